This is an optimization exercise on Yosys and OpenROAD, whose aim is small area and a short achievable clock period, not a production implementation.
Where RTL was checked, it was by simulation tests only, not by an equivalence proof against the original.
Order is by start time. A run may have started before the one above it ended, and the first run may already hold edits.
Not every run is shown, and edits may drop behaviour that the tests do not exercise.
No functional check of the RTL was part of runs 2, 5 and 22.

File: flow/run.sh
#!/bin/bash
# synth_recipe.tcl (not shown) runs the flow's synth.tcl, then flattens the netlist and writes it again
# the make line also repeats each setting of config.mk as NAME=value (left out here)
make -C /OpenROAD-flow-scripts/flow DESIGN_CONFIG=/design/flow/config.mk WORK_HOME=/design/flow/orfs CLKGATE_MAP_FILE= SYNTH_SCRIPT=/design/flow/synth_recipe.tcl finish
File: flow/constraint.sdc
create_clock -name core_clock -period 5.5 [get_ports {clk}]
set_input_delay 1.1000 -clock core_clock [delete_from_list [all_inputs] [get_ports {clk}]]
set_output_delay 1.1000 -clock core_clock [all_outputs]
set_load 0.01 [all_outputs]
File: flow/design.v
`timescale 1ns / 1ps
module top_pip(input [15:0] X,Y,
input [3:0] sn_1,
input clk,
input reset,
input [15:0] theta_in,
output reg [3:0] sn_op,
output reg [15:0] theta_op,
output reg [15:0] Xo,Yo);
wire [15:0] Xin_r1,Yin_r1,theta_in_r1;
reg [15:0] Xin_r2,Yin_r2,theta_in_r2;
reg [15:0] Xin_r3,Yin_r3,theta_in_r3;
reg [15:0] Xin_r4,Yin_r4,theta_in_r4;
reg [15:0] Xin_r5,Yin_r5,theta_in_r5;
reg [15:0] Xin_r6,Yin_r6,theta_in_r6;
reg [15:0] Xin_r7,Yin_r7,theta_in_r7;
reg [15:0] Xin_r8,Yin_r8,theta_in_r8;
reg [15:0] Xin_r9,Yin_r9,theta_in_r9;
reg [15:0] Xin_r10,Yin_r10,theta_in_r10;
reg [15:0] Xin_r11,Yin_r11,theta_in_r11;
wire [3:0] sn_l_r1;
reg [3:0] sn_l_r2;
reg [3:0] sn_l_r3;
reg [3:0] sn_l_r4;
reg [3:0] sn_l_r5;
reg [3:0] sn_l_r6;
reg [3:0] sn_l_r7;
reg [3:0] sn_l_r8;
reg [3:0] sn_l_r9;
reg [3:0] sn_l_r10;
reg [3:0] sn_l_r11;
wire [15:0] Xo_w1,Yo_w1,theta_op_w1;
wire [15:0] Xo_w2,Yo_w2,theta_op_w2;
wire [15:0] Xo_w3,Yo_w3,theta_op_w3;
wire [15:0] Xo_w4,Yo_w4,theta_op_w4;
wire [15:0] Xo_w5,Yo_w5,theta_op_w5;
wire [15:0] Xo_w6,Yo_w6,theta_op_w6;
wire [15:0] Xo_w7,Yo_w7,theta_op_w7;
wire [15:0] Xo_w8,Yo_w8,theta_op_w8;
wire [15:0] Xo_w9,Yo_w9,theta_op_w9;
wire [15:0] Xo_w10,Yo_w10,theta_op_w10;
wire [15:0] Xo_w11,Yo_w11,theta_op_w11;
wire [3:0] sn_op_w1;
wire [3:0] sn_op_w2;
wire [3:0] sn_op_w3;
wire [3:0] sn_op_w4;
wire [3:0] sn_op_w5;
wire [3:0] sn_op_w6;
wire [3:0] sn_op_w7;
wire [3:0] sn_op_w8;
wire [3:0] sn_op_w9;
wire [3:0] sn_op_w10;
wire [3:0] sn_op_w11;
assign Xin_r1 = X;
assign Yin_r1 = Y;
assign theta_in_r1 = theta_in;
assign sn_l_r1 = sn_1;
s_cordic itr_1(.X(Xin_r1),.Y(Yin_r1),.theta_in(theta_in_r1),.sn_1( sn_l_r1),.sn_op(sn_op_w1),.theta_op(theta_op_w1),.Xo(Xo_w1),.Yo(Yo_w1));
s_cordic itr_2(.X(Xin_r2),.Y(Yin_r2),.theta_in(theta_in_r2),.sn_1( sn_l_r2),.sn_op(sn_op_w2),.theta_op(theta_op_w2),.Xo(Xo_w2),.Yo(Yo_w2));
s_cordic itr_3(.X(Xin_r3),.Y(Yin_r3),.theta_in(theta_in_r3),.sn_1( sn_l_r3),.sn_op(sn_op_w3),.theta_op(theta_op_w3),.Xo(Xo_w3),.Yo(Yo_w3));
s_cordic itr_4(.X(Xin_r4),.Y(Yin_r4),.theta_in(theta_in_r4),.sn_1( sn_l_r4),.sn_op(sn_op_w4),.theta_op(theta_op_w4),.Xo(Xo_w4),.Yo(Yo_w4));
s_cordic itr_5(.X(Xin_r5),.Y(Yin_r5),.theta_in(theta_in_r5),.sn_1( sn_l_r5),.sn_op(sn_op_w5),.theta_op(theta_op_w5),.Xo(Xo_w5),.Yo(Yo_w5));
s_cordic itr_6(.X(Xin_r6),.Y(Yin_r6),.theta_in(theta_in_r6),.sn_1( sn_l_r6),.sn_op(sn_op_w6),.theta_op(theta_op_w6),.Xo(Xo_w6),.Yo(Yo_w6));
s_cordic itr_7(.X(Xin_r7),.Y(Yin_r7),.theta_in(theta_in_r7),.sn_1( sn_l_r7),.sn_op(sn_op_w7),.theta_op(theta_op_w7),.Xo(Xo_w7),.Yo(Yo_w7));
s_cordic itr_8(.X(Xin_r8),.Y(Yin_r8),.theta_in(theta_in_r8),.sn_1( sn_l_r8),.sn_op(sn_op_w8),.theta_op(theta_op_w8),.Xo(Xo_w8),.Yo(Yo_w8));
s_cordic itr_9(.X(Xin_r9),.Y(Yin_r9),.theta_in(theta_in_r9),.sn_1( sn_l_r9),.sn_op(sn_op_w9),.theta_op(theta_op_w9),.Xo(Xo_w9),.Yo(Yo_w9));
s_cordic itr_10(.X(Xin_r10),.Y(Yin_r10),.theta_in(theta_in_r10),.sn_1( sn_l_r10),.sn_op(sn_op_w10),.theta_op(theta_op_w10),.Xo(Xo_w10),.Yo(Yo_w10));
always@(posedge clk)
	begin
	if (reset)
	begin
	       Xo    <= 0;  
           Yo    <= 0;  
           sn_op <= 0;
           theta_op <= 0;
	end
	   else
	   begin
	   Xin_r2      <= Xo_w1;
	   Yin_r2      <= Yo_w1;
	   theta_in_r2 <= theta_op_w1;
	   sn_l_r2     <= sn_op_w1;
	   Xin_r3      <= Xo_w2;
	   Yin_r3      <= Yo_w2;
	   theta_in_r3 <= theta_op_w2;
	   sn_l_r3     <= sn_op_w2;
	   Xin_r4      <= Xo_w3;
	   Yin_r4      <= Yo_w3;
	   theta_in_r4 <= theta_op_w3;
	   sn_l_r4     <= sn_op_w3;
	   Xin_r5      <= Xo_w4;
	   Yin_r5      <= Yo_w4;
	   theta_in_r5 <= theta_op_w4;
	   sn_l_r5     <= sn_op_w4;
	   Xin_r6      <= Xo_w5;
	   Yin_r6      <= Yo_w5;
	   theta_in_r6 <= theta_op_w5;
	   sn_l_r6     <= sn_op_w5;
	   Xin_r7      <= Xo_w6;
	   Yin_r7      <= Yo_w6;
	   theta_in_r7 <= theta_op_w6;
	   sn_l_r7     <= sn_op_w6;
	   Xin_r8      <= Xo_w7;
	   Yin_r8      <= Yo_w7;
	   theta_in_r8 <= theta_op_w7;
	   sn_l_r8     <= sn_op_w7;
	   Xin_r9      <= Xo_w8;
	   Yin_r9      <= Yo_w8;
	   theta_in_r9 <= theta_op_w8;
	   sn_l_r9     <= sn_op_w8;
	   Xin_r10      <= Xo_w9;
	   Yin_r10      <= Yo_w9;
	   theta_in_r10 <= theta_op_w9;
	   sn_l_r10     <= sn_op_w9;
       Xo    <= Xo_w10;  
       Yo    <= Yo_w10;  
       sn_op <= sn_op_w10;
       theta_op <= theta_op_w10;
       end
    end
endmodule
module s_cordic( input [15:0] X,Y,
input [3:0] sn_1,
input [15:0] theta_in,
output [3:0] sn_op,
output [15:0] theta_op,
output [15:0] Xo,Yo
    );
wire [3:0] so;
wire [15:0] theta_o;
(*DONT_TOUCH = "YES"*) micro_sequence_gen inst_micro (.theta(theta_in),.so(so),.theta_o(theta_o));
assign theta_op =  theta_o;  
assign sn_op = so;  
wire [3:0] op1; 
wire [3:0] op2; 
(*DONT_TOUCH = "YES"*) shift inst_sh (.s_n_1(sn_1),.op1(op1),.op2(op2));
wire [15:0] Xout,Yout;
(*DONT_TOUCH = "YES"*) coordinate_calc inst_cord (.xn(X),.yn(Y),.i(sn_1),
                            .op1(op1),.op2(op2),
                             .xo(Xout),.yo(Yout));
assign Xo = Xout;  
assign Yo = Yout;  
endmodule
module micro_sequence_gen(input [15:0]theta,
                          output [3:0] so,  
                          output [15:0] theta_o);
wire [3:0] x1;
wire [3:0]ML;
localparam integer N = 15;  
wire [15:0] Nc;  
assign Nc = N[15:0];
(*DONT_TOUCH = "YES"*) MSODetector instMSO (.data(theta),.MSO(ML));
assign x1 = 15 - ML;  
assign so = (ML == N-1) ? 2 : x1;
wire [15:0] theta_n;
reg [15:0] temp;
always@ *
begin
    temp = 16'h7FFF; 
    temp[ML-1] = 0;  
end
assign theta_n = theta & temp;
assign theta_o = (ML == (Nc-4'b0001)) ? (theta - 16'b0010000000000000) :theta_n;
endmodule
module coordinate_calc(input [15:0]xn,yn,
                       input [3:0] op1,op2,i,
                       output [15:0]xo,yo);
wire [15:0] x1,x2;
wire [15:0] y1,y2;
assign x1 = xn + (xn >> op1);
assign y1 = (xn >> op2) + (xn >> i) ;
assign x2 = (yn >> op2) + (yn >> i) ;
assign y2 = yn + (yn >> op1);
assign xo = x1 + x2;
assign yo = y1 + y2;
endmodule 
module shift(input [3:0] s_n_1,
output reg [3:0] op1,op2);
wire [3:0] w1,w2;
assign w1 =  (s_n_1 << 1);
assign w2 =  s_n_1 + 2;
always@(*)begin
 op1 = w1 + 4'b0001;   
 op2 = w1 + w2;  
end
endmodule
module MSODetector (
    input [15:0] data,   
    output reg [3:0] MSO        
);
    parameter integer N = 16;   
    always @(data) begin
        casex (data)
		16'b01xxxxxxxxxxxxxx : MSO = 14;
		16'b001xxxxxxxxxxxxx : MSO = 13;
		16'b0001xxxxxxxxxxxx : MSO = 12;
		16'b00001xxxxxxxxxxx : MSO = 11;
		16'b000001xxxxxxxxxx : MSO = 10;
		16'b0000001xxxxxxxxx : MSO = 9;
		16'b00000001xxxxxxxx : MSO = 8;
		16'b000000001xxxxxxx : MSO = 7;
		16'b0000000001xxxxxx : MSO = 6;
		16'b00000000001xxxxx : MSO = 5;
		16'b000000000001xxxx : MSO = 4;
		16'b0000000000001xxx : MSO = 3;
		16'b00000000000001xx : MSO = 2;
		16'b000000000000001x : MSO = 1;
		16'b0000000000000001 : MSO = 0;
		default : MSO = 0;
		endcase    
    end
endmodule
File: flow/config.mk
export PLATFORM = sky130hd
export DESIGN_NAME = top_pip
export DESIGN_NICKNAME = top_pip
export VERILOG_FILES = /design/flow/design.v
export SDC_FILE = /design/flow/constraint.sdc
export NUM_CORES = 4
export LEC_CHECK = 0
export CAP_MARGIN = 20
export CORE_MARGIN = 2
export CORE_UTILIZATION = 40
export SLEW_MARGIN = 20
==> summary.txt, run 1 <==
Setup path
  – CP arrival: around 5.8 ns
  – RR Endpoint: Yin_r9[14]
  – Worst Setup SP: sn_l_r8[0]
  – Slowest cell on crit path: fa_1
  – Crit path top cell by count: a21oi_1
  – CP cell instances: clkinv_1 > ha_4 > buf_2 > buf_4 > o21ai_0 > nor2_1 > a21oi_1 > mux2_2 > fa_1 > fa_1 > inv_1 > ha_1 > a21o_1 > a21oi_1 > o21ai_0 > a31o_2 > o41ai_1 > buf_4 > o21bai_1 > a21oi_1 > xnor2_1
  – WS Path Type: reg2reg
  – Critical R2R Launch: sn_l_r8[0]
  – R2R setup slack: ~0.21 ns
  – WP data required: about 6.0 ns
  – Worst-path fanout max: 6
  – CP endpoint kind: register
  – Reg2reg path depth: 21
  – Nature of the critical path startpoint: register
  – CP max stage delay: around 0.55 ns

CTS
  – Clk slew on worst S/H paths: 0.06 ns
  – H-tree depth: 3
  – CTS tree: built
  – CTS root buffer: clkbuf_16
  – Hold_buf cts: 0
  – CTS Buf Count: 70
  – Sink Count: between 500 and 600
  – CTS Buffer Depth: 3
  – Worst skew pair latency: roughly 0.70 ns

STA
  – Slew Viols, Final: 0
  – Hold Fails Final Rpt: 0
  – Final min period: 5.29 ns
  – Fmax: 0.189 GHz
  – Least-Margin Pin Slew: between 0.9 and 1 ns
  – Skew final: between 0.04 and 0.05 ns
  – # setup viols final: 0
  – RSZ-0062 raised after global routing: yes
  – Worst hold slack: 0.558 ns
  – Slew HR: ~36%
  – Final worst path period share: 96.3%

Logic synthesis
  – Synth cell types: 99
  – Mapped Avg Cell Area: 8.36 sq um
  – Most common cell in the synthesized netlist: nor2_1
  – Post-synth EDFFs: 468
  – Mapped Area: ~80000 sq um
  – Ys flop type: edfxtp_1
  – Leading area contributor after synthesis: edfxtp_1
  – Gate Count Post-Synth: around 9400
  – FF+latch count, synth: 520
  – Synth cell count leaders: 1171 x nor2_1, 826 x nand2_1, 743 x o21ai_0
  – Synth top area cells: edfxtp_1 18%, fa_1 15%, ha_1 7.5%
  – Post-synth top area share: roughly 18%
  – Asr flop ratio synth: 0%
  – Yosys warnings: 4
  – Post-synthesis sequential area ratio: between 10% and 20%

Layout
  – # diodes: 0
  – Share of cells above drive strength 1: between 10% and 20%
  – Nets@finish: between 10000 and 15000
  – Synth-to-layout area growth: 16.7%
  – Fill cells: roughly 19000

Routing
  – Wirelength per Cell: a little over 20 um
  – DRT antenna net count: 0
  – DR iter-0 viols: ~6900
  – Drt pass-1 iters: 9
  – Drt total wl: between 200000 and 300000 um
  – DR DRC count: 0
  – Via Count: 73200
  – Vias per inst: roughly 5.8

Global route
  – Grt ovf: 0
  – First-pass GRT wire length: around 410000 um
  – Initial antenna violation count: 2
  – Total global-route track usage: approximately a quarter
  – Vias in the first global route: about 70000
  – Largest net degree at the start of global routing: approximately 130

Placed design
  – PortBufs: 105
  – Gpl congestion: 0.966
  – Hpwl dp: between 200000 and 250000 um

Floorplan
  – Die area: 201000 sq um
  – Starting density of the core: 40.1%
  – Cell Rows: around 160
  – Core area: 197000 sq um
  – I/O Pins: about 110
  – Height of the chip: approximately 450 um
  – Width of the die: roughly 450 um

Min path
  – Hold Path Depth: 1
  – Hold Crit Start: theta_in_r7[1]
  – Worst hold endpoint: theta_in_r8[1]
  – Hold Crit Class: reg2reg

Status
  – Outcome: timing/DRC/antenna clean

Run
  – Max Cap Violations: 0
[per-stage QoR]
step | worst slack, ns | instance area, sq um | util, % | std cells | TNS [ns]
floorplan | -0.123 | 79300 | - | 9448 | -0.123
global placement | -0.665 | 88500 | 45.0 | 12500 | -4.22
detailed placement | -0.652 | 88500 | 45.0 | 12500 | -6.45
CTS | 0.00310 | 91100 | 46.3 | 12700 | 0
global route | -0.0565 | 92200 | 46.8 | 12700 | -0.140
finish | 0.205 | 92200 | 46.8 | 12700 | 0
[what timing repair did]
item / 4_1_cts / 5_1_grt
pin swaps: 1 / 25
cloned: 0 / 8
gates resized for setup: 22 / 193
endpoints found under the setup margin: 15 / 133
buffers inserted: 5 / 15
[layer usage]
layer | vias up | wire length (um) | share of wire, % | global-route usage, %
met5 | - | 13 | 0.0050 | 0
met4 | 2 | 7220 | 2.8 | 6.88
met3 | 447 | 17100 | 6.5 | 2.93
met2 | 2750 | 122000 | 46 | 41.6
met1 | 35500 | 116000 | 44 | 35.5
li1 | 34600 | - | - | -
[area by class of cell]
| class | count | area [sq um] | share of cell area, % |
|---|---|---|---|
| well taps | 2640 | 3300 | 3.58 |
| inverters | 722 | 2730 | 2.96 |
| clock inverters | 54 | 723 | 0.785 |
| clock buffers | 74 | 1810 | 1.96 |
| multi-input cells | 7683 | 60000 | 65.1 |
| flip-flops and latches | 520 | 15100 | 16.4 |
| repair buffers | 1009 | 8500 | 9.23 |
[critical path, delay by kind of cell (launching register included)]
family | cells | cell delay, ns
adders and majority gates | 4 | 1.57
DFF | 1 | 0.45
muxes | 1 | 0.25
and+or+nand+nor | 1 | 0.07
xor gates and xnor gates | 1 | 0.08
AOI/OAI and AO/OA | 9 | 1.86
buffers and inverters | 5 | 0.77
[placed cells by master (no fill, tap or decap), types with 52 or more instances in the layout]
cell / instances
mux2i_1: 342
buf_4: 835
a21oi_1: 694
o21ai_0: 697
a31oi_1: 106
clkdlybuf4s50_1: 101
nand2_1: 826
or3_1: 54
and2_1: 76
edfxtp_1: 468
dfxtp_1: 52
nand3_1: 177
mux4_2: 147
ha_1: 457
clkbuf_16: 80
nand2b_1: 94
xor2_1: 60
a21o_1: 91
and3_1: 59
a211oi_1: 178
nor3_1: 253
nor2b_1: 180
nor2_1: 1167
xnor2_1: 313
o22ai_1: 82
mux2_2: 158
fa_1: 599
o21a_1: 113
inv_1: 703
[cell families (layout without fill, tap and decap cells)]
kind of cell               count (synthesis)  after routing  synth area share [%]
DFF                                      520            520                  19.1
and+or+nand+nor                         3109           3109                  18.0
AOI/OAI and AO/OA                       2452           2452                  19.0
adders and majority gates               1072           1072                  22.7
muxes                                    652            652                  10.8
xor gates and xnor gates                 398            398                  4.47
buffers and inverters                   1245           1859                  5.94
[worst max path at each step]
stage                 end  slack (ns)
2_1_floorplan  Yin_r2[15]       -0.12
3_3_place_gp   Yin_r2[15]       -0.66
3_5_place_dp   Yin_r2[15]       -0.65
4_1_cts        Yin_r4[15]       0.003
5_1_grt        Xin_r5[15]       -0.06
6_report       Yin_r9[14]        0.21
Power of run 1 is left out: the tool's default activity adds up to more than one toggle a clock period on the data nets, which glitch-free logic cannot reach.
==> run 2: changes to the inputs <==
==> flow/design.v (replaced) <==
module top_pip(input [15:0] X,Y,
input [3:0] sn_1,
input clk,
input reset,
input [15:0] theta_in,
output reg [3:0] sn_op,
output reg [15:0] theta_op,
output reg [15:0] Xo,Yo);
wire [14:0] t = theta_in[14:0];
reg  [3:0]  s_c;
reg  [14:0] th_fin;
integer j;
always @* begin
    s_c = 4'd15;
    for (j = 1; j <= 13; j = j + 1)
        if (t[j]) s_c = 15 - j;
    if (t[14]) s_c = 4'd2;
end
always @* begin
    for (j = 0; j <= 12; j = j + 1)
        th_fin[j] = t[j] & ~(t[j+1] & ~|(t >> (j+2)));
    th_fin[13] = t[13];
    th_fin[14] = 1'b0;
    if (t[14]) th_fin = {3'b010, t[11:0]};
end
wire [15:0] xo_w [1:10];
wire [15:0] yo_w [1:10];
wire [14:0] th_w [1:10];
wire [3:0]  s_w  [1:10];
reg         b15;
rot r1 (.xn(X), .yn(Y), .i(sn_1), .xo(xo_w[1]), .yo(yo_w[1]));
assign th_w[1] = th_fin;
assign s_w[1]  = s_c;
always @(posedge clk) b15 <= theta_in[15];
genvar k;
generate
    for (k = 2; k <= 10; k = k + 1) begin : st
        reg [15:0] xr, yr;
        reg [14:0] thr;
        reg [3:0]  sr;
        always @(posedge clk) begin
            xr  <= xo_w[k-1];
            yr  <= yo_w[k-1];
            thr <= th_w[k-1];
            sr  <= s_w[k-1];
        end
        if (k == 2) begin : first
            rot rk (.xn(xr), .yn(yr), .i(b15 ? 4'd15 : sr), .xo(xo_w[k]), .yo(yo_w[k]));
        end else begin : other
            rot rk (.xn(xr), .yn(yr), .i(sr), .xo(xo_w[k]), .yo(yo_w[k]));
        end
        assign th_w[k] = thr;
        assign s_w[k]  = sr;
    end
endgenerate
always @(posedge clk) begin
    if (reset) begin
        Xo <= 0;
        Yo <= 0;
        sn_op <= 0;
        theta_op <= 0;
    end else begin
        Xo <= xo_w[10];
        Yo <= yo_w[10];
        sn_op <= s_w[10];
        theta_op <= {1'b0, th_w[10]};
    end
end
endmodule
module rot(input [15:0] xn, yn,
           input [3:0] i,
           output [15:0] xo, yo);
wire [3:0] op1 = {i[2:0], 1'b1};       
wire [3:0] op2 = {i[2:0], 1'b0} + i + 4'd2;  
assign xo = xn + (xn >> op1) + (yn >> op2) + (yn >> i);
assign yo = yn + (yn >> op1) + (xn >> op2) + (xn >> i);
endmodule
==> run 2 against run 1 <==
Net effect:
- die area shrank 15%
- still clean
- final cell count shrank 12%
- worst setup slack gained 0.073 ns
- critical path type unchanged
==> summary.txt, run 2 <==
Setup path
  – Slowest cell on crit path: fa_1 (unchanged)
  – CP max stage delay: 0.47 ns (was 0.55 ns)
  – CP endpoint kind: register (unchanged)
  – Nature of the critical path startpoint: register (unchanged)
  – WP data required: 6.12 ns (was 5.96 ns)
  – Crit path max-delay family: compound AO/OA/AOI/OAI gates (unchanged)
  – WS Path Type: reg2reg (unchanged)
  – CP arrival: 5.85 ns (was 5.75 ns)
  – Buf/Inv on CP: 4 (was 5)
  – CP cell instances: buf_4 > nor2b_1 > xnor2_1 > nand2_2 > xnor2_4 > mux2i_1 > mux2i_1 > o21ai_0 > fa_1 > inv_1 > fa_1 > inv_1 > ha_1 > o21a_1 > a2111oi_1 > buf_4 > o21bai_1 > nor3_1 > o21bai_1 > a21oi_1 > xnor2_1 (was clkinv_1 > ha_4 > buf_2 > buf_4 > o21ai_0 > nor2_1 > a21oi_1 > mux2_2 > fa_1 > fa_1 > inv_1 > ha_1 > a21o_1 > a21oi_1 > o21ai_0 > a31o_2 > o41ai_1 > buf_4 > o21bai_1 > a21oi_1 > xnor2_1)
  – Worst-path fanout max: 4 (was 6)

Routing
  – DRT antenna net count: 0 (unchanged)
  – DR DRC count: 0 (unchanged)
  – DR iter-0 viols: 6157 (was 6930)
  – Drt total wl: 247000 um (was 262000 um)
  – Via Count: 63400 (was 73200)
  – Vias per inst: 5.67 (was 5.76)
  – Drt pass-1 iters: 8 (was 9)
  – Wirelength per Cell: 22.1 um (was 20.6 um)

CTS
  – CTS Buffer Depth: 3 (unchanged)
  – CTS tree: built (unchanged)
  – H-tree depth: 3 (unchanged)
  – CTS root buffer: clkbuf_16 (unchanged)
  – Worst skew pair latency: 0.70 ns (about the same)
  – Sink Count: 501 (was 520)
  – Clk slew on worst S/H paths: 0.06 ns (about the same)
  – CTS Buf Count: 66 (was 70)

Layout
  – Nets@finish: 9901 (was 11100)
  – Share of cells above drive strength 1: 12.8% (was 15.5%)
  – Seq. cell area: 10100 sq um (was 15100 sq um)
  – Most common cell after layout, fill and taps aside: nand2_1 (was nor2_1)
  – Most frequent cells in the layout: 1100 x nand2_1, 902 x inv_1, 838 x o21ai_0 (was 1167 x nor2_1, 835 x buf_4, 826 x nand2_1)
  – Multi-input combinational cell area: 52200 sq um (was 60000 sq um)
  – Largest regs: st.xr (144), st.yr (144), st.thr (126)
  – Synth-to-layout area growth: 14.6% (was 16.7%)
  – Fill cells: 16700 (was 19200)
  – # diodes: 0 (unchanged)
  – Layout Cells excl Fill: 11200 (was 12700)

Global route
  – Initial antenna violation count: 0 (was 2)
  – Total global-route track usage: 28.0% (was 25.4%)
  – First-pass GRT wire length: 376000 um (was 406000 um)
  – Largest net degree at the start of global routing: 92 (was 127)
  – Grt ovf: 0 (unchanged)
  – Vias in the first global route: 62100 (was 71000)

Logic synthesis
  – Synth cell types: 82 (was 99)
  – Most common cell in the synthesized netlist: nand2_1 (was nor2_1)
  – FF+latch count, synth: 501 (was 520)
  – Yosys warnings: 1 (was 4)
  – Synth top area cells: fa_1 18%, dfxtp_1 15%, mux4_2 6.5% (was edfxtp_1 18%, fa_1 15%, ha_1 7.5%)
  – Gate Count Post-Synth: 8591 (was 9448)
  – Synth cell count leaders: 1101 x nand2_1, 903 x inv_1, 852 x o21ai_0 (was 1171 x nor2_1, 826 x nand2_1, 743 x o21ai_0)
  – Post-synthesis sequential area ratio: 14.9% (was 19.1%)
  – Leading area contributor after synthesis: fa_1 (was edfxtp_1)
  – Post-synth top area share: 17.8% (about the same)
  – Mapped Area: 67400 sq um (was 79000 sq um)
  – Post-synth EDFFs: 0 (was 468)
  – Mapped Avg Cell Area: 7.84 sq um (was 8.36 sq um)
  – Ys flop type: dfxtp_1 (was edfxtp_1)
  – Asr flop ratio synth: 0% (unchanged)

Placed design
  – DP Worst Slack: -0.489 ns (was -0.652 ns)
  – Hpwl dp: 201000 um (was 207000 um)
  – Gpl congestion: 0.985 (was 0.966)
  – PortBufs: 103 (was 105)
  – Placed insts: 11100 (was 12500)

STA
  – Final worst path period share: 94.9% (was 96.3%)
  – Worst hold slack: 0.315 ns (was 0.558 ns)
  – # setup viols final: 0 (unchanged)
  – Slew Viols, Final: 0 (unchanged)
  – Hold Fails Final Rpt: 0 (unchanged)
  – Final min period: 5.22 ns (was 5.29 ns)
  – Skew final: 0.0346 ns (was 0.0432 ns)
  – Fmax: 0.192 GHz (was 0.189 GHz)
  – Slew HR: 41.3% (was 35.7%)
  – Least-Margin Pin Slew: 0.880 ns (was 0.965 ns)
  – Worst setup slack after layout: 0.278 ns (was 0.205 ns)

Floorplan
  – Core area: 167000 sq um (was 197000 sq um)
  – Starting density of the core: 40.3% (was 40.1%)
  – Cell Rows: 150 (was 163)
  – Height of the chip: 414 um (was 448 um)
  – I/O Pins: 106 (unchanged)
  – Die area: 172000 sq um (was 201000 sq um)
  – Width of the die: 414 um (was 448 um)

Run
  – Max Cap Violations: 0 (unchanged)

Status
  – Outcome: timing/DRC/antenna clean (unchanged)

Min path
  – Hold Crit Class: reg2reg (unchanged)
==> run 2: layout make-up <==
class	instances	share of cell area, %
Inverter	919	4.49
Clock inverter	44	0.842
Clock buffer	75	2.22
Timing Repair Buffer	769	8.27
Multi-Input combinational cell	6661	67.6
Tap cell	2204	3.57
Sequential cell	501	13.0
==> run 2: worst paths after layout <==
kind              cells past startpoint            end  slack, ns          start
setup reg to reg                     21   st[3].xr[14]       0.28    st[2].sr[2]
hold / removal                        0  st[4].thr[13]       0.32  st[3].thr[13]
hold reg to reg                       0  st[4].thr[13]       0.32  st[3].thr[13]
setup / recovery                     21   st[3].xr[14]       0.28    st[2].sr[2]
==> run 2: repair_timing <==
item | 4_1_cts | 5_1_grt
buffers inserted | 0 | 0
cloned | 0 | 2
hold buffers | 0 | 0
gates resized for setup | 1 | 60
setup endpoints to repair | 1 | 36
pin swaps | 0 | 1
==> run 2: worst register-to-register path: cells and delay by family (launching register included) <==
kind	cells	cell delay, ns
AO/OA/AOI/OAI	6	1.33
adder cells (fa/ha/maj)	3	1.20
AND/OR/NAND/NOR	3	0.73
XOR/XNOR	3	0.61
buffers and inverters	4	0.55
flip-flops	1	0.41
multiplexers	2	0.34
==> run 2: metal layers <==
metal  share of wire (%)  track usage (%)  routed length (um)
met4                 3.6             9.44                8780
met2                  46             45.6              114000
met1                  44             38.7              108000
met5                   0                0                   0
met3                 6.2             2.81               15200
==> run 2: kinds of logic (layout without fill, tap and decap cells) <==
logic type | Yosys count | count (layout) | synth area share [%]
AND/OR/NAND/NOR | 2588 | 2588 | 16.7
AO/OA/AOI/OAI | 2253 | 2253 | 19.8
buffers and inverters | 1430 | 1807 | 8.22
adder cells (fa/ha/maj) | 929 | 929 | 23.9
multiplexers | 557 | 557 | 12.0
flip-flops | 501 | 501 | 14.9
XOR/XNOR | 332 | 332 | 4.45
other | 1 | 2 | 0.00556
==> run 2: through the flow <==
step / instance area (sq um) / TNS, ns / util [%]
after floorplan: 67500 / -0.0370 / -
final: 77300 / 0 / 46.2
after CTS: 76900 / 0 / 46.0
after global placement: 74600 / -3.01 / 44.6
after global routing: 77300 / -0.000595 / 46.2
after detailed placement: 74600 / -3.25 / 44.6
Power of run 2 is left out for the same reason.
==> run 3: changes to the inputs <==
==> flow/design.v (replaced) <==
module top_pip(input [15:0] X,Y,
input [3:0] sn_1,
input clk,
input reset,
input [15:0] theta_in,
output reg [3:0] sn_op,
output reg [15:0] theta_op,
output reg [15:0] Xo,Yo);
wire [14:0] t = theta_in[14:0];
reg  [3:0]  s_c;
reg  [14:0] th_fin;
integer j;
always @* begin
    s_c = 4'd15;
    for (j = 1; j <= 13; j = j + 1)
        if (t[j]) s_c = 15 - j;
    if (t[14]) s_c = 4'd2;
end
always @* begin
    for (j = 0; j <= 12; j = j + 1)
        th_fin[j] = t[j] & ~(t[j+1] & ~|(t >> (j+2)));
    th_fin[13] = t[13];
    th_fin[14] = 1'b0;
    if (t[14]) th_fin = {3'b010, t[11:0]};
end
wire [3:0] p_c = {s_c[2:0], 1'b0} + s_c + 4'd2;    
wire [3:0] s_1 = theta_in[15] ? 4'd15 : s_c;
wire [3:0] p_1 = theta_in[15] ? 4'd15 : p_c;        
wire [15:0] xo_w [1:10];
wire [15:0] yo_w [1:10];
rot1 r1 (.xn(X), .yn(Y), .i(sn_1), .xo(xo_w[1]), .yo(yo_w[1]));
reg [15:0] x2r, y2r;
reg [14:0] th2r;
reg [3:0]  i2r, p2r, c2r, q2r;    
always @(posedge clk) begin
    x2r <= xo_w[1]; y2r <= yo_w[1];
    th2r <= th_fin;
    i2r <= s_1; p2r <= p_1;
    c2r <= s_c; q2r <= p_c;
end
rot r2 (.xn(x2r), .yn(y2r), .i(i2r), .op2(p2r), .xo(xo_w[2]), .yo(yo_w[2]));
wire [14:0] th_w [2:10];
wire [3:0]  i_w  [2:10];
wire [3:0]  p_w  [2:10];
assign th_w[2] = th2r;
assign i_w[2]  = c2r;
assign p_w[2]  = q2r;
genvar k;
generate
    for (k = 3; k <= 10; k = k + 1) begin : st
        reg [15:0] xr, yr;
        reg [14:0] thr;
        reg [3:0]  ir, pr;
        always @(posedge clk) begin
            xr  <= xo_w[k-1];
            yr  <= yo_w[k-1];
            thr <= th_w[k-1];
            ir  <= i_w[k-1];
            pr  <= p_w[k-1];
        end
        rot rk (.xn(xr), .yn(yr), .i(ir), .op2(pr), .xo(xo_w[k]), .yo(yo_w[k]));
        assign th_w[k] = thr;
        assign i_w[k]  = ir;
        assign p_w[k]  = pr;
    end
endgenerate
always @(posedge clk) begin
    if (reset) begin
        Xo <= 0;
        Yo <= 0;
        sn_op <= 0;
        theta_op <= 0;
    end else begin
        Xo <= xo_w[10];
        Yo <= yo_w[10];
        sn_op <= i_w[10];
        theta_op <= {1'b0, th_w[10]};
    end
end
endmodule
module shr16(input [15:0] a, input [3:0] s, output [15:0] y);
wire [15:0] l1 = s[0] ? {1'b0, a[15:1]}  : a;
wire [15:0] l2 = s[1] ? {2'b0, l1[15:2]} : l1;
wire [15:0] l4 = s[2] ? {4'b0, l2[15:4]} : l2;
assign y       = s[3] ? {8'b0, l4[15:8]} : l4;
endmodule
module add4(input [15:0] a, b, c, d, output [15:0] y);
wire [15:0] s1 = a ^ b ^ c;
wire [15:0] c1 = {(a[14:0] & b[14:0]) | (a[14:0] & c[14:0]) | (b[14:0] & c[14:0]), 1'b0};
wire [15:0] s2 = s1 ^ c1 ^ d;
wire [15:0] c2 = {(s1[14:0] & c1[14:0]) | (s1[14:0] & d[14:0]) | (c1[14:0] & d[14:0]), 1'b0};
assign y = s2 + c2;
endmodule
module rot1(input [15:0] xn, yn,
            input [3:0] i,
            output [15:0] xo, yo);
wire [3:0] op2 = {i[2:0], 1'b0} + i + 4'd2;    
wire [15:0] x1, y1, x2, y2, xi, yi;
assign x1 = {1'b0, xn[15:1]} >> {i[2:0], 1'b0};
assign y1 = {1'b0, yn[15:1]} >> {i[2:0], 1'b0};
shr16 sx2 (.a(xn), .s(op2), .y(x2));
shr16 sy2 (.a(yn), .s(op2), .y(y2));
shr16 sxi (.a(xn), .s(i),   .y(xi));
shr16 syi (.a(yn), .s(i),   .y(yi));
add4 ax (.a(xn), .b(x1), .c(y2), .d(yi), .y(xo));
add4 ay (.a(yn), .b(y1), .c(x2), .d(xi), .y(yo));
endmodule
module rot(input [15:0] xn, yn,
           input [3:0] i, op2,
           output [15:0] xo, yo);
wire [3:0] u = i - 4'd2;                        
wire [15:0] x1 = {1'b0, xn[15:1]} >> {i[2:0], 1'b0};
wire [15:0] y1 = {1'b0, yn[15:1]} >> {i[2:0], 1'b0};
wire [15:0] x2, y2, xi, yi;
shr16 sx2 (.a(xn), .s(op2), .y(x2));
shr16 sy2 (.a(yn), .s(op2), .y(y2));
shr16 sxi (.a({2'b0, xn[15:2]}), .s(u), .y(xi));
shr16 syi (.a({2'b0, yn[15:2]}), .s(u), .y(yi));
add4 ax (.a(xn), .b(x1), .c(y2), .d(yi), .y(xo));
add4 ay (.a(yn), .b(y1), .c(x2), .d(xi), .y(yo));
endmodule
--- a/flow/config.mk
+++ b/flow/config.mk
@@ -9,3 +9,3 @@
 export CORE_MARGIN = 2
-export CORE_UTILIZATION = 40
+export CORE_UTILIZATION = 65
 export SLEW_MARGIN = 20
==> run 3 against run 2 <==
Net effect:
- still clean on timing, DRC and antenna
- worst setup slack got worse by 0.030 ns
- synthesized cell count decreased by 2.9%
- critical path depth down 2
- sequential share of layout area rose by 1.7 points
- non-clock buffer count shrank 302
- final cell count is 12% lower
- largest cell class unchanged
- highest routed layer is now met5
==> summary.txt, run 3 <==
Status
  – Outcome: timing/DRC/antenna clean (unchanged)

Logic synthesis
  – Yosys warnings: 1 (unchanged)
  – Gate Count Post-Synth: 8344 (was 8591)
  – Asr flop ratio synth: 0% (unchanged)
  – Mapped Area: 67200 sq um (was 67400 sq um)
  – Synth cell count leaders: 1008 x nor2_1, 827 x nand2_1, 764 x inv_1 (was 1101 x nand2_1, 903 x inv_1, 852 x o21ai_0)
  – FF+latch count, synth: 534 (was 501)
  – Post-synth top area share: 17.3% (was 17.8%)
  – Synth top area cells: fa_1 17%, dfxtp_1 16%, ha_1 6.2% (was fa_1 18%, dfxtp_1 15%, mux4_2 6.5%)
  – Leading area contributor after synthesis: fa_1 (unchanged)
  – Post-synthesis sequential area ratio: 15.9% (was 14.9%)
  – Synth cell types: 84 (was 82)
  – Mapped Avg Cell Area: 8.05 sq um (was 7.84 sq um)
  – Most common cell in the synthesized netlist: nor2_1 (was nand2_1)
  – Post-synth EDFFs: 0 (unchanged)
  – Ys flop type: dfxtp_1 (unchanged)

Floorplan
  – Core area: 102000 sq um (was 167000 sq um)
  – Die area: 106000 sq um (was 172000 sq um)
  – Cell Rows: 117 (was 150)
  – Width of the die: 326 um (was 414 um)
  – Height of the chip: 326 um (was 414 um)
  – I/O Pins: 106 (unchanged)
  – Starting density of the core: 65.8% (was 40.3%)

STA
  – Fmax: 0.190 GHz (was 0.192 GHz)
  – # setup viols final: 0 (unchanged)
  – Skew final: 0.0307 ns (was 0.0346 ns)
  – Slew Viols, Final: 0 (unchanged)
  – Final worst path period share: 95.5% (was 94.9%)
  – Final min period: 5.25 ns (was 5.22 ns)
  – RSZ-0062 raised after global routing: no
  – Worst setup slack after layout: 0.248 ns (was 0.278 ns)
  – Hold Fails Final Rpt: 0 (unchanged)
  – Least-Margin Pin Slew: 1.18 ns (was 0.880 ns)
  – Slew HR: 20.4% (was 41.3%)

Global route
  – Grt ovf: 0 (unchanged)
  – Vias in the first global route: 62100 (about the same)
  – Initial antenna violation count: 12 (was 0)
  – Largest net degree at the start of global routing: 82 (was 92)
  – First-pass GRT wire length: 355000 um (was 376000 um)
  – Total global-route track usage: 42.3% (was 28.0%)

Layout
  – Share of cells above drive strength 1: 10.0% (was 12.8%)
  – Most common cell after layout, fill and taps aside: nor2_1 (was nand2_1)
  – Largest regs: st.xr (128), st.yr (128), st.thr (112) (was st.xr (144), st.yr (144), st.thr (126))
  – Most frequent cells in the layout: 1008 x nor2_1, 827 x nand2_1, 763 x inv_1 (was 1100 x nand2_1, 902 x inv_1, 838 x o21ai_0)
  – Synth-to-layout area growth: 8.61% (was 14.6%)
  – Util after Layout: 71.4% (was 46.2%)
  – Nets@finish: 9346 (was 9901)

Min path
  – Hold Crit Start: st[3].thr[1] (was st[3].thr[13])
  – Hold Crit Class: reg2reg (unchanged)
  – Hold Path Depth: 0 (unchanged)

CTS
  – Clk slew on worst S/H paths: 0.06 ns (about the same)
  – Worst skew pair latency: 0.70 ns (about the same)
  – CTS Buf Count: 60 (was 66)
  – CTS Buffer Depth: 3 (unchanged)
  – Sink Count: 534 (was 501)
  – CTS tree: built (unchanged)
  – Hold_buf cts: 0 (unchanged)
  – H-tree depth: 2 (was 3)
  – CTS root buffer: clkbuf_16 (unchanged)
  – Post-CTS setup buffers: 0 (unchanged)

Setup path
  – Nature of the critical path startpoint: register (unchanged)
  – Crit path top cell by count: fa_1
  – Crit path max-delay family: adder cells (was compound AO/OA/AOI/OAI gates)
  – CP endpoint kind: register (unchanged)
  – CP max stage delay: 0.66 ns (was 0.47 ns)
  – Setup crit end: st[8].yr[15] (was st[3].xr[14])
  – Critical path depth: 19 (was 21)
  – Worst Setup SP: st[7].pr[0] (was st[2].sr[2])
  – Critical R2R Launch: st[7].pr[0] (was st[2].sr[2])
  – Slowest cell on crit path: dfxtp_2 (was fa_1)
  – CP cell instances: buf_4 > nor2_1 > a211oi_1 > nor3_1 > a21oi_1 > nor2_1 > a21o_1 > fa_1 > inv_1 > fa_1 > ha_1 > inv_1 > fa_1 > nor2b_1 > o31a_1 > o22ai_1 > o211ai_1 > o41ai_1 > xnor2_1 (was buf_4 > nor2b_1 > xnor2_1 > nand2_2 > xnor2_4 > mux2i_1 > mux2i_1 > o21ai_0 > fa_1 > inv_1 > fa_1 > inv_1 > ha_1 > o21a_1 > a2111oi_1 > buf_4 > o21bai_1 > nor3_1 > o21bai_1 > a21oi_1 > xnor2_1)
  – Buf/Inv on CP: 3 (was 4)
  – WS Path Type: reg2reg (unchanged)
  – Reg2reg path depth: 19 (was 21)
  – Worst-path fanout max: 23 (was 4)
  – R2R setup slack: 0.25 ns (was 0.28 ns)
  – WP data required: 6.03 ns (was 6.12 ns)
  – RR Endpoint: st[8].yr[15] (was st[3].xr[14])
  – CP arrival: 5.78 ns (was 5.85 ns)

Routing
  – Drt total wl: 228000 um (was 247000 um)
  – DR DRC count: 0 (unchanged)
  – Wirelength per Cell: 23.3 um (was 22.1 um)
  – Vias per inst: 6.56 (was 5.67)
  – DR iter-0 viols: 8761 (was 6157)
  – Drt pass-1 iters: 7 (was 8)
  – DRT antenna net count: 0 (unchanged)
  – Via Count: 64300 (was 63400)

Placed design
  – DP Worst Slack: -0.255 ns (was -0.489 ns)
  – Gpl congestion: 1.08 (was 0.985)
  – PortBufs: 103 (unchanged)
  – Hpwl dp: 180000 um (was 201000 um)

Run
  – Max Cap Violations: 0 (unchanged)
[run 3: cells by family after synthesis]
| logic type | after synthesis | share of synthesized area [%] |
|---|---|---|
| AND/OR/NAND/NOR | 2525 | 16.5 |
| buffers and inverters | 1274 | 7.31 |
| adder cells (fa/ha/maj) | 915 | 23.5 |
| XOR/XNOR | 295 | 3.85 |
| other | 1 | 0.00558 |
| multiplexers | 651 | 13.1 |
| AO/OA/AOI/OAI | 2149 | 19.7 |
| flip-flops | 534 | 15.9 |
[run 3: repair_timing]
action / 4_1_cts / 5_1_grt
setup endpoints to repair: 0 / 2
gates resized for setup: 0 / 3
endpoints found under the hold margin: 0 / 0
[run 3: final cells by class]
class	instances	area, sq um
diodes	2	5.00
fillers	8219	29200
inverters	777	2920
multi-input cells	6537	51700
clock inverters	42	428
flip-flops and latches	534	10700
well taps	1368	1710
clock buffers	71	1610
repair buffers	467	3860
[run 3: worst min path at each step]
stage / to / slack [ns]
4_1_cts: st[4].thr[1] / 0.32
5_1_grt: st[9].thr[9] / 0.33
3_3_place_gp: st[7].thr[6] / 0.31
6_report: st[4].thr[1] / 0.32
2_1_floorplan: st[10].thr[0] / 0.31
3_5_place_dp: st[3].pr[2] / 0.31
[run 3: routing by layer]
layer	global-route usage (%)	part of all wire [%]	up-vias
met5	0	0.018	-
met4	20.9	5.9	6
met3	10.5	12	808
met2	63.9	43	4310
met1	56.9	39	30300
li1	-	-	28800
[run 3: metrics by stage]
stage	setup TNS [ns]	cells	hold slack [ns]	instance area [sq um]
after global routing	0	9796	0.328	73000
after CTS	0	9795	0.323	73000
after global placement	-0.710	9682	0.309	70900
after detailed placement	-1.24	9682	0.312	70900
after floorplan	0	8345	0.310	67400
final	0	9798	0.323	73000
Power of run 3 is left out for the same reason.
==> run 4: changes to the inputs <==
--- a/flow/config.mk
+++ b/flow/config.mk
@@ -9,3 +9,4 @@
 export CORE_MARGIN = 2
-export CORE_UTILIZATION = 65
+export CORE_UTILIZATION = 40
+export SETUP_SLACK_MARGIN = 1.0
 export SLEW_MARGIN = 20
==> run 4 against run 3 <==
Net effect:
- register-to-register slack gained 0.69 ns
- routed wire length grew 7.5%
- critical path type is now in2reg
- first-iteration DRC count shrank 18%
- largest cell class unchanged
==> summary.txt, run 4 <==
Logic synthesis
  – Synth top area cells: fa_1 17%, dfxtp_1 16%, ha_1 6.2% (unchanged)
  – Mapped Avg Cell Area: 8.05 sq um (unchanged)
  – Post-synth top area share: 17.3% (unchanged)
  – Post-synth EDFFs: 0 (unchanged)
  – FF+latch count, synth: 534 (unchanged)
  – Synth cell count leaders: 1008 x nor2_1, 827 x nand2_1, 764 x inv_1 (unchanged)
  – Synth cell types: 84 (unchanged)
  – Post-synthesis sequential area ratio: 15.9% (unchanged)
  – Asr flop ratio synth: 0% (unchanged)
  – Leading area contributor after synthesis: fa_1 (unchanged)
  – Ys flop type: dfxtp_1 (unchanged)
  – Yosys warnings: 1 (unchanged)
  – Mapped Area: 67200 sq um (unchanged)
  – Most common cell in the synthesized netlist: nor2_1 (unchanged)
  – Gate Count Post-Synth: 8344 (unchanged)

Routing
  – Vias per inst: 5.87 (was 6.56)
  – DR iter-0 viols: 7222 (was 8761)
  – DRT antenna net count: 0 (unchanged)
  – Wirelength per Cell: 22.3 um (was 23.3 um)
  – Drt pass-1 iters: 6 (was 7)
  – DR DRC count: 0 (unchanged)
  – Drt total wl: 245000 um (was 228000 um)
  – Via Count: 64600 (was 64300)

Global route
  – Vias in the first global route: 61300 (was 62100)
  – Largest net degree at the start of global routing: 72 (was 82)
  – Met2 GRT Util: 41.8% (was 63.9%)
  – Total global-route track usage: 27.4% (was 42.3%)
  – First-pass GRT wire length: 367000 um (was 355000 um)
  – Met1 usage: 39.1% (was 56.9%)
  – GRT busiest layer: met2 (unchanged)
  – Grt ovf: 0 (unchanged)
  – Initial antenna violation count: 3 (was 12)
  – Met3 Track Usage GR: 5.09% (was 10.5%)

Layout
  – Multi-input combinational cell area: 55100 sq um (was 51700 sq um)
  – Most frequent cells in the layout: 987 x nor2_1, 807 x nand2_1, 720 x inv_1 (was 1008 x nor2_1, 827 x nand2_1, 763 x inv_1)
  – Util after Layout: 48.9% (was 71.4%)
  – Synth-to-layout area growth: 21.6% (was 8.61%)
  – Largest regs: st.xr (128), st.yr (128), st.thr (112) (unchanged)
  – Nets@finish: 9706 (was 9346)
  – Fill cells: 16100 (was 8219)
  – Share of cells above drive strength 1: 21.2% (was 10.0%)
  – Seq. cell area: 10900 sq um (was 10700 sq um)
  – Most common cell after layout, fill and taps aside: nor2_1 (unchanged)

Setup path
  – Slowest cell on crit path: clkdlybuf4s50_1 (was dfxtp_2)
  – WS Path Type: in2reg (was reg2reg)
  – CP cell instances: clkdlybuf4s50_1 > buf_4 > mux2i_1 > nor2_1 > a31oi_1 > a21oi_1 > fa_1 > inv_2 > fa_1 > inv_2 > ha_4 > inv_2 > fa_2 > nor2b_2 > o2111ai_2 > a211oi_2 > nor4_1 > o21bai_1 > xnor2_1 (was buf_4 > nor2_1 > a211oi_1 > nor3_1 > a21oi_1 > nor2_1 > a21o_1 > fa_1 > inv_1 > fa_1 > ha_1 > inv_1 > fa_1 > nor2b_1 > o31a_1 > o22ai_1 > o211ai_1 > o41ai_1 > xnor2_1)
  – CP max stage delay: 0.58 ns (was 0.66 ns)
  – Nature of the critical path startpoint: input pin (was register)
  – CP endpoint kind: register (unchanged)
  – Crit path max-delay family: adder cells (unchanged)
  – CP arrival: 5.31 ns (was 5.78 ns)
  – Buf/Inv on CP: 5 (was 3)
  – Reg2reg path depth: 14 (was 19)
  – WP data required: 6.11 ns (was 6.03 ns)
  – Worst-path fanout max: 4 (was 23)
  – Crit path top cell by count: inv_2 (was fa_1)
  – Critical path depth: 19 (unchanged)

CTS
  – H-tree depth: 3 (was 2)
  – Clk slew on worst S/H paths: 0.06 ns (about the same)
  – Hold_buf cts: 0 (unchanged)
  – CTS Buffer Depth: 3 (unchanged)
  – Worst skew pair latency: 0.71 ns (was 0.70 ns)
  – Sink Count: 534 (unchanged)
  – CTS Buf Count: 68 (was 60)
  – CTS tree: built (unchanged)
  – CTS root buffer: clkbuf_16 (unchanged)

STA
  – # setup viols final: 0 (unchanged)
  – Slew HR: 25.3% (was 20.4%)
  – Worst setup slack after layout: 0.799 ns (was 0.248 ns)
  – Skew final: 0.0622 ns (was 0.0307 ns)
  – Slew Viols, Final: 0 (unchanged)
  – Fmax: 0.213 GHz (was 0.190 GHz)
  – Final min period: 4.70 ns (was 5.25 ns)
  – Final worst path period share: 85.5% (was 95.5%)
  – Hold Fails Final Rpt: 0 (unchanged)
  – RSZ-0062 raised after global routing: yes (was no)
  – Least-Margin Pin Slew: 1.12 ns (was 1.18 ns)

Status
  – Outcome: timing/DRC/antenna clean (unchanged)

Floorplan
  – Cell Rows: 150 (was 117)
  – Die area: 171000 sq um (was 106000 sq um)
  – Starting density of the core: 40.2% (was 65.8%)
  – Height of the chip: 414 um (was 326 um)
  – Width of the die: 414 um (was 326 um)
  – I/O Pins: 106 (unchanged)
  – Core area: 167000 sq um (was 102000 sq um)

Min path
  – Hold Crit Class: reg2reg (unchanged)
  – Hold Path Depth: 0 (unchanged)

Placed design
  – PortBufs: 103 (unchanged)
  – Hpwl dp: 186000 um (was 180000 um)
  – DP Worst Slack: -0.0675 ns (was -0.255 ns)
  – Gpl congestion: 0.994 (was 1.08)

Run
  – Max Cap Violations: 0 (unchanged)
==> run 4: changes by cell type in the layout (fill, tap and decap cells not counted), sizes merged <==
cell,delta
inv,-15
clkbuf,+23
dlygate4sd2,+3
clkinvlp,+17
clkinv,-7
bufbuf,+6
clkdlybuf4s50,-6
dlymetal6s2s,+3
bufinv,+2
buf,+339
diode,-1
==> run 4: worst paths after layout <==
path                               startpoint  slack, ns              to
worst min-delay path            st[9].thr[13]       0.32  st[10].thr[13]
worst max-delay path                    X[10]       0.80         x2r[15]
worst min register to register  st[9].thr[13]       0.32  st[10].thr[13]
worst max register to register    st[5].ir[2]       0.94    st[6].xr[14]
==> run 4: kinds of logic (layout without fill, tap and decap cells) <==
kind of cell    after synthesis  after routing  share of synthesized area, %
flops                       534            534                          15.9
compound gates             2149           2149                          19.7
xor+xnor                    295            295                          3.85
other cells                   1              3                       0.00558
fa+ha+maj                   915            915                          23.5
buf+inv                    1274           1722                          7.31
mux                         651            651                          13.1
simple gates               2525           2525                          16.5
==> run 4: final cells by class <==
| type | count | area share (%) |
|---|---|---|
| Sequential cell | 534 | 13.3 |
| Multi-Input combinational cell | 6537 | 67.5 |
| Timing Repair Buffer | 818 | 9.29 |
| Timing Repair inverter | 1 | 0.00919 |
| Antenna cell | 1 | 0.00306 |
| Clock buffer | 88 | 2.34 |
| Tap cell | 2204 | 3.38 |
| Inverter | 777 | 3.63 |
| Clock inverter | 38 | 0.584 |
==> run 4: what timing repair did <==
| item | 4_1_cts | 5_1_grt |
|---|---|---|
| resized for setup | 332 | 718 |
| endpoints found under the setup margin | 137 | 113 |
| pin swaps | 89 | 263 |
| buffers inserted | 98 | 209 |
| cloned | 9 | 7 |
==> run 4: layer usage <==
metal | routed length, um | share of wire [%] | vias up
li1 | - | - | 29500
met1 | 105000 | 43 | 31200
met2 | 108000 | 44 | 3298
met3 | 23000 | 9.4 | 576
met4 | 9160 | 3.7 | 2
met5 | 13 | 0.0053 | -
==> run 4: worst reg2reg max path: cells and delay by family, from the launching register on <==
kind / cells / cell delay [ns]
AO/OA/AOI/OAI: 5 / 1.57
adder cells (fa/ha/maj): 3 / 1.12
AND/OR/NAND/NOR: 3 / 0.86
buffers and inverters: 2 / 0.49
flip-flops: 1 / 0.33
XOR/XNOR: 1 / 0.11
==> run 4: through the flow <==
| step | cells | hold slack (ns) | TNS [ns] | area [sq um] |
|---|---|---|---|---|
| 5_1_grt | 11000 | 0.327 | 0 | 81700 |
| 6_report | 11000 | 0.319 | 0 | 81700 |
| 3_3_place_gp | 10500 | 0.310 | -0.314 | 72400 |
| 2_1_floorplan | 8345 | 0.310 | 0 | 67600 |
| 4_1_cts | 10800 | 0.323 | 0 | 77100 |
| 3_5_place_dp | 10500 | 0.312 | -0.325 | 72400 |
Power of run 4 is left out for the same reason.
==> run 5: changes to the inputs <==
--- a/flow/design.v
+++ b/flow/design.v
@@ -7,3 +7,3 @@
 output reg [15:0] theta_op,
-output reg [15:0] Xo,Yo);
+output [15:0] Xo,Yo);
 wire [14:0] t = theta_in[14:0];
@@ -28,6 +28,10 @@
 wire [3:0] p_1 = theta_in[15] ? 4'd15 : p_c;        
-wire [15:0] xo_w [1:10];
-wire [15:0] yo_w [1:10];
-rot1 r1 (.xn(X), .yn(Y), .i(sn_1), .xo(xo_w[1]), .yo(yo_w[1]));
-reg [15:0] x2r, y2r;
+wire [15:0] xs_w [1:10];
+wire [15:0] xc_w [1:10];
+wire [15:0] ys_w [1:10];
+wire [15:0] yc_w [1:10];
+rot1 r1 (.xn(X), .yn(Y), .i(sn_1),
+         .xs(xs_w[1]), .xc(xc_w[1]), .ys(ys_w[1]), .yc(yc_w[1]));
+reg [15:0] xs2r, ys2r;
+reg [15:1] xc2r, yc2r;
 reg [14:0] th2r;
@@ -35,3 +39,4 @@
 always @(posedge clk) begin
-    x2r <= xo_w[1]; y2r <= yo_w[1];
+    xs2r <= xs_w[1]; xc2r <= xc_w[1][15:1];
+    ys2r <= ys_w[1]; yc2r <= yc_w[1][15:1];
     th2r <= th_fin;
@@ -40,3 +45,4 @@
 end
-rot r2 (.xn(x2r), .yn(y2r), .i(i2r), .op2(p2r), .xo(xo_w[2]), .yo(yo_w[2]));
+rot r2 (.xn(xs2r + {xc2r, 1'b0}), .yn(ys2r + {yc2r, 1'b0}), .i(i2r), .op2(p2r),
+        .xs(xs_w[2]), .xc(xc_w[2]), .ys(ys_w[2]), .yc(yc_w[2]));
 wire [14:0] th_w [2:10];
@@ -50,3 +56,4 @@
     for (k = 3; k <= 10; k = k + 1) begin : st
-        reg [15:0] xr, yr;
+        reg [15:0] xs, ys;
+        reg [15:1] xc, yc;
         reg [14:0] thr;
@@ -54,4 +61,6 @@
         always @(posedge clk) begin
-            xr  <= xo_w[k-1];
-            yr  <= yo_w[k-1];
+            xs  <= xs_w[k-1];
+            xc  <= xc_w[k-1][15:1];
+            ys  <= ys_w[k-1];
+            yc  <= yc_w[k-1][15:1];
             thr <= th_w[k-1];
@@ -60,3 +69,4 @@
         end
-        rot rk (.xn(xr), .yn(yr), .i(ir), .op2(pr), .xo(xo_w[k]), .yo(yo_w[k]));
+        rot rk (.xn(xs + {xc, 1'b0}), .yn(ys + {yc, 1'b0}), .i(ir), .op2(pr),
+                .xs(xs_w[k]), .xc(xc_w[k]), .ys(ys_w[k]), .yc(yc_w[k]));
         assign th_w[k] = thr;
@@ -66,6 +76,8 @@
 endgenerate
+reg [15:0] xso, yso;
+reg [15:1] xco, yco;
 always @(posedge clk) begin
     if (reset) begin
-        Xo <= 0;
-        Yo <= 0;
+        xso <= 0; xco <= 0;
+        yso <= 0; yco <= 0;
         sn_op <= 0;
@@ -73,4 +85,4 @@
     end else begin
-        Xo <= xo_w[10];
-        Yo <= yo_w[10];
+        xso <= xs_w[10]; xco <= xc_w[10][15:1];
+        yso <= ys_w[10]; yco <= yc_w[10][15:1];
         sn_op <= i_w[10];
@@ -79,2 +91,4 @@
 end
+assign Xo = xso + {xco, 1'b0};
+assign Yo = yso + {yco, 1'b0};
 endmodule
@@ -86,8 +100,18 @@
 endmodule
-module add4(input [15:0] a, b, c, d, output [15:0] y);
-wire [15:0] s1 = a ^ b ^ c;
-wire [15:0] c1 = {(a[14:0] & b[14:0]) | (a[14:0] & c[14:0]) | (b[14:0] & c[14:0]), 1'b0};
-wire [15:0] s2 = s1 ^ c1 ^ d;
-wire [15:0] c2 = {(s1[14:0] & c1[14:0]) | (s1[14:0] & d[14:0]) | (c1[14:0] & d[14:0]), 1'b0};
-assign y = s2 + c2;
+module csa4(input [15:0] a, b, c, d, output [15:0] s, cy);
+wire [15:0] s1, c1, c2;
+genvar k;
+generate
+    for (k = 0; k < 16; k = k + 1) begin : l1
+        assign {c1[k], s1[k]} = a[k] + b[k] + c[k];
+    end
+    for (k = 0; k < 16; k = k + 1) begin : l2
+        if (k == 0) begin : b0
+            assign {c2[k], s[k]} = s1[k] + d[k];
+        end else begin : bk
+            assign {c2[k], s[k]} = s1[k] + c1[k-1] + d[k];
+        end
+    end
+endgenerate
+assign cy = {c2[14:0], 1'b0};
 endmodule
@@ -95,3 +119,3 @@
             input [3:0] i,
-            output [15:0] xo, yo);
+            output [15:0] xs, xc, ys, yc);
 wire [3:0] op2 = {i[2:0], 1'b0} + i + 4'd2;    
@@ -104,4 +128,4 @@
 shr16 syi (.a(yn), .s(i),   .y(yi));
-add4 ax (.a(xn), .b(x1), .c(y2), .d(yi), .y(xo));
-add4 ay (.a(yn), .b(y1), .c(x2), .d(xi), .y(yo));
+csa4 ax (.a(xn), .b(x1), .c(y2), .d(yi), .s(xs), .cy(xc));
+csa4 ay (.a(yn), .b(y1), .c(x2), .d(xi), .s(ys), .cy(yc));
 endmodule
@@ -109,3 +133,3 @@
            input [3:0] i, op2,
-           output [15:0] xo, yo);
+           output [15:0] xs, xc, ys, yc);
 wire [3:0] u = i - 4'd2;                        
@@ -118,4 +142,4 @@
 shr16 syi (.a({2'b0, yn[15:2]}), .s(u), .y(yi));
-add4 ax (.a(xn), .b(x1), .c(y2), .d(yi), .y(xo));
-add4 ay (.a(yn), .b(y1), .c(x2), .d(xi), .y(yo));
+csa4 ax (.a(xn), .b(x1), .c(y2), .d(yi), .s(xs), .cy(xc));
+csa4 ay (.a(yn), .b(y1), .c(x2), .d(xi), .s(ys), .cy(yc));
 endmodule
--- a/flow/config.mk
+++ b/flow/config.mk
@@ -10,3 +10,2 @@
 export CORE_UTILIZATION = 40
-export SETUP_SLACK_MARGIN = 1.0
 export SLEW_MARGIN = 20
==> run 5 against run 4 <==
Net effect:
- still clean on timing, DRC and antenna
- synthesized area grew 10%
- fmax decreased by 8.4%
- global-route usage up 1.7 points
- routed wire length is 15% higher
- worst hold slack worse by 0.0022 ns
- first-iteration DRC count up 8.6%
- final area grew 0.13%
- register-to-register slack worse by 0.41 ns
- critical path type is now reg2out
- highest routed layer unchanged
==> summary.txt, run 5 <==
Layout
  – Most common cell after layout, fill and taps aside: nor2_1 (unchanged)
  – Nets@finish: 9816 (was 9706)
  – Synth-to-layout area growth: 10.2% (was 21.6%)
  – Most frequent cells in the layout: 932 x nor2_1, 815 x dfxtp_1, 745 x nand2_1, 745 x inv_1, 667 x a21oi_1 (was 987 x nor2_1, 807 x nand2_1, 720 x inv_1)
  – Largest regs: st.xs (128), st.ys (128) (was st.xr (128), st.yr (128), st.thr (112))
  – Share of cells above drive strength 1: 8.89% (was 21.2%)

Setup path
  – Nature of the critical path startpoint: register (was input pin)
  – WP data required: 4.40 ns (was 6.11 ns)
  – CP arrival: 4.03 ns (was 5.31 ns)
  – Worst-path fanout max: 3 (was 4)
  – Reg2reg path depth: 13 (was 14)
  – CP endpoint kind: output port (was register)
  – WS Path Type: reg2out (was in2reg)

Logic synthesis
  – Yosys warnings: 1 (unchanged)
  – Ys flop type: dfxtp_1 (unchanged)
  – Synth cell types: 108 (was 84)
  – Synth cell count leaders: 932 x nor2_1, 834 x dfxtp_1, 745 x inv_1, 745 x nand2_1, 668 x a21oi_1 (was 1008 x nor2_1, 827 x nand2_1, 764 x inv_1)
  – Most common cell in the synthesized netlist: nor2_1 (unchanged)
  – Post-synth EDFFs: 0 (unchanged)
  – Post-synthesis sequential area ratio: 22.5% (was 15.9%)
  – Gate Count Post-Synth: 8876 (was 8344)
  – Mapped Area: 74200 sq um (was 67200 sq um)
  – Synth top area cells: dfxtp_1 22%, fa_1 16%, ha_1 5.6% (was fa_1 17%, dfxtp_1 16%, ha_1 6.2%)
  – Post-synth top area share: 22.5% (was 17.3%)
  – Leading area contributor after synthesis: dfxtp_1 (was fa_1)
  – Asr flop ratio synth: 0% (unchanged)
  – Mapped Avg Cell Area: 8.36 sq um (was 8.05 sq um)
  – FF+latch count, synth: 834 (was 534)

Min path
  – Hold Path Depth: 0 (unchanged)
  – Hold Crit Class: reg2reg (unchanged)

Floorplan
  – Core area: 185000 sq um (was 167000 sq um)
  – Die area: 189000 sq um (was 171000 sq um)
  – Starting density of the core: 40.1% (was 40.2%)
  – Cell Rows: 158 (was 150)
  – Height of the chip: 435 um (was 414 um)
  – I/O Pins: 106 (unchanged)
  – Width of the die: 435 um (was 414 um)

Routing
  – Vias per inst: 6.01 (was 5.87)
  – Drt pass-1 iters: 6 (unchanged)
  – Via Count: 68500 (was 64600)
  – DRT antenna net count: 0 (unchanged)
  – DR DRC count: 0 (unchanged)
  – DR iter-0 viols: 7844 (was 7222)
  – Drt total wl: 283000 um (was 245000 um)
  – Wirelength per Cell: 24.8 um (was 22.3 um)

CTS
  – CTS Buffer Depth: 3 (unchanged)
  – CTS Buf Count: 92 (was 68)
  – Sink Count: 834 (was 534)
  – Hold_buf cts: 0 (unchanged)
  – H-tree depth: 3 (unchanged)
  – Worst skew pair latency: 0.77 ns (was 0.71 ns)
  – Clk slew on worst S/H paths: 0.07 ns (was 0.06 ns)
  – CTS tree: built (unchanged)
  – CTS root buffer: clkbuf_16 (unchanged)

Placed design
  – Gpl congestion: 1.02 (was 0.994)
  – Hpwl dp: 223000 um (was 186000 um)
  – PortBufs: 103 (unchanged)

STA
  – Slew HR: 22.0% (was 25.3%)
  – Fmax: 0.195 GHz (was 0.213 GHz)
  – RSZ-0062 raised after global routing: no (was yes)
  – Slew Viols, Final: 0 (unchanged)
  – Hold Fails Final Rpt: 0 (unchanged)
  – # setup viols final: 0 (unchanged)
  – Final min period: 5.13 ns (was 4.70 ns)
  – Setup TNS: 0 ns (unchanged)
  – Final worst path period share: 93.3% (was 85.5%)
  – Least-Margin Pin Slew: 1.17 ns (was 1.12 ns)
  – Skew final: 0.0673 ns (was 0.0622 ns)

Status
  – Outcome: timing/DRC/antenna clean (unchanged)

Global route
  – Largest net degree at the start of global routing: 77 (was 72)
  – Total global-route track usage: 29.1% (was 27.4%)
  – First-pass GRT wire length: 426000 um (was 367000 um)
  – Vias in the first global route: 67500 (was 61300)
  – Grt ovf: 0 (unchanged)
  – Initial antenna violation count: 2 (was 3)

Run
  – Max Cap Violations: 0 (unchanged)
## run 5: changes by cell type in the layout (fill, tap and decap cells not counted), moves of 54 or more
cell	previous run	this run
nor2_1	987	932
dfxtp_1	439	815
mux4_2	175	91
ha_1	276	333
nand3_1	70	135
a211oi_1	116	209
dfxtp_2	73	19
nand2_1	807	745
a21oi_1	550	667
a21oi_2	95	5
buf_4	599	269
nor3_1	105	180
a21o_1	76	137
## run 5: what timing repair did
item                       in CTS  in global routing
buffers inserted                0                  0
gates resized for setup         0                  3
setup endpoints to repair       0                  2
## run 5: area by class of cell
type / count / area (sq um)
clock inverters: 37 / 584
well taps: 2480 / 3100
fillers: 18300 / 103000
flip-flops and latches: 834 / 16700
clock buffers: 129 / 2630
inverters: 775 / 2910
diodes: 9 / 22.5
multi-input cells: 6771 / 52800
repair buffers: 373 / 3050
## run 5: cell families (layout without fill, tap and decap cells)
logic type	after synthesis	in the layout	share of synthesized area, %
xor gates and xnor gates	274	274	3.27
other	1	11	0.00505
buffers and inverters	1272	1314	6.47
AOI/OAI and AO/OA	2508	2508	22.3
adders and majority gates	915	915	21.3
muxes	494	494	8.38
DFF	834	834	22.5
and+or+nand+nor	2578	2578	15.7
## run 5: routing by layer
metal	GRT usage, %	vias up	share of wire (%)
li1	-	31100	-
met1	36.7	33300	40
met2	48.1	3379	47
met3	3.58	718	7.3
met4	16.7	2	6.3
met5	0	-	0.0035
## run 5: path summary, 6_finish.rpt
kind | slack, ns | endpoint | startpoint
min reg2reg | 0.32 | st[7].thr[0] | st[6].thr[0]
max | 0.37 | Xo[15] | xso[1]
min | 0.32 | st[7].thr[0] | st[6].thr[0]
max reg2reg | 0.53 | st[6].ys[12] | st[5].xs[1]
## run 5: stage by stage
step | std cells | worst slack, ns | utilization [%] | hold slack, ns | instance area, sq um
global placement | 11200 | 0.127 | 42.5 | 0.310 | 78500
finish | 11400 | 0.370 | 44.2 | 0.316 | 81800
CTS | 11400 | 0.0461 | 44.2 | 0.318 | 81700
global route | 11400 | 0.0514 | 44.2 | 0.322 | 81800
floorplan | 8877 | 0.822 | - | 0.310 | 74200
detailed placement | 11200 | 0.560 | 42.5 | 0.312 | 78500
## run 5: critical path, stage by stage, from the launching register on
cell and delay (ns):
dfxtp_1 0.32, ha_1 0.16, inv_1 0.06, fa_1 0.40, nor2b_1 0.12, o21ai_0 0.11, a21boi_0 0.30, o21ai_1 0.17
a211oi_2 0.29, nor3_1 0.14, o41ai_2 0.35, a21oi_1 0.15, xnor2_1 0.15, clkdlybuf4s50_1 0.58
Power of run 5 is left out for the same reason.
==> run 6: changes to the inputs <==
==> flow/design.v: back to that of run 3 <==
==> run 6 against run 5 <==
Net effect:
- worst setup slack worse by 0.15 ns
- fmax shrank 2.8%
- die area is 9.4% lower
- largest cell class unchanged
==> summary.txt, run 6 <==
Status
  – Outcome: timing/DRC/antenna clean (unchanged)

CTS
  – Hold_buf cts: 0 (unchanged)
  – Clk slew on worst S/H paths: 0.06 ns (was 0.07 ns)
  – Worst skew pair latency: 0.73 ns (was 0.77 ns)
  – Sink Count: 534 (was 834)
  – CTS root buffer: clkbuf_16 (unchanged)
  – CTS Buf Count: 61 (was 92)
  – H-tree depth: 2 (was 3)
  – CTS tree: built (unchanged)
  – CTS Buffer Depth: 3 (unchanged)

Floorplan
  – Starting density of the core: 40.2% (was 40.1%)
  – Core area: 167000 sq um (was 185000 sq um)
  – Height of the chip: 414 um (was 435 um)
  – Width of the die: 414 um (was 435 um)
  – Die area: 171000 sq um (was 189000 sq um)
  – Cell Rows: 150 (was 158)
  – I/O Pins: 106 (unchanged)

Global route
  – Largest net degree at the start of global routing: 88 (was 77)
  – Total global-route track usage: 26.5% (was 29.1%)
  – Initial antenna violation count: 1 (was 2)
  – Vias in the first global route: 59500 (was 67500)
  – Grt ovf: 0 (unchanged)
  – First-pass GRT wire length: 357000 um (was 426000 um)

Logic synthesis
  – Synth Area in Adders: 23.5% (was 21.3%)
  – Synth cell types: 84 (was 108)
  – Synth Area in XOR/XNOR: 3.85% (was 3.27%)
  – Post-synthesis sequential area ratio: 15.9% (was 22.5%)
  – Mapped Area: 67200 sq um (was 74200 sq um)
  – Leading area contributor after synthesis: fa_1 (was dfxtp_1)
  – Mux cell area share after synthesis: 13.1% (was 8.38%)
  – Largest family of logic cells by synthesized area: adder cells (was compound AO/OA/AOI/OAI gates)
  – Most common cell in the synthesized netlist: nor2_1 (unchanged)
  – Gate Count Post-Synth: 8344 (was 8876)
  – Post-Synth Simple-Gate Area: 16.5% (was 15.7%)
  – Yosys warnings: 1 (unchanged)
  – Post-synth top area share: 17.3% (was 22.5%)
  – Mapped Avg Cell Area: 8.05 sq um (was 8.36 sq um)
  – FF+latch count, synth: 534 (was 834)
  – Post-synth EDFFs: 0 (unchanged)
  – Synth cell count leaders: 1008 x nor2_1, 827 x nand2_1, 764 x inv_1 (was 932 x nor2_1, 834 x dfxtp_1, 745 x inv_1, 745 x nand2_1, 668 x a21oi_1)
  – Ys flop type: dfxtp_1 (unchanged)
  – Synth top area cells: fa_1 17%, dfxtp_1 16%, ha_1 6.2% (was dfxtp_1 22%, fa_1 16%, ha_1 5.6%)
  – Asr flop ratio synth: 0% (unchanged)
  – Synth Area in Compound Gates: 19.7% (was 22.3%)

STA
  – Final min period: 5.28 ns (was 5.13 ns)
  – # setup viols final: 0 (unchanged)
  – Fmax: 0.189 GHz (was 0.195 GHz)
  – Final worst path period share: 96.0% (was 93.3%)
  – Skew final: 0.0441 ns (was 0.0673 ns)
  – Slew HR: 25.5% (was 22.0%)
  – Slew Viols, Final: 0 (unchanged)
  – RSZ-0062 raised after global routing: no (unchanged)
  – Least-Margin Pin Slew: 1.12 ns (was 1.17 ns)
  – Hold Fails Final Rpt: 0 (unchanged)

Placed design
  – Placed insts: 10600 (was 11200)
  – Gpl congestion: 0.987 (was 1.02)
  – Hpwl dp: 185000 um (was 223000 um)
  – PortBufs: 103 (unchanged)
  – Post-placement cell area: 72300 sq um (was 78500 sq um)

Layout
  – Util after Layout: 44.7% (was 44.2%)
  – Layout Cells excl Fill: 10700 (was 11400)
  – Share of cells above drive strength 1: 10.4% (was 8.89%)
  – Largest regs: st.xr (128), st.yr (128), st.thr (112) (was st.xs (128), st.ys (128))
  – Synth-to-layout area growth: 11.1% (was 10.2%)
  – Most frequent cells in the layout: 1008 x nor2_1, 827 x nand2_1, 763 x inv_1 (was 932 x nor2_1, 815 x dfxtp_1, 745 x nand2_1, 745 x inv_1, 667 x a21oi_1)
  – Design area: 74600 sq um (was 81800 sq um)
  – Most common cell after layout, fill and taps aside: nor2_1 (unchanged)
  – Nets@finish: 9382 (was 9816)

Routing
  – Vias per inst: 5.79 (was 6.01)
  – DRT antenna net count: 0 (unchanged)
  – DR DRC count: 0 (unchanged)
  – Drt total wl: 231000 um (was 283000 um)
  – Drt pass-1 iters: 8 (was 6)
  – Wirelength per Cell: 21.6 um (was 24.8 um)
  – DR iter-0 viols: 6141 (was 7844)
  – Via Count: 61800 (was 68500)

Run
  – Max Cap Violations: 0 (unchanged)

Setup path
  – Buf/Inv on CP: 2 (unchanged)
  – Worst-path fanout max: 35 (was 3)
  – Crit path max-delay family: adder cells (was compound AO/OA/AOI/OAI gates)
  – CP cell instances: buf_4 > mux2i_1 > mux4_2 > o21ai_0 > fa_1 > fa_1 > ha_1 > inv_1 > fa_1 > nor2b_1 > o211ai_1 > a31oi_1 > a221o_1 > mux2i_1 > nand4_1 (was ha_1 > inv_1 > fa_1 > nor2b_1 > o21ai_0 > a21boi_0 > o21ai_1 > a211oi_2 > nor3_1 > o41ai_2 > a21oi_1 > xnor2_1 > clkdlybuf4s50_1)
  – Nature of the critical path startpoint: register (unchanged)
  – WP data required: 6.06 ns (was 4.40 ns)
  – Slowest cell on crit path: dfxtp_2 (was clkdlybuf4s50_1)
  – CP max stage delay: 0.60 ns (was 0.58 ns)
  – Crit path top cell by count: fa_1
  – WS Path Type: reg2reg (was reg2out)
  – CP endpoint kind: register (was output port)
  – CP arrival: 5.84 ns (was 4.03 ns)

Min path
  – Hold Crit Class: reg2reg (unchanged)
-- run 6: changes by cell type after synthesis, moves of 53 or more --
cell | previous run | this run
nor2_1 | 932 | 1008
dfxtp_1 | 834 | 534
or2_2 | 63 | 10
clkbuf_1 | 442 | 315
nand2_1 | 745 | 827
buf_2 | 4 | 98
mux2i_1 | 292 | 380
nor3_1 | 180 | 113
mux4_2 | 91 | 175
o21ai_0 | 491 | 616
a21o_1 | 137 | 76
nand3_1 | 135 | 72
-- run 6: stage by stage --
step / TNS, ns / worst slack, ns / hold WS, ns
floorplan: 0 / 0.000270 / 0.310
global placement: -0.654 / -0.126 / 0.310
detailed placement: -0.966 / -0.189 / 0.312
CTS: 0 / 0.262 / 0.327
global route: 0 / 0.0166 / 0.329
finish: 0 / 0.221 / 0.320
-- run 6: final cells by class --
| class | instances | area (sq um) |
|---|---|---|
| clock inverter | 43 | 574 |
| inverter | 777 | 2920 |
| fill | 16800 | 92400 |
| tap | 2204 | 2760 |
| multi-input combinational | 6537 | 51700 |
| clock buffer | 73 | 1680 |
| sequential | 534 | 10700 |
| antenna | 1 | 2.50 |
| timing repair buffer | 502 | 4230 |
-- run 6: repair_timing --
item,CTS,global route
resized for setup,0,3
setup endpoints to repair,0,4
setup buffers,0,1
-- run 6: logic make-up (layout without fill, tap and decap cells) --
logic type	after synthesis	count (layout)
compound gates	2149	2149
flops	534	534
buf+inv	1274	1395
simple gates	2525	2525
fa+ha+maj	915	915
other cells	1	3
xor+xnor	295	295
mux	651	651
-- run 6: final timing paths --
kind | startpoint | to | slack, ns | cells past startpoint
worst max-delay path | st[6].pr[1] | st[7].xr[15] | 0.22 | 15
worst min-delay path | st[6].thr[3] | st[7].thr[3] | 0.32 | 0
worst max register to register | st[6].pr[1] | st[7].xr[15] | 0.22 | 15
worst min register to register | st[6].thr[3] | st[7].thr[3] | 0.32 | 0
-- run 6: routing by layer --
layer  vias up  track usage [%]  wire, um
li1      28900                -         -
met1     29900             37.9    103000
met2      2681             41.7    103000
met3       387             3.63     17500
met4         0             7.28      7080
met5         -                0         0
Power of run 6 is left out for the same reason.
==> run 7: changes to the inputs <==
==> flow/flow/run.sh (new file) <==
#!/bin/bash
# The standard layout, with Yosys's generic synthesis run without its quick
# ABC pass (SYNTH_ARGS=-noabc): the full adders are then extracted from the
# unmapped logic and need no polarity-fixing inverters.  Everything else,
# including the final ABC mapping, is the standard flow.
set -euo pipefail
bash standard.sh SYNTH_ARGS=-noabc finish > orfs_make.log 2>&1
==> flow/standard.sh (new file) <==
#!/bin/bash
# synth_recipe.tcl (not shown) runs the flow's synth.tcl, then flattens the netlist and writes it again
# the make line also repeats each setting of config.mk as NAME=value (left out here)
make -C /OpenROAD-flow-scripts/flow DESIGN_CONFIG=/design/flow/config.mk WORK_HOME=/design/flow/orfs CLKGATE_MAP_FILE= SYNTH_SCRIPT=/design/flow/synth_recipe.tcl "${@:-finish}"
removed: flow/run.sh
==> run 7 against run 6 <==
Net effect:
- sequential cell count unchanged
- count of clock-buffer cells in the layout is 12 higher
- first-iteration DRC count grew 4.3%
- final cell count is 9.9% lower
- largest cell class unchanged
- clock skew up 0.0084 ns
- critical endpoint is now st[6].xr[15]
- critical path depth shrank 1
- sequential share of layout area up 0.73 points
- via count shrank 6.6%
- core utilization is 0.62 points higher
- still clean
- routed wire length down 2.0%
==> summary.txt, run 7 <==
Layout
  – Largest regs: st.xr (128), st.yr (128), st.thr (112) (unchanged)
  – Seq. cell area: 10700 sq um (about the same)
  – Nets@finish: 8471 (was 9382)
  – Design area: 70900 sq um (was 74600 sq um)
  – Multi-input combinational cell area: 50300 sq um (was 51700 sq um)
  – Most frequent cells in the layout: 1079 x nor2_1, 689 x a21oi_1, 580 x fa_1 (was 1008 x nor2_1, 827 x nand2_1, 763 x inv_1)
  – Most common cell after layout, fill and taps aside: nor2_1 (unchanged)
  – Fill cells: 15500 (was 16800)
  – Synth-to-layout area growth: 12.2% (was 11.1%)
  – Share of cells above drive strength 1: 12.1% (was 10.4%)

Floorplan
  – Die area: 161000 sq um (was 171000 sq um)
  – I/O Pins: 106 (unchanged)
  – Cell Rows: 145 (was 150)
  – Width of the die: 402 um (was 414 um)
  – Core area: 157000 sq um (was 167000 sq um)
  – Starting density of the core: 40.4% (was 40.2%)
  – Height of the chip: 402 um (was 414 um)

Global route
  – Met2 GRT Util: 40.7% (was 41.7%)
  – Largest net degree at the start of global routing: 91 (was 88)
  – Vias in the first global route: 56000 (was 59500)
  – Met1 usage: 40.2% (was 37.9%)
  – GRT busiest layer: met2 (unchanged)
  – Met3 Track Usage GR: 5.56% (was 3.63%)
  – First-pass GRT wire length: 346000 um (was 357000 um)
  – Total global-route track usage: 27.5% (was 26.5%)
  – Grt ovf: 0 (unchanged)
  – Initial antenna violation count: 8 (was 1)

Routing
  – Via Count: 57700 (was 61800)
  – DRT antenna net count: 0 (unchanged)
  – Wirelength per Cell: 23.5 um (was 21.6 um)
  – DR iter-0 viols: 6402 (was 6141)
  – DR DRC count: 0 (unchanged)
  – Drt pass-1 iters: 8 (unchanged)
  – Vias per inst: 6.00 (was 5.79)
  – Drt total wl: 226000 um (was 231000 um)

Placed design
  – Post-placement cell area: 68600 sq um (was 72300 sq um)
  – Gpl congestion: 0.998 (was 0.987)
  – PortBufs: 103 (unchanged)
  – Hpwl dp: 182000 um (was 185000 um)

Setup path
  – CP cell instances: mux4_2 > and2_1 > a211oi_1 > a21oi_1 > fa_1 > fa_1 > ha_1 > fa_1 > a211oi_2 > o21bai_2 > o41ai_2 > a21oi_2 > or4_1 > and3_1 (was buf_4 > mux2i_1 > mux4_2 > o21ai_0 > fa_1 > fa_1 > ha_1 > inv_1 > fa_1 > nor2b_1 > o211ai_1 > a31oi_1 > a221o_1 > mux2i_1 > nand4_1)
  – WP data required: 6.07 ns (was 6.06 ns)
  – CP arrival: 5.78 ns (was 5.84 ns)
  – Buf/Inv on CP: 0 (was 2)
  – WS Path Type: reg2reg (unchanged)
  – Crit path max-delay family: adder cells (unchanged)
  – Nature of the critical path startpoint: register (unchanged)
  – CP endpoint kind: register (unchanged)
  – CP max stage delay: 0.65 ns (was 0.60 ns)
  – Worst-path fanout max: 21 (was 35)
  – Crit path top cell by count: fa_1 (unchanged)
  – Slowest cell on crit path: dfxtp_2 (unchanged)

Logic synthesis
  – Leading area contributor after synthesis: fa_1 (unchanged)
  – Mapped Area: 63200 sq um (was 67200 sq um)
  – Ys flop type: dfxtp_1 (unchanged)
  – Post-synthesis sequential area ratio: 16.9% (was 15.9%)
  – Mapped Avg Cell Area: 8.62 sq um (was 8.05 sq um)
  – Gate Count Post-Synth: 7331 (was 8344)
  – Post-synth EDFFs: 0 (unchanged)
  – Synth cell count leaders: 1079 x nor2_1, 691 x a21oi_1, 582 x fa_1 (was 1008 x nor2_1, 827 x nand2_1, 764 x inv_1)
  – FF+latch count, synth: 534 (unchanged)
  – Yosys warnings: 1 (unchanged)
  – Synth cell types: 74 (was 84)
  – Post-synth top area share: 18.4% (was 17.3%)
  – Asr flop ratio synth: 0% (unchanged)
  – Synth top area cells: fa_1 18%, dfxtp_1 17%, mux2i_1 8.3% (was fa_1 17%, dfxtp_1 16%, ha_1 6.2%)
  – Most common cell in the synthesized netlist: nor2_1 (unchanged)

CTS
  – Hold_buf cts: 0 (unchanged)
  – Post-cts resize count: 0 (unchanged)
  – Worst skew pair latency: 0.71 ns (was 0.73 ns)
  – Sink Count: 534 (unchanged)
  – CTS Buffer Depth: 3 (unchanged)
  – CTS Buf Count: 69 (was 61)
  – CTS tree: built (unchanged)
  – H-tree depth: 3 (was 2)
  – CTS root buffer: clkbuf_16 (unchanged)
  – Post-CTS setup buffers: 0 (unchanged)
  – Clk slew on worst S/H paths: 0.06 ns (about the same)

STA
  – Skew final: 0.0525 ns (was 0.0441 ns)
  – Final worst path period share: 94.8% (was 96.0%)
  – Hold Fails Final Rpt: 0 (unchanged)
  – Least-Margin Pin Slew: 1.02 ns (was 1.12 ns)
  – RSZ-0062 raised after global routing: no (unchanged)
  – Slew Viols, Final: 0 (unchanged)
  – Fmax: 0.192 GHz (was 0.189 GHz)
  – Setup TNS: 0 ns (unchanged)
  – Slew HR: 31.5% (was 25.5%)
  – Final min period: 5.21 ns (was 5.28 ns)
  – # setup viols final: 0 (unchanged)

Min path
  – Hold Crit Class: reg2reg (unchanged)

Status
  – Outcome: timing/DRC/antenna clean (unchanged)

Run
  – Max Cap Violations: 0 (unchanged)
==> run 7: changes by cell type after synthesis, sizes merged, moves of 51 or more <==
cell	before	now
o22ai	30	116
inv	772	83
nor2	1008	1079
nand2	827	523
clkbuf	316	247
o21ai	617	459
a211oi	159	210
mux4	175	115
mux2	96	152
o21a	102	51
mux2i	380	526
==> run 7: worst paths after layout <==
kind | startpoint | slack (ns) | cells past startpoint | to
hold reg to reg | st[7].thr[0] | 0.31 | 0 | st[8].thr[0]
hold / removal | st[7].thr[0] | 0.31 | 0 | st[8].thr[0]
setup reg to reg | st[5].pr[1] | 0.29 | 14 | st[6].xr[15]
setup / recovery | st[5].pr[1] | 0.29 | 14 | st[6].xr[15]
==> run 7: metrics by stage <==
step / hold WS, ns / std cells / setup slack, ns / utilization, %
finish: 0.310 / 9615 / 0.287 / 45.3
global route: 0.320 / 9613 / 0.00157 / 45.3
CTS: 0.314 / 9613 / 0.249 / 45.3
detailed placement: 0.312 / 9489 / -0.297 / 43.8
global placement: 0.311 / 9489 / -0.267 / 43.8
floorplan: 0.310 / 7332 / 0.0275 / -
==> run 7: kinds of logic after synthesis <==
kind of cell,share of synthesized area (%)
flip-flops,16.9
multiplexers,15.1
buffers and inverters,3.55
AND/OR/NAND/NOR,14.7
XOR/XNOR,4.64
adder cells (fa/ha/maj),25.0
AO/OA/AOI/OAI,20.0
other,0.00593
==> run 7: routing by layer <==
| layer | routed length (um) | part of all wire, % |
|---|---|---|
| met1 | 102000 | 45 |
| met2 | 96500 | 43 |
| met3 | 20900 | 9.2 |
| met4 | 6420 | 2.8 |
| met5 | 28 | 0.012 |
==> run 7: layout make-up <==
type	count	area share, %
Multi-Input combinational cell	6247	71.0
Sequential cell	534	15.1
Timing Repair Buffer	543	6.37
Tap cell	2058	3.63
Clock buffer	85	2.68
Clock inverter	39	0.626
Inverter	107	0.580
Antenna cell	2	0.00706
==> run 7: worst register-to-register path, stage by stage, from the launching register on <==
cell and delay [ns]:
dfxtp_2 0.65, mux4_2 0.57, and2_1 0.18, a211oi_1 0.28, a21oi_1 0.12, fa_1 0.58, fa_1 0.44, ha_1 0.26
fa_1 0.49, a211oi_2 0.22, o21bai_2 0.13, o41ai_2 0.38, a21oi_2 0.14, or4_1 0.48, and3_1 0.19
Power of run 7 is left out for the same reason.
==> run 8: changes to the inputs <==
==> flow/flow/run.sh (replaced) <==
#!/bin/bash
# The standard layout, with two synthesis options changed:
#  - Yosys's generic synthesis runs without its quick ABC pass
#    (SYNTH_ARGS=-noabc), so the full adders are extracted from the unmapped
#    logic and need no polarity-fixing inverters;
#  - the carry-propagate adders use Yosys's own Brent-Kung carry-lookahead
#    instead of the Kogge-Stone extra map (SYNTH_OPERATIONS_ARGS holds only
#    -nofsm, which the standard flow's synthesis passes anyway).
# Everything else, including the final ABC mapping, is the standard flow.
set -euo pipefail
bash standard.sh SYNTH_ARGS=-noabc SYNTH_OPERATIONS_ARGS=-nofsm finish > orfs_make.log 2>&1
==> run 8 against run 7 <==
Net effect:
- still clean on timing, DRC and antenna
- critical path depth increased by 1
- fmax shrank 2.7%
- first-iteration DRC count grew 0.36%
- synthesized area is 1.7% lower
- largest cell class unchanged
==> summary.txt, run 8 <==
Routing
  – DRT antenna net count: 0 (unchanged)
  – Wirelength per Cell: 24.2 um (was 23.5 um)
  – DR iter-0 viols: 6425 (was 6402)
  – Vias per inst: 5.95 (was 6.00)
  – Via Count: 54100 (was 57700)
  – Drt total wl: 220000 um (was 226000 um)
  – DR DRC count: 0 (unchanged)
  – Drt pass-1 iters: 9 (was 8)

Setup path
  – CP arrival: 5.88 ns (was 5.78 ns)
  – RR Endpoint: st[5].xr[12] (was st[6].xr[15])
  – WP data required: 6.02 ns (was 6.07 ns)
  – Reg2reg path depth: 15 (was 14)
  – WS Path Type: reg2reg (unchanged)
  – R2R setup slack: 0.14 ns (was 0.29 ns)
  – Worst-path fanout max: 17 (was 21)
  – Nature of the critical path startpoint: register (unchanged)
  – Critical R2R Launch: st[4].pr[1] (was st[5].pr[1])
  – CP endpoint kind: register (unchanged)

Floorplan
  – Die area: 159000 sq um (was 161000 sq um)
  – Starting density of the core: 40.3% (was 40.4%)
  – I/O Pins: 106 (unchanged)
  – Width of the die: 398 um (was 402 um)
  – Cell Rows: 144 (was 145)
  – Height of the chip: 398 um (was 402 um)
  – Core area: 154000 sq um (was 157000 sq um)

Layout
  – Largest regs: st.xr (128), st.yr (128), st.thr (112) (unchanged)
  – Most common cell after layout, fill and taps aside: nor2_1 (unchanged)
  – Nets@finish: 8070 (was 8471)
  – Share of cells above drive strength 1: 13.5% (was 12.1%)
  – Most frequent cells in the layout: 904 x nor2_1, 696 x fa_1, 580 x a21oi_1 (was 1079 x nor2_1, 689 x a21oi_1, 580 x fa_1)
  – Synth-to-layout area growth: 11.6% (was 12.2%)

CTS
  – Clk slew on worst S/H paths: 0.06 ns (about the same)
  – Sink Count: 534 (unchanged)
  – H-tree depth: 3 (unchanged)
  – Worst skew pair latency: 0.68 ns (was 0.71 ns)
  – CTS Buf Count: 67 (was 69)
  – CTS Buffer Depth: 3 (unchanged)
  – CTS root buffer: clkbuf_16 (unchanged)
  – CTS tree: built (unchanged)

STA
  – Worst setup slack after layout: 0.142 ns (was 0.287 ns)
  – Slew HR: 34.6% (was 31.5%)
  – Least-Margin Pin Slew: 0.982 ns (was 1.02 ns)
  – # setup viols final: 0 (unchanged)
  – Setup TNS: 0 ns (unchanged)
  – Fmax: 0.187 GHz (was 0.192 GHz)
  – Final min period: 5.36 ns (was 5.21 ns)
  – Worst hold slack: 0.319 ns (was 0.310 ns)
  – Slew Viols, Final: 0 (unchanged)
  – Hold Fails Final Rpt: 0 (unchanged)
  – Skew final: 0.0389 ns (was 0.0525 ns)
  – RSZ-0062 raised after global routing: no (unchanged)
  – Final worst path period share: 97.4% (was 94.8%)

Global route
  – GRT busiest layer: met1 (was met2)
  – Met2 GRT Util: 40.1% (was 40.7%)
  – Total global-route track usage: 27.3% (was 27.5%)
  – Met3 Track Usage GR: 4.65% (was 5.56%)
  – First-pass GRT wire length: 333000 um (was 346000 um)
  – Met1 usage: 40.4% (was 40.2%)
  – Largest net degree at the start of global routing: 70 (was 91)
  – Grt ovf: 0 (unchanged)
  – Vias in the first global route: 52800 (was 56000)
  – Initial antenna violation count: 4 (was 8)

Logic synthesis
  – Ys flop type: dfxtp_1 (unchanged)
  – Mapped Avg Cell Area: 9.10 sq um (was 8.62 sq um)
  – Post-synth EDFFs: 0 (unchanged)
  – FF+latch count, synth: 534 (unchanged)
  – Synth cell types: 85 (was 74)
  – Most common cell in the synthesized netlist: nor2_1 (unchanged)
  – Leading area contributor after synthesis: fa_1 (unchanged)
  – Synth cell count leaders: 904 x nor2_1, 702 x fa_1, 587 x a21oi_1 (was 1079 x nor2_1, 691 x a21oi_1, 582 x fa_1)
  – Synth top area cells: fa_1 23%, dfxtp_1 17%, mux2i_1 7.3% (was fa_1 18%, dfxtp_1 17%, mux2i_1 8.3%)
  – Yosys warnings: 1 (unchanged)
  – Mapped Area: 62100 sq um (was 63200 sq um)
  – Post-synthesis sequential area ratio: 17.2% (was 16.9%)
  – Gate Count Post-Synth: 6831 (was 7331)
  – Post-synth top area share: 22.6% (was 18.4%)
  – Asr flop ratio synth: 0% (unchanged)

Placed design
  – Hpwl dp: 177000 um (was 182000 um)
  – PortBufs: 103 (unchanged)
  – Gpl congestion: 0.982 (was 0.998)
  – DP Worst Slack: -0.413 ns (was -0.297 ns)

Min path
  – Hold Path Depth: 0 (unchanged)
  – Hold Crit Start: st[6].thr[6] (was st[7].thr[0])
  – Hold Crit Class: reg2reg (unchanged)
  – Worst hold endpoint: st[7].thr[6] (was st[8].thr[0])

Run
  – Max Cap Violations: 0 (unchanged)

Status
  – Outcome: timing/DRC/antenna clean (unchanged)
==> run 8: cells by family after synthesis <==
family	share of synthesized area, %
buf+inv	4.60
simple gates	14.2
fa+ha+maj	28.9
xor+xnor	3.14
compound gates	17.2
flops	17.2
mux	14.7
other cells	0.00603
==> run 8: worst max-delay path: stages, from the launching register on <==
cell,delay [ns]
dfxtp_2,0.62
mux4_2,0.55
and2_1,0.16
a211oi_1,0.44
a21oi_1,0.20
fa_1,0.58
fa_1,0.42
ha_1,0.23
fa_1,0.47
a21oi_1,0.22
nand4b_1,0.17
a21bo_2,0.17
o21a_1,0.13
o21ai_0,0.11
fa_1,0.45
xor2_1,0.27
==> run 8: stage by stage <==
step,util (%),instance area [sq um],cells
2_1_floorplan,-,62300,6832
3_3_place_gp,43.5,67100,8976
3_5_place_dp,43.5,67100,8976
4_1_cts,45.0,69300,9095
5_1_grt,45.0,69300,9095
6_report,45.0,69400,9097
==> run 8: how the worst max path moves through the flow <==
stage / start / end / cells past startpoint / slack [ns]
floorplan: sn_1[0] / x2r[12] / 21 / -0.25
CTS: st[6].pr[1] / st[7].yr[12] / 18 / 0.13
detailed placement: sn_1[1] / y2r[12] / 21 / -0.41
global placement: sn_1[0] / y2r[12] / 22 / -0.40
global route: st[4].pr[1] / st[5].xr[12] / 15 / 0.005
finish: st[4].pr[1] / st[5].xr[12] / 15 / 0.14
==> run 8: timing repair <==
| action | CTS | global route |
|---|---|---|
| endpoints found under the setup margin | 0 | 9 |
| buffers inserted | 0 | 0 |
| hold buffers | 0 | 0 |
| endpoints found under the hold margin | 0 | 0 |
| gates resized for setup | 0 | 6 |
==> run 8: area by class of cell <==
type,instances,area (sq um)
diodes,2,5.00
clock buffers,80,1810
clock inverters,39,440
flip-flops and latches,534,10700
repair buffers,552,4630
multi-input cells,5725,48700
inverters,121,464
fillers,15100,84900
well taps,2044,2560
==> run 8: layer usage <==
| layer | vias to the layer above | wire length (um) |
|---|---|---|
| met1 | 26500 | 99900 |
| li1 | 24600 | - |
| met2 | 2562 | 93200 |
| met4 | 2 | 8080 |
| met5 | - | 13 |
| met3 | 388 | 18600 |
Power of run 8 is left out for the same reason.
==> run 9: changes to the inputs <==
--- a/flow/design.v
+++ b/flow/design.v
@@ -32,3 +32,3 @@
 reg [15:0] x2r, y2r;
-reg [14:0] th2r;
+reg [11:0] th2r;
 reg [3:0]  i2r, p2r, c2r, q2r;    
@@ -36,3 +36,3 @@
     x2r <= xo_w[1]; y2r <= yo_w[1];
-    th2r <= th_fin;
+    th2r <= th_fin[11:0];
     i2r <= s_1; p2r <= p_1;
@@ -41,3 +41,3 @@
 rot r2 (.xn(x2r), .yn(y2r), .i(i2r), .op2(p2r), .xo(xo_w[2]), .yo(yo_w[2]));
-wire [14:0] th_w [2:10];
+wire [11:0] th_w [2:10];
 wire [3:0]  i_w  [2:10];
@@ -51,3 +51,3 @@
         reg [15:0] xr, yr;
-        reg [14:0] thr;
+        reg [11:0] thr;
         reg [3:0]  ir, pr;
@@ -76,3 +76,3 @@
         sn_op <= i_w[10];
-        theta_op <= {1'b0, th_w[10]};
+        theta_op <= {2'b00, i_w[10] == 4'd2, i_w[10] == 4'd3, th_w[10]};
     end
==> flow/flow/run.sh (replaced) <==
#!/bin/bash
# The standard layout, with Yosys's generic synthesis run without its quick
# ABC pass (SYNTH_ARGS=-noabc): the full adders are then extracted from the
# unmapped logic and need no polarity-fixing inverters.  Everything else,
# including the final ABC mapping, is the standard flow.
set -euo pipefail
bash standard.sh SYNTH_ARGS=-noabc finish > orfs_make.log 2>&1
==> run 9 against run 8 <==
Net effect:
- still clean
- sequential share of layout area is 0.78 points lower
- via count is 6.7% higher
- fmax is 1.2% higher
- final cell count is 5.5% higher
- worst hold slack worse by 0.011 ns
- clock skew is 0.035 ns higher
- core utilization hardly changed
- synthesized cell count is 7.9% higher
- synthesized area is 1.9% higher
- global-route usage is 0.84 points lower
- routed wire length hardly changed
- die area is 1.8% higher
- largest cell class unchanged
==> summary.txt, run 9 <==
Layout
  – Largest regs: st.xr (128), st.yr (128), st.thr (96) (was st.xr (128), st.yr (128), st.thr (112))
  – Synth-to-layout area growth: 11.4% (was 11.6%)
  – Share of cells above drive strength 1: 11.6% (was 13.5%)
  – Design area: 70500 sq um (was 69400 sq um)
  – Most frequent cells in the layout: 1007 x nor2_1, 719 x a21oi_1, 580 x fa_1 (was 904 x nor2_1, 696 x fa_1, 580 x a21oi_1)
  – Nets@finish: 8461 (was 8070)
  – # diodes: 0 (was 2)
  – Util after Layout: 45.0% (about the same)
  – Most common cell after layout, fill and taps aside: nor2_1 (unchanged)
  – Fill cells: 15600 (was 15100)

Routing
  – Drt pass-1 iters: 6 (was 9)
  – DRT antenna net count: 0 (unchanged)
  – DR iter-0 viols: 5832 (was 6425)
  – Via Count: 57700 (was 54100)
  – Drt total wl: 220000 um (about the same)
  – DR DRC count: 0 (unchanged)
  – Wirelength per Cell: 22.9 um (was 24.2 um)
  – Vias per inst: 6.01 (was 5.95)

Placed design
  – DP Worst Slack: -0.200 ns (was -0.413 ns)
  – Hpwl dp: 176000 um (was 177000 um)
  – PortBufs: 103 (unchanged)
  – Gpl congestion: 0.975 (was 0.982)
  – Post-placement cell area: 68400 sq um (was 67100 sq um)

STA
  – Final min period: 5.29 ns (was 5.36 ns)
  – Slew Viols, Final: 0 (unchanged)
  – Least-Margin Pin Slew: 0.933 ns (was 0.982 ns)
  – Fmax: 0.189 GHz (was 0.187 GHz)
  – # setup viols final: 0 (unchanged)
  – Final worst path period share: 96.2% (was 97.4%)
  – Hold Fails Final Rpt: 0 (unchanged)
  – RSZ-0062 raised after global routing: no (unchanged)
  – Skew final: 0.0743 ns (was 0.0389 ns)
  – Slew HR: 37.1% (was 34.6%)
  – Worst setup slack after layout: 0.207 ns (was 0.142 ns)

Min path
  – Worst hold endpoint: st[3].pr[2] (was st[7].thr[6])
  – Hold Crit Start: q2r[2] (was st[6].thr[6])
  – Hold Crit Class: reg2reg (unchanged)
  – Hold Path Depth: 0 (unchanged)

Global route
  – Met1 usage: 37.1% (was 40.4%)
  – Grt ovf: 0 (unchanged)
  – Total global-route track usage: 26.5% (was 27.3%)
  – Vias in the first global route: 56600 (was 52800)
  – GRT busiest layer: met2 (was met1)
  – Met3 Track Usage GR: 3.38% (was 4.65%)
  – Met2 GRT Util: 42.5% (was 40.1%)
  – Initial antenna violation count: 5 (was 4)
  – Largest net degree at the start of global routing: 71 (was 70)
  – First-pass GRT wire length: 340000 um (was 333000 um)

Logic synthesis
  – Gate Count Post-Synth: 7374 (was 6831)
  – Ys flop type: dfxtp_1 (unchanged)
  – Post-Synth Simple-Gate Area: 14.9% (was 14.2%)
  – Synth cell types: 79 (was 85)
  – Post-synthesis sequential area ratio: 16.3% (was 17.2%)
  – Mapped Avg Cell Area: 8.58 sq um (was 9.10 sq um)
  – Synth Area in Adders: 25.0% (was 28.9%)
  – Mapped Area: 63300 sq um (was 62100 sq um)
  – Post-synth top area share: 18.4% (was 22.6%)
  – Most common cell in the synthesized netlist: nor2_1 (unchanged)
  – Largest family of logic cells by synthesized area: adder cells (unchanged)
  – Synth Area in XOR/XNOR: 4.52% (was 3.14%)
  – Yosys warnings: 1 (unchanged)
  – Post-synth EDFFs: 0 (unchanged)
  – Synth cell count leaders: 1007 x nor2_1, 719 x a21oi_1, 582 x fa_1 (was 904 x nor2_1, 702 x fa_1, 587 x a21oi_1)
  – Mux cell area share after synthesis: 14.9% (was 14.7%)
  – FF+latch count, synth: 516 (was 534)
  – Asr flop ratio synth: 0% (unchanged)
  – Synth Area in Compound Gates: 20.7% (was 17.2%)
  – Synth top area cells: fa_1 18%, dfxtp_1 16%, mux2i_1 8.0% (was fa_1 23%, dfxtp_1 17%, mux2i_1 7.3%)
  – Leading area contributor after synthesis: fa_1 (unchanged)

Run
  – Max Cap Violations: 0 (unchanged)

Setup path
  – CP endpoint kind: register (unchanged)
  – Crit path top cell by count: fa_1 (unchanged)
  – Worst-path fanout max: 15 (was 17)
  – WS Path Type: reg2reg (unchanged)
  – WP data required: 6.10 ns (was 6.02 ns)
  – Buf/Inv on CP: 0 (unchanged)
  – Nature of the critical path startpoint: register (unchanged)
  – R2R setup slack: 0.21 ns (was 0.14 ns)
  – Slowest cell on crit path: a311oi_1 (was dfxtp_2)
  – RR Endpoint: st[4].yr[11] (was st[5].xr[12])
  – CP arrival: 5.89 ns (was 5.88 ns)
  – CP max stage delay: 0.60 ns (was 0.62 ns)
  – Crit path max-delay family: compound AO/OA/AOI/OAI gates (was adder cells)
  – Reg2reg path depth: 14 (was 15)
  – CP cell instances: mux2_2 > o21ai_0 > nor2_1 > a311oi_1 > a21oi_1 > fa_1 > fa_1 > fa_1 > a211oi_1 > o21bai_1 > a2111oi_1 > o21bai_1 > a21oi_1 > xnor2_1 (was mux4_2 > and2_1 > a211oi_1 > a21oi_1 > fa_1 > fa_1 > ha_1 > fa_1 > a21oi_1 > nand4b_1 > a21bo_2 > o21a_1 > o21ai_0 > fa_1 > xor2_1)
  – Critical R2R Launch: st[3].pr[1] (was st[4].pr[1])

CTS
  – CTS Buf Count: 59 (was 67)
  – CTS tree: built (unchanged)
  – Post-CTS setup buffers: 0 (unchanged)
  – CTS root buffer: clkbuf_16 (unchanged)
  – Worst skew pair latency: 0.71 ns (was 0.68 ns)
  – H-tree depth: 2 (was 3)
  – Hold_buf cts: 0 (unchanged)
  – CTS Buffer Depth: 3 (unchanged)
  – Clk slew on worst S/H paths: 0.07 ns (was 0.06 ns)
  – Sink Count: 516 (was 534)

Floorplan
  – Width of the die: 402 um (was 398 um)
  – Die area: 161000 sq um (was 159000 sq um)
  – Height of the chip: 402 um (was 398 um)
  – Core area: 157000 sq um (was 154000 sq um)
  – Starting density of the core: 40.4% (was 40.3%)
  – Cell Rows: 145 (was 144)
  – I/O Pins: 106 (unchanged)

Status
  – Outcome: timing/DRC/antenna clean (unchanged)
run 9: per-layer routing:
metal	part of all wire, %	up-vias
met4	3.2	2
met2	45	2449
met5	0.0091	-
met3	7.3	402
li1	-	26700
met1	44	28100
run 9: final cells by class:
class / count / area [sq um] / share of cell area, %
flip-flops and latches: 516 / 10400 / 14.7
clock buffers: 69 / 1540 / 2.19
multi-input cells: 6292 / 50700 / 72.0
inverters: 111 / 429 / 0.609
repair buffers: 512 / 4350 / 6.16
well taps: 2058 / 2570 / 3.65
clock inverters: 41 / 508 / 0.720
run 9: cell families (layout without fill, tap and decap cells):
kind of cell,Yosys count,after routing
buffers and inverters,567,733
adder cells (fa/ha/maj),915,915
flip-flops,516,516
multiplexers,784,784
AND/OR/NAND/NOR,2145,2145
XOR/XNOR,327,327
AO/OA/AOI/OAI,2119,2119
other,1,2
run 9: worst max-delay path by stage:
stage               slack (ns)           end  depth (start not counted)        start
global placement         -0.15       x2r[15]                         20      sn_1[1]
finish                    0.21  st[4].yr[11]                         14  st[3].pr[1]
CTS                       0.25  st[4].yr[11]                         14  st[3].pr[1]
global route             0.007  st[6].xr[15]                         15  st[5].pr[1]
floorplan                -0.03       y2r[15]                         23      sn_1[0]
detailed placement       -0.20       y2r[15]                         19      sn_1[1]
run 9: through the flow:
step                instances  setup TNS, ns  hold WS, ns
floorplan                7375        -0.0842        0.310
global placement         9489         -0.553        0.310
detailed placement       9489          -1.03        0.312
CTS                      9599              0        0.317
global route             9599              0        0.330
finish                   9599              0        0.308
run 9: worst reg2reg max path, delay by kind of cell (launching register included):
kind | cells | cell delay (ns)
AO/OA/AOI/OAI | 8 | 2.50
flip-flops | 1 | 0.57
AND/OR/NAND/NOR | 1 | 0.08
adder cells (fa/ha/maj) | 3 | 1.49
XOR/XNOR | 1 | 0.16
multiplexers | 1 | 0.40
run 9: repair_timing:
action / 4_1_cts / 5_1_grt
gates resized for setup: 0 / 4
endpoints found under the hold margin: 0 / 0
endpoints found under the setup margin: 0 / 3
Power of run 9 is left out for the same reason.
==> run 10: changes to the inputs <==
--- a/flow/config.mk
+++ b/flow/config.mk
@@ -10,2 +10,4 @@
 export CORE_UTILIZATION = 40
+export CTS_BUF_LIST = sky130_fd_sc_hd__clkbuf_8 sky130_fd_sc_hd__clkbuf_4
+export CTS_CLUSTER_SIZE = 24
 export SLEW_MARGIN = 20
==> run 10 against run 9 <==
Net effect:
- non-clock buffer count is the same
- worst hold slack got worse by 0.0067 ns
- clock skew shrank 0.014 ns
- via count is 0.18% higher
- global-route usage rose by 0.14 points
- synthesized cell count unchanged
- sequential cell count did not move
- synthesized area unchanged
- routed wire length up 0.15%
- sequential share of layout area about the same
- count of clock-buffer cells in the layout grew 56
- highest routed layer is now met4
==> summary.txt, run 10 <==
Logic synthesis
  – Synth top area cells: fa_1 18%, dfxtp_1 16%, mux2i_1 8.0% (unchanged)
  – Asr flop ratio synth: 0% (unchanged)
  – FF+latch count, synth: 516 (unchanged)
  – Post-synth top area share: 18.4% (unchanged)
  – Mapped Avg Cell Area: 8.58 sq um (unchanged)
  – Post-synthesis sequential area ratio: 16.3% (unchanged)
  – Ys flop type: dfxtp_1 (unchanged)
  – Post-synth EDFFs: 0 (unchanged)
  – Gate Count Post-Synth: 7374 (unchanged)
  – Synth cell types: 79 (unchanged)
  – Mapped Area: 63300 sq um (unchanged)
  – Leading area contributor after synthesis: fa_1 (unchanged)
  – Most common cell in the synthesized netlist: nor2_1 (unchanged)
  – Yosys warnings: 1 (unchanged)
  – Synth cell count leaders: 1007 x nor2_1, 719 x a21oi_1, 582 x fa_1 (unchanged)

CTS
  – CTS tree: built (unchanged)
  – Worst skew pair latency: 0.84 ns (was 0.71 ns)
  – CTS Buf Count: 88 (was 59)
  – CTS root buffer: clkbuf_8 (was clkbuf_16)
  – Post-CTS setup buffers: 0 (unchanged)
  – Clk slew on worst S/H paths: 0.06 ns (was 0.07 ns)
  – H-tree depth: 3 (was 2)
  – CTS Buffer Depth: 3 (unchanged)
  – Sink Count: 516 (unchanged)

STA
  – Least-Margin Pin Slew: 0.948 ns (was 0.933 ns)
  – Hold Fails Final Rpt: 0 (unchanged)
  – Slew HR: 36.1% (was 37.1%)
  – Final worst path period share: 96.1% (was 96.2%)
  – Final min period: 5.28 ns (was 5.29 ns)
  – Fmax: 0.189 GHz (about the same)
  – Skew final: 0.0601 ns (was 0.0743 ns)
  – Slew Viols, Final: 0 (unchanged)
  – Setup TNS: 0 ns (unchanged)
  – RSZ-0062 raised after global routing: no (unchanged)
  – # setup viols final: 0 (unchanged)

Floorplan
  – I/O Pins: 106 (unchanged)
  – Cell Rows: 145 (unchanged)
  – Width of the die: 402 um (unchanged)
  – Die area: 161000 sq um (unchanged)
  – Starting density of the core: 40.4% (unchanged)
  – Height of the chip: 402 um (unchanged)
  – Core area: 157000 sq um (unchanged)

Setup path
  – WP data required: 6.22 ns (was 6.10 ns)
  – Setup crit end: st[4].yr[11] (unchanged)
  – R2R setup slack: 0.22 ns (was 0.21 ns)
  – Worst Setup SP: st[3].pr[1] (unchanged)
  – CP endpoint kind: register (unchanged)
  – RR Endpoint: st[4].yr[11] (unchanged)
  – Reg2reg path depth: 14 (unchanged)
  – Critical R2R Launch: st[3].pr[1] (unchanged)
  – CP arrival: 6.00 ns (was 5.89 ns)
  – Nature of the critical path startpoint: register (unchanged)
  – WS Path Type: reg2reg (unchanged)
  – Worst-path fanout max: 15 (unchanged)

Layout
  – Design area: 70400 sq um (was 70500 sq um)
  – Most frequent cells in the layout: 1007 x nor2_1, 719 x a21oi_1, 580 x fa_1 (unchanged)
  – Multi-input combinational cell area: 50700 sq um (unchanged)
  – Largest regs: st.xr (128), st.yr (128), st.thr (96) (unchanged)
  – Synth-to-layout area growth: 11.2% (was 11.4%)
  – Seq. cell area: 10400 sq um (about the same)
  – Util after Layout: 44.9% (was 45.0%)
  – Most common cell after layout, fill and taps aside: nor2_1 (unchanged)
  – Nets@finish: 8490 (was 8461)
  – Fill cells: 15600 (about the same)
  – Share of cells above drive strength 1: 12.2% (was 11.6%)

Routing
  – DR iter-0 viols: 5807 (was 5832)
  – Wirelength per Cell: 22.8 um (was 22.9 um)
  – Via Count: 57800 (was 57700)
  – DR DRC count: 0 (unchanged)
  – Vias per inst: 5.99 (was 6.01)
  – Drt total wl: 220000 um (about the same)
  – Drt pass-1 iters: 8 (was 6)
  – DRT antenna net count: 0 (unchanged)

Placed design
  – Gpl congestion: 0.975 (unchanged)
  – PortBufs: 103 (unchanged)
  – Hpwl dp: 176000 um (unchanged)
  – Post-placement cell area: 68400 sq um (unchanged)

Min path
  – Hold Crit Class: reg2reg (unchanged)

Global route
  – Initial antenna violation count: 5 (unchanged)
  – First-pass GRT wire length: 340000 um (about the same)
  – Largest net degree at the start of global routing: 71 (unchanged)
  – Vias in the first global route: 56900 (was 56600)
  – Grt ovf: 0 (unchanged)
  – Total global-route track usage: 26.6% (was 26.5%)

Status
  – Outcome: timing/DRC/antenna clean (unchanged)

Run
  – Max Cap Violations: 0 (unchanged)
-- run 10: cell count changes in the layout (fill, tap and decap cells not counted), moves of 4 or more --
| cell | change |
|---|---|
| clkbuf_16 | -59 |
| clkbuf_1 | -7 |
| clkbuf_8 | +97 |
| inv_8 | -4 |
| clkbuf_4 | +25 |
-- run 10: metrics by stage --
step	hold slack, ns	instances	setup WS [ns]
2_1_floorplan	0.310	7375	-0.0259
3_3_place_gp	0.310	9489	-0.150
3_5_place_dp	0.312	9489	-0.200
4_1_cts	0.300	9646	0.245
5_1_grt	0.312	9647	0.0401
6_report	0.301	9647	0.216
-- run 10: how the worst min path moves through the flow --
| stage | startpoint | end | slack [ns] | cells after the start |
|---|---|---|---|---|
| 2_1_floorplan | st[9].thr[0] | st[10].thr[0] | 0.31 | 0 |
| 3_3_place_gp | st[8].thr[0] | st[9].thr[0] | 0.31 | 0 |
| 3_5_place_dp | st[9].thr[3] | st[10].thr[3] | 0.31 | 0 |
| 4_1_cts | st[3].thr[6] | st[4].thr[6] | 0.30 | 0 |
| 5_1_grt | st[8].thr[0] | st[9].thr[0] | 0.31 | 0 |
| 6_report | st[7].thr[2] | st[8].thr[2] | 0.30 | 0 |
-- run 10: area by class of cell --
cell class	instances	share of cell area [%]
repair buffers	512	6.18
diodes	1	0.00356
clock buffers	125	2.22
flip-flops and latches	516	14.7
inverters	111	0.610
clock inverters	32	0.484
multi-input cells	6292	72.1
well taps	2058	3.66
-- run 10: critical path: stages, from the launching register on --
cell       delay (ns)
dfxtp_2          0.57
mux2_2           0.39
o21ai_0          0.40
nor2_1           0.08
a311oi_1         0.58
a21oi_1          0.12
fa_1             0.56
fa_1             0.47
fa_1             0.46
a211oi_1         0.38
o21bai_1         0.16
a2111oi_1        0.50
o21bai_1         0.14
a21oi_1          0.19
xnor2_1          0.16
-- run 10: metal layers --
| layer | share of wire [%] | track usage, % | vias to the layer above |
|---|---|---|---|
| met1 | 44 | 37.0 | 28200 |
| li1 | - | - | 26800 |
| met2 | 45 | 42.4 | 2447 |
| met5 | 0 | 0 | - |
| met4 | 3.4 | 9.23 | 0 |
| met3 | 7.1 | 3.56 | 415 |
-- run 10: repair_timing --
item | in CTS | in global routing
endpoints found under the hold margin | 0 | 0
hold buffers | 0 | 0
resized for setup | 0 | 5
endpoints found under the setup margin | 0 | 4
-- run 10: logic make-up (layout without fill, tap and decap cells) --
group           Yosys count  after routing  synth area share [%]
xor+xnor                327            327                  4.52
flops                   516            516                  16.3
buf+inv                 567            780                  3.62
simple gates           2145           2145                  14.9
other cells               1              3               0.00592
mux                     784            784                  14.9
fa+ha+maj               915            915                  25.0
compound gates         2119           2119                  20.7
Power of run 10 is left out for the same reason.
==> run 11: changes to the inputs <==
--- a/flow/config.mk
+++ b/flow/config.mk
@@ -7,2 +7,3 @@
 export LEC_CHECK = 0
+export ABC_AREA = 1
 export CAP_MARGIN = 20
@@ -10,4 +11,2 @@
 export CORE_UTILIZATION = 40
-export CTS_BUF_LIST = sky130_fd_sc_hd__clkbuf_8 sky130_fd_sc_hd__clkbuf_4
-export CTS_CLUSTER_SIZE = 24
 export SLEW_MARGIN = 20
==> run 11 against run 10 <==
Net effect:
- still clean
- sequential share of layout area is 0.76 points higher
- critical path depth up 3
- sequential cell count stayed put
- die area down 3.4%
- fmax grew 6.8%
==> summary.txt, run 11 <==
Logic synthesis
  – Mapped Area: 61100 sq um (was 63300 sq um)
  – Ys flop type: dfxtp_1 (unchanged)
  – Gate Count Post-Synth: 9043 (was 7374)
  – Post-synth top area share: 19.1% (was 18.4%)
  – Post-synth EDFFs: 0 (unchanged)
  – FF+latch count, synth: 516 (unchanged)
  – Synth top area cells: fa_1 19%, dfxtp_1 17%, nand2_1 17% (was fa_1 18%, dfxtp_1 16%, mux2i_1 8.0%)
  – Leading area contributor after synthesis: fa_1 (unchanged)
  – Asr flop ratio synth: 0% (unchanged)
  – Post-synthesis sequential area ratio: 16.9% (was 16.3%)
  – Synth cell count leaders: 2746 x nand2_1, 1094 x o21ai_0, 818 x nor2_1 (was 1007 x nor2_1, 719 x a21oi_1, 582 x fa_1)
  – Synth cell types: 55 (was 79)
  – Mapped Avg Cell Area: 6.76 sq um (was 8.58 sq um)
  – Most common cell in the synthesized netlist: nand2_1 (was nor2_1)
  – Yosys warnings: 1 (unchanged)

Global route
  – Vias in the first global route: 58200 (was 56900)
  – Initial antenna violation count: 10 (was 5)
  – First-pass GRT wire length: 344000 um (was 340000 um)
  – Grt ovf: 0 (unchanged)
  – Total global-route track usage: 27.9% (was 26.6%)
  – Largest net degree at the start of global routing: 71 (unchanged)

CTS
  – CTS root buffer: clkbuf_16 (was clkbuf_8)
  – Post-cts resize count: 0 (unchanged)
  – CTS Buffer Depth: 3 (unchanged)
  – CTS tree: built (unchanged)
  – H-tree depth: 3 (unchanged)
  – Worst skew pair latency: 0.68 ns (was 0.84 ns)
  – Hold_buf cts: 0 (unchanged)
  – Sink Count: 516 (unchanged)
  – Clk slew on worst S/H paths: 0.07 ns (was 0.06 ns)
  – Post-CTS setup buffers: 0 (unchanged)
  – CTS Buf Count: 68 (was 88)

Setup path
  – Nature of the critical path startpoint: register (unchanged)
  – Worst-path fanout max: 38 (was 15)
  – WS Path Type: reg2reg (unchanged)
  – WP data required: 6.04 ns (was 6.22 ns)
  – CP endpoint kind: register (unchanged)
  – CP arrival: 5.48 ns (was 6.00 ns)

Floorplan
  – Starting density of the core: 40.2% (was 40.4%)
  – Die area: 156000 sq um (was 161000 sq um)
  – Core area: 152000 sq um (was 157000 sq um)
  – I/O Pins: 106 (unchanged)
  – Height of the chip: 395 um (was 402 um)
  – Width of the die: 395 um (was 402 um)
  – Cell Rows: 143 (was 145)

STA
  – Worst setup slack after layout: 0.554 ns (was 0.216 ns)
  – Slew HR: 36.7% (was 36.1%)
  – Final worst path period share: 89.9% (was 96.1%)
  – Fmax: 0.202 GHz (was 0.189 GHz)
  – RSZ-0062 raised after global routing: no (unchanged)
  – # setup viols final: 0 (unchanged)
  – Final min period: 4.95 ns (was 5.28 ns)
  – Skew final: 0.0279 ns (was 0.0601 ns)
  – Hold Fails Final Rpt: 0 (unchanged)
  – Worst hold slack: 0.314 ns (was 0.301 ns)
  – Slew Viols, Final: 0 (unchanged)
  – Least-Margin Pin Slew: 0.946 ns (was 0.948 ns)

Placed design
  – Gpl congestion: 0.963 (was 0.975)
  – DP Worst Slack: -0.0218 ns (was -0.200 ns)
  – Hpwl dp: 183000 um (was 176000 um)
  – PortBufs: 103 (unchanged)

Routing
  – Wirelength per Cell: 20.1 um (was 22.8 um)
  – Via Count: 61200 (was 57800)
  – DRT antenna net count: 0 (unchanged)
  – Vias per inst: 5.53 (was 5.99)
  – Drt total wl: 223000 um (was 220000 um)
  – DR DRC count: 0 (unchanged)
  – DR iter-0 viols: 6015 (was 5807)
  – Drt pass-1 iters: 8 (unchanged)

Layout
  – Fill cells: 16100 (was 15600)
  – Share of cells above drive strength 1: 4.48% (was 12.2%)
  – Most frequent cells in the layout: 2746 x nand2_1, 1094 x o21ai_0, 818 x nor2_1 (was 1007 x nor2_1, 719 x a21oi_1, 580 x fa_1)
  – Nets@finish: 9948 (was 8490)
  – Largest regs: st.xr (128), st.yr (128), st.thr (96) (unchanged)
  – Synth-to-layout area growth: 9.07% (was 11.2%)
  – Most common cell after layout, fill and taps aside: nand2_1 (was nor2_1)

Min path
  – Hold Crit Class: reg2reg (unchanged)

Status
  – Outcome: timing/DRC/antenna clean (unchanged)

Run
  – Max Cap Violations: 0 (unchanged)
## run 11: changes by cell type in the layout (fill, tap and decap cells not counted), moves of 170 or more
cell      before   now
nand2_1      549  2746
o21ai_0      467  1094
mux2i_1      506     9
nand3_1       56   509
inv_1         82   475
a21oi_1      719   441
a211oi_1     215     7
nor2_1      1007   818
buf_4        389   219
## run 11: cells by family after synthesis
logic type | synth area share (%)
fa+ha+maj | 25.9
simple gates | 28.3
flops | 16.9
buf+inv | 6.63
mux | 0.147
xor+xnor | 3.44
other cells | 0.00614
compound gates | 18.7
## run 11: final cells by class
cell class | instances | area [sq um] | area share, %
tap | 2030 | 2540 | 3.81
timing repair buffer | 326 | 2750 | 4.13
antenna | 4 | 10.0 | 0.0150
inverter | 517 | 1950 | 2.92
multi-input combinational | 7550 | 46700 | 70.1
sequential | 516 | 10300 | 15.5
clock buffer | 82 | 1820 | 2.74
clock inverter | 43 | 518 | 0.777
## run 11: path summary, 6_finish.rpt
kind,from,cells past startpoint,to,slack [ns]
setup reg to reg,st[3].pr[0],17,st[4].yr[8],0.55
hold / removal,st[5].thr[1],0,st[6].thr[1],0.31
setup / recovery,st[3].pr[0],17,st[4].yr[8],0.55
hold reg to reg,st[5].thr[1],0,st[6].thr[1],0.31
## run 11: metrics by stage
step / TNS (ns) / std cells / area [sq um] / util [%]
2_1_floorplan: 0 / 9044 / 61100 / -
3_3_place_gp: -0.108 / 10900 / 64300 / 42.3
3_5_place_dp: -0.0503 / 10900 / 64300 / 42.3
4_1_cts: 0 / 11100 / 66700 / 43.9
5_1_grt: 0 / 11100 / 66700 / 43.9
6_report: 0 / 11100 / 66700 / 43.9
## run 11: metal layers
metal | track usage, % | wire length (um) | share of wire [%] | vias up
met5 | 0 | 91 | 0.041 | -
met4 | 7.71 | 6020 | 2.7 | 12
met3 | 4.85 | 16500 | 7.4 | 332
met2 | 43.0 | 97400 | 44 | 2281
met1 | 40.0 | 103000 | 46 | 28900
li1 | - | - | - | 29700
## run 11: critical path: stages, from the launching register on
cell and delay (ns):
dfxtp_1 0.36, inv_2 0.53, nand2_1 0.15, nand2_1 0.17, inv_1 0.11, nand2_1 0.06
o21ai_0 0.13, nand2_1 0.09, nand2_1 0.07, o21ai_0 0.44, fa_1 0.55, fa_1 0.48
ha_1 0.39, a21oi_1 0.19, nand2_1 0.12, a21boi_0 0.43, o21ai_0 0.17, xor2_1 0.34
Power of run 11 is left out for the same reason.
==> run 12: changes to the inputs <==
==> flow/flow/run.sh (replaced) <==
#!/bin/bash
# The standard layout, with two synthesis options changed:
#  - Yosys's generic synthesis runs without its quick ABC pass
#    (SYNTH_ARGS=-noabc), so the full adders are extracted from the unmapped
#    logic and need no polarity-fixing inverters;
#  - the carry-propagate adders use Yosys's own Brent-Kung carry-lookahead
#    instead of the Kogge-Stone extra map (SYNTH_OPERATIONS_ARGS holds only
#    -nofsm, which the standard flow's synthesis passes anyway).
# Everything else, including the final ABC mapping, is the standard flow.
set -euo pipefail
bash standard.sh SYNTH_ARGS=-noabc SYNTH_OPERATIONS_ARGS=-nofsm finish > orfs_make.log 2>&1
==> run 12 against run 11 <==
Net effect:
- critical path type is now in2reg
- global-route usage decreased by 0.99 points
- final cell count decreased by 9.6%
- synthesized area decreased by 4.3%
- first-iteration DRC count decreased by 3.3%
- sequential cell count unchanged
- critical path depth increased by 3
- via count decreased by 9.5%
- non-clock buffer count increased by 101
- routed wire length decreased by 8.3%
- highest routed layer unchanged
==> summary.txt, run 12 <==
Status
  – Outcome: timing/DRC/antenna clean (unchanged)

Logic synthesis
  – Yosys warnings: 1 (unchanged)
  – Synth cell count leaders: 2359 x nand2_1, 801 x o21ai_0, 702 x fa_1 (was 2746 x nand2_1, 1094 x o21ai_0, 818 x nor2_1)
  – Most common cell in the synthesized netlist: nand2_1 (unchanged)
  – Asr flop ratio synth: 0% (unchanged)
  – Mapped Avg Cell Area: 7.30 sq um (was 6.76 sq um)
  – Post-synth EDFFs: 0 (unchanged)
  – Post-synth top area share: 24.0% (was 19.1%)
  – Post-synthesis sequential area ratio: 17.7% (was 16.9%)
  – Ys flop type: dfxtp_1 (unchanged)
  – Mapped Area: 58500 sq um (was 61100 sq um)
  – FF+latch count, synth: 516 (unchanged)
  – Synth top area cells: fa_1 24%, dfxtp_1 18%, nand2_1 15% (was fa_1 19%, dfxtp_1 17%, nand2_1 17%)
  – Leading area contributor after synthesis: fa_1 (unchanged)
  – Synth cell types: 59 (was 55)
  – Gate Count Post-Synth: 8013 (was 9043)

Global route
  – Vias in the first global route: 52500 (was 58200)
  – Total global-route track usage: 26.9% (was 27.9%)
  – Grt ovf: 0 (unchanged)
  – Largest net degree at the start of global routing: 69 (was 71)
  – Initial antenna violation count: 7 (was 10)
  – First-pass GRT wire length: 315000 um (was 344000 um)

STA
  – Slew HR: 34.0% (was 36.7%)
  – Least-Margin Pin Slew: 0.989 ns (was 0.946 ns)
  – RSZ-0062 raised after global routing: no (unchanged)
  – Skew final: 0.0238 ns (was 0.0279 ns)
  – Setup TNS: 0 ns (unchanged)
  – Final min period: 5.09 ns (was 4.95 ns)
  – Slew Viols, Final: 0 (unchanged)
  – Final worst path period share: 92.6% (was 89.9%)
  – # setup viols final: 0 (unchanged)
  – Hold Fails Final Rpt: 0 (unchanged)
  – Fmax: 0.196 GHz (was 0.202 GHz)

Setup path
  – WS Path Type: in2reg (was reg2reg)
  – Nature of the critical path startpoint: input pin (was register)
  – CP endpoint kind: register (unchanged)
  – R2R setup slack: 0.57 ns (was 0.55 ns)
  – WP data required: 6.05 ns (was 6.04 ns)
  – CP arrival: 5.64 ns (was 5.48 ns)
  – Worst-path fanout max: 10 (was 38)

Layout
  – Multi-input combinational cell area: 44200 sq um (was 46700 sq um)
  – Most common cell after layout, fill and taps aside: nand2_1 (unchanged)
  – Seq. cell area: 10300 sq um (unchanged)
  – # diodes: 0 (was 4)
  – Nets@finish: 9107 (was 9948)
  – Largest regs: st.xr (128), st.yr (128), st.thr (96) (unchanged)
  – Fill cells: 15100 (was 16100)
  – Share of cells above drive strength 1: 7.00% (was 4.48%)
  – Most frequent cells in the layout: 2357 x nand2_1, 801 x o21ai_0, 700 x fa_1 (was 2746 x nand2_1, 1094 x o21ai_0, 818 x nor2_1)
  – Synth-to-layout area growth: 10.2% (was 9.07%)

Min path
  – Hold Crit Class: reg2reg (unchanged)

Routing
  – DR iter-0 viols: 5815 (was 6015)
  – DR DRC count: 0 (unchanged)
  – DRT antenna net count: 0 (unchanged)
  – Drt total wl: 204000 um (was 223000 um)
  – Drt pass-1 iters: 7 (was 8)
  – Vias per inst: 5.54 (was 5.53)
  – Wirelength per Cell: 20.4 um (was 20.1 um)
  – Via Count: 55400 (was 61200)

CTS
  – CTS root buffer: clkbuf_16 (unchanged)
  – CTS Buffer Depth: 3 (unchanged)
  – Hold_buf cts: 0 (unchanged)
  – CTS tree: built (unchanged)
  – Sink Count: 516 (unchanged)
  – Clk slew on worst S/H paths: 0.06 ns (was 0.07 ns)
  – H-tree depth: 3 (unchanged)
  – Worst skew pair latency: 0.67 ns (was 0.68 ns)
  – Post-cts resize count: 0 (unchanged)
  – CTS Buf Count: 67 (was 68)
  – Post-CTS setup buffers: 0 (unchanged)

Placed design
  – Gpl congestion: 0.953 (was 0.963)
  – Hpwl dp: 169000 um (was 183000 um)
  – PortBufs: 103 (unchanged)

Floorplan
  – Height of the chip: 386 um (was 395 um)
  – I/O Pins: 106 (unchanged)
  – Core area: 145000 sq um (was 152000 sq um)
  – Die area: 149000 sq um (was 156000 sq um)
  – Starting density of the core: 40.2% (about the same)
  – Width of the die: 386 um (was 395 um)
  – Cell Rows: 140 (was 143)

Run
  – Max Cap Violations: 0 (unchanged)
==> run 12: logic make-up (layout without fill, tap and decap cells) <==
logic type      count (synthesis)  in the layout  synth area share [%]
fa+ha+maj                    1015           1015                  30.7
other cells                     1              2               0.00641
flops                         516            516                  17.7
simple gates                 3505           3505                  24.1
compound gates               1846           1846                  17.8
xor+xnor                      182            182                  2.75
buf+inv                       943           1014                  6.83
mux                             5              5                0.0856
==> run 12: final timing paths <==
check,start,cells after the start,endpoint
max,sn_1[1],20,y2r[12]
min,st[3].thr[7],0,st[4].thr[7]
max reg2reg,p2r[0],19,st[3].xr[12]
min reg2reg,st[3].thr[7],0,st[4].thr[7]
==> run 12: area by class of cell <==
cell class	count	area share [%]
inverter	471	2.76
clock inverter	31	0.555
multi-input combinational	6555	68.5
tap	1917	3.72
clock buffer	85	2.93
sequential	516	16.0
timing repair buffer	427	5.48
==> run 12: worst max-delay path, stage by stage <==
cell,delay [ns]
clkdlybuf4s50_1,0.46
ha_1,0.31
ha_1,0.26
xor2_1,0.19
nand2_2,0.11
nand2_4,0.09
inv_4,0.16
buf_4,0.17
nand3_1,0.10
o21ai_1,0.14
fa_1,0.47
fa_1,0.48
ha_1,0.34
a21oi_1,0.19
nand2_2,0.09
nand3_1,0.09
nand2_2,0.09
a31o_2,0.23
fa_1,0.43
xor2_1,0.15
==> run 12: stage by stage <==
stage	area (sq um)	worst slack, ns	cells	utilization, %	hold slack [ns]
2_1_floorplan	58600	0.0108	8014	-	0.310
3_3_place_gp	62200	-0.236	9886	42.8	0.310
3_5_place_dp	62200	-0.275	9886	42.8	0.312
4_1_cts	64500	0.426	10000	44.4	0.312
5_1_grt	64500	0.165	10000	44.4	0.321
6_report	64500	0.407	10000	44.4	0.314
==> run 12: layer usage <==
metal	vias up	routed length, um	part of all wire (%)	global-route usage [%]
met1	26400	95800	47	40.8
li1	26300	-	-	-
met4	2	3760	1.8	5.55
met5	-	13	0.0064	0
met3	232	17200	8.4	3.77
met2	2346	87400	43	40.3
Power of run 12 is not shown: the default activity estimate is doubtful for this run.
==> run 13: changes to the inputs <==
--- a/flow/design.v
+++ b/flow/design.v
@@ -25,5 +25,3 @@
 end
-wire [3:0] p_c = {s_c[2:0], 1'b0} + s_c + 4'd2;    
 wire [3:0] s_1 = theta_in[15] ? 4'd15 : s_c;
-wire [3:0] p_1 = theta_in[15] ? 4'd15 : p_c;        
 wire [15:0] xo_w [1:10];
@@ -33,3 +31,3 @@
 reg [11:0] th2r;
-reg [3:0]  i2r, p2r, c2r, q2r;    
+reg [3:0]  i2r, c2r;    
 always @(posedge clk) begin
@@ -37,12 +35,10 @@
     th2r <= th_fin[11:0];
-    i2r <= s_1; p2r <= p_1;
-    c2r <= s_c; q2r <= p_c;
+    i2r <= s_1;
+    c2r <= s_c;
 end
-rot r2 (.xn(x2r), .yn(y2r), .i(i2r), .op2(p2r), .xo(xo_w[2]), .yo(yo_w[2]));
+rot r2 (.xn(x2r), .yn(y2r), .i(i2r), .xo(xo_w[2]), .yo(yo_w[2]));
 wire [11:0] th_w [2:10];
 wire [3:0]  i_w  [2:10];
-wire [3:0]  p_w  [2:10];
 assign th_w[2] = th2r;
 assign i_w[2]  = c2r;
-assign p_w[2]  = q2r;
 genvar k;
@@ -52,3 +48,3 @@
         reg [11:0] thr;
-        reg [3:0]  ir, pr;
+        reg [3:0]  ir;
         always @(posedge clk) begin
@@ -58,8 +54,6 @@
             ir  <= i_w[k-1];
-            pr  <= p_w[k-1];
         end
-        rot rk (.xn(xr), .yn(yr), .i(ir), .op2(pr), .xo(xo_w[k]), .yo(yo_w[k]));
+        rot rk (.xn(xr), .yn(yr), .i(ir), .xo(xo_w[k]), .yo(yo_w[k]));
         assign th_w[k] = thr;
         assign i_w[k]  = ir;
-        assign p_w[k]  = pr;
     end
@@ -96,3 +90,11 @@
             output [15:0] xo, yo);
-wire [3:0] op2 = {i[2:0], 1'b0} + i + 4'd2;    
+function [3:0] op2f(input [3:0] i);
+    case (i)
+        4'd0: op2f = 4'd2;   4'd1: op2f = 4'd5;   4'd2: op2f = 4'd8;   4'd3: op2f = 4'd11;
+        4'd4: op2f = 4'd14;  4'd5: op2f = 4'd1;   4'd6: op2f = 4'd4;   4'd7: op2f = 4'd7;
+        4'd8: op2f = 4'd10;  4'd9: op2f = 4'd13;  4'd10: op2f = 4'd0;  4'd11: op2f = 4'd3;
+        4'd12: op2f = 4'd6;  4'd13: op2f = 4'd9;  4'd14: op2f = 4'd12; default: op2f = 4'd15;
+    endcase
+endfunction
+wire [3:0] op2 = op2f(i);
 wire [15:0] x1, y1, x2, y2, xi, yi;
@@ -108,4 +110,13 @@
 module rot(input [15:0] xn, yn,
-           input [3:0] i, op2,
+           input [3:0] i,
            output [15:0] xo, yo);
+function [3:0] op2f(input [3:0] i);
+    case (i)
+        4'd0: op2f = 4'd2;   4'd1: op2f = 4'd5;   4'd2: op2f = 4'd8;   4'd3: op2f = 4'd11;
+        4'd4: op2f = 4'd14;  4'd5: op2f = 4'd1;   4'd6: op2f = 4'd4;   4'd7: op2f = 4'd7;
+        4'd8: op2f = 4'd10;  4'd9: op2f = 4'd13;  4'd10: op2f = 4'd0;  4'd11: op2f = 4'd3;
+        4'd12: op2f = 4'd6;  4'd13: op2f = 4'd9;  4'd14: op2f = 4'd12; default: op2f = 4'd15;
+    endcase
+endfunction
+wire [3:0] op2 = op2f(i);
 wire [3:0] u = i - 4'd2;                        
==> flow/flow/run.sh (replaced) <==
#!/bin/bash
# The standard layout, with Yosys's generic synthesis run without its quick
# ABC pass (SYNTH_ARGS=-noabc): the full adders are then extracted from the
# unmapped logic and need no polarity-fixing inverters.  Everything else,
# including the final ABC mapping, is the standard flow.
set -euo pipefail
bash standard.sh SYNTH_ARGS=-noabc finish > orfs_make.log 2>&1
==> run 13 against run 12 <==
Net effect:
- critical path depth decreased by 6
- critical endpoint is now st[4].xr[14]
- highest routed layer unchanged
- largest cell class unchanged
- worst hold slack improved by 0.0091 ns
- register-to-register slack improved by 0.04 ns
- final area increased by 1.4%
- clock skew increased by 0.018 ns
- non-clock buffer count decreased by 60
==> summary.txt, run 13 <==
Status
  – Outcome: timing/DRC/antenna clean (unchanged)

Floorplan
  – Cell Rows: 141 (was 140)
  – Die area: 152000 sq um (was 149000 sq um)
  – Width of the die: 390 um (was 386 um)
  – I/O Pins: 106 (unchanged)
  – Starting density of the core: 40.3% (was 40.2%)
  – Core area: 148000 sq um (was 145000 sq um)
  – Height of the chip: 390 um (was 386 um)

Layout
  – Util after Layout: 44.2% (was 44.4%)
  – Most common cell after layout, fill and taps aside: nand2_1 (unchanged)
  – Nets@finish: 9508 (was 9107)
  – Design area: 65400 sq um (was 64500 sq um)
  – Most frequent cells in the layout: 2331 x nand2_1, 1065 x o21ai_0, 735 x nor2_1 (was 2357 x nand2_1, 801 x o21ai_0, 700 x fa_1)
  – Synth-to-layout area growth: 9.77% (was 10.2%)
  – Fill cells: 15400 (was 15100)
  – Share of cells above drive strength 1: 5.47% (was 7.00%)
  – Largest regs: st.xr (128), st.yr (128), st.thr (96) (unchanged)

CTS
  – H-tree depth: 3 (unchanged)
  – Post-CTS setup buffers: 0 (unchanged)
  – CTS Buf Count: 68 (was 67)
  – Hold_buf cts: 0 (unchanged)
  – CTS Buffer Depth: 3 (unchanged)
  – Clk slew on worst S/H paths: 0.07 ns (was 0.06 ns)
  – CTS tree: built (unchanged)
  – CTS root buffer: clkbuf_16 (unchanged)
  – Sink Count: 514 (was 516)
  – Post-cts resize count: 0 (unchanged)
  – Worst skew pair latency: 0.69 ns (was 0.67 ns)

Placed design
  – Gpl congestion: 0.964 (was 0.953)
  – PortBufs: 103 (unchanged)
  – Post-placement cell area: 63200 sq um (was 62200 sq um)
  – Hpwl dp: 185000 um (was 169000 um)

Logic synthesis
  – Synth top area cells: fa_1 20%, dfxtp_1 17%, nand2_1 15% (was fa_1 24%, dfxtp_1 18%, nand2_1 15%)
  – Post-synthesis sequential area ratio: 17.3% (was 17.7%)
  – Yosys warnings: 3 (was 1)
  – Most common cell in the synthesized netlist: nand2_1 (unchanged)
  – Synth cell types: 63 (was 59)
  – Asr flop ratio synth: 0% (unchanged)
  – Mapped Avg Cell Area: 6.97 sq um (was 7.30 sq um)
  – Gate Count Post-Synth: 8554 (was 8013)
  – Post-synth top area share: 19.6% (was 24.0%)
  – Ys flop type: dfxtp_1 (unchanged)
  – Mapped Area: 59600 sq um (was 58500 sq um)
  – Synth cell count leaders: 2331 x nand2_1, 1065 x o21ai_0, 735 x nor2_1 (was 2359 x nand2_1, 801 x o21ai_0, 702 x fa_1)
  – Post-synth EDFFs: 0 (unchanged)
  – FF+latch count, synth: 514 (was 516)
  – Leading area contributor after synthesis: fa_1 (unchanged)

STA
  – # setup viols final: 0 (unchanged)
  – Setup TNS: 0 ns (unchanged)
  – Hold Fails Final Rpt: 0 (unchanged)
  – RSZ-0062 raised after global routing: no (unchanged)
  – Final worst path period share: 89.0% (was 92.6%)
  – Skew final: 0.0419 ns (was 0.0238 ns)
  – Fmax: 0.204 GHz (was 0.196 GHz)
  – Final min period: 4.89 ns (was 5.09 ns)
  – Slew HR: 30.2% (was 34.0%)
  – Least-Margin Pin Slew: 1.04 ns (was 0.989 ns)
  – Slew Viols, Final: 0 (unchanged)

Routing
  – Wirelength per Cell: 21.4 um (was 20.4 um)
  – DR DRC count: 0 (unchanged)
  – Drt total wl: 225000 um (was 204000 um)
  – DRT antenna net count: 0 (unchanged)
  – Vias per inst: 5.60 (was 5.54)
  – Drt pass-1 iters: 8 (was 7)
  – Via Count: 59000 (was 55400)
  – DR iter-0 viols: 6317 (was 5815)

Global route
  – First-pass GRT wire length: 343000 um (was 315000 um)
  – Total global-route track usage: 29.2% (was 26.9%)
  – Largest net degree at the start of global routing: 54 (was 69)
  – Initial antenna violation count: 9 (was 7)
  – Grt ovf: 0 (unchanged)
  – Vias in the first global route: 56000 (was 52500)

Setup path
  – CP endpoint kind: register (unchanged)
  – Slowest cell on crit path: nor2_1 (was fa_1)
  – CP arrival: 5.50 ns (was 5.64 ns)
  – CP cell instances: inv_1 > nor2_1 > inv_1 > o21ai_0 > fa_1 > fa_1 > ha_1 > nand2_1 > o21ai_0 > a21oi_1 > o21ai_0 > nand2_1 > o21bai_1 > xor2_1 (was clkdlybuf4s50_1 > ha_1 > ha_1 > xor2_1 > nand2_2 > nand2_4 > inv_4 > buf_4 > nand3_1 > o21ai_1 > fa_1 > fa_1 > ha_1 > a21oi_1 > nand2_2 > nand3_1 > nand2_2 > a31o_2 > fa_1 > xor2_1)
  – WS Path Type: reg2reg (was in2reg)
  – Worst-path fanout max: 10 (unchanged)
  – Buf/Inv on CP: 2 (was 3)
  – WP data required: 6.10 ns (was 6.05 ns)
  – Nature of the critical path startpoint: register (was input pin)
  – Crit path top cell by count: o21ai_0
  – Crit path max-delay family: adder cells (unchanged)
  – CP max stage delay: 0.78 ns (was 0.48 ns)

Min path
  – Hold Crit Class: reg2reg (unchanged)

Run
  – Max Cap Violations: 0 (unchanged)
-- run 13: cell count changes in the layout (fill, tap and decap cells not counted), moves of 98 or more --
| cell | change |
|---|---|
| nor2_1 | +126 |
| o21ai_1 | -208 |
| inv_1 | +164 |
| fa_1 | -118 |
| a21oi_1 | +311 |
| and2_1 | -98 |
| o21ai_0 | +264 |
-- run 13: layout make-up --
| type | count | area, sq um | area share [%] |
|---|---|---|---|
| sequential | 514 | 10300 | 15.7 |
| multi-input combinational | 6972 | 45000 | 68.9 |
| inverter | 622 | 2340 | 3.57 |
| clock buffer | 86 | 1890 | 2.89 |
| tap | 1930 | 2410 | 3.69 |
| clock inverter | 37 | 350 | 0.536 |
| antenna | 1 | 2.50 | 0.00383 |
| timing repair buffer | 367 | 3080 | 4.71 |
-- run 13: metrics by stage --
step / std cells / hold slack, ns / setup WS [ns]
2_1_floorplan: 8555 / 0.310 / 0.826
3_3_place_gp: 10400 / 0.310 / 0.156
3_5_place_dp: 10400 / 0.312 / 0.168
4_1_cts: 10500 / 0.324 / 0.680
5_1_grt: 10500 / 0.325 / 0.256
6_report: 10500 / 0.324 / 0.606
-- run 13: path summary, 6_finish.rpt --
| path | startpoint | endpoint | slack [ns] | cells after the start |
|---|---|---|---|---|
| max | st[3].ir[1] | st[4].xr[14] | 0.61 | 14 |
| min | st[9].thr[8] | st[10].thr[8] | 0.32 | 0 |
| max reg2reg | st[3].ir[1] | st[4].xr[14] | 0.61 | 14 |
| min reg2reg | st[9].thr[8] | st[10].thr[8] | 0.32 | 0 |
-- run 13: layer usage --
| metal | part of all wire, % | global-route usage [%] | vias to the layer above |
|---|---|---|---|
| li1 | - | - | 28300 |
| met1 | 47 | 43.0 | 28000 |
| met2 | 43 | 43.7 | 2390 |
| met3 | 8.2 | 4.98 | 314 |
| met4 | 2.6 | 7.60 | 8 |
| met5 | 0.025 | 0 | - |
-- run 13: worst register-to-register path, cell delays in order (launching register included) --
cell      delay (ns)
dfxtp_1         0.55
inv_1           0.10
nor2_1          0.78
inv_1           0.49
o21ai_0         0.36
fa_1            0.51
fa_1            0.49
ha_1            0.39
nand2_1         0.09
o21ai_0         0.16
a21oi_1         0.09
o21ai_0         0.38
nand2_1         0.09
o21bai_1        0.17
xor2_1          0.21
-- run 13: cell families after synthesis --
| group | share of synthesized area (%) |
|---|---|
| AOI/OAI and AO/OA | 20.6 |
| xor gates and xnor gates | 4.80 |
| adders and majority gates | 26.4 |
| buffers and inverters | 7.14 |
| DFF | 17.3 |
| muxes | 0.269 |
| other | 0.00629 |
| and+or+nand+nor | 23.4 |
Power of run 13 is left out: the tool's default activity adds up to more than one toggle a clock period on the data nets, which glitch-free logic cannot reach.
==> run 14: changes to the inputs <==
==> flow/flow/run.sh (replaced) <==
#!/bin/bash
# The standard layout, with two synthesis options changed:
#  - Yosys's generic synthesis runs without its quick ABC pass
#    (SYNTH_ARGS=-noabc), so the full adders are extracted from the unmapped
#    logic and need no polarity-fixing inverters;
#  - the carry-propagate adders use Yosys's own Brent-Kung carry-lookahead
#    instead of the Kogge-Stone extra map (SYNTH_OPERATIONS_ARGS holds only
#    -nofsm, which the standard flow's synthesis passes anyway).
# Everything else, including the final ABC mapping, is the standard flow.
set -euo pipefail
bash standard.sh SYNTH_ARGS=-noabc SYNTH_OPERATIONS_ARGS=-nofsm finish > orfs_make.log 2>&1
==> run 14 against run 13 <==
Net effect:
- still clean on timing, DRC and antenna
- routed wire length down 7.2%
- sequential cell count is the same
- worst setup slack worse by 0.32 ns
- first-iteration DRC count unchanged
- fmax shrank 6.1%
- critical path depth up 5
- die area shrank 3.1%
- critical path type unchanged
- highest routed layer unchanged
==> summary.txt, run 14 <==
CTS
  – CTS Buf Count: 66 (was 68)
  – Worst skew pair latency: 0.68 ns (was 0.69 ns)
  – Hold_buf cts: 0 (unchanged)
  – CTS root buffer: clkbuf_16 (unchanged)
  – H-tree depth: 3 (unchanged)
  – CTS Buffer Depth: 3 (unchanged)
  – Sink Count: 514 (unchanged)
  – CTS tree: built (unchanged)
  – Post-cts resize count: 0 (unchanged)
  – Post-CTS setup buffers: 0 (unchanged)
  – Clk slew on worst S/H paths: 0.07 ns (about the same)

Setup path
  – R2R setup slack: 0.29 ns (was 0.61 ns)
  – CP cell instances: clkinv_1 > a21boi_0 > nand2_1 > o21ai_0 > mux2i_1 > inv_1 > o21ai_0 > fa_1 > fa_1 > ha_1 > fa_1 > nand3_1 > nand2_1 > nand4_1 > nand3_1 > nand4_1 > nand2_1 > fa_1 > xor2_1 (was inv_1 > nor2_1 > inv_1 > o21ai_0 > fa_1 > fa_1 > ha_1 > nand2_1 > o21ai_0 > a21oi_1 > o21ai_0 > nand2_1 > o21bai_1 > xor2_1)
  – Buf/Inv on CP: 2 (unchanged)
  – CP arrival: 5.75 ns (was 5.50 ns)
  – Crit path max-delay family: adder cells (unchanged)
  – Worst-path fanout max: 16 (was 10)
  – Crit path top cell by count: fa_1 (was o21ai_0)
  – WP data required: 6.04 ns (was 6.10 ns)
  – CP endpoint kind: register (unchanged)
  – Slowest cell on crit path: a21boi_0 (was nor2_1)
  – WS Path Type: reg2reg (unchanged)
  – CP max stage delay: 0.73 ns (was 0.78 ns)
  – Critical R2R Launch: st[6].rk.sx2.s[0] (was st[3].ir[1])
  – Reg2reg path depth: 19 (was 14)
  – RR Endpoint: st[7].xr[14] (was st[4].xr[14])
  – Nature of the critical path startpoint: register (unchanged)

Logic synthesis
  – Leading area contributor after synthesis: fa_1 (unchanged)
  – Ys flop type: dfxtp_1 (unchanged)
  – Mapped Area: 57700 sq um (was 59600 sq um)
  – Yosys warnings: 3 (unchanged)
  – Asr flop ratio synth: 0% (unchanged)
  – Gate Count Post-Synth: 7915 (was 8554)
  – Post-synth EDFFs: 0 (unchanged)
  – Post-synth top area share: 24.4% (was 19.6%)
  – Post-synthesis sequential area ratio: 17.8% (was 17.3%)
  – Most common cell in the synthesized netlist: nand2_1 (unchanged)
  – FF+latch count, synth: 514 (unchanged)
  – Mapped Avg Cell Area: 7.29 sq um (was 6.97 sq um)
  – Synth cell count leaders: 2107 x nand2_1, 1062 x o21ai_0, 702 x fa_1 (was 2331 x nand2_1, 1065 x o21ai_0, 735 x nor2_1)
  – Synth cell types: 52 (was 63)
  – Synth top area cells: fa_1 24%, dfxtp_1 18%, nand2_1 14% (was fa_1 20%, dfxtp_1 17%, nand2_1 15%)

Routing
  – Vias per inst: 5.54 (was 5.60)
  – Drt total wl: 209000 um (was 225000 um)
  – DR iter-0 viols: 6317 (unchanged)
  – Wirelength per Cell: 20.9 um (was 21.4 um)
  – DRT antenna net count: 0 (unchanged)
  – DR DRC count: 0 (unchanged)
  – Via Count: 55600 (was 59000)
  – Drt pass-1 iters: 6 (was 8)

STA
  – Slew Viols, Final: 0 (unchanged)
  – Fmax: 0.192 GHz (was 0.204 GHz)
  – Skew final: 0.0256 ns (was 0.0419 ns)
  – # setup viols final: 0 (unchanged)
  – Hold Fails Final Rpt: 0 (unchanged)
  – Setup TNS: 0 ns (unchanged)
  – Final worst path period share: 94.8% (was 89.0%)
  – Least-Margin Pin Slew: 1.27 ns (was 1.04 ns)
  – Slew HR: 14.9% (was 30.2%)
  – Final min period: 5.21 ns (was 4.89 ns)
  – RSZ-0062 raised after global routing: no (unchanged)

Min path
  – Hold Crit Start: st[7].thr[8] (was st[9].thr[8])
  – Hold Path Depth: 0 (unchanged)
  – Worst hold endpoint: st[8].thr[8] (was st[10].thr[8])
  – Hold Crit Class: reg2reg (unchanged)

Layout
  – Most common cell after layout, fill and taps aside: nand2_1 (unchanged)
  – Share of cells above drive strength 1: 7.77% (was 5.47%)
  – Nets@finish: 9137 (was 9508)
  – Fill cells: 14600 (was 15400)
  – Largest regs: st.xr (128), st.yr (128), st.thr (96) (unchanged)
  – Synth-to-layout area growth: 12.5% (was 9.77%)
  – Most frequent cells in the layout: 2107 x nand2_1, 1062 x o21ai_0, 702 x fa_1 (was 2331 x nand2_1, 1065 x o21ai_0, 735 x nor2_1)
  – Util after Layout: 45.2% (was 44.2%)

Floorplan
  – Die area: 147000 sq um (was 152000 sq um)
  – I/O Pins: 106 (unchanged)
  – Starting density of the core: 40.2% (was 40.3%)
  – Cell Rows: 139 (was 141)
  – Core area: 143000 sq um (was 148000 sq um)
  – Height of the chip: 384 um (was 390 um)
  – Width of the die: 384 um (was 390 um)

Global route
  – First-pass GRT wire length: 321000 um (was 343000 um)
  – Vias in the first global route: 52800 (was 56000)
  – Total global-route track usage: 28.1% (was 29.2%)
  – Initial antenna violation count: 8 (was 9)
  – Largest net degree at the start of global routing: 56 (was 54)
  – Grt ovf: 0 (unchanged)

Placed design
  – Hpwl dp: 174000 um (was 185000 um)
  – PortBufs: 103 (unchanged)
  – Gpl congestion: 0.989 (was 0.964)

Run
  – Max Cap Violations: 0 (unchanged)

Status
  – Outcome: timing/DRC/antenna clean (unchanged)
run 14: cell types whose count changed in the layout (fill, tap and decap cells not counted), sizes merged, moves of 67 or more:
cell | previous run | this run
a21oi | 594 | 399
xnor2 | 112 | 44
nand2 | 2339 | 2107
inv | 604 | 537
fa | 582 | 702
buf | 266 | 435
run 14: worst max-delay path by stage:
stage	startpoint	endpoint	slack (ns)	cells past startpoint
global route	st[6].rk.sx2.s[0]	st[7].xr[14]	0.01	19
floorplan	sn_1[0]	x2r[14]	0.40	19
global placement	sn_1[0]	y2r[12]	-0.28	22
detailed placement	sn_1[0]	x2r[14]	-0.30	22
finish	st[6].rk.sx2.s[0]	st[7].xr[14]	0.29	19
CTS	sn_1[0]	y2r[14]	0.41	22
run 14: worst reg2reg max path: cells and delay by family, from the launching register on:
family	cells	cell delay [ns]
compound gates	3	1.10
xor+xnor	1	0.17
fa+ha+maj	5	2.03
buf+inv	2	0.63
flops	1	0.33
mux	1	0.11
simple gates	7	0.72
run 14: area by class of cell:
class | instances | area, sq um | share of cell area (%)
Antenna cell | 2 | 5.00 | 0.00771
Clock buffer | 83 | 1820 | 2.80
Clock inverter | 35 | 422 | 0.650
Inverter | 561 | 2110 | 3.24
Multi-Input combinational cell | 6394 | 43500 | 67.0
Sequential cell | 514 | 10300 | 15.9
Tap cell | 1903 | 2380 | 3.67
Timing Repair Buffer | 537 | 4400 | 6.77
run 14: logic make-up (layout without fill, tap and decap cells):
kind of cell	count (synthesis)	count (layout)	synth area share, %
AOI/OAI and AO/OA	1904	1904	18.5
xor gates and xnor gates	214	214	3.28
adders and majority gates	1009	1009	31.0
buffers and inverters	1008	1216	6.80
DFF	514	514	17.8
muxes	15	15	0.260
other	1	4	0.00650
and+or+nand+nor	3250	3250	22.3
run 14: stage by stage:
| stage | cell area, sq um | worst slack (ns) | std cells | hold slack [ns] |
|---|---|---|---|---|
| 2_1_floorplan | 57700 | 0.401 | 7916 | 0.310 |
| 3_3_place_gp | 62700 | -0.278 | 9908 | 0.310 |
| 3_5_place_dp | 62700 | -0.296 | 9908 | 0.312 |
| 5_1_grt | 64900 | 0.0130 | 10000 | 0.325 |
| 4_1_cts | 64900 | 0.408 | 10000 | 0.318 |
| 6_report | 64900 | 0.288 | 10000 | 0.318 |
run 14: layer usage:
layer  global-route usage, %  wire, um  share of wire, %
met5                       0       186             0.089
met4                    7.35      5680               2.7
met3                    5.45     18900               9.0
met2                    42.1     89500                43
met1                    41.3     95000                45
Power of run 14 is not shown: the default activity estimate is doubtful for this run.
==> run 15: changes to the inputs <==
==> flow/flow/run.sh (replaced) <==
#!/bin/bash
# The standard layout, with Yosys's generic synthesis run without its quick
# ABC pass (SYNTH_ARGS=-noabc): the full adders are then extracted from the
# unmapped logic and need no polarity-fixing inverters.  Everything else,
# including the final ABC mapping, is the standard flow.
set -euo pipefail
bash standard.sh SYNTH_ARGS=-noabc finish > orfs_make.log 2>&1
--- a/flow/config.mk
+++ b/flow/config.mk
@@ -11,2 +11,3 @@
 export CORE_UTILIZATION = 40
+export SETUP_SLACK_MARGIN = 0.3
 export SLEW_MARGIN = 20
==> run 15 against run 14 <==
Net effect:
- sequential cell count unchanged
- worst setup slack improved by 0.33 ns
- core utilization shrank 0.99 points
- sequential share of layout area down 0.12 points
- count of clock-buffer cells in the layout up 3
- global-route usage up 1.0 points
- critical path type unchanged
- register-to-register slack better by 0.33 ns
- first-iteration DRC count unchanged
- die area up 3.2%
==> summary.txt, run 15 <==
Logic synthesis
  – Mux cell area share after synthesis: 0.269% (was 0.260%)
  – Synth Area in XOR/XNOR: 4.80% (was 3.28%)
  – Mapped Area: 59600 sq um (was 57700 sq um)
  – Post-synth top area share: 19.6% (was 24.4%)
  – Most common cell in the synthesized netlist: nand2_1 (unchanged)
  – Largest family of logic cells by synthesized area: adder cells (unchanged)
  – Asr flop ratio synth: 0% (unchanged)
  – Synth cell types: 63 (was 52)
  – Post-synthesis sequential area ratio: 17.3% (was 17.8%)
  – Ys flop type: dfxtp_1 (unchanged)
  – Gate Count Post-Synth: 8554 (was 7915)
  – Mapped Avg Cell Area: 6.97 sq um (was 7.29 sq um)
  – Synth cell count leaders: 2331 x nand2_1, 1065 x o21ai_0, 735 x nor2_1 (was 2107 x nand2_1, 1062 x o21ai_0, 702 x fa_1)
  – Leading area contributor after synthesis: fa_1 (unchanged)
  – Synth Area in Compound Gates: 20.6% (was 18.5%)
  – Synth top area cells: fa_1 20%, dfxtp_1 17%, nand2_1 15% (was fa_1 24%, dfxtp_1 18%, nand2_1 14%)
  – Synth Area in Adders: 26.4% (was 31.0%)
  – Yosys warnings: 3 (unchanged)
  – FF+latch count, synth: 514 (unchanged)
  – Post-synth EDFFs: 0 (unchanged)
  – Post-Synth Simple-Gate Area: 23.4% (was 22.3%)

Placed design
  – Placed insts: 10400 (was 9908)
  – Gpl congestion: 0.964 (was 0.989)
  – Post-placement cell area: 63200 sq um (was 62700 sq um)
  – Hpwl dp: 185000 um (was 174000 um)
  – PortBufs: 103 (unchanged)

STA
  – Hold Fails Final Rpt: 0 (unchanged)
  – Final min period: 4.88 ns (was 5.21 ns)
  – Slew HR: 30.2% (was 14.9%)
  – Setup TNS: 0 ns (unchanged)
  – # setup viols final: 0 (unchanged)
  – Fmax: 0.205 GHz (was 0.192 GHz)
  – Final worst path period share: 88.7% (was 94.8%)
  – RSZ-0062 raised after global routing: no (unchanged)
  – Skew final: 0.0422 ns (was 0.0256 ns)
  – Least-Margin Pin Slew: 1.04 ns (was 1.27 ns)
  – Slew Viols, Final: 0 (unchanged)
  – Worst hold slack: 0.324 ns (was 0.318 ns)

CTS
  – Clk slew on worst S/H paths: 0.07 ns (about the same)
  – CTS Buffer Depth: 3 (unchanged)
  – H-tree depth: 3 (unchanged)
  – CTS root buffer: clkbuf_16 (unchanged)
  – CTS Buf Count: 68 (was 66)
  – Hold_buf cts: 0 (unchanged)
  – Worst skew pair latency: 0.69 ns (was 0.68 ns)
  – Sink Count: 514 (unchanged)
  – Post-CTS setup buffers: 0 (unchanged)
  – CTS tree: built (unchanged)

Setup path
  – CP arrival: 5.48 ns (was 5.75 ns)
  – Critical R2R Launch: st[3].ir[1] (was st[6].rk.sx2.s[0])
  – CP endpoint kind: register (unchanged)
  – R2R setup slack: 0.62 ns (was 0.29 ns)
  – WP data required: 6.10 ns (was 6.04 ns)
  – WS Path Type: reg2reg (unchanged)
  – Reg2reg path depth: 14 (was 19)
  – Worst-path fanout max: 10 (was 16)
  – Setup crit end: st[4].xr[14] (was st[7].xr[14])
  – Worst Setup SP: st[3].ir[1] (was st[6].rk.sx2.s[0])
  – Nature of the critical path startpoint: register (unchanged)
  – CP max stage delay: 0.76 ns (was 0.73 ns)
  – Slowest cell on crit path: nor2_1 (was a21boi_0)
  – CP cell instances: inv_1 > nor2_1 > inv_1 > o21ai_0 > fa_1 > fa_1 > ha_1 > nand2_1 > o21ai_0 > a21oi_1 > o21ai_0 > nand2_1 > o21bai_1 > xor2_1 (was clkinv_1 > a21boi_0 > nand2_1 > o21ai_0 > mux2i_1 > inv_1 > o21ai_0 > fa_1 > fa_1 > ha_1 > fa_1 > nand3_1 > nand2_1 > nand4_1 > nand3_1 > nand4_1 > nand2_1 > fa_1 > xor2_1)
  – RR Endpoint: st[4].xr[14] (was st[7].xr[14])
  – Crit path top cell by count: o21ai_0 (was fa_1)

Global route
  – First-pass GRT wire length: 343000 um (was 321000 um)
  – Vias in the first global route: 56000 (was 52800)
  – Largest net degree at the start of global routing: 54 (was 56)
  – Grt ovf: 0 (unchanged)
  – Total global-route track usage: 29.2% (was 28.1%)
  – Initial antenna violation count: 9 (was 8)

Floorplan
  – Width of the die: 390 um (was 384 um)
  – Core area: 148000 sq um (was 143000 sq um)
  – Starting density of the core: 40.3% (was 40.2%)
  – I/O Pins: 106 (unchanged)
  – Height of the chip: 390 um (was 384 um)
  – Cell Rows: 141 (was 139)
  – Die area: 152000 sq um (was 147000 sq um)

Layout
  – Most common cell after layout, fill and taps aside: nand2_1 (unchanged)
  – Synth-to-layout area growth: 9.78% (was 12.5%)
  – Most frequent cells in the layout: 2331 x nand2_1, 1065 x o21ai_0, 735 x nor2_1 (was 2107 x nand2_1, 1062 x o21ai_0, 702 x fa_1)
  – Share of cells above drive strength 1: 5.47% (was 7.77%)
  – Layout Cells excl Fill: 10500 (was 10000)
  – Largest regs: st.xr (128), st.yr (128), st.thr (96) (unchanged)
  – Design area: 65400 sq um (was 64900 sq um)
  – Nets@finish: 9508 (was 9137)

Routing
  – Vias per inst: 5.61 (was 5.54)
  – Drt total wl: 225000 um (was 209000 um)
  – Via Count: 59000 (was 55600)
  – DRT antenna net count: 0 (unchanged)
  – DR DRC count: 0 (unchanged)
  – DR iter-0 viols: 6317 (unchanged)
  – Wirelength per Cell: 21.4 um (was 20.9 um)
  – Drt pass-1 iters: 8 (was 6)

Run
  – Max Cap Violations: 0 (unchanged)

Min path
  – Hold Crit Class: reg2reg (unchanged)

Status
  – Outcome: timing/DRC/antenna clean (unchanged)
==> run 15: cell count changes after synthesis, sizes merged, moves of 41 or more <==
cell    before   now
nand2     2107  2339
a21oi      399   594
fa         702   582
xnor2       44   112
inv        530   594
buf        129   179
clkbuf     318   268
a31oi       14    55
==> run 15: final cells by class <==
cell class / count / area (sq um)
timing repair buffer: 367 / 3080
fill: 15400 / 82400
sequential: 514 / 10300
clock inverter: 37 / 350
inverter: 622 / 2340
tap: 1930 / 2410
clock buffer: 86 / 1890
antenna: 1 / 2.50
multi-input combinational: 6972 / 45000
==> run 15: logic make-up (layout without fill, tap and decap cells) <==
| group | after synthesis | after routing |
|---|---|---|
| compound gates | 2195 | 2195 |
| simple gates | 3528 | 3528 |
| xor+xnor | 322 | 322 |
| flops | 514 | 514 |
| other cells | 1 | 3 |
| fa+ha+maj | 909 | 909 |
| buf+inv | 1069 | 1112 |
| mux | 16 | 16 |
==> run 15: worst min path at each step <==
| stage | start | slack [ns] | end | depth (start not counted) |
|---|---|---|---|---|
| 6_report | st[9].thr[8] | 0.32 | st[10].thr[8] | 0 |
| 5_1_grt | th2r[4] | 0.33 | st[3].thr[4] | 0 |
| 3_5_place_dp | st[9].thr[10] | 0.31 | st[10].thr[10] | 0 |
| 3_3_place_gp | st[3].thr[8] | 0.31 | st[4].thr[8] | 0 |
| 4_1_cts | th2r[4] | 0.32 | st[3].thr[4] | 0 |
| 2_1_floorplan | st[9].thr[0] | 0.31 | st[10].thr[0] | 0 |
==> run 15: what timing repair did <==
action / 4_1_cts / 5_1_grt
setup endpoints to repair: 0 / 2
resized for setup: 0 / 2
hold endpoints to repair: 0 / 0
==> run 15: worst max-delay path, delay by kind of cell, from the launching register on <==
kind	cells	cell delay, ns
buf+inv	2	0.58
fa+ha+maj	3	1.39
xor+xnor	1	0.21
compound gates	5	1.16
simple gates	3	0.94
flops	1	0.55
==> run 15: stage by stage <==
step           setup WS (ns)  utilization, %
5_1_grt                0.340            44.2
3_5_place_dp           0.168            42.7
3_3_place_gp           0.156            42.7
2_1_floorplan          0.826               -
6_report               0.622            44.2
4_1_cts                0.680            44.2
==> run 15: layer usage <==
layer,wire (um),GRT usage [%],up-vias
met3,18600,4.98,323
met4,5820,7.60,8
met5,57,0,-
met2,95900,43.7,2385
met1,105000,43.0,28000
li1,-,-,28300
Power of run 15 is left out: the tool's default activity adds up to more than one toggle a clock period on the data nets, which glitch-free logic cannot reach.
==> run 16: changes to the inputs <==
--- a/flow/config.mk
+++ b/flow/config.mk
@@ -10,4 +10,3 @@
 export CORE_MARGIN = 2
-export CORE_UTILIZATION = 40
-export SETUP_SLACK_MARGIN = 0.3
+export CORE_UTILIZATION = 55
 export SLEW_MARGIN = 20
==> run 16 against run 15 <==
Net effect:
- sequential share of layout area is 0.37 points higher
- die area is 27% lower
- still clean on timing, DRC and antenna
- synthesized cell count stayed put
- critical path type unchanged
- critical path depth is 4 higher
- global-route usage is 6.5 points higher
- highest routed layer is now met4
==> summary.txt, run 16 <==
Status
  – Outcome: timing/DRC/antenna clean (unchanged)

Setup path
  – CP cell instances: inv_2 > buf_4 > a21oi_1 > nand2_1 > o21ai_0 > o21ai_0 > nand2_1 > o21ai_0 > fa_1 > fa_1 > ha_1 > fa_1 > nand3_1 > nand3_1 > a31oi_1 > o21ai_0 > a21oi_1 > xnor2_1 (was inv_1 > nor2_1 > inv_1 > o21ai_0 > fa_1 > fa_1 > ha_1 > nand2_1 > o21ai_0 > a21oi_1 > o21ai_0 > nand2_1 > o21bai_1 > xor2_1)
  – CP max stage delay: 0.70 ns (was 0.76 ns)
  – WP data required: 6.05 ns (was 6.10 ns)
  – Crit path top cell by count: o21ai_0 (unchanged)
  – Nature of the critical path startpoint: register (unchanged)
  – WS Path Type: reg2reg (unchanged)
  – CP endpoint kind: register (unchanged)
  – CP arrival: 5.62 ns (was 5.48 ns)
  – Slowest cell on crit path: dfxtp_1 (was nor2_1)
  – Worst-path fanout max: 21 (was 10)

STA
  – Worst hold slack: 0.272 ns (was 0.324 ns)
  – Fmax: 0.197 GHz (was 0.205 GHz)
  – Final min period: 5.07 ns (was 4.88 ns)
  – Hold Fails Final Rpt: 0 (unchanged)
  – Least-Margin Pin Slew: 1.12 ns (was 1.04 ns)
  – Final worst path period share: 92.1% (was 88.7%)
  – Slew Viols, Final: 0 (unchanged)
  – # setup viols final: 0 (unchanged)
  – Setup TNS: 0 ns (unchanged)
  – Skew final: 0.0536 ns (was 0.0422 ns)
  – RSZ-0062 raised after global routing: no (unchanged)
  – Slew HR: 25.3% (was 30.2%)

Run
  – Max Cap Violations: 0 (unchanged)

Global route
  – Vias in the first global route: 55000 (was 56000)
  – Largest net degree at the start of global routing: 54 (unchanged)
  – First-pass GRT wire length: 315000 um (was 343000 um)
  – Initial antenna violation count: 0 (was 9)
  – Total global-route track usage: 35.6% (was 29.2%)
  – Grt ovf: 0 (unchanged)

CTS
  – CTS tree: built (unchanged)
  – H-tree depth: 2 (was 3)
  – Worst skew pair latency: 0.69 ns (about the same)
  – Clk slew on worst S/H paths: 0.06 ns (was 0.07 ns)
  – Sink Count: 514 (unchanged)
  – CTS Buf Count: 58 (was 68)
  – CTS root buffer: clkbuf_16 (unchanged)
  – CTS Buffer Depth: 3 (unchanged)

Logic synthesis
  – Most common cell in the synthesized netlist: nand2_1 (unchanged)
  – Ys flop type: dfxtp_1 (unchanged)
  – Yosys warnings: 3 (unchanged)
  – Synth top area cells: fa_1 20%, dfxtp_1 17%, nand2_1 15% (unchanged)
  – Leading area contributor after synthesis: fa_1 (unchanged)
  – FF+latch count, synth: 514 (unchanged)
  – Mapped Area: 59600 sq um (unchanged)
  – Synth cell count leaders: 2331 x nand2_1, 1065 x o21ai_0, 735 x nor2_1 (unchanged)
  – Mapped Avg Cell Area: 6.97 sq um (unchanged)
  – Post-synthesis sequential area ratio: 17.3% (unchanged)
  – Post-synth top area share: 19.6% (unchanged)
  – Asr flop ratio synth: 0% (unchanged)
  – Gate Count Post-Synth: 8554 (unchanged)
  – Post-synth EDFFs: 0 (unchanged)
  – Synth cell types: 63 (unchanged)

Layout
  – # diodes: 0 (was 1)
  – Share of cells above drive strength 1: 4.42% (was 5.47%)
  – Design area: 63900 sq um (was 65400 sq um)
  – Synth-to-layout area growth: 7.24% (was 9.78%)
  – Largest regs: st.xr (128), st.yr (128), st.thr (96) (unchanged)
  – Nets@finish: 9417 (was 9508)
  – Most common cell after layout, fill and taps aside: nand2_1 (unchanged)
  – Most frequent cells in the layout: 2331 x nand2_1, 1065 x o21ai_0, 735 x nor2_1 (unchanged)

Routing
  – Drt total wl: 202000 um (was 225000 um)
  – Drt pass-1 iters: 7 (was 8)
  – Vias per inst: 6.01 (was 5.61)
  – Wirelength per Cell: 20.4 um (was 21.4 um)
  – DRT antenna net count: 0 (unchanged)
  – DR DRC count: 0 (unchanged)
  – DR iter-0 viols: 7243 (was 6317)
  – Via Count: 59600 (was 59000)

Floorplan
  – Height of the chip: 333 um (was 390 um)
  – Starting density of the core: 55.6% (was 40.3%)
  – Core area: 107000 sq um (was 148000 sq um)
  – I/O Pins: 106 (unchanged)
  – Width of the die: 333 um (was 390 um)
  – Die area: 111000 sq um (was 152000 sq um)
  – Cell Rows: 120 (was 141)

Placed design
  – Gpl congestion: 1.03 (was 0.964)
  – PortBufs: 103 (unchanged)
  – Hpwl dp: 164000 um (was 185000 um)
  – Post-placement cell area: 61900 sq um (was 63200 sq um)

Min path
  – Hold Crit Class: reg2reg (unchanged)
[run 16: final cells by class]
class,instances,area [sq um]
fill,10200,43300
timing repair buffer,286,2420
sequential,514,10300
clock inverter,33,433
multi-input combinational,6972,45000
tap,1403,1760
inverter,622,2340
clock buffer,77,1610
[run 16: critical path: cells and delay by family, from the launching register on]
kind,cells,cell delay (ns)
adder cells (fa/ha/maj),4,1.74
AO/OA/AOI/OAI,7,1.62
flip-flops,1,0.70
AND/OR/NAND/NOR,4,0.39
buffers and inverters,2,0.32
XOR/XNOR,1,0.18
[run 16: path summary, 6_finish.rpt]
path	from	endpoint	slack, ns	depth (start not counted)
worst max register to register	st[3].rk.sx2.s[0]	st[4].xr[11]	0.43	18
worst min register to register	st[3].thr[11]	st[4].thr[11]	0.27	0
worst min-delay path	st[3].thr[11]	st[4].thr[11]	0.27	0
worst max-delay path	st[3].rk.sx2.s[0]	st[4].xr[11]	0.43	18
[run 16: repair_timing]
action                                  in CTS  in global routing
hold buffers                                 0                  0
hold endpoints to repair                     0                  0
buffers inserted                             0                  0
resized for setup                            0                  2
endpoints found under the setup margin       0                  5
[run 16: cells by family (layout without fill, tap and decap cells)]
logic type               count (synthesis)  after routing  synth area share [%]
AND/OR/NAND/NOR                       3528           3528                  23.4
AO/OA/AOI/OAI                         2195           2195                  20.6
buffers and inverters                 1069           1018                  7.14
adder cells (fa/ha/maj)                909            909                  26.4
flip-flops                             514            514                  17.3
XOR/XNOR                               322            322                  4.80
multiplexers                            16             16                 0.269
other                                    1              2               0.00629
[run 16: routing by layer]
layer / vias to the layer above / global-route usage (%) / part of all wire, %
li1: 28100 / - / -
met1: 27800 / 51.4 / 43
met2: 3214 / 54.2 / 43
met3: 484 / 5.67 / 9.5
met4: 0 / 11.9 / 3.6
met5: - / 0 / 0
[run 16: through the flow]
step	utilization [%]	worst slack (ns)	std cells
finish	59.6	0.432	9907
detailed placement	57.7	0.0566	9797
global route	59.6	0.0829	9907
CTS	59.6	0.338	9907
global placement	57.7	0.0667	9797
floorplan	-	0.826	8555
Power of run 16 is left out for the same reason.
==> run 17: changes to the inputs <==
--- a/flow/config.mk
+++ b/flow/config.mk
@@ -10,3 +10,4 @@
 export CORE_MARGIN = 2
-export CORE_UTILIZATION = 55
+export CORE_UTILIZATION = 40
+export SETUP_SLACK_MARGIN = 0.8
 export SLEW_MARGIN = 20
==> run 17 against run 16 <==
Net effect:
- count of clock-buffer cells in the layout rose by 9
- routed wire length rose by 12%
- first-iteration DRC count fell by 12%
- worst hold slack improved by 0.050 ns
- register-to-register slack improved by 0.50 ns
- synthesized cell count did not move
- final cell count rose by 6.5%
- clock skew fell by 0.0079 ns
- via count fell by 0.73%
- critical path depth fell by 3
- worst setup slack improved by 0.50 ns
==> summary.txt, run 17 <==
CTS
  – CTS Buf Count: 68 (was 58)
  – CTS Buffer Depth: 3 (unchanged)
  – CTS tree: built (unchanged)
  – Hold_buf cts: 0 (unchanged)
  – Sink Count: 514 (unchanged)
  – Worst skew pair latency: 0.69 ns (about the same)
  – H-tree depth: 3 (was 2)
  – Clk slew on worst S/H paths: 0.06 ns (about the same)
  – CTS root buffer: clkbuf_16 (unchanged)

Global route
  – Met1 usage: 43.0% (was 51.4%)
  – GRT busiest layer: met2 (unchanged)
  – Grt ovf: 0 (unchanged)
  – Initial antenna violation count: 8 (was 0)
  – First-pass GRT wire length: 343000 um (was 315000 um)
  – Met2 GRT Util: 43.8% (was 54.2%)
  – Met3 Track Usage GR: 4.98% (was 5.67%)
  – Largest net degree at the start of global routing: 54 (unchanged)
  – Total global-route track usage: 29.2% (was 35.6%)
  – Vias in the first global route: 56000 (was 55000)

Setup path
  – CP arrival: 5.17 ns (was 5.62 ns)
  – CP endpoint kind: register (unchanged)
  – Buf/Inv on CP: 3 (was 2)
  – Slowest cell on crit path: fa_1 (was dfxtp_1)
  – Worst-path fanout max: 9 (was 21)
  – Crit path max-delay family: adder cells (unchanged)
  – CP max stage delay: 0.54 ns (was 0.70 ns)
  – Crit path top cell by count: fa_1 (was o21ai_0)
  – Nature of the critical path startpoint: register (unchanged)
  – WP data required: 6.10 ns (was 6.05 ns)
  – CP cell instances: buf_4 > nor2_2 > buf_4 > clkinv_1 > o221ai_1 > fa_1 > fa_1 > ha_1 > fa_1 > nand3_1 > nand2_1 > a21oi_1 > o21ai_0 > a31oi_1 > xnor2_1 (was inv_2 > buf_4 > a21oi_1 > nand2_1 > o21ai_0 > o21ai_0 > nand2_1 > o21ai_0 > fa_1 > fa_1 > ha_1 > fa_1 > nand3_1 > nand3_1 > a31oi_1 > o21ai_0 > a21oi_1 > xnor2_1)
  – WS Path Type: reg2reg (unchanged)

Logic synthesis
  – Mapped Avg Cell Area: 6.97 sq um (unchanged)
  – Synth cell count leaders: 2331 x nand2_1, 1065 x o21ai_0, 735 x nor2_1 (unchanged)
  – Gate Count Post-Synth: 8554 (unchanged)
  – Ys flop type: dfxtp_1 (unchanged)
  – Asr flop ratio synth: 0% (unchanged)
  – Post-synth EDFFs: 0 (unchanged)
  – Mapped Area: 59600 sq um (unchanged)
  – FF+latch count, synth: 514 (unchanged)
  – Leading area contributor after synthesis: fa_1 (unchanged)
  – Post-synthesis sequential area ratio: 17.3% (unchanged)
  – Most common cell in the synthesized netlist: nand2_1 (unchanged)
  – Synth top area cells: fa_1 20%, dfxtp_1 17%, nand2_1 15% (unchanged)
  – Post-synth top area share: 19.6% (unchanged)
  – Yosys warnings: 3 (unchanged)
  – Synth cell types: 63 (unchanged)

Routing
  – Vias per inst: 5.60 (was 6.01)
  – DR DRC count: 0 (unchanged)
  – Via Count: 59100 (was 59600)
  – Drt pass-1 iters: 9 (was 7)
  – Drt total wl: 226000 um (was 202000 um)
  – Wirelength per Cell: 21.5 um (was 20.4 um)
  – DR iter-0 viols: 6390 (was 7243)
  – DRT antenna net count: 0 (unchanged)

Floorplan
  – Width of the die: 390 um (was 333 um)
  – Cell Rows: 141 (was 120)
  – Starting density of the core: 40.3% (was 55.6%)
  – Die area: 152000 sq um (was 111000 sq um)
  – Core area: 148000 sq um (was 107000 sq um)
  – Height of the chip: 390 um (was 333 um)
  – I/O Pins: 106 (unchanged)

STA
  – # setup viols final: 0 (unchanged)
  – Final min period: 4.57 ns (was 5.07 ns)
  – Hold Fails Final Rpt: 0 (unchanged)
  – Final worst path period share: 83.1% (was 92.1%)
  – Slew HR: 38.6% (was 25.3%)
  – Slew Viols, Final: 0 (unchanged)
  – Least-Margin Pin Slew: 0.917 ns (was 1.12 ns)
  – Skew final: 0.0457 ns (was 0.0536 ns)
  – Setup TNS: 0 ns (unchanged)
  – Fmax: 0.219 GHz (was 0.197 GHz)
  – RSZ-0062 raised after global routing: yes (was no)

Layout
  – Multi-input combinational cell area: 45400 sq um (was 45000 sq um)
  – Largest regs: st.xr (128), st.yr (128), st.thr (96) (unchanged)
  – Synth-to-layout area growth: 11.0% (was 7.24%)
  – Seq. cell area: 10300 sq um (about the same)
  – Most common cell after layout, fill and taps aside: nand2_1 (unchanged)
  – Nets@finish: 9526 (was 9417)
  – Fill cells: 15300 (was 10200)
  – Share of cells above drive strength 1: 6.95% (was 4.42%)
  – Most frequent cells in the layout: 2325 x nand2_1, 1014 x o21ai_0, 722 x nor2_1 (was 2331 x nand2_1, 1065 x o21ai_0, 735 x nor2_1)

Status
  – Outcome: timing/DRC/antenna clean (unchanged)

Placed design
  – Hpwl dp: 185000 um (was 164000 um)
  – PortBufs: 103 (unchanged)
  – Gpl congestion: 0.964 (was 1.03)

Run
  – Max Cap Violations: 0 (unchanged)

Min path
  – Hold Crit Class: reg2reg (unchanged)
## run 17: cell count changes in the layout (fill, tap and decap cells not counted), moves of 14 or more
cell / previous run / this run
clkinvlp_4: 10 / 24
clkbuf_16: 58 / 73
a21oi_2: 3 / 27
o21ai_1: 51 / 82
o21ai_0: 1065 / 1014
buf_4: 181 / 256
a21oi_1: 591 / 567
o21ai_2: 4 / 24
## run 17: timing repair
item                       4_1_cts  5_1_grt
setup endpoints to repair       13      106
cloned                           0        6
pin swaps                        0       17
setup buffers                    0       12
gates resized for setup         10      214
## run 17: path summary, 6_finish.rpt
kind | cells after the start | slack (ns) | startpoint | to
max | 15 | 0.93 | st[9].ir[2] | st[10].xr[11]
min | 0 | 0.32 | th2r[4] | st[3].thr[4]
max reg2reg | 15 | 0.93 | st[9].ir[2] | st[10].xr[11]
min reg2reg | 0 | 0.32 | th2r[4] | st[3].thr[4]
## run 17: layout make-up
class	instances	area share, %
inverters	622	3.66
multi-input cells	6972	68.6
diodes	9	0.0340
flip-flops and latches	514	15.6
clock inverters	37	0.529
well taps	1930	3.65
repair buffers	381	5.03
clock buffers	86	2.86
repair inverters	4	0.0340
## run 17: through the flow
step	instances	hold WS [ns]	util (%)	cell area, sq um	setup slack [ns]
2_1_floorplan	8555	0.310	-	59600	0.826
3_3_place_gp	10400	0.310	42.7	63200	0.156
3_5_place_dp	10400	0.312	42.7	63200	0.168
4_1_cts	10500	0.324	44.3	65400	0.736
5_1_grt	10500	0.325	44.7	66100	0.736
6_report	10600	0.322	44.8	66200	0.929
## run 17: kinds of logic (layout without fill, tap and decap cells)
group	after synthesis	after routing	share of synthesized area, %
multiplexers	16	16	0.269
other	1	11	0.00629
buffers and inverters	1069	1130	7.14
adder cells (fa/ha/maj)	909	909	26.4
XOR/XNOR	322	322	4.80
AO/OA/AOI/OAI	2195	2195	20.6
flip-flops	514	514	17.3
AND/OR/NAND/NOR	3528	3528	23.4
## run 17: layer usage
layer	vias up	routed length (um)
li1	28400	-
met5	-	59
met4	8	5850
met1	28000	105000
met3	330	18500
met2	2431	96800
## run 17: worst reg2reg max path, stage by stage (launching register included)
cell and delay, ns:
dfxtp_1 0.49, buf_4 0.29, nor2_2 0.10, buf_4 0.20, clkinv_1 0.41, o221ai_1 0.43
fa_1 0.54, fa_1 0.49, ha_1 0.24, fa_1 0.40, nand3_1 0.10, nand2_1 0.11
a21oi_1 0.22, o21ai_0 0.17, a31oi_1 0.20, xnor2_1 0.14
Power of run 17 is left out for the same reason.
==> run 18: changes to the inputs <==
--- a/flow/config.mk
+++ b/flow/config.mk
@@ -11,3 +11,3 @@
 export CORE_UTILIZATION = 40
-export SETUP_SLACK_MARGIN = 0.8
+export SETUP_SLACK_MARGIN = 2.0
 export SLEW_MARGIN = 20
==> run 18 against run 17 <==
Net effect:
- still clean
- core utilization up 14 points
- final cell count up 7.3%
- register-to-register slack better by 0.51 ns
- final area up 31%
- routed wire length up 12%
- count of clock-buffer cells in the layout down 4
- synthesized cell count unchanged
- worst setup slack better by 0.51 ns
- critical path type unchanged
- critical endpoint is now st[5].xr[3]
==> summary.txt, run 18 <==
Status
  – Outcome: timing/DRC/antenna clean (unchanged)

Global route
  – Met3 Track Usage GR: 6.12% (was 4.98%)
  – Met2 GRT Util: 49.3% (was 43.8%)
  – Total global-route track usage: 31.6% (was 29.2%)
  – First-pass GRT wire length: 376000 um (was 343000 um)
  – GRT busiest layer: met2 (unchanged)
  – Largest net degree at the start of global routing: 70 (was 54)
  – Met1 usage: 43.2% (was 43.0%)
  – Initial antenna violation count: 6 (was 8)
  – Vias in the first global route: 63300 (was 56000)
  – Grt ovf: 0 (unchanged)

STA
  – Hold Fails Final Rpt: 0 (unchanged)
  – Fmax: 0.246 GHz (was 0.219 GHz)
  – Final worst path period share: 73.8% (was 83.1%)
  – Final min period: 4.06 ns (was 4.57 ns)
  – Least-Margin Pin Slew: 1.14 ns (was 0.917 ns)
  – # setup viols final: 0 (unchanged)
  – Skew final: 0.0299 ns (was 0.0457 ns)
  – Setup TNS: 0 ns (unchanged)
  – Slew HR: 24.1% (was 38.6%)
  – RSZ-0062 raised after global routing: yes (unchanged)
  – Slew Viols, Final: 0 (unchanged)

Layout
  – Most frequent cells in the layout: 1940 x nand2_1, 639 x buf_4, 580 x nor2_1 (was 2325 x nand2_1, 1014 x o21ai_0, 722 x nor2_1)
  – Seq. cell area: 10400 sq um (was 10300 sq um)
  – Largest regs: st.xr (128), st.yr (128), st.thr (96) (unchanged)
  – Design area: 86400 sq um (was 66200 sq um)
  – Util after Layout: 58.5% (was 44.8%)
  – Share of cells above drive strength 1: 34.8% (was 6.95%)
  – Synth-to-layout area growth: 45.0% (was 11.0%)
  – Layout Cells excl Fill: 11300 (was 10600)
  – Nets@finish: 10300 (was 9526)
  – Multi-input combinational cell area: 56300 sq um (was 45400 sq um)
  – Most common cell after layout, fill and taps aside: nand2_1 (unchanged)
  – Fill cells: 13100 (was 15300)

Setup path
  – Nature of the critical path startpoint: register (unchanged)
  – CP arrival: 4.60 ns (was 5.17 ns)
  – CP endpoint kind: register (unchanged)
  – WS Path Type: reg2reg (unchanged)
  – R2R setup slack: 1.44 ns (was 0.93 ns)
  – WP data required: 6.04 ns (was 6.10 ns)
  – Worst-path fanout max: 4 (was 9)
  – Reg2reg path depth: 22 (was 15)
  – RR Endpoint: st[5].xr[3] (was st[10].xr[11])
  – Critical R2R Launch: st[4].rk.sx2.s[0] (was st[9].ir[2])

Routing
  – DR DRC count: 0 (unchanged)
  – DR iter-0 viols: 6742 (was 6390)
  – DRT antenna net count: 0 (unchanged)
  – Drt total wl: 254000 um (was 226000 um)
  – Wirelength per Cell: 22.4 um (was 21.5 um)
  – Drt pass-1 iters: 6 (was 9)
  – Via Count: 65500 (was 59100)
  – Vias per inst: 5.79 (was 5.60)

Logic synthesis
  – Ys flop type: dfxtp_1 (unchanged)
  – Synth cell types: 63 (unchanged)
  – Synth cell count leaders: 2331 x nand2_1, 1065 x o21ai_0, 735 x nor2_1 (unchanged)
  – Gate Count Post-Synth: 8554 (unchanged)
  – Post-synthesis sequential area ratio: 17.3% (unchanged)
  – Post-synth EDFFs: 0 (unchanged)
  – Asr flop ratio synth: 0% (unchanged)
  – FF+latch count, synth: 514 (unchanged)
  – Most common cell in the synthesized netlist: nand2_1 (unchanged)
  – Synth top area cells: fa_1 20%, dfxtp_1 17%, nand2_1 15% (unchanged)
  – Yosys warnings: 3 (unchanged)
  – Post-synth top area share: 19.6% (unchanged)
  – Mapped Avg Cell Area: 6.97 sq um (unchanged)
  – Leading area contributor after synthesis: fa_1 (unchanged)
  – Mapped Area: 59600 sq um (unchanged)

CTS
  – Clk slew on worst S/H paths: 0.06 ns (about the same)
  – CTS Buffer Depth: 3 (unchanged)
  – Worst skew pair latency: 0.67 ns (was 0.69 ns)
  – CTS Buf Count: 67 (was 68)
  – Sink Count: 514 (unchanged)
  – CTS tree: built (unchanged)
  – Hold_buf cts: 0 (unchanged)
  – CTS root buffer: clkbuf_16 (unchanged)
  – H-tree depth: 3 (unchanged)

Floorplan
  – Die area: 152000 sq um (unchanged)
  – Core area: 148000 sq um (unchanged)
  – Height of the chip: 390 um (unchanged)
  – Width of the die: 390 um (unchanged)
  – Starting density of the core: 40.3% (unchanged)
  – I/O Pins: 106 (unchanged)
  – Cell Rows: 141 (unchanged)

Placed design
  – PortBufs: 103 (unchanged)
  – Placed insts: 10300 (was 10400)
  – Post-placement cell area: 63600 sq um (was 63200 sq um)
  – Gpl congestion: 1.01 (was 0.964)
  – Hpwl dp: 179000 um (was 185000 um)

Min path
  – Hold Crit Class: reg2reg (unchanged)
  – Worst hold endpoint: st[4].thr[5] (was st[3].thr[4])
  – Hold Crit Start: st[3].thr[5] (was th2r[4])
  – Hold Path Depth: 0 (unchanged)

Run
  – Max Cap Violations: 0 (unchanged)
==> run 18: routing by layer <==
layer | vias up | part of all wire (%)
met3 | 749 | 8.9
met1 | 31500 | 42
met5 | - | 0.0051
met4 | 2 | 4.9
met2 | 3297 | 44
li1 | 30000 | -
==> run 18: logic make-up (layout without fill, tap and decap cells) <==
group	Yosys count	count (layout)	share of synthesized area, %
other	1	3	0.00629
flip-flops	514	514	17.3
XOR/XNOR	322	322	4.80
AO/OA/AOI/OAI	2195	2195	20.6
multiplexers	16	16	0.269
adder cells (fa/ha/maj)	909	909	26.4
AND/OR/NAND/NOR	3528	3528	23.4
buffers and inverters	1069	1910	7.14
==> run 18: area by class of cell <==
| class | instances | area share [%] |
|---|---|---|
| Multi-Input combinational cell | 6972 | 65.2 |
| Clock inverter | 38 | 0.570 |
| Tap cell | 1930 | 2.79 |
| Clock buffer | 82 | 2.14 |
| Inverter | 622 | 3.16 |
| Timing Repair inverter | 25 | 0.229 |
| Sequential cell | 514 | 12.0 |
| Antenna cell | 1 | 0.00290 |
| Timing Repair Buffer | 1143 | 13.9 |
==> run 18: through the flow <==
stage	worst slack, ns	hold WS, ns
floorplan	1.21	0.310
detailed placement	0.189	0.312
global route	1.28	0.329
finish	1.44	0.320
global placement	0.210	0.310
CTS	1.45	0.320
==> run 18: repair_timing <==
action / in CTS / in global routing
gates resized for setup: 2380 / 937
pin swaps: 756 / 666
setup endpoints to repair: 284 / 249
buffers inserted: 553 / 265
cloned: 73 / 8
==> run 18: worst max-delay path by stage <==
| stage | startpoint | to | slack [ns] |
|---|---|---|---|
| 2_1_floorplan | sn_1[2] | y2r[11] | 1.21 |
| 4_1_cts | st[3].rk.sx2.s[0] | st[4].xr[15] | 1.45 |
| 3_5_place_dp | sn_1[1] | x2r[10] | 0.19 |
| 6_report | st[4].rk.sx2.s[0] | st[5].xr[3] | 1.44 |
| 3_3_place_gp | sn_1[1] | x2r[10] | 0.21 |
| 5_1_grt | st[4].rk.sx2.s[0] | st[5].xr[3] | 1.28 |
==> run 18: critical path, stage by stage (launching register included) <==
cell and delay [ns]:
dfxtp_4 0.39, buf_6 0.15, buf_16 0.13, buf_8 0.12, nand2_4 0.06, inv_4 0.04, a21oi_4 0.13, nor2_1 0.07
o311ai_1 0.27, o21ai_1 0.15, fa_2 0.42, fa_1 0.47, ha_2 0.20, fa_2 0.35, buf_4 0.14, buf_6 0.10
buf_6 0.10, buf_6 0.11, buf_6 0.10, buf_6 0.10, buf_6 0.10, buf_6 0.10, xor2_1 0.13
Power of run 18 is left out for the same reason.
==> run 19: changes to the inputs <==
--- a/flow/config.mk
+++ b/flow/config.mk
@@ -11,3 +11,3 @@
 export CORE_UTILIZATION = 40
-export SETUP_SLACK_MARGIN = 2.0
+export SETUP_SLACK_MARGIN = 1.6
 export SLEW_MARGIN = 20
==> run 19 against run 18 <==
Net effect:
- still clean on timing, DRC and antenna
- sequential share of layout area up 1.2 points
- worst setup slack worse by 0.0042 ns
- register-to-register slack barely moved
- count of clock-buffer cells in the layout grew 2
- final area fell by 8.8%
- core utilization is 5.2 points lower
- global-route usage fell by 1.7 points
- worst hold slack improved by 0.0051 ns
- first-iteration DRC count is 4.1% lower
- sequential cell count did not move
- synthesized area unchanged
- synthesized cell count unchanged
==> summary.txt, run 19 <==
CTS
  – Worst skew pair latency: 0.70 ns (was 0.67 ns)
  – Sink Count: 514 (unchanged)
  – CTS root buffer: clkbuf_16 (unchanged)
  – H-tree depth: 3 (unchanged)
  – CTS tree: built (unchanged)
  – CTS Buf Count: 67 (unchanged)
  – CTS Buffer Depth: 3 (unchanged)
  – Hold_buf cts: 0 (unchanged)
  – Clk slew on worst S/H paths: 0.06 ns (about the same)

Setup path
  – Slowest cell on crit path: fa_1 (unchanged)
  – Crit path max-delay family: adder cells (unchanged)
  – Worst-path fanout max: 8 (was 4)
  – Crit path top cell by count: nand2_1 (was buf_6)
  – CP max stage delay: 0.55 ns (was 0.47 ns)
  – WS Path Type: reg2reg (unchanged)
  – CP arrival: 4.68 ns (was 4.60 ns)
  – CP cell instances: buf_12 > clkinv_16 > buf_12 > a21oi_4 > nand2_2 > o21ai_2 > nand2_1 > o311ai_2 > o21ai_2 > fa_1 > fa_1 > ha_2 > fa_2 > nand3_2 > nand2_4 > nand4_1 > nand3_2 > nand2_1 > nand2_1 > a21oi_2 > xor2_1 (was buf_6 > buf_16 > buf_8 > nand2_4 > inv_4 > a21oi_4 > nor2_1 > o311ai_1 > o21ai_1 > fa_2 > fa_1 > ha_2 > fa_2 > buf_4 > buf_6 > buf_6 > buf_6 > buf_6 > buf_6 > buf_6 > buf_6 > xor2_1)
  – WP data required: 6.12 ns (was 6.04 ns)
  – CP endpoint kind: register (unchanged)
  – Buf/Inv on CP: 3 (was 12)
  – Nature of the critical path startpoint: register (unchanged)

Layout
  – Fill cells: 14100 (was 13100)
  – Nets@finish: 9973 (was 10300)
  – Most common cell after layout, fill and taps aside: nand2_1 (unchanged)
  – Most frequent cells in the layout: 2077 x nand2_1, 633 x nor2_1, 595 x o21ai_0 (was 1940 x nand2_1, 639 x buf_4, 580 x nor2_1)
  – Design area: 78800 sq um (was 86400 sq um)
  – Largest regs: st.xr (128), st.yr (128), st.thr (96) (unchanged)
  – Share of cells above drive strength 1: 26.5% (was 34.8%)
  – Synth-to-layout area growth: 32.2% (was 45.0%)
  – Util after Layout: 53.3% (was 58.5%)
  – Layout Cells excl Fill: 11000 (was 11300)

STA
  – Skew final: 0.0482 ns (was 0.0299 ns)
  – Final worst path period share: 73.9% (was 73.8%)
  – Least-Margin Pin Slew: 0.943 ns (was 1.14 ns)
  – # setup viols final: 0 (unchanged)
  – Hold Fails Final Rpt: 0 (unchanged)
  – RSZ-0062 raised after global routing: yes (unchanged)
  – Fmax: 0.246 GHz (about the same)
  – Final min period: 4.06 ns (about the same)
  – Slew HR: 36.6% (was 24.1%)
  – Slew Viols, Final: 0 (unchanged)
  – Setup TNS: 0 ns (unchanged)

Floorplan
  – I/O Pins: 106 (unchanged)
  – Starting density of the core: 40.3% (unchanged)
  – Width of the die: 390 um (unchanged)
  – Core area: 148000 sq um (unchanged)
  – Die area: 152000 sq um (unchanged)
  – Cell Rows: 141 (unchanged)
  – Height of the chip: 390 um (unchanged)

Routing
  – Drt pass-1 iters: 9 (was 6)
  – Wirelength per Cell: 22.2 um (was 22.4 um)
  – M1 WL: 106000 um (about the same)
  – DR WL met3: 20600 um (was 22500 um)
  – Routed met2 length: 108000 um (was 113000 um)
  – DR iter-0 viols: 6467 (was 6742)
  – DR DRC count: 0 (unchanged)
  – Top Layer Used: met5 (unchanged)
  – Vias per inst: 5.74 (was 5.79)
  – Via Count: 63100 (was 65500)
  – Drt total wl: 244000 um (was 254000 um)
  – DRT antenna net count: 0 (unchanged)

Logic synthesis
  – Mapped Area: 59600 sq um (unchanged)
  – Asr flop ratio synth: 0% (unchanged)
  – Post-synth top area share: 19.6% (unchanged)
  – Synth top area cells: fa_1 20%, dfxtp_1 17%, nand2_1 15% (unchanged)
  – Mapped Avg Cell Area: 6.97 sq um (unchanged)
  – Post-synth EDFFs: 0 (unchanged)
  – Most common cell in the synthesized netlist: nand2_1 (unchanged)
  – Yosys warnings: 3 (unchanged)
  – Synth cell count leaders: 2331 x nand2_1, 1065 x o21ai_0, 735 x nor2_1 (unchanged)
  – Synth cell types: 63 (unchanged)
  – Leading area contributor after synthesis: fa_1 (unchanged)
  – Post-synthesis sequential area ratio: 17.3% (unchanged)
  – Ys flop type: dfxtp_1 (unchanged)
  – FF+latch count, synth: 514 (unchanged)
  – Gate Count Post-Synth: 8554 (unchanged)

Min path
  – Hold Crit Class: reg2reg (unchanged)

Placed design
  – PortBufs: 103 (unchanged)
  – Hpwl dp: 183000 um (was 179000 um)
  – Placed insts: 10400 (was 10300)
  – Post-placement cell area: 63000 sq um (was 63600 sq um)
  – Gpl congestion: 0.972 (was 1.01)

Global route
  – Vias in the first global route: 58600 (was 63300)
  – Total global-route track usage: 30.0% (was 31.6%)
  – Initial antenna violation count: 3 (was 6)
  – Grt ovf: 0 (unchanged)
  – First-pass GRT wire length: 354000 um (was 376000 um)
  – Largest net degree at the start of global routing: 72 (was 70)

Status
  – Outcome: timing/DRC/antenna clean (unchanged)

Run
  – Max Cap Violations: 0 (unchanged)
[run 19: metal layers]
layer / vias to the layer above / global-route usage, %
met1: 30200 / 42.5
met5: - / 0
li1: 29300 / -
met2: 3020 / 46.0
met3: 552 / 4.75
met4: 2 / 10.5
[run 19: cell families after synthesis]
| kind of cell | share of synthesized area [%] |
|---|---|
| mux | 0.269 |
| simple gates | 23.4 |
| other cells | 0.00629 |
| xor+xnor | 4.80 |
| compound gates | 20.6 |
| buf+inv | 7.14 |
| flops | 17.3 |
| fa+ha+maj | 26.4 |
[run 19: layout make-up]
cell class | count | area, sq um | area share [%]
timing repair buffer | 813 | 8200 | 10.4
clock inverter | 38 | 484 | 0.615
antenna | 1 | 2.50 | 0.00318
timing repair inverter | 20 | 191 | 0.243
inverter | 622 | 2640 | 3.35
multi-input combinational | 6972 | 52600 | 66.8
tap | 1930 | 2410 | 3.07
clock buffer | 84 | 1850 | 2.35
sequential | 514 | 10400 | 13.2
[run 19: through the flow]
stage | hold WS [ns] | worst slack [ns]
after floorplan | 0.310 | 1.21
after global placement | 0.311 | 0.0527
after detailed placement | 0.312 | 0.0888
after CTS | 0.325 | 1.48
after global routing | 0.328 | 1.27
final | 0.325 | 1.44
[run 19: what timing repair did]
| item | 4_1_cts | 5_1_grt |
|---|---|---|
| cloned | 31 | 33 |
| pin swaps | 243 | 536 |
| endpoints found under the setup margin | 245 | 182 |
| buffers inserted | 172 | 279 |
| gates resized for setup | 1220 | 1383 |
[run 19: path summary, 6_finish.rpt]
| path | start | to | slack, ns | cells after the start |
|---|---|---|---|---|
| min reg2reg | st[5].thr[9] | st[6].thr[9] | 0.33 | 0 |
| max | st[3].rk.sx2.s[0] | st[4].yr[15] | 1.44 | 21 |
| max reg2reg | st[3].rk.sx2.s[0] | st[4].yr[15] | 1.44 | 21 |
| min | st[5].thr[9] | st[6].thr[9] | 0.33 | 0 |
Power of run 19 is left out for the same reason.
==> run 20: changes to the inputs <==
--- a/flow/config.mk
+++ b/flow/config.mk
@@ -11,3 +11,3 @@
 export CORE_UTILIZATION = 40
-export SETUP_SLACK_MARGIN = 1.6
+export SETUP_SLACK_MARGIN = 1.2
 export SLEW_MARGIN = 20
==> run 20 against run 19 <==
Net effect:
- highest routed layer is now met4
- routed wire length fell by 6.6%
- worst hold slack lost 0.026 ns
- critical endpoint is now st[4].xr[13]
- count of clock-buffer cells in the layout shrank 10
==> summary.txt, run 20 <==
Setup path
  – CP endpoint kind: register (unchanged)
  – Nature of the critical path startpoint: register (unchanged)
  – Buf/Inv on CP: 2 (was 3)
  – Worst-path fanout max: 24 (was 8)
  – Crit path top cell by count: fa_1 (was nand2_1)
  – WS Path Type: reg2reg (unchanged)
  – CP cell instances: buf_4 > a21oi_1 > a221o_1 > o21ai_0 > nand2_1 > o21ai_2 > fa_1 > fa_1 > ha_2 > fa_1 > nand3_1 > nand3_2 > nand3_1 > nand4_1 > buf_4 > xor2_1 (was buf_12 > clkinv_16 > buf_12 > a21oi_4 > nand2_2 > o21ai_2 > nand2_1 > o311ai_2 > o21ai_2 > fa_1 > fa_1 > ha_2 > fa_2 > nand3_2 > nand2_4 > nand4_1 > nand3_2 > nand2_1 > nand2_1 > a21oi_2 > xor2_1)
  – WP data required: 6.04 ns (was 6.12 ns)
  – CP arrival: 4.71 ns (was 4.68 ns)
  – Crit path max-delay family: adder cells (unchanged)
  – Slowest cell on crit path: fa_1 (unchanged)
  – CP max stage delay: 0.47 ns (was 0.55 ns)

Floorplan
  – Cell Rows: 141 (unchanged)
  – I/O Pins: 106 (unchanged)
  – Width of the die: 390 um (unchanged)
  – Die area: 152000 sq um (unchanged)
  – Height of the chip: 390 um (unchanged)
  – Starting density of the core: 40.3% (unchanged)
  – Core area: 148000 sq um (unchanged)

Layout
  – Most common cell after layout, fill and taps aside: nand2_1 (unchanged)
  – Most frequent cells in the layout: 2267 x nand2_1, 823 x o21ai_0, 710 x nor2_1 (was 2077 x nand2_1, 633 x nor2_1, 595 x o21ai_0)
  – Share of cells above drive strength 1: 11.3% (was 26.5%)
  – Nets@finish: 9588 (was 9973)
  – Largest regs: st.xr (128), st.yr (128), st.thr (96) (unchanged)
  – Layout Cells excl Fill: 10600 (was 11000)
  – Synth-to-layout area growth: 15.3% (was 32.2%)

Logic synthesis
  – Post-synth top area share: 19.6% (unchanged)
  – Gate Count Post-Synth: 8554 (unchanged)
  – Most common cell in the synthesized netlist: nand2_1 (unchanged)
  – Yosys warnings: 3 (unchanged)
  – Leading area contributor after synthesis: fa_1 (unchanged)
  – Asr flop ratio synth: 0% (unchanged)
  – Mapped Avg Cell Area: 6.97 sq um (unchanged)
  – Synth cell types: 63 (unchanged)
  – Post-synth EDFFs: 0 (unchanged)
  – Post-synthesis sequential area ratio: 17.3% (unchanged)
  – Synth cell count leaders: 2331 x nand2_1, 1065 x o21ai_0, 735 x nor2_1 (unchanged)
  – Synth top area cells: fa_1 20%, dfxtp_1 17%, nand2_1 15% (unchanged)
  – Mapped Area: 59600 sq um (unchanged)
  – FF+latch count, synth: 514 (unchanged)
  – Ys flop type: dfxtp_1 (unchanged)

Placed design
  – PortBufs: 103 (unchanged)
  – Hpwl dp: 182000 um (was 183000 um)
  – Placed insts: 10400 (about the same)
  – Gpl congestion: 0.959 (was 0.972)

STA
  – Slew HR: 35.4% (was 36.6%)
  – Final min period: 4.17 ns (was 4.06 ns)
  – Slew Viols, Final: 0 (unchanged)
  – Fmax: 0.240 GHz (was 0.246 GHz)
  – Final worst path period share: 75.8% (was 73.9%)
  – Setup TNS: 0 ns (unchanged)
  – RSZ-0062 raised after global routing: yes (unchanged)
  – Hold Fails Final Rpt: 0 (unchanged)
  – Least-Margin Pin Slew: 0.968 ns (was 0.943 ns)
  – Skew final: 0.0450 ns (was 0.0482 ns)
  – # setup viols final: 0 (unchanged)

Min path
  – Hold Crit Class: reg2reg (unchanged)

CTS
  – CTS Buffer Depth: 3 (unchanged)
  – H-tree depth: 2 (was 3)
  – Hold_buf cts: 0 (unchanged)
  – CTS root buffer: clkbuf_16 (unchanged)
  – Worst skew pair latency: 0.70 ns (about the same)
  – CTS tree: built (unchanged)
  – Clk slew on worst S/H paths: 0.06 ns (about the same)
  – Sink Count: 514 (unchanged)
  – CTS Buf Count: 61 (was 67)

Routing
  – DRT antenna net count: 0 (unchanged)
  – DR DRC count: 0 (unchanged)
  – Vias per inst: 5.63 (was 5.74)
  – Drt pass-1 iters: 6 (was 9)
  – Via Count: 59800 (was 63100)
  – Drt total wl: 228000 um (was 244000 um)
  – Wirelength per Cell: 21.5 um (was 22.2 um)
  – DR iter-0 viols: 6152 (was 6467)

Global route
  – First-pass GRT wire length: 341000 um (was 354000 um)
  – Grt ovf: 0 (unchanged)
  – Vias in the first global route: 56100 (was 58600)
  – Initial antenna violation count: 5 (was 3)
  – Total global-route track usage: 28.8% (was 30.0%)
  – Largest net degree at the start of global routing: 45 (was 72)

Run
  – Max Cap Violations: 0 (unchanged)

Status
  – Outcome: timing/DRC/antenna clean (unchanged)
run 20: cell types whose count changed in the layout (fill, tap and decap cells not counted), moves of 73 or more:
cell / before / now
nand2_1: 2077 / 2267
nor2_1: 633 / 710
o21ai_0: 595 / 823
buf_4: 523 / 280
o21ai_2: 260 / 77
a21oi_2: 127 / 54
ha_1: 150 / 283
nand2_2: 193 / 66
ha_4: 126 / 27
a21oi_1: 400 / 518
run 20: cell type report:
| class | instances | area, sq um |
|---|---|---|
| fillers | 15200 | 79100 |
| well taps | 1930 | 2410 |
| clock buffers | 74 | 1680 |
| multi-input cells | 6972 | 46900 |
| inverters | 622 | 2530 |
| repair inverters | 13 | 92.6 |
| clock inverters | 39 | 512 |
| flip-flops and latches | 514 | 10300 |
| repair buffers | 441 | 4210 |
| diodes | 4 | 10.0 |
run 20: cell families (layout without fill, tap and decap cells):
logic type | count (synthesis) | after routing | share of synthesized area, %
and+or+nand+nor | 3528 | 3528 | 23.4
xor gates and xnor gates | 322 | 322 | 4.80
muxes | 16 | 16 | 0.269
buffers and inverters | 1069 | 1189 | 7.14
adders and majority gates | 909 | 909 | 26.4
AOI/OAI and AO/OA | 2195 | 2195 | 20.6
DFF | 514 | 514 | 17.3
other | 1 | 6 | 0.00629
run 20: repair_timing:
item | in CTS | in global routing
endpoints found under the hold margin | 0 | 0
gates resized for setup | 215 | 671
gates cloned | 6 | 19
pin swaps | 7 | 81
setup buffers | 11 | 77
endpoints found under the setup margin | 122 | 135
run 20: path summary, 6_finish.rpt:
kind	start	end	slack (ns)	depth (start not counted)
hold reg to reg	st[7].thr[8]	st[8].thr[8]	0.30	0
setup reg to reg	st[3].rk.sx2.s[1]	st[4].xr[13]	1.33	16
setup / recovery	st[3].rk.sx2.s[1]	st[4].xr[13]	1.33	16
hold / removal	st[7].thr[8]	st[8].thr[8]	0.30	0
run 20: per-stage QoR:
step	worst slack (ns)	hold WS (ns)	utilization [%]	cell area, sq um
6_report	1.33	0.299	46.5	68700
5_1_grt	1.14	0.296	46.5	68700
4_1_cts	1.17	0.291	44.6	65900
3_5_place_dp	0.212	0.312	42.7	63100
3_3_place_gp	0.169	0.309	42.7	63100
2_1_floorplan	1.17	0.310	-	59700
run 20: metal layers:
| layer | part of all wire, % | track usage, % | wire length, um |
|---|---|---|---|
| met1 | 46 | 42.4 | 105000 |
| met2 | 43 | 43.7 | 98500 |
| met3 | 8.1 | 4.56 | 18400 |
| met4 | 2.5 | 6.86 | 5730 |
| met5 | 0 | 0 | 0 |
Power of run 20 is left out for the same reason.
==> run 21: changes to the inputs <==
--- a/flow/config.mk
+++ b/flow/config.mk
@@ -11,3 +11,3 @@
 export CORE_UTILIZATION = 40
-export SETUP_SLACK_MARGIN = 1.2
+export SETUP_SLACK_MARGIN = 1.35
 export SLEW_MARGIN = 20
==> run 21 against run 20 <==
Net effect:
- final cell count up 0.57%
- core utilization increased by 1.6 points
- critical endpoint is now st[4].yr[15]
- final area is 3.4% higher
- sequential share of layout area shrank 0.48 points
- largest cell class unchanged
- routed wire length fell by 0.17%
- non-clock buffer count is 60 higher
- synthesized area unchanged
- via count is 1.9% higher
- worst setup slack better by 0.0084 ns
- count of clock-buffer cells in the layout rose by 5
- first-iteration DRC count increased by 11%
- still clean
- synthesized cell count unchanged
==> summary.txt, run 21 <==
Status
  – Outcome: timing/DRC/antenna clean (unchanged)

Logic synthesis
  – Synth top area cells: fa_1 20%, dfxtp_1 17%, nand2_1 15% (unchanged)
  – Largest family of logic cells by synthesized area: adder cells (unchanged)
  – Ys flop type: dfxtp_1 (unchanged)
  – Mapped Avg Cell Area: 6.97 sq um (unchanged)
  – Synth cell types: 63 (unchanged)
  – Synth cell count leaders: 2331 x nand2_1, 1065 x o21ai_0, 735 x nor2_1 (unchanged)
  – Synth Area in Compound Gates: 20.6% (unchanged)
  – Post-synthesis sequential area ratio: 17.3% (unchanged)
  – Synth Area in XOR/XNOR: 4.80% (unchanged)
  – Mux cell area share after synthesis: 0.269% (unchanged)
  – Post-Synth Simple-Gate Area: 23.4% (unchanged)
  – Yosys warnings: 3 (unchanged)
  – FF+latch count, synth: 514 (unchanged)
  – Post-synth top area share: 19.6% (unchanged)
  – Post-synth EDFFs: 0 (unchanged)
  – Most common cell in the synthesized netlist: nand2_1 (unchanged)
  – Gate Count Post-Synth: 8554 (unchanged)
  – Asr flop ratio synth: 0% (unchanged)
  – Synth Area in Adders: 26.4% (unchanged)
  – Mapped Area: 59600 sq um (unchanged)
  – Leading area contributor after synthesis: fa_1 (unchanged)

STA
  – Fmax: 0.241 GHz (was 0.240 GHz)
  – Worst setup slack after layout: 1.34 ns (was 1.33 ns)
  – Final min period: 4.16 ns (was 4.17 ns)
  – RSZ-0062 raised after global routing: yes (unchanged)
  – Skew final: 0.0231 ns (was 0.0450 ns)
  – Final worst path period share: 75.6% (was 75.8%)
  – Worst hold slack: 0.302 ns (was 0.299 ns)
  – Slew Viols, Final: 0 (unchanged)
  – Slew HR: 42.6% (was 35.4%)
  – Hold Fails Final Rpt: 0 (unchanged)
  – Least-Margin Pin Slew: 0.860 ns (was 0.968 ns)
  – Setup TNS: 0 ns (unchanged)
  – # setup viols final: 0 (unchanged)

Routing
  – DR DRC count: 0 (unchanged)
  – Wirelength per Cell: 21.3 um (was 21.5 um)
  – DRT antenna net count: 0 (unchanged)
  – Vias per inst: 5.71 (was 5.63)
  – Drt total wl: 227000 um (was 228000 um)
  – Drt pass-1 iters: 9 (was 6)
  – DR iter-0 viols: 6857 (was 6152)
  – Via Count: 60900 (was 59800)

CTS
  – Clk slew on worst S/H paths: 0.06 ns (about the same)
  – CTS tree: built (unchanged)
  – H-tree depth: 2 (unchanged)
  – Worst skew pair latency: 0.69 ns (was 0.70 ns)
  – CTS Buffer Depth: 3 (unchanged)
  – CTS root buffer: clkbuf_16 (unchanged)
  – CTS Buf Count: 61 (unchanged)
  – Sink Count: 514 (unchanged)

Global route
  – Largest net degree at the start of global routing: 71 (was 45)
  – Total global-route track usage: 28.2% (was 28.8%)
  – Grt ovf: 0 (unchanged)
  – Vias in the first global route: 56000 (was 56100)
  – Initial antenna violation count: 8 (was 5)
  – First-pass GRT wire length: 336000 um (was 341000 um)

Layout
  – Nets@finish: 9656 (was 9588)
  – Largest regs: st.xr (128), st.yr (128), st.thr (96) (unchanged)
  – Synth-to-layout area growth: 19.3% (was 15.3%)
  – Most frequent cells in the layout: 2220 x nand2_1, 732 x o21ai_0, 693 x nor2_1 (was 2267 x nand2_1, 823 x o21ai_0, 710 x nor2_1)
  – Design area: 71100 sq um (was 68700 sq um)
  – Most common cell after layout, fill and taps aside: nand2_1 (unchanged)
  – Share of cells above drive strength 1: 15.3% (was 11.3%)

Setup path
  – Worst Setup SP: st[3].rk.sx2.s[0] (was st[3].rk.sx2.s[1])
  – WP data required: 6.12 ns (was 6.04 ns)
  – CP arrival: 4.78 ns (was 4.71 ns)
  – Slowest cell on crit path: fa_1 (unchanged)
  – Nature of the critical path startpoint: register (unchanged)
  – Critical R2R Launch: st[3].rk.sx2.s[0] (was st[3].rk.sx2.s[1])
  – CP max stage delay: 0.60 ns (was 0.47 ns)
  – Worst-path fanout max: 8 (was 24)
  – Crit path top cell by count: nand2_1 (was fa_1)
  – CP cell instances: inv_8 > clkbuf_16 > buf_4 > a21oi_4 > nand2_1 > o21ai_2 > nand2_1 > o311ai_2 > o21ai_2 > fa_1 > fa_1 > ha_2 > fa_1 > nand3_1 > nand2_2 > nand4_1 > nand3_2 > nand2_1 > nand2_1 > a21oi_2 > xor2_1 (was buf_4 > a21oi_1 > a221o_1 > o21ai_0 > nand2_1 > o21ai_2 > fa_1 > fa_1 > ha_2 > fa_1 > nand3_1 > nand3_2 > nand3_1 > nand4_1 > buf_4 > xor2_1)
  – WS Path Type: reg2reg (unchanged)
  – CP endpoint kind: register (unchanged)

Placed design
  – Post-placement cell area: 62800 sq um (was 63100 sq um)
  – DP Worst Slack: -0.00436 ns (was 0.212 ns)
  – Hpwl dp: 177000 um (was 182000 um)
  – Gpl congestion: 0.972 (was 0.959)
  – PortBufs: 103 (unchanged)

Floorplan
  – I/O Pins: 106 (unchanged)
  – Height of the chip: 390 um (unchanged)
  – Core area: 148000 sq um (unchanged)
  – Cell Rows: 141 (unchanged)
  – Width of the die: 390 um (unchanged)
  – Die area: 152000 sq um (unchanged)
  – Starting density of the core: 40.3% (unchanged)

Run
  – Max Cap Violations: 0 (unchanged)

Min path
  – Hold Crit Start: st[9].thr[9] (was st[7].thr[8])
  – Hold Crit Class: reg2reg (unchanged)
[run 21: cell counts after synthesis]
Identical to the previous run, type by type.
[run 21: cells by family after synthesis]
group,after synthesis
AND/OR/NAND/NOR,3528
AO/OA/AOI/OAI,2195
buffers and inverters,1069
adder cells (fa/ha/maj),909
flip-flops,514
XOR/XNOR,322
multiplexers,16
other,1
[run 21: area by class of cell]
cell class	instances	area [sq um]
Fill cell	14800	76800
Multi-Input combinational cell	6972	48400
Sequential cell	514	10400
Timing Repair Buffer	501	5050
Inverter	622	2550
Tap cell	1930	2410
Clock buffer	79	1730
Clock inverter	30	420
Timing Repair inverter	21	151
Antenna cell	1	2.50
[run 21: metrics by stage]
stage	cells	utilization (%)
after floorplan	8555	-
after global placement	10300	42.5
after detailed placement	10300	42.5
after CTS	10500	45.1
after global routing	10700	48.1
final	10700	48.1
[run 21: critical path: cells and delay by family, from the launching register on]
| kind | cells | cell delay [ns] |
|---|---|---|
| fa+ha+maj | 4 | 1.72 |
| simple gates | 8 | 0.76 |
| compound gates | 5 | 0.56 |
| flops | 1 | 0.48 |
| buf+inv | 3 | 0.39 |
| xor+xnor | 1 | 0.15 |
[run 21: final timing paths]
check | depth (start not counted) | to | slack, ns
worst max-delay path | 21 | st[4].yr[15] | 1.34
worst min-delay path | 0 | st[10].thr[9] | 0.30
worst max register to register | 21 | st[4].yr[15] | 1.34
worst min register to register | 0 | st[10].thr[9] | 0.30
[run 21: per-layer routing]
layer / vias up / part of all wire (%) / global-route usage, %
met5: - / 0.019 / 0
met4: 8 / 2.8 / 6.85
met3: 414 / 9.9 / 5.65
met2: 2976 / 42 / 41.8
met1: 28900 / 45 / 41.7
li1: 28600 / - / -
[run 21: what timing repair did]
item,in CTS,in global routing
resized for setup,483,897
buffers inserted,46,128
pin swaps,46,226
endpoints found under the setup margin,188,144
cloned,11,34
hold buffers,0,0
Power of run 21 is left out for the same reason.
==> run 22: changes to the inputs <==
--- a/flow/design.v
+++ b/flow/design.v
@@ -32,2 +32,3 @@
 reg [3:0]  i2r, c2r;    
+reg [3:0]  n2r, d2r;    
 always @(posedge clk) begin
@@ -37,8 +38,12 @@
     c2r <= s_c;
+    n2r <= ~s_1;
+    d2r <= ~s_c;
 end
-rot r2 (.xn(x2r), .yn(y2r), .i(i2r), .xo(xo_w[2]), .yo(yo_w[2]));
+rot r2 (.xn(x2r), .yn(y2r), .i(i2r), .i_n(n2r), .xo(xo_w[2]), .yo(yo_w[2]));
 wire [11:0] th_w [2:10];
 wire [3:0]  i_w  [2:10];
+wire [3:0]  n_w  [2:10];
 assign th_w[2] = th2r;
 assign i_w[2]  = c2r;
+assign n_w[2]  = d2r;
 genvar k;
@@ -48,3 +53,3 @@
         reg [11:0] thr;
-        reg [3:0]  ir;
+        reg [3:0]  ir, nr;
         always @(posedge clk) begin
@@ -54,6 +59,8 @@
             ir  <= i_w[k-1];
+            nr  <= n_w[k-1];
         end
-        rot rk (.xn(xr), .yn(yr), .i(ir), .xo(xo_w[k]), .yo(yo_w[k]));
+        rot rk (.xn(xr), .yn(yr), .i(ir), .i_n(nr), .xo(xo_w[k]), .yo(yo_w[k]));
         assign th_w[k] = thr;
         assign i_w[k]  = ir;
+        assign n_w[k]  = nr;
     end
@@ -110,3 +117,3 @@
 module rot(input [15:0] xn, yn,
-           input [3:0] i,
+           input [3:0] i, i_n,
            output [15:0] xo, yo);
@@ -120,11 +127,14 @@
 endfunction
-wire [3:0] op2 = op2f(i);
-wire [3:0] u = i - 4'd2;                        
+wire [3:0] ib  = ~i_n;
+wire [3:0] ua  = i - 4'd2;                        
+wire [3:0] ub  = ib - 4'd2;
+wire [3:0] pa  = op2f(i);
+wire [3:0] pb  = op2f(ib);
 wire [15:0] x1 = {1'b0, xn[15:1]} >> {i[2:0], 1'b0};
-wire [15:0] y1 = {1'b0, yn[15:1]} >> {i[2:0], 1'b0};
+wire [15:0] y1 = {1'b0, yn[15:1]} >> {ib[2:0], 1'b0};
 wire [15:0] x2, y2, xi, yi;
-shr16 sx2 (.a(xn), .s(op2), .y(x2));
-shr16 sy2 (.a(yn), .s(op2), .y(y2));
-shr16 sxi (.a({2'b0, xn[15:2]}), .s(u), .y(xi));
-shr16 syi (.a({2'b0, yn[15:2]}), .s(u), .y(yi));
+shr16 sy2 (.a(yn), .s(pa), .y(y2));
+shr16 syi (.a({2'b0, yn[15:2]}), .s(ua), .y(yi));
+shr16 sx2 (.a(xn), .s(pb), .y(x2));
+shr16 sxi (.a({2'b0, xn[15:2]}), .s(ub), .y(xi));
 add4 ax (.a(xn), .b(x1), .c(y2), .d(yi), .y(xo));
--- a/flow/config.mk
+++ b/flow/config.mk
@@ -11,3 +11,3 @@
 export CORE_UTILIZATION = 40
-export SETUP_SLACK_MARGIN = 1.35
+export SETUP_SLACK_MARGIN = 1.2
 export SLEW_MARGIN = 20
==> run 22 against run 21 <==
Net effect:
- synthesized cell count up 5.4%
- still clean
- sequential cell count up 39
- worst setup slack worse by 0.033 ns
- via count increased by 2.2%
- critical path depth decreased by 4
- count of clock-buffer cells in the layout rose by 2
- non-clock buffer count decreased by 89
- clock skew is 0.035 ns higher
- sequential share of layout area rose by 1.1 points
- register-to-register slack worse by 0.03 ns
==> summary.txt, run 22 <==
Logic synthesis
  – Synth cell count leaders: 2245 x nand2_1, 1474 x o21ai_0, 836 x nor2_1 (was 2331 x nand2_1, 1065 x o21ai_0, 735 x nor2_1)
  – Post-Synth Simple-Gate Area: 21.7% (was 23.4%)
  – Mux cell area share after synthesis: 0.271% (was 0.269%)
  – Synth top area cells: fa_1 19%, dfxtp_1 18%, nand2_1 13% (was fa_1 20%, dfxtp_1 17%, nand2_1 15%)
  – Synth Area in Compound Gates: 22.7% (was 20.6%)
  – Mapped Avg Cell Area: 6.97 sq um (about the same)
  – Post-synth EDFFs: 0 (unchanged)
  – Synth cell types: 68 (was 63)
  – Mapped Area: 62800 sq um (was 59600 sq um)
  – Asr flop ratio synth: 0% (unchanged)
  – Yosys warnings: 3 (unchanged)
  – Ys flop type: dfxtp_1 (unchanged)
  – Post-synthesis sequential area ratio: 17.6% (was 17.3%)
  – Post-synth top area share: 18.5% (was 19.6%)
  – FF+latch count, synth: 553 (was 514)
  – Gate Count Post-Synth: 9015 (was 8554)
  – Synth Area in XOR/XNOR: 4.96% (was 4.80%)
  – Leading area contributor after synthesis: fa_1 (unchanged)
  – Synth Area in Adders: 25.4% (was 26.4%)
  – Most common cell in the synthesized netlist: nand2_1 (unchanged)
  – Largest family of logic cells by synthesized area: adder cells (unchanged)

Setup path
  – Worst-path fanout max: 15 (was 8)
  – WP data required: 6.13 ns (was 6.12 ns)
  – Reg2reg path depth: 17 (was 21)
  – Critical R2R Launch: st[9].nr[0] (was st[3].rk.sx2.s[0])
  – RR Endpoint: st[10].yr[15] (was st[4].yr[15])
  – CP endpoint kind: register (unchanged)
  – WS Path Type: reg2reg (unchanged)
  – CP arrival: 4.82 ns (was 4.78 ns)
  – Nature of the critical path startpoint: register (unchanged)
  – R2R setup slack: 1.31 ns (was 1.34 ns)

Layout
  – Multi-input combinational cell area: 48500 sq um (was 48400 sq um)
  – Fill cells: 15900 (was 14800)
  – Seq. cell area: 11300 sq um (was 10400 sq um)
  – # diodes: 0 (was 1)
  – Most frequent cells in the layout: 2228 x nand2_1, 1175 x o21ai_0, 827 x nor2_1 (was 2220 x nand2_1, 732 x o21ai_0, 693 x nor2_1)
  – Most common cell after layout, fill and taps aside: nand2_1 (unchanged)
  – Nets@finish: 10100 (was 9656)
  – Synth-to-layout area growth: 14.2% (was 19.3%)
  – Design area: 71700 sq um (was 71100 sq um)
  – Share of cells above drive strength 1: 10.3% (was 15.3%)
  – Largest regs: st.xr (128), st.yr (128), st.thr (96) (unchanged)

CTS
  – Clk slew on worst S/H paths: 0.06 ns (about the same)
  – CTS tree: built (unchanged)
  – CTS root buffer: clkbuf_16 (unchanged)
  – CTS Buf Count: 70 (was 61)
  – Sink Count: 553 (was 514)
  – CTS Buffer Depth: 3 (unchanged)
  – Worst skew pair latency: 0.71 ns (was 0.69 ns)
  – H-tree depth: 3 (was 2)

STA
  – Skew final: 0.0582 ns (was 0.0231 ns)
  – Setup TNS: 0 ns (unchanged)
  – Hold Fails Final Rpt: 0 (unchanged)
  – Least-Margin Pin Slew: 1.02 ns (was 0.860 ns)
  – Final worst path period share: 76.2% (was 75.6%)
  – RSZ-0062 raised after global routing: yes (unchanged)
  – Final min period: 4.19 ns (was 4.16 ns)
  – Fmax: 0.239 GHz (was 0.241 GHz)
  – # setup viols final: 0 (unchanged)
  – Slew HR: 31.7% (was 42.6%)
  – Slew Viols, Final: 0 (unchanged)

Global route
  – First-pass GRT wire length: 337000 um (was 336000 um)
  – Total global-route track usage: 26.3% (was 28.2%)
  – Grt ovf: 0 (unchanged)
  – Vias in the first global route: 58500 (was 56000)
  – Initial antenna violation count: 3 (was 8)
  – Largest net degree at the start of global routing: 35 (was 71)

Routing
  – DRT antenna net count: 0 (unchanged)
  – Vias per inst: 5.54 (was 5.71)
  – Drt total wl: 220000 um (was 227000 um)
  – DR DRC count: 0 (unchanged)
  – DR iter-0 viols: 6118 (was 6857)
  – Via Count: 62200 (was 60900)
  – Wirelength per Cell: 19.6 um (was 21.3 um)
  – Drt pass-1 iters: 9 (unchanged)

Floorplan
  – Cell Rows: 145 (was 141)
  – I/O Pins: 106 (unchanged)
  – Width of the die: 400 um (was 390 um)
  – Die area: 160000 sq um (was 152000 sq um)
  – Height of the chip: 400 um (was 390 um)
  – Core area: 156000 sq um (was 148000 sq um)
  – Starting density of the core: 40.3% (about the same)

Min path
  – Worst hold endpoint: st[3].nr[1] (was st[10].thr[9])
  – Hold Path Depth: 0 (unchanged)
  – Hold Crit Class: reg2reg (unchanged)
  – Hold Crit Start: d2r[1] (was st[9].thr[9])

Placed design
  – Hpwl dp: 179000 um (was 177000 um)
  – Post-placement cell area: 66300 sq um (was 62800 sq um)
  – Gpl congestion: 0.974 (was 0.972)
  – PortBufs: 103 (unchanged)

Run
  – Max Cap Violations: 0 (unchanged)

Status
  – Outcome: timing/DRC/antenna clean (unchanged)
[run 22: per-stage QoR]
step | cells | setup slack [ns] | utilization (%) | hold WS (ns)
global placement | 11000 | 0.146 | 42.5 | 0.310
global route | 11200 | 1.14 | 46.0 | 0.317
finish | 11200 | 1.31 | 46.0 | 0.303
CTS | 11100 | 1.13 | 44.6 | 0.309
floorplan | 9016 | 1.10 | - | 0.310
detailed placement | 11000 | 0.120 | 42.5 | 0.312
[run 22: repair_timing]
item                       in CTS  in global routing
hold buffers                    0                  0
buffers inserted               23                 83
setup endpoints to repair     167                142
pin swaps                      12                 69
resized for setup             338                536
cloned                          6                 16
[run 22: how the worst max path moves through the flow]
stage | end | start | cells after the start | slack, ns
after floorplan | x2r[11] | sn_1[2] | 20 | 1.10
after global placement | x2r[11] | sn_1[0] | 21 | 0.15
after detailed placement | x2r[11] | sn_1[0] | 21 | 0.12
after CTS | st[10].yr[11] | st[9].nr[0] | 20 | 1.13
after global routing | st[5].xr[11] | st[4].rk.sy2.s[0] | 19 | 1.14
final | st[10].yr[15] | st[9].nr[0] | 17 | 1.31
[run 22: final cells by class]
type / instances / area share (%)
well taps: 2058 / 3.59
clock buffers: 81 / 2.61
inverters: 768 / 4.26
repair inverters: 11 / 0.101
multi-input cells: 7302 / 67.6
repair buffers: 412 / 5.22
clock inverters: 45 / 0.912
flip-flops and latches: 553 / 15.7
[run 22: cell families (layout without fill, tap and decap cells)]
group                      Yosys count  count (layout)
AOI/OAI and AO/OA                 2544            2544
xor gates and xnor gates           341             342
adders and majority gates          927             927
buffers and inverters             1165            1317
DFF                                553             553
muxes                               17              17
other                                1               2
and+or+nand+nor                   3467            3470
[run 22: worst max-delay path: stages (launching register included)]
cell and delay (ns):
dfxtp_4 0.39, buf_12 0.16, o21ai_0 0.53, inv_1 0.19, nand2_1 0.10, o21ai_0 0.09, nand2_1 0.11, nand3_1 0.09
o21ai_0 0.14, fa_1 0.49, fa_1 0.47, ha_1 0.36, a21oi_1 0.17, nand2_2 0.11, a21boi_2 0.19, buf_4 0.14
o211a_1 0.18, xor2_2 0.18
[run 22: per-layer routing]
layer,wire (um),share of wire [%],global-route usage [%],up-vias
met2,98600,45,41.8,2387
met1,101000,46,37.4,29300
li1,-,-,-,30200
met5,22,0.010,0,-
met3,14700,6.7,3.39,362
met4,5920,2.7,7.36,4
Power of run 22 is left out for the same reason.
==> run 23: changes to the inputs <==
--- a/flow/design.v
+++ b/flow/design.v
@@ -32,3 +32,2 @@
 reg [3:0]  i2r, c2r;    
-reg [3:0]  n2r, d2r;    
 always @(posedge clk) begin
@@ -38,12 +37,8 @@
     c2r <= s_c;
-    n2r <= ~s_1;
-    d2r <= ~s_c;
 end
-rot r2 (.xn(x2r), .yn(y2r), .i(i2r), .i_n(n2r), .xo(xo_w[2]), .yo(yo_w[2]));
+rot r2 (.xn(x2r), .yn(y2r), .i(i2r), .xo(xo_w[2]), .yo(yo_w[2]));
 wire [11:0] th_w [2:10];
 wire [3:0]  i_w  [2:10];
-wire [3:0]  n_w  [2:10];
 assign th_w[2] = th2r;
 assign i_w[2]  = c2r;
-assign n_w[2]  = d2r;
 genvar k;
@@ -53,3 +48,3 @@
         reg [11:0] thr;
-        reg [3:0]  ir, nr;
+        reg [3:0]  ir;
         always @(posedge clk) begin
@@ -59,8 +54,6 @@
             ir  <= i_w[k-1];
-            nr  <= n_w[k-1];
         end
-        rot rk (.xn(xr), .yn(yr), .i(ir), .i_n(nr), .xo(xo_w[k]), .yo(yo_w[k]));
+        rot rk (.xn(xr), .yn(yr), .i(ir), .xo(xo_w[k]), .yo(yo_w[k]));
         assign th_w[k] = thr;
         assign i_w[k]  = ir;
-        assign n_w[k]  = nr;
     end
@@ -117,3 +110,3 @@
 module rot(input [15:0] xn, yn,
-           input [3:0] i, i_n,
+           input [3:0] i,
            output [15:0] xo, yo);
@@ -127,14 +120,11 @@
 endfunction
-wire [3:0] ib  = ~i_n;
-wire [3:0] ua  = i - 4'd2;                        
-wire [3:0] ub  = ib - 4'd2;
-wire [3:0] pa  = op2f(i);
-wire [3:0] pb  = op2f(ib);
+wire [3:0] op2 = op2f(i);
+wire [3:0] u = i - 4'd2;                        
 wire [15:0] x1 = {1'b0, xn[15:1]} >> {i[2:0], 1'b0};
-wire [15:0] y1 = {1'b0, yn[15:1]} >> {ib[2:0], 1'b0};
+wire [15:0] y1 = {1'b0, yn[15:1]} >> {i[2:0], 1'b0};
 wire [15:0] x2, y2, xi, yi;
-shr16 sy2 (.a(yn), .s(pa), .y(y2));
-shr16 syi (.a({2'b0, yn[15:2]}), .s(ua), .y(yi));
-shr16 sx2 (.a(xn), .s(pb), .y(x2));
-shr16 sxi (.a({2'b0, xn[15:2]}), .s(ub), .y(xi));
+shr16 sx2 (.a(xn), .s(op2), .y(x2));
+shr16 sy2 (.a(yn), .s(op2), .y(y2));
+shr16 sxi (.a({2'b0, xn[15:2]}), .s(u), .y(xi));
+shr16 syi (.a({2'b0, yn[15:2]}), .s(u), .y(yi));
 add4 ax (.a(xn), .b(x1), .c(y2), .d(yi), .y(xo));
--- a/flow/config.mk
+++ b/flow/config.mk
@@ -11,3 +11,3 @@
 export CORE_UTILIZATION = 40
-export SETUP_SLACK_MARGIN = 1.2
+export SETUP_SLACK_MARGIN = 1.0
 export SLEW_MARGIN = 20
==> run 23 against run 22 <==
Net effect:
- sequential cell count down 39
- fmax down 4.0%
- global-route usage up 1.9 points
- worst hold slack better by 0.013 ns
==> summary.txt, run 23 <==
Logic synthesis
  – Synth Area in XOR/XNOR: 4.80% (was 4.96%)
  – Post-synth top area share: 19.6% (was 18.5%)
  – Mapped Avg Cell Area: 6.97 sq um (about the same)
  – Ys flop type: dfxtp_1 (unchanged)
  – Gate Count Post-Synth: 8554 (was 9015)
  – Synth cell count leaders: 2331 x nand2_1, 1065 x o21ai_0, 735 x nor2_1 (was 2245 x nand2_1, 1474 x o21ai_0, 836 x nor2_1)
  – Mux cell area share after synthesis: 0.269% (was 0.271%)
  – Leading area contributor after synthesis: fa_1 (unchanged)
  – Post-Synth Simple-Gate Area: 23.4% (was 21.7%)
  – Post-synth EDFFs: 0 (unchanged)
  – Yosys warnings: 3 (unchanged)
  – Synth top area cells: fa_1 20%, dfxtp_1 17%, nand2_1 15% (was fa_1 19%, dfxtp_1 18%, nand2_1 13%)
  – Synth Area in Adders: 26.4% (was 25.4%)
  – FF+latch count, synth: 514 (was 553)
  – Asr flop ratio synth: 0% (unchanged)
  – Mapped Area: 59600 sq um (was 62800 sq um)
  – Largest family of logic cells by synthesized area: adder cells (unchanged)
  – Synth Area in Compound Gates: 20.6% (was 22.7%)
  – Most common cell in the synthesized netlist: nand2_1 (unchanged)
  – Synth cell types: 63 (was 68)
  – Post-synthesis sequential area ratio: 17.3% (was 17.6%)

Run
  – Max Cap Violations: 0 (unchanged)

Placed design
  – Placed insts: 10400 (was 11000)
  – PortBufs: 103 (unchanged)
  – Hpwl dp: 178000 um (was 179000 um)
  – Gpl congestion: 0.967 (was 0.974)

Floorplan
  – Starting density of the core: 40.3% (about the same)
  – Core area: 148000 sq um (was 156000 sq um)
  – Cell Rows: 141 (was 145)
  – Width of the die: 390 um (was 400 um)
  – I/O Pins: 106 (unchanged)
  – Height of the chip: 390 um (was 400 um)
  – Die area: 152000 sq um (was 160000 sq um)

STA
  – RSZ-0062 raised after global routing: yes (unchanged)
  – Skew final: 0.0477 ns (was 0.0582 ns)
  – Slew Viols, Final: 0 (unchanged)
  – # setup viols final: 0 (unchanged)
  – Final min period: 4.36 ns (was 4.19 ns)
  – Hold Fails Final Rpt: 0 (unchanged)
  – Fmax: 0.229 GHz (was 0.239 GHz)
  – Slew HR: 41.2% (was 31.7%)
  – Final worst path period share: 79.4% (was 76.2%)
  – Least-Margin Pin Slew: 0.874 ns (was 1.02 ns)

Routing
  – Drt pass-1 iters: 8 (was 9)
  – Vias per inst: 5.65 (was 5.54)
  – Drt total wl: 223000 um (was 220000 um)
  – DR DRC count: 0 (unchanged)
  – Via Count: 59700 (was 62200)
  – DR iter-0 viols: 6750 (was 6118)
  – Wirelength per Cell: 21.1 um (was 19.6 um)
  – DRT antenna net count: 0 (unchanged)

Setup path
  – CP endpoint kind: register (unchanged)
  – Slowest cell on crit path: fa_1 (was o21ai_0)
  – Nature of the critical path startpoint: register (unchanged)
  – Buf/Inv on CP: 1 (was 3)
  – Worst-path fanout max: 11 (was 15)
  – CP max stage delay: 0.46 ns (was 0.53 ns)
  – WP data required: 6.05 ns (was 6.13 ns)
  – WS Path Type: reg2reg (unchanged)
  – Crit path max-delay family: adder cells (unchanged)
  – CP cell instances: clkinvlp_4 > nand2_1 > o21ai_1 > mux2i_1 > nand2_1 > nand2_1 > o21ai_0 > fa_1 > fa_1 > ha_1 > fa_1 > nand3_1 > nand2_1 > a31oi_1 > o21ai_0 > nand2_1 > nand2_1 > xor2_1 (was buf_12 > o21ai_0 > inv_1 > nand2_1 > o21ai_0 > nand2_1 > nand3_1 > o21ai_0 > fa_1 > fa_1 > ha_1 > a21oi_1 > nand2_2 > a21boi_2 > buf_4 > o211a_1 > xor2_2)
  – CP arrival: 4.92 ns (was 4.82 ns)
  – Crit path top cell by count: nand2_1 (was o21ai_0)

Layout
  – Seq. cell area: 10300 sq um (was 11300 sq um)
  – Layout Cells excl Fill: 10600 (was 11200)
  – Most frequent cells in the layout: 2307 x nand2_1, 953 x o21ai_0, 724 x nor2_1 (was 2228 x nand2_1, 1175 x o21ai_0, 827 x nor2_1)
  – Multi-input combinational cell area: 45800 sq um (was 48500 sq um)
  – Nets@finish: 9545 (was 10100)
  – Synth-to-layout area growth: 12.8% (was 14.2%)
  – Fill cells: 15200 (was 15900)
  – Largest regs: st.xr (128), st.yr (128), st.thr (96) (unchanged)
  – Share of cells above drive strength 1: 8.12% (was 10.3%)
  – # diodes: 0 (unchanged)
  – Most common cell after layout, fill and taps aside: nand2_1 (unchanged)

CTS
  – CTS tree: built (unchanged)
  – Sink Count: 514 (was 553)
  – Hold_buf cts: 0 (unchanged)
  – CTS Buf Count: 71 (was 70)
  – H-tree depth: 3 (unchanged)
  – Clk slew on worst S/H paths: 0.06 ns (about the same)
  – Worst skew pair latency: 0.70 ns (was 0.71 ns)
  – CTS root buffer: clkbuf_16 (unchanged)
  – CTS Buffer Depth: 3 (unchanged)

Global route
  – First-pass GRT wire length: 335000 um (was 337000 um)
  – Largest net degree at the start of global routing: 54 (was 35)
  – Initial antenna violation count: 8 (was 3)
  – Grt ovf: 0 (unchanged)
  – Vias in the first global route: 56000 (was 58500)
  – Total global-route track usage: 28.2% (was 26.3%)

Status
  – Outcome: timing/DRC/antenna clean (unchanged)

Min path
  – Hold Crit Class: reg2reg (unchanged)
run 23: cell types whose count changed in the layout (fill, tap and decap cells not counted), moves of 38 or more:
cell / before / now
o21ai_0: 1175 / 953
o21ai_1: 257 / 134
inv_1: 661 / 552
nor2_1: 827 / 724
a21oi_1: 464 / 550
nand2_1: 2228 / 2307
nand3_1: 278 / 352
o21ai_2: 91 / 30
a22oi_1: 62 / 18
o221ai_1: 22 / 60
run 23: through the flow:
step	cell area [sq um]	hold WS, ns	setup TNS (ns)	util, %	setup slack [ns]
2_1_floorplan	59600	0.310	0	-	1.02
3_3_place_gp	63000	0.310	-0.00193	42.6	-0.00193
3_5_place_dp	63000	0.312	-0.0907	42.6	-0.0632
4_1_cts	65800	0.320	0	44.5	0.965
5_1_grt	67200	0.328	0	45.5	0.925
6_report	67200	0.316	0	45.5	1.14
run 23: cell type report:
| class | count | share of cell area [%] |
|---|---|---|
| Clock inverter | 33 | 0.678 |
| Tap cell | 1930 | 3.59 |
| Multi-Input combinational cell | 6972 | 68.1 |
| Inverter | 622 | 3.70 |
| Sequential cell | 514 | 15.4 |
| Timing Repair Buffer | 391 | 5.48 |
| Timing Repair inverter | 10 | 0.0949 |
| Clock buffer | 94 | 2.97 |
run 23: worst paths after layout:
kind                 startpoint       endpoint  slack [ns]  cells past startpoint
setup / recovery    r2.sx2.s[0]   st[3].xr[11]        1.14                     18
hold / removal    st[3].thr[11]  st[4].thr[11]        0.32                      0
setup reg to reg    r2.sx2.s[0]   st[3].xr[11]        1.14                     18
hold reg to reg   st[3].thr[11]  st[4].thr[11]        0.32                      0
run 23: layer usage:
metal,track usage [%],up-vias,wire (um)
met5,0,-,48
met4,7.74,8,6260
met3,5.80,391,21900
met1,41.5,28100,101000
met2,41.5,2845,93400
li1,-,28400,-
run 23: logic make-up after synthesis:
logic type	after synthesis
buffers and inverters	1069
flip-flops	514
XOR/XNOR	322
AO/OA/AOI/OAI	2195
multiplexers	16
AND/OR/NAND/NOR	3528
adder cells (fa/ha/maj)	909
other	1
run 23: repair_timing:
item                       in CTS  in global routing
buffers inserted               13                 33
gates cloned                    4                 15
pin swaps                       1                 22
setup endpoints to repair      78                118
gates resized for setup        74                383
Power of run 23 is left out for the same reason.

-- static timing again, ports no longer ideal --
How much do the figures lean on ideal ports? The routed layouts below were timed once more, with nothing changed but the port constraints.
Step 1 assumes that a clkbuf_16 drives the clock port and a buf_2 every other input.
Step 2, shift: input delay + t, output delay - t, t = (earliest + latest rising clock arrival at the registers) / 2. This alone moves slack from input paths to output paths.
a / b / c = ideal ports / drivers / drivers and shift; a / b = the first two.
| run | shift t [ns] | setup WS [ns] | clock arrival spread, ns |
|---|---|---|---|
| run 1 | 0.769 | 0.205 / 0.205 / -0.483 | 0.049 / 0.048 |
| run 2 | 0.753 | 0.278 / 0.278 / -0.319 | 0.042 / 0.042 |
| run 3 | 0.774 | 0.248 / 0.248 / -0.333 | 0.041 / 0.041 |
| run 4 | 0.752 | 0.799 / 0.855 / 0.103 | 0.071 / 0.072 |
| run 5 | 0.825 | 0.370 / 0.279 / 0.525 | 0.070 / 0.070 |
| run 6 | 0.780 | 0.221 / 0.221 / -0.239 | 0.053 / 0.053 |
| run 7 | 0.761 | 0.287 / 0.287 / -0.295 | 0.054 / 0.054 |
| run 8 | 0.735 | 0.142 / 0.142 / -0.454 | 0.052 / 0.052 |
| run 9 | 0.751 | 0.207 / 0.207 / -0.193 | 0.074 / 0.074 |
| run 10 | 0.897 | 0.216 / 0.216 / -0.210 | 0.071 / 0.072 |
| run 11 | 0.746 | 0.554 / 0.554 / -0.097 | 0.029 / 0.029 |
| run 12 | 0.729 | 0.407 / 0.457 / -0.272 | 0.032 / 0.032 |
| run 13 | 0.736 | 0.606 / 0.606 / 0.111 | 0.047 / 0.047 |
| run 14 | 0.732 | 0.288 / 0.288 / -0.351 | 0.033 / 0.033 |
| run 15 | 0.736 | 0.622 / 0.622 / 0.111 | 0.047 / 0.047 |
| run 16 | 0.746 | 0.432 / 0.432 / -0.031 | 0.058 / 0.058 |
| run 17 | 0.740 | 0.929 / 0.929 / 0.301 | 0.049 / 0.049 |
| run 18 | 0.740 | 1.439 / 1.439 / 0.811 | 0.034 / 0.034 |
| run 19 | 0.752 | 1.435 / 1.435 / 0.784 | 0.063 / 0.063 |
| run 20 | 0.753 | 1.334 / 1.334 / 0.629 | 0.050 / 0.050 |
| run 21 | 0.758 | 1.342 / 1.342 / 0.617 | 0.025 / 0.025 |
| run 22 | 0.760 | 1.309 / 1.309 / 0.620 | 0.059 / 0.059 |
| run 23 | 0.756 | 1.135 / 1.135 / 0.449 | 0.055 / 0.055 |
Met with ideal ports but missed after step 2: setup timing in 12 of these runs. For run 21, which loses most, drivers alone change the setup slack by 0.000 ns; drivers and shift together by -0.725 ns.
